This is an optimization exercise on Yosys and OpenROAD, whose aim is small area, a short achievable clock period and few clock cycles, not a production implementation. In this exercise RTL edits were held to simulation tests only and were not proved equivalent to the original. Order is by start time. A run may have started before the one above it ended, and the first run may already hold edits. Some runs may be left out. An edit can pass the tests and still lose a function that they never use.

==> flow/config.mk <==
export PLATFORM = sky130hd
export DESIGN_NAME = LASER
export DESIGN_NICKNAME = LASER
export VERILOG_FILES = /design/flow/design.v
export SDC_FILE = /design/flow/constraint.sdc
export NUM_CORES = 4
export LEC_CHECK = 0
export CAP_MARGIN = 20
export CORE_MARGIN = 2
export CORE_UTILIZATION = 40
export SLEW_MARGIN = 20
==> flow/design.v <==
`timescale 1ps/1ps
module LASER (
	input CLK,
	input RST,
	input [3:0] X,
	input [3:0] Y,
	output reg [3:0] C1X,
	output reg [3:0] C1Y,
	output reg [3:0] C2X,
	output reg [3:0] C2Y,
	output DONE
);
parameter State_Data_Read									= 0,
					State_Calculate_Cover 					= 1,
					State_Next_Circle 							= 2,
					State_Refresh_Max_Cover_Circle	= 3,
					State_Data_Out 									= 4;
reg [2:0] State;
reg [3:0] DATA [39:0][1:0];  
reg [3:0] CNT_X,CNT_Y;
reg [5:0] CNT;
reg [2:0] STEP_CNT;
reg [6:0] ITER;  
reg [8:0] Calculate_REG;
reg [3:0] Distance1,Distance2,Distance3,Distance4;
reg S;
wire [3:0] Set_Circle [1:0];
reg [5:0] Max_Cover,Cover;
reg [3:0] Max_Cover_X,Max_Cover_Y;
reg inC1,inC2;
reg [7:0] sqrd1,sqrd2,sqrd3,sqrd4;
assign Set_Circle[0] = S ? C1X:C2X;
assign Set_Circle[1] = S ? C1Y:C2Y;
assign DONE = State== State_Data_Out ? 1'b1:1'b0;
always@(posedge CLK or posedge RST)begin
	if(RST)begin
		State <= State_Data_Read;	
		S<=0;
		{CNT_Y,CNT_X} <= 0;
		CNT <= 0;
		STEP_CNT <= 0;
		ITER <= 0;
		{Cover,Max_Cover} <= 0;
		{C1X,C1Y,C2X,C2Y} <= 0;
		{Max_Cover_Y,Max_Cover_X} <= 0; 
	end
	else begin
		case(State)
			State_Data_Read								:begin
				if(CNT>=39) begin
					State <= State_Calculate_Cover;
					CNT <= 0;
				end
				else CNT <= CNT+1;
				DATA[CNT][0] <= X;
				DATA[CNT][1] <= Y;
			end
			State_Calculate_Cover 				:begin  
				if(CNT>=39)begin
					State <= State_Next_Circle;
					CNT <= 0;
				end
				else begin
					CNT <= CNT+1;
				end
				if(inC1||inC2)begin
					Cover <= Cover+1;
				end
			end
			State_Next_Circle 						:begin  
				if(Cover>=Max_Cover)begin
					Max_Cover <= Cover;
					Max_Cover_Y <= CNT_Y;
					Max_Cover_X <= CNT_X;
				end
				if(Cover<=3)begin
					if(CNT_Y==15 && (CNT_X+10)>15)begin
						State <= State_Refresh_Max_Cover_Circle;
						CNT_Y <= 0;
						CNT_X <= 0;
					end
					else if((CNT_X+10)>15)begin
						CNT_Y <= CNT_Y+1;
						CNT_X <= 0;
						State <= State_Calculate_Cover;
					end
					else begin
						CNT_X <= CNT_X+10;
						State <= State_Calculate_Cover;
					end
				end
				else if(Cover<=10)begin
					if(CNT_Y==15 && (CNT_X+7)>15)begin
						State <= State_Refresh_Max_Cover_Circle;
						CNT_Y <= 0;
						CNT_X <= 0;
					end
					else if((CNT_X+7)>15)begin
						CNT_Y <= CNT_Y+1;
						CNT_X <= 0;
						State <= State_Calculate_Cover;
					end
					else begin
						CNT_X <= CNT_X+7;
						State <= State_Calculate_Cover;
					end
				end
				else if(Cover<=20)begin
					if(CNT_Y==15 && (CNT_X+3)>15)begin
						State <= State_Refresh_Max_Cover_Circle;
						CNT_Y <= 0;
						CNT_X <= 0;
					end
					else if((CNT_X+3)>15)begin
						CNT_Y <= CNT_Y+1;
						CNT_X <= 0;
						State <= State_Calculate_Cover;
					end
					else begin
						CNT_X <= CNT_X+3;
						State <= State_Calculate_Cover;
					end
				end
				else begin
					{CNT_Y,CNT_X}<= &{CNT_Y,CNT_X} ? 0:{CNT_Y,CNT_X}+1 ;
					State <= &{CNT_Y,CNT_X} ? State_Refresh_Max_Cover_Circle : State_Calculate_Cover;
				end
				Cover<=0;
			end
			State_Refresh_Max_Cover_Circle 	:begin 
				if(  (S&&{Max_Cover_Y,Max_Cover_X}=={C2Y,C2X}) ||
				 			(~S&&{Max_Cover_Y,Max_Cover_X}=={C1Y,C1X}) || (&ITER) ) State <= State_Data_Out;
				else begin 
					if(S) {C2Y,C2X} <= {Max_Cover_Y,Max_Cover_X};
					else {C1Y,C1X} <= {Max_Cover_Y,Max_Cover_X};
					State <= State_Calculate_Cover ; 
				end
				{CNT_Y,CNT_X} <= 0;
				CNT <= 0;
				STEP_CNT <= 0;
				ITER <= ITER+1;
				Cover<=0;
				S <= ~S;
			end
			State_Data_Out 								:begin 
				State <= State_Data_Read;	
				{CNT_Y,CNT_X} <= 0;
				S <= 0;
				CNT <= 0;
				STEP_CNT <= 0;
				ITER <= 0;
				{Cover,Max_Cover} <= 0;
				{C1X,C1Y,C2X,C2Y} <= 0;
				{Max_Cover_Y,Max_Cover_X} <= 0; 
			end
		endcase
	end
end
always@(*)begin
	if(State==State_Calculate_Cover)begin
		Distance1 = (CNT_X>DATA[CNT][0]) ? (CNT_X-DATA[CNT][0]):(DATA[CNT][0]-CNT_X);
		Distance2 = (CNT_Y>DATA[CNT][1]) ? (CNT_Y-DATA[CNT][1]):(DATA[CNT][1]-CNT_Y);	
		sqrd1 = Distance1*Distance1;
		sqrd2 = Distance2*Distance2;
		if( (sqrd1+sqrd2)<=16) inC1 = 1;
		else inC1 = 0;
		Distance3 = (Set_Circle[0]>DATA[CNT][0]) ? (Set_Circle[0]-DATA[CNT][0]):(DATA[CNT][0]-Set_Circle[0]);
		Distance4 = (Set_Circle[1]>DATA[CNT][1]) ? (Set_Circle[1]-DATA[CNT][1]):(DATA[CNT][1]-Set_Circle[1]);
		sqrd4 = Distance3*Distance3;
    sqrd3 = Distance4*Distance4;
		if( (sqrd3+sqrd4)<=16) inC2 = 1;
		else inC2 = 0;
	end
	else {Distance1,Distance2,inC1,inC2} = 0;
end
endmodule
==> flow/constraint.sdc <==
create_clock -name core_clock -period 9.0 [get_ports {CLK}]
set_input_delay 1.8000 -clock core_clock [delete_from_list [all_inputs] [get_ports {CLK}]]
set_output_delay 1.8000 -clock core_clock [all_outputs]
set_load 0.01 [all_outputs]
==> flow/run.sh <==
#!/bin/bash
# synth_recipe.tcl (not shown) runs the flow's synth.tcl, then flattens the netlist and writes it again
# the make line also repeats each setting of config.mk as NAME=value (left out here)
make -C /OpenROAD-flow-scripts/flow DESIGN_CONFIG=/design/flow/config.mk WORK_HOME=/design/flow/orfs CLKGATE_MAP_FILE= SYNTH_SCRIPT=/design/flow/synth_recipe.tcl finish
==> results of run 1 <==
## worst reg2reg max path: cells and delay by family (launching register included)
| family | cells | cell delay, ns |
|---|---|---|
| AO/OA/AOI/OAI | 10 | 2.02 |
| XOR/XNOR | 1 | 0.18 |
| adder cells (fa/ha/maj) | 7 | 2.77 |
| buffers and inverters | 10 | 1.56 |
| flip-flops | 1 | 0.38 |
| multiplexers | 2 | 0.33 |
| AND/OR/NAND/NOR | 5 | 1.31 |
## per-stage QoR
stage / std cells / hold slack, ns / TNS (ns)
5_1_grt: 2538 / 0.518 / -0.108
3_5_place_dp: 2446 / 0.482 / -0.316
2_1_floorplan: 1670 / 0.451 / 0
3_3_place_gp: 2445 / 0.473 / -0.0258
4_1_cts: 2521 / 0.494 / 0
6_report: 2538 / 0.494 / 0
## state kept, by name (all words and copies together), names as in the netlist, 6 cells and up
register	count
Cover	6
ITER	7
DATA	320
CNT	6
Max_Cover	6
## cell families after synthesis
| group | synth area share [%] |
|---|---|
| AOI/OAI and AO/OA | 10.7 |
| buffers and inverters | 4.16 |
| and+or+nand+nor | 9.90 |
| muxes | 10.7 |
| DFF | 54.8 |
| adders and majority gates | 8.19 |
| xor gates and xnor gates | 1.55 |
## routing by layer
metal	up-vias	global-route usage, %	share of wire, %
met3	148	3.76	7.8
met2	679	40.3	48
li1	6632	-	-
met4	0	10.2	4.4
met5	-	0	0
met1	7516	32.7	40
## repair_timing
| item | CTS | global route |
|---|---|---|
| hold buffers | 0 | 0 |
| buffers inserted | 3 | 16 |
| cloned | 0 | 1 |
| pin swaps | 0 | 27 |
| setup endpoints to repair | 6 | 6 |
| gates resized for setup | 5 | 83 |
## layout make-up
class,count,share of cell area (%)
Sequential cell,381,45.1
Multi-Input combinational cell,1074,36.4
Timing Repair Buffer,243,8.28
Clock buffer,54,4.65
Tap cell,672,3.41
Inverter,96,1.46
Clock inverter,18,0.669
## worst max-delay path by stage
stage | startpoint | endpoint | slack, ns | cells past startpoint
detailed placement | CNT[3] | Cover[3] | -0.17 | 34
global placement | CNT[3] | Cover[3] | -0.02 | 34
global route | CNT[3] | Cover[3] | -0.07 | 38
floorplan | CNT[3] | Cover[3] | 0.05 | 35
finish | CNT[3] | Cover[3] | 0.33 | 35
CTS | CNT[3] | Cover[3] | 0.005 | 34
## layout by cell type (no fill, tap or decap), types with 17 or more instances in the layout
cell                                n
sky130_fd_sc_hd__nand4_1           36
sky130_fd_sc_hd__clkbuf_16         45
sky130_fd_sc_hd__nor2_1            71
sky130_fd_sc_hd__nor4_2            27
sky130_fd_sc_hd__edfxtp_1         320
sky130_fd_sc_hd__nor3_2            22
sky130_fd_sc_hd__inv_1             92
sky130_fd_sc_hd__nor4_1            17
sky130_fd_sc_hd__xnor2_1           23
sky130_fd_sc_hd__a21o_1            22
sky130_fd_sc_hd__ha_1              78
sky130_fd_sc_hd__mux2_2           163
sky130_fd_sc_hd__o21ai_0           57
sky130_fd_sc_hd__nand2_1          130
sky130_fd_sc_hd__a21oi_1           31
sky130_fd_sc_hd__dfrtp_1           60
sky130_fd_sc_hd__mux2i_1           28
sky130_fd_sc_hd__a22oi_1          124
sky130_fd_sc_hd__nand3_1           21
sky130_fd_sc_hd__nor3_1            23
sky130_fd_sc_hd__buf_4            197
sky130_fd_sc_hd__fa_1              26
sky130_fd_sc_hd__clkdlybuf4s50_1   21
==> flow_summary.html, run 1 <==
<table>
<tr><th>Metric</th><th>Value</th></tr>
<tr><th colspan="2">Route</th></tr>
<tr><td>1st-iter DRT viols</td><td>1449</td></tr>
<tr><td>Remaining DRCs</td><td>0</td></tr>
<tr><td>Pre-Repair DR Iteration Count</td><td>6</td></tr>
<tr><td>DR vias/cell</td><td>5.90</td></tr>
<tr><td>WL/cell</td><td>25.7 µm</td></tr>
<tr><td>Vias post-DR</td><td>15000</td></tr>
<tr><td>Wire length after detailed routing</td><td>65.1 mm</td></tr>
<tr><td>Post-DRT Antenna Nets</td><td>0</td></tr>
<tr><th colspan="2">Setup path</th></tr>
<tr><td>Number of buffer and inverter instances along the worst setup path</td><td>10</td></tr>
<tr><td>Worst EP arrival</td><td>9.13 ns</td></tr>
<tr><td>CP most frequent cell</td><td>sky130_fd_sc_hd__buf_4</td></tr>
<tr><td>Endpoint of the most critical register-to-register path</td><td>Cover[3]</td></tr>
<tr><td>Family with the most delay on the worst path</td><td>adder cells</td></tr>
<tr><td>Startpoint types</td><td>flop</td></tr>
<tr><td>Slowest cell on the critical path</td><td>sky130_fd_sc_hd__nor3_1</td></tr>
<tr><td>Slack of the worst reg-to-reg path</td><td>0.33 ns</td></tr>
<tr><td>Max FO, Critical Path</td><td>15</td></tr>
<tr><td>R2r worst-path depth</td><td>35</td></tr>
<tr><td>Startpoint-to-endpoint class of the critical path</td><td>reg -&gt; reg</td></tr>
<tr><td>Startpoint of the most critical register-to-register path</td><td>CNT[3]</td></tr>
<tr><td>CP endpoint kind</td><td>flop</td></tr>
<tr><td>Crit path largest cell delay</td><td>0.55 ns</td></tr>
<tr><td>Required time worst endpoint</td><td>9.46 ns</td></tr>
<tr><th colspan="2">STA</th></tr>
<tr><td>Pins over their slew limit</td><td>0</td></tr>
<tr><td>Share of the clock period used by the worst path after layout</td><td>96.4%</td></tr>
<tr><td>Worst-case setup margin in the final layout</td><td>0.328 ns</td></tr>
<tr><td>Final hold violation count</td><td>0</td></tr>
<tr><td>Clock period minus final worst setup slack</td><td>8.67 ns</td></tr>
<tr><td>Relative slew slack</td><td>24.5%</td></tr>
<tr><td>Max Clock Skew</td><td>0.0199 ns</td></tr>
<tr><td>Maximum operating frequency</td><td>115 MHz</td></tr>
<tr><td>Setup violators final</td><td>0</td></tr>
<tr><td>Tightest Pin Transition</td><td>1.12 ns</td></tr>
<tr><th colspan="2">Status</th></tr>
<tr><td>Outcome</td><td>timing/DRC/antenna clean</td></tr>
<tr><th colspan="2">GRT</th></tr>
<tr><td>First-pass GRT wire length</td><td>97.0 mm</td></tr>
<tr><td>Global-route total usage across every layer</td><td>24.6%</td></tr>
<tr><td>Number of global-route vias before repair</td><td>14700</td></tr>
<tr><td>Maximum number of pins on one net before global-route repair</td><td>81</td></tr>
<tr><td>Total congestion overflow</td><td>0</td></tr>
<tr><td>Number of antenna violations at the first check in global routing</td><td>0</td></tr>
<tr><th colspan="2">Synth</th></tr>
<tr><td>Ranking of synthesized cells by area</td><td>sky130_fd_sc_hd__edfxtp_1 47%, sky130_fd_sc_hd__mux2_2 9.0%, sky130_fd_sc_hd__dfrtp_1 7.5%</td></tr>
<tr><td>Post-synth top area cell</td><td>sky130_fd_sc_hd__edfxtp_1</td></tr>
<tr><td>FF+latch count, synth</td><td>381</td></tr>
<tr><td>Top flip-flop cell by instance count after synthesis</td><td>sky130_fd_sc_hd__edfxtp_1</td></tr>
<tr><td>Part of the Yosys area used for sequential elements</td><td>54.8%</td></tr>
<tr><td>Number of nets in the synthesized netlist</td><td>1795</td></tr>
<tr><td>Fraction of synthesized cell area taken by the top area cell type</td><td>47.3%</td></tr>
<tr><td>Number of enable flip-flop cells after synthesis</td><td>320</td></tr>
<tr><td>Most instantiated cells after synthesis</td><td>320 x sky130_fd_sc_hd__edfxtp_1, 163 x sky130_fd_sc_hd__mux2_2, 135 x sky130_fd_sc_hd__a22oi_1, 134 x sky130_fd_sc_hd__nand2_1, 96 x sky130_fd_sc_hd__clkbuf_1</td></tr>
<tr><td>Top-count cell post-synth</td><td>sky130_fd_sc_hd__edfxtp_1</td></tr>
<tr><td>Synthesized instance count</td><td>1670</td></tr>
<tr><td>Synth Cell Area</td><td>20300 µm²</td></tr>
<tr><td>Distinct cell type count after synthesis</td><td>61</td></tr>
<tr><td>Fraction of registers with async set/reset</td><td>16.0%</td></tr>
<tr><td>Syn_area_per_cell</td><td>12.2 µm²</td></tr>
<tr><td>Count of synthesis-stage warnings from yosys</td><td>2</td></tr>
<tr><th colspan="2">Floorplanning</th></tr>
<tr><td>Initial Util</td><td>40.5%</td></tr>
<tr><td>Row count</td><td>82</td></tr>
<tr><td>I/O pin count</td><td>27</td></tr>
<tr><td>Total die area</td><td>52600 µm²</td></tr>
<tr><td>Die span in x</td><td>229 µm</td></tr>
<tr><td>Core Region</td><td>50200 µm²</td></tr>
<tr><td>Vertical die dimension</td><td>229 µm</td></tr>
<tr><th colspan="2">Layout</th></tr>
<tr><td>Area used by multi-input combinational logic</td><td>8990 µm²</td></tr>
<tr><td>Net count of the finished layout</td><td>1963</td></tr>
<tr><td>Number of antenna repair diodes</td><td>0</td></tr>
<tr><td>Final core area utilization</td><td>49.2%</td></tr>
<tr><td>Sequential cell area</td><td>11100 µm²</td></tr>
<tr><td>Final Instance Area</td><td>24700 µm²</td></tr>
<tr><td>P&amp;R area growth vs syn</td><td>21.5%</td></tr>
<tr><td>Fraction of layout cells with a size suffix above 1</td><td>30.1%</td></tr>
<tr><td>Number of fillers in the final layout</td><td>4406</td></tr>
<tr><th colspan="2">Clocking</th></tr>
<tr><td>H-tree levels</td><td>2</td></tr>
<tr><td>Clock-pin transition on the worst setup and hold timing paths</td><td>0.06 ns</td></tr>
<tr><td>CTS Buffer Depth</td><td>3</td></tr>
<tr><td>Clock tree sinks</td><td>381</td></tr>
<tr><td>Clk latency of the worst-skew pair</td><td>0.59 ns</td></tr>
<tr><td>TritonCTS clock tree</td><td>built</td></tr>
<tr><td>Clk root buf</td><td>sky130_fd_sc_hd__clkbuf_16</td></tr>
<tr><td>Clock buffer count from CTS</td><td>42</td></tr>
<tr><th colspan="2">Job</th></tr>
<tr><td>Number of maximum-capacitance constraint violations</td><td>0</td></tr>
<tr><th colspan="2">Placed design</th></tr>
<tr><td>HPWL after detailed placement</td><td>44.6 mm</td></tr>
<tr><td>Final weighted congestion in routability-driven placement</td><td>0.961</td></tr>
<tr><td>Quantity of I/O buffers inserted on ports</td><td>26</td></tr>
<tr><td>Post-placement cell area</td><td>22800 µm²</td></tr>
<tr><td>Post-Place Worst Slack</td><td>-0.171 ns</td></tr>
<tr><th colspan="2">Hold path</th></tr>
<tr><td>WHS Path Cells</td><td>1</td></tr>
<tr><td>Launch instance of the worst min-delay path</td><td>ITER[6]</td></tr>
<tr><td>Hold EP</td><td>ITER[6]</td></tr>
<tr><td>Path category of the worst min-delay check</td><td>reg -&gt; reg</td></tr>
</table>
Testbench counts, summed over its fixed seeds: cycles 3,865,014.
Power of run 1 is not shown: the default activity estimate is doubtful for this run.
==> inputs of run 2 (changes only) <==
==> flow/design.v (replaced) <==
`timescale 1ps/1ps
module LASER (
	input CLK,
	input RST,
	input [3:0] X,
	input [3:0] Y,
	output reg [3:0] C1X,
	output reg [3:0] C1Y,
	output reg [3:0] C2X,
	output reg [3:0] C2Y,
	output DONE
);
localparam ST_LOAD = 3'd0, ST_ROWS = 3'd1, ST_WAIT1 = 3'd2, ST_WAIT2 = 3'd3, ST_REFR = 3'd4;
reg [2:0] State;
reg [5:0] CNT;
reg [3:0] ROW;
reg [6:0] ITER;
reg S;                        
reg [5:0] Max_Cover;
reg [3:0] Max_X, Max_Y;
reg [159:0] PX, PY;
reg [39:0]  PF;               
reg [95:0] COV2;
reg [3:0]  Y2, Y3;
reg        V2, V3;
reg [5:0]  RMAX3;
reg [3:0]  RPOS3;
wire refresh = (State == ST_REFR);
wire [3:0] FX = S ? C1X : C2X;
wire [3:0] FY = S ? C1Y : C2Y;
wire term = (S ? ({Max_Y, Max_X} == {C2Y, C2X}) : ({Max_Y, Max_X} == {C1Y, C1X})) || (&ITER);
assign DONE = refresh & term;
wire [3:0] yS1 = refresh ? Max_Y : ROW;
wire [39:0] M [0:15];
wire [39:0] FT;               
genvar gi, gx;
generate
for (gi = 0; gi < 40; gi = gi + 1) begin : g_pt
	wire [3:0] px = PX[4*gi +: 4];
	wire [3:0] py = PY[4*gi +: 4];
	wire [3:0] dy = (py > yS1) ? (py - yS1) : (yS1 - py);
	wire r4 = (dy == 4'd0);
	wire r3 = (dy == 4'd1) || (dy == 4'd2);
	wire r2 = (dy == 4'd3);
	wire r0 = (dy == 4'd4);
	for (gx = 0; gx < 16; gx = gx + 1) begin : g_x
		wire [3:0] dx = (px > gx) ? (px - gx) : (gx - px);
		assign M[gx][gi] = PF[gi] | (r4 & (dx <= 4'd4)) | (r3 & (dx <= 4'd3)) |
		                   (r2 & (dx <= 4'd2)) | (r0 & (dx == 4'd0));
	end
	wire [3:0] dxf = (px > Max_X) ? (px - Max_X) : (Max_X - px);
	assign FT[gi] = (r4 & (dxf <= 4'd4)) | (r3 & (dxf <= 4'd3)) |
	                (r2 & (dxf <= 4'd2)) | (r0 & (dxf == 4'd0));
end
for (gx = 0; gx < 16; gx = gx + 1) begin : g_pc
	wire [5:0] c;
	LASER_pc40 u_pc (.b(M[gx]), .s(c));
	always @(posedge CLK) COV2[6*gx +: 6] <= c;
end
endgenerate
wire [5:0] cv [0:15];
wire [15:0] s1, s3, s7, s10, vis;
generate
for (gx = 0; gx < 16; gx = gx + 1) begin : g_st
	assign cv[gx] = COV2[6*gx +: 6];
	assign s10[gx] = (cv[gx] <= 6'd3);
	assign s7[gx]  = (cv[gx] > 6'd3)  && (cv[gx] <= 6'd10);
	assign s3[gx]  = (cv[gx] > 6'd10) && (cv[gx] <= 6'd20);
	assign s1[gx]  = (cv[gx] > 6'd20);
	if (gx == 0) begin : g_v0
		assign vis[gx] = 1'b1;
	end else begin : g_vn
		assign vis[gx] = (vis[gx-1] & s1[gx-1]) |
		                 ((gx >= 3)  ? (vis[(gx>=3)?gx-3:0]   & s3[(gx>=3)?gx-3:0])   : 1'b0) |
		                 ((gx >= 7)  ? (vis[(gx>=7)?gx-7:0]   & s7[(gx>=7)?gx-7:0])   : 1'b0) |
		                 ((gx >= 10) ? (vis[(gx>=10)?gx-10:0] & s10[(gx>=10)?gx-10:0]) : 1'b0);
	end
end
endgenerate
wire [6:0] tv [0:30];
wire [3:0] tp [0:30];
generate
for (gx = 0; gx < 16; gx = gx + 1) begin : g_leaf
	assign tv[15+gx] = {vis[gx], cv[gx]};
	assign tp[15+gx] = gx;
end
for (gx = 0; gx < 15; gx = gx + 1) begin : g_node
	wire right = (tv[2*gx+2] >= tv[2*gx+1]);
	assign tv[gx] = right ? tv[2*gx+2] : tv[2*gx+1];
	assign tp[gx] = right ? tp[2*gx+2] : tp[2*gx+1];
end
endgenerate
always @(posedge CLK) begin
	RMAX3 <= tv[0][5:0];
	RPOS3 <= tp[0];
	Y3 <= Y2;
	Y2 <= ROW;
end
wire f00 = ({1'b0, X} * {1'b0, X} + {1'b0, Y} * {1'b0, Y}) <= 10'd16;
always @(posedge CLK) begin
	PX <= {PX[155:0], (State == ST_LOAD) ? X : PX[159:156]};
	PY <= {PY[155:0], (State == ST_LOAD) ? Y : PY[159:156]};
	if (State == ST_LOAD)
		PF <= {PF[38:0], f00};
	else if (refresh)
		PF <= {FT[38:0], FT[39]};
	else
		PF <= {PF[38:0], PF[39]};
end
always @(posedge CLK or posedge RST) begin
	if (RST) begin
		State <= ST_LOAD;
		CNT <= 0;
		ROW <= 0;
		ITER <= 0;
		S <= 0;
		Max_Cover <= 0;
		{Max_Y, Max_X} <= 0;
		{C1X, C1Y, C2X, C2Y} <= 0;
		V2 <= 0;
		V3 <= 0;
	end else begin
		V2 <= (State == ST_ROWS);
		V3 <= V2;
		if (V3 && (RMAX3 >= Max_Cover)) begin
			Max_Cover <= RMAX3;
			{Max_Y, Max_X} <= {Y3, RPOS3};
		end
		case (State)
		ST_LOAD: begin
			CNT <= CNT + 1;
			if (CNT == 6'd39) begin
				CNT <= 0;
				State <= ST_ROWS;
				ROW <= 0;
			end
		end
		ST_ROWS: begin
			ROW <= ROW + 1;
			if (ROW == 4'd15) State <= ST_WAIT1;
		end
		ST_WAIT1: State <= ST_WAIT2;
		ST_WAIT2: State <= ST_REFR;
		ST_REFR: begin
			if (term) begin
				State <= ST_LOAD;
				CNT <= 0;
				ITER <= 0;
				S <= 0;
				Max_Cover <= 0;
				{Max_Y, Max_X} <= 0;
				{C1X, C1Y, C2X, C2Y} <= 0;
			end else begin
				if (S) {C2Y, C2X} <= {Max_Y, Max_X};
				else   {C1Y, C1X} <= {Max_Y, Max_X};
				S <= ~S;
				ITER <= ITER + 1;
				State <= ST_ROWS;
				ROW <= 0;
			end
		end
		default: State <= ST_LOAD;
		endcase
	end
end
endmodule
module LASER_pc40 (input [39:0] b, output [5:0] s);
  wire t1, t2, t3, t4, t5, t6, t7, t8, t9, t10, t11, t12, t13, t14, t15, t16, t17, t18, t19, t20, t21, t22, t23, t24, t25, t26, t27, t28, t29, t30, t31, t32, t33, t34, t35, t36, t37, t38, t39, t40, t41, t42, t43, t44, t45, t46, t47, t48, t49, t50, t51, t52, t53, t54, t55, t56, t57, t58, t59, t60, t61, t62, t63, t64, t65, t66, t67, t68;
  assign t1 = b[0] ^ b[1] ^ b[2];
  assign t2 = (b[0] & b[1]) | (b[0] & b[2]) | (b[1] & b[2]);
  assign t3 = b[3] ^ b[4] ^ b[5];
  assign t4 = (b[3] & b[4]) | (b[3] & b[5]) | (b[4] & b[5]);
  assign t5 = b[6] ^ b[7] ^ b[8];
  assign t6 = (b[6] & b[7]) | (b[6] & b[8]) | (b[7] & b[8]);
  assign t7 = b[9] ^ b[10] ^ b[11];
  assign t8 = (b[9] & b[10]) | (b[9] & b[11]) | (b[10] & b[11]);
  assign t9 = b[12] ^ b[13] ^ b[14];
  assign t10 = (b[12] & b[13]) | (b[12] & b[14]) | (b[13] & b[14]);
  assign t11 = b[15] ^ b[16] ^ b[17];
  assign t12 = (b[15] & b[16]) | (b[15] & b[17]) | (b[16] & b[17]);
  assign t13 = b[18] ^ b[19] ^ b[20];
  assign t14 = (b[18] & b[19]) | (b[18] & b[20]) | (b[19] & b[20]);
  assign t15 = b[21] ^ b[22] ^ b[23];
  assign t16 = (b[21] & b[22]) | (b[21] & b[23]) | (b[22] & b[23]);
  assign t17 = b[24] ^ b[25] ^ b[26];
  assign t18 = (b[24] & b[25]) | (b[24] & b[26]) | (b[25] & b[26]);
  assign t19 = b[27] ^ b[28] ^ b[29];
  assign t20 = (b[27] & b[28]) | (b[27] & b[29]) | (b[28] & b[29]);
  assign t21 = b[30] ^ b[31] ^ b[32];
  assign t22 = (b[30] & b[31]) | (b[30] & b[32]) | (b[31] & b[32]);
  assign t23 = b[33] ^ b[34] ^ b[35];
  assign t24 = (b[33] & b[34]) | (b[33] & b[35]) | (b[34] & b[35]);
  assign t25 = b[36] ^ b[37] ^ b[38];
  assign t26 = (b[36] & b[37]) | (b[36] & b[38]) | (b[37] & b[38]);
  assign t27 = t1 ^ t3 ^ t5;
  assign t28 = (t1 & t3) | (t1 & t5) | (t3 & t5);
  assign t29 = t7 ^ t9 ^ t11;
  assign t30 = (t7 & t9) | (t7 & t11) | (t9 & t11);
  assign t31 = t13 ^ t15 ^ t17;
  assign t32 = (t13 & t15) | (t13 & t17) | (t15 & t17);
  assign t33 = t19 ^ t21 ^ t23;
  assign t34 = (t19 & t21) | (t19 & t23) | (t21 & t23);
  assign t35 = t25 ^ b[39];
  assign t36 = t25 & b[39];
  assign t37 = t2 ^ t4 ^ t6;
  assign t38 = (t2 & t4) | (t2 & t6) | (t4 & t6);
  assign t39 = t8 ^ t10 ^ t12;
  assign t40 = (t8 & t10) | (t8 & t12) | (t10 & t12);
  assign t41 = t14 ^ t16 ^ t18;
  assign t42 = (t14 & t16) | (t14 & t18) | (t16 & t18);
  assign t43 = t20 ^ t22 ^ t24;
  assign t44 = (t20 & t22) | (t20 & t24) | (t22 & t24);
  assign t45 = t27 ^ t29 ^ t31;
  assign t46 = (t27 & t29) | (t27 & t31) | (t29 & t31);
  assign t47 = t33 ^ t35;
  assign t48 = t33 & t35;
  assign t49 = t28 ^ t30 ^ t32;
  assign t50 = (t28 & t30) | (t28 & t32) | (t30 & t32);
  assign t51 = t34 ^ t36 ^ t37;
  assign t52 = (t34 & t36) | (t34 & t37) | (t36 & t37);
  assign t53 = t39 ^ t41 ^ t43;
  assign t54 = (t39 & t41) | (t39 & t43) | (t41 & t43);
  assign t55 = t38 ^ t40 ^ t42;
  assign t56 = (t38 & t40) | (t38 & t42) | (t40 & t42);
  assign t57 = t46 ^ t48 ^ t49;
  assign t58 = (t46 & t48) | (t46 & t49) | (t48 & t49);
  assign t59 = t51 ^ t53 ^ t26;
  assign t60 = (t51 & t53) | (t51 & t26) | (t53 & t26);
  assign t61 = t50 ^ t52 ^ t54;
  assign t62 = (t50 & t52) | (t50 & t54) | (t52 & t54);
  assign t63 = t55 ^ t44;
  assign t64 = t55 & t44;
  assign t65 = t58 ^ t60 ^ t61;
  assign t66 = (t58 & t60) | (t58 & t61) | (t60 & t61);
  assign t67 = t62 ^ t64 ^ t56;
  assign t68 = (t62 & t64) | (t62 & t56) | (t64 & t56);
  assign s = {1'b0, t68, t66, t65, t57, t45} + {1'b0, 1'b0, t67, t63, t59, t47};
endmodule
==> run 2 against run 1 <==
  * Final cell count rose to 7.6 times the previous value
  * Sequential share of layout area fell by 37 points
  * Register-to-register slack got worse by 0.07 ns
  * Clock-buffer cell count rose by 51
  * Critical path depth rose by 10
  * Still clean on timing, DRC and antenna
  * Clock skew rose by 0.036 ns
  * Worst setup slack got worse by 0.070 ns
  * Synthesized area rose to 5.8 times the previous value
==> flow_summary.html, run 2 <==
<table>
<tr><th>Metric</th><th>Value</th></tr>
<tr><th colspan="2">Floorplanning</th></tr>
<tr><td>Die span in x</td><td>547 µm (+140%)</td></tr>
<tr><td>I/O pin count</td><td>27 (unchanged)</td></tr>
<tr><td>Total die area</td><td>299000 µm² (+470%)</td></tr>
<tr><td>Vertical die dimension</td><td>547 µm (+140%)</td></tr>
<tr><td>Row count</td><td>199 (+140%)</td></tr>
<tr><td>Initial Util</td><td>40.2% (-0.34 points)</td></tr>
<tr><td>Core Region</td><td>294000 µm² (+490%)</td></tr>
<tr><th colspan="2">Placed design</th></tr>
<tr><td>Final weighted congestion in routability-driven placement</td><td>1.04 (+7.8%)</td></tr>
<tr><td>Post-placement cell area</td><td>125000 µm² (+450%)</td></tr>
<tr><td>Quantity of I/O buffers inserted on ports</td><td>26 (unchanged)</td></tr>
<tr><td>HPWL after detailed placement</td><td>356 mm (+700%)</td></tr>
<tr><th colspan="2">STA</th></tr>
<tr><td>Final hold violation count</td><td>0 (unchanged)</td></tr>
<tr><td>Relative slew slack</td><td>23.7% (-0.86 points)</td></tr>
<tr><td>Pins over their slew limit</td><td>0 (unchanged)</td></tr>
<tr><td>Maximum operating frequency</td><td>114 MHz (-0.80%)</td></tr>
<tr><td>Clock period minus final worst setup slack</td><td>8.74 ns (+0.0703 ns)</td></tr>
<tr><td>Max Clock Skew</td><td>0.0558 ns (+0.0360 ns)</td></tr>
<tr><td>Share of the clock period used by the worst path after layout</td><td>97.1% (+0.78 points)</td></tr>
<tr><td>Tightest Pin Transition</td><td>1.14 ns (+0.0207 ns)</td></tr>
<tr><td>Setup repair after global routing missed its margin</td><td>yes</td></tr>
<tr><td>Setup violators final</td><td>0 (unchanged)</td></tr>
<tr><th colspan="2">Setup path</th></tr>
<tr><td>Family with the most delay on the worst path</td><td>compound AO/OA/AOI/OAI gates</td></tr>
<tr><td>Max FO, Critical Path</td><td>5 (-10)</td></tr>
<tr><td>R2r worst-path depth</td><td>45 (+29%)</td></tr>
<tr><td>Startpoint types</td><td>flop</td></tr>
<tr><td>Startpoint-to-endpoint class of the critical path</td><td>reg -&gt; reg</td></tr>
<tr><td>Slowest cell on the critical path</td><td>sky130_fd_sc_hd__o311ai_4</td></tr>
<tr><td>Worst EP arrival</td><td>9.38 ns (+0.25 ns)</td></tr>
<tr><td>Slack of the worst reg-to-reg path</td><td>0.26 ns (-0.07 ns)</td></tr>
<tr><td>Endpoint of the most critical register-to-register path</td><td>RPOS3[0]</td></tr>
<tr><td>CP endpoint kind</td><td>flop</td></tr>
<tr><td>Startpoint of the most critical register-to-register path</td><td>COV2[12]</td></tr>
<tr><td>Crit path largest cell delay</td><td>0.38 ns (-0.17 ns)</td></tr>
<tr><td>Number of buffer and inverter instances along the worst setup path</td><td>3 (-7)</td></tr>
<tr><td>Required time worst endpoint</td><td>9.64 ns (+0.18 ns)</td></tr>
<tr><td>CP most frequent cell</td><td>sky130_fd_sc_hd__a21o_1</td></tr>
<tr><th colspan="2">Clocking</th></tr>
<tr><td>H-tree levels</td><td>3 (+1)</td></tr>
<tr><td>TritonCTS clock tree</td><td>built</td></tr>
<tr><td>Clock tree sinks</td><td>527 (+38%)</td></tr>
<tr><td>Clk latency of the worst-skew pair</td><td>0.76 ns (+0.17 ns)</td></tr>
<tr><td>CTS Buffer Depth</td><td>3 (unchanged)</td></tr>
<tr><td>Hold buffer count at CTS</td><td>0 (unchanged)</td></tr>
<tr><td>Clock-pin transition on the worst setup and hold timing paths</td><td>0.07 ns (about the same)</td></tr>
<tr><td>Clk root buf</td><td>sky130_fd_sc_hd__clkbuf_16</td></tr>
<tr><td>Clock buffer count from CTS</td><td>79 (+88%)</td></tr>
<tr><th colspan="2">Route</th></tr>
<tr><td>Routed wl met3</td><td>39.1 mm (+670%)</td></tr>
<tr><td>Vias post-DR</td><td>115000 (+670%)</td></tr>
<tr><td>Wire length after detailed routing</td><td>467 mm (+620%)</td></tr>
<tr><td>Remaining DRCs</td><td>0 (unchanged)</td></tr>
<tr><td>Wire length on met2</td><td>196 mm (+530%)</td></tr>
<tr><td>WL/cell</td><td>24.3 µm (-5.3%)</td></tr>
<tr><td>Wire length on met1</td><td>206 mm (+690%)</td></tr>
<tr><td>Uppermost signal routing layer after detailed routing</td><td>met5</td></tr>
<tr><td>Pre-Repair DR Iteration Count</td><td>7 (+1)</td></tr>
<tr><td>1st-iter DRT viols</td><td>15000 (+930%)</td></tr>
<tr><td>Post-DRT Antenna Nets</td><td>0 (unchanged)</td></tr>
<tr><td>DR vias/cell</td><td>6.01 (+1.8%)</td></tr>
<tr><th colspan="2">Job</th></tr>
<tr><td>Number of maximum-capacitance constraint violations</td><td>0 (unchanged)</td></tr>
<tr><th colspan="2">Synth</th></tr>
<tr><td>Distinct cell type count after synthesis</td><td>116 (+90%)</td></tr>
<tr><td>Fraction of registers with async set/reset</td><td>10.1% (-6.0 points)</td></tr>
<tr><td>Top-count cell post-synth</td><td>sky130_fd_sc_hd__a21oi_1</td></tr>
<tr><td>Post-synth top area cell</td><td>sky130_fd_sc_hd__ha_1</td></tr>
<tr><td>FF+latch count, synth</td><td>527 (+38%)</td></tr>
<tr><td>Top flip-flop cell by instance count after synthesis</td><td>sky130_fd_sc_hd__dfxtp_1</td></tr>
<tr><td>Count of synthesis-stage warnings from yosys</td><td>1 (-1)</td></tr>
<tr><td>Syn_area_per_cell</td><td>7.59 µm² (-38%)</td></tr>
<tr><td>Part of the Yosys area used for sequential elements</td><td>9.17% (-46 points)</td></tr>
<tr><td>Ranking of synthesized cells by area</td><td>sky130_fd_sc_hd__ha_1 17%, sky130_fd_sc_hd__fa_1 12%, sky130_fd_sc_hd__dfxtp_1 8.0%</td></tr>
<tr><td>Most instantiated cells after synthesis</td><td>1712 x sky130_fd_sc_hd__a21oi_1, 1594 x sky130_fd_sc_hd__ha_1, 1326 x sky130_fd_sc_hd__nand2_1, 1273 x sky130_fd_sc_hd__inv_1, 1174 x sky130_fd_sc_hd__o21ai_0</td></tr>
<tr><td>Fraction of synthesized cell area taken by the top area cell type</td><td>16.9% (-30 points)</td></tr>
<tr><td>Synthesized instance count</td><td>15500 (+830%)</td></tr>
<tr><td>Number of enable flip-flop cells after synthesis</td><td>0 (-100%)</td></tr>
<tr><td>Number of nets in the synthesized netlist</td><td>17800 (+890%)</td></tr>
<tr><td>Synth Cell Area</td><td>118000 µm² (+480%)</td></tr>
<tr><th colspan="2">GRT</th></tr>
<tr><td>First-pass GRT wire length</td><td>693 mm (+610%)</td></tr>
<tr><td>Global-route total usage across every layer</td><td>29.9% (+5.3 points)</td></tr>
<tr><td>Maximum number of pins on one net before global-route repair</td><td>54 (-33%)</td></tr>
<tr><td>Number of antenna violations at the first check in global routing</td><td>15 (+15)</td></tr>
<tr><td>Total congestion overflow</td><td>0 (unchanged)</td></tr>
<tr><td>Number of global-route vias before repair</td><td>105000 (+610%)</td></tr>
<tr><th colspan="2">Status</th></tr>
<tr><td>Outcome</td><td>timing/DRC/antenna clean</td></tr>
<tr><th colspan="2">Layout</th></tr>
<tr><td>Largest regs</td><td>PX x160, PY x160, COV2 x96</td></tr>
<tr><td>Net count of the finished layout</td><td>17500 (+790%)</td></tr>
<tr><td>Fraction of layout cells with a size suffix above 1</td><td>8.80% (-21 points)</td></tr>
<tr><td>P&amp;R area growth vs syn</td><td>8.47%</td></tr>
<tr><td>Final core area utilization</td><td>43.6% (-5.6 points)</td></tr>
<tr><td>Most common cell after layout, fill and taps aside</td><td>sky130_fd_sc_hd__a21oi_1</td></tr>
<tr><td>Final Instance Area</td><td>128000 µm² (+420%)</td></tr>
<tr><td>Area used by multi-input combinational logic</td><td>101000 µm² (+1000%)</td></tr>
<tr><td>Most frequent cells in the layout</td><td>1645 x sky130_fd_sc_hd__a21oi_1, 1577 x sky130_fd_sc_hd__ha_1, 1307 x sky130_fd_sc_hd__nand2_1</td></tr>
<tr><td>Number of fillers in the final layout</td><td>29800 (+580%)</td></tr>
<tr><td>Sequential cell area</td><td>10800 µm² (-2.8%)</td></tr>
<tr><th colspan="2">Hold path</th></tr>
<tr><td>Path category of the worst min-delay check</td><td>reg -&gt; reg</td></tr>
<tr><td>Launch instance of the worst min-delay path</td><td>Y2[0]</td></tr>
<tr><td>WHS Path Cells</td><td>0 (-1)</td></tr>
<tr><td>Hold EP</td><td>Y3[0]</td></tr>
</table>
run 2: changes by cell type in the layout (fill, tap and decap cells not counted), sizes merged, moves of 490 or more:
cell   before   now
nor2       72  1164
a21o       22   512
o21ai      60  1182
mux2i      30   686
inv        99  1303
xnor2      25   740
a21oi      32  1713
nand2     134  1327
ha         85  1594
fa         30   683
run 2: cells by family after synthesis:
family                     count (synthesis)  share of synthesized area (%)
DFF                                      527                           9.17
buffers and inverters                   2172                           6.94
other                                      1                        0.00318
adders and majority gates               2278                           28.5
xor gates and xnor gates                 889                           6.62
muxes                                    824                           7.15
AOI/OAI and AO/OA                       5036                           26.9
and+or+nand+nor                         3801                           14.7
run 2: final cells by class:
class / count / area share, %
clock buffer: 105 / 1.75
tap: 3919 / 3.83
timing repair buffer: 435 / 2.73
clock inverter: 36 / 0.373
sequential: 527 / 8.47
multi-input combinational: 12800 / 78.9
inverter: 1341 / 3.96
antenna: 9 / 0.0176
run 2: worst max-delay path by stage:
| stage | startpoint | depth (start not counted) | endpoint |
|---|---|---|---|
| after floorplan | State[1] | 31 | COV2[52] |
| after CTS | COV2[6] | 46 | RMAX3[0] |
| after global placement | COV2[19] | 45 | RMAX3[3] |
| final | COV2[12] | 45 | RPOS3[0] |
| after global routing | COV2[12] | 46 | RMAX3[0] |
| after detailed placement | COV2[10] | 45 | RMAX3[0] |
run 2: repair_timing:
action / in CTS / in global routing
endpoints found under the setup margin: 7 / 10
buffers inserted: 1 / 5
pin swaps: 2 / 40
cloned: 0 / 1
resized for setup: 3 / 29
run 2: metrics by stage:
stage / hold WS (ns) / instances / setup TNS [ns] / setup WS (ns)
floorplan: 0.310 / 15500 / -136.20 / -1.83
global placement: 0.310 / 19000 / 0 / 0.144
detailed placement: 0.314 / 19000 / -0.0108 / -0.0108
CTS: 0.329 / 19200 / 0 / 0.00169
global route: 0.330 / 19200 / -1.06 / -0.163
finish: 0.326 / 19200 / 0 / 0.258
run 2: metal layers:
layer	vias up	global-route usage [%]
met3	777	4.68
met5	-	0
met4	2	13.8
met2	5246	44.1
li1	53900	-
met1	55400	42.4
run 2: worst register-to-register path, delay by kind of cell (launching register included):
kind	cells	cell delay [ns]
fa+ha+maj	4	1.13
mux	2	0.55
compound gates	31	5.69
buf+inv	3	0.40
flops	1	0.32
simple gates	5	0.53
Testbench counts for the RTL of run 2, summed over its fixed seeds: cycles 21,633.
Power of run 2 is not shown: the default activity estimate is doubtful for this run.
==> inputs of run 3 (changes only) <==
==> flow/design.v (replaced) <==
`timescale 1ps/1ps
module LASER (
	input CLK,
	input RST,
	input [3:0] X,
	input [3:0] Y,
	output reg [3:0] C1X,
	output reg [3:0] C1Y,
	output reg [3:0] C2X,
	output reg [3:0] C2Y,
	output reg DONE
);
localparam ST_LOAD = 2'd0, ST_ROWS = 2'd1, ST_DRAIN = 2'd2, ST_REFR = 2'd3;
reg [1:0] State;
reg [5:0] CNT;                
reg [3:0] ROW;
reg [6:0] ITER;
reg S;                        
reg [5:0] Max_Cover;
reg [3:0] Max_X, Max_Y;
reg TERM;
reg [159:0] PX, PY;
reg [39:0]  PF;               
wire refresh = (State == ST_REFR);
wire [39:0] M [0:15];
wire [39:0] FT;               
reg  [159:0] CLS;             
wire [3:0] yN;                
wire [159:0] PYN = {PY[155:0], (State == ST_LOAD) ? Y : PY[159:156]};
function TT(input [15:0] t, input integer k);
	TT = (k < 0) ? 1'b0 : (k > 15) ? 1'b1 : t[k];
endfunction
function GE7(input [6:0] a, input [6:0] b);
	reg g, e; integer i;
	begin
		g = 1'b0; e = 1'b1;
		for (i = 6; i >= 0; i = i - 1) begin
			g = g | (e & a[i] & ~b[i]);
			e = e & ~(a[i] ^ b[i]);
		end
		GE7 = g | e;
	end
endfunction
genvar gi, gx;
generate
for (gi = 0; gi < 40; gi = gi + 1) begin : g_pt
	wire [3:0] px = PX[4*gi +: 4];
	wire [3:0] pyn = PYN[4*gi +: 4];
	wire [4:0] d = {1'b0, pyn} - {1'b0, yN};
	always @(posedge CLK)
		CLS[4*gi +: 4] <= {(d == 5'd4) || (d == 5'h1c), (d == 5'd3) || (d == 5'h1d),
		                   (d == 5'd1) || (d == 5'd2) || (d == 5'h1f) || (d == 5'h1e),
		                   (d == 5'd0)};
	wire r4 = CLS[4*gi];
	wire r3 = CLS[4*gi+1];
	wire r2 = CLS[4*gi+2];
	wire r0 = CLS[4*gi+3];
	wire [15:0] t;
	for (gx = 0; gx < 16; gx = gx + 1) begin : g_t
		assign t[gx] = (px <= gx);
	end
	wire [15:0] raw;
	for (gx = 0; gx < 16; gx = gx + 1) begin : g_x
		assign raw[gx] =
			(r4 & TT(t, gx+4) & ~TT(t, gx-5)) | (r3 & TT(t, gx+3) & ~TT(t, gx-4)) |
			(r2 & TT(t, gx+2) & ~TT(t, gx-3)) | (r0 & TT(t, gx) & ~TT(t, gx-1));
		assign M[gx][gi] = PF[gi] | raw[gx];
	end
	assign FT[gi] = raw[Max_X];
end
endgenerate
reg [5:0] COVC [0:15];
reg [1:0] STC [0:15];         
generate
for (gx = 0; gx < 16; gx = gx + 1) begin : g_pc
	wire [5:0] c;
	LASER_pc40 u_pc (.clk(CLK), .b(M[gx]), .s(c));
	always @(posedge CLK) begin
		COVC[gx] <= c;
		STC[gx] <= (c <= 6'd3) ? 2'd0 : (c <= 6'd10) ? 2'd1 : (c <= 6'd20) ? 2'd2 : 2'd3;
	end
end
endgenerate
wire [15:0] k1, k3, k7, k10;
generate
for (gx = 0; gx < 16; gx = gx + 1) begin : g_k
	assign k1[gx]  = (STC[gx] == 2'd3);
	assign k3[gx]  = (STC[gx] == 2'd2);
	assign k7[gx]  = (STC[gx] == 2'd1);
	assign k10[gx] = (STC[gx] == 2'd0);
end
endgenerate
function STEP(input [15:0] k1, input [15:0] k3, input [15:0] k7, input [15:0] k10,
              input integer a, input integer b);
	STEP = (b - a == 1)  ? k1[a]  :
	       (b - a == 3)  ? k3[a]  :
	       (b - a == 7)  ? k7[a]  :
	       (b - a == 10) ? k10[a] : 1'b0;
endfunction
wire [15:0] vis;
wire [7:0] ent;               
wire [15:0] rv [8:15];        
assign vis[0] = 1'b1;
genvar ge, gj;
generate
for (gx = 1; gx < 8; gx = gx + 1) begin : g_lo
	wire [7:0] t;
	for (gj = 0; gj < 8; gj = gj + 1) begin : g_t
		assign t[gj] = (gj < gx) ? (vis[gj] & STEP(k1, k3, k7, k10, gj, gx)) : 1'b0;
	end
	assign vis[gx] = |t;
end
for (ge = 8; ge < 16; ge = ge + 1) begin : g_ent
	wire [7:0] t;
	for (gj = 0; gj < 8; gj = gj + 1) begin : g_t
		assign t[gj] = vis[gj] & STEP(k1, k3, k7, k10, gj, ge);
	end
	assign ent[ge-8] = |t;
	for (gx = 0; gx < 16; gx = gx + 1) begin : g_rv
		if (gx < ge) begin : g_z
			assign rv[ge][gx] = 1'b0;
		end else if (gx == ge) begin : g_o
			assign rv[ge][gx] = 1'b1;
		end else begin : g_r
			wire [15:0] u;
			for (gj = 0; gj < 16; gj = gj + 1) begin : g_u
				assign u[gj] = (gj >= ge && gj < gx) ? (rv[ge][gj] & STEP(k1, k3, k7, k10, gj, gx)) : 1'b0;
			end
			assign rv[ge][gx] = |u;
		end
	end
end
for (gx = 8; gx < 16; gx = gx + 1) begin : g_hi
	wire [7:0] t;
	for (ge = 8; ge < 16; ge = ge + 1) begin : g_t
		assign t[ge-8] = (ge <= gx) ? (ent[ge-8] & rv[ge][gx]) : 1'b0;
	end
	assign vis[gx] = |t;
end
endgenerate
reg [5:0]  COVD [0:15];
reg [15:0] VISD;
reg [23:0] GED;               
generate
for (gx = 0; gx < 16; gx = gx + 1) begin : g_cd
	always @(posedge CLK) COVD[gx] <= COVC[gx];
end
for (gx = 0; gx < 4; gx = gx + 1) begin : g_ge
	always @(posedge CLK) begin
		GED[6*gx+0] <= GE7({1'b0, COVC[4*gx+1]}, {1'b0, COVC[4*gx+0]});
		GED[6*gx+1] <= GE7({1'b0, COVC[4*gx+2]}, {1'b0, COVC[4*gx+0]});
		GED[6*gx+2] <= GE7({1'b0, COVC[4*gx+3]}, {1'b0, COVC[4*gx+0]});
		GED[6*gx+3] <= GE7({1'b0, COVC[4*gx+2]}, {1'b0, COVC[4*gx+1]});
		GED[6*gx+4] <= GE7({1'b0, COVC[4*gx+3]}, {1'b0, COVC[4*gx+1]});
		GED[6*gx+5] <= GE7({1'b0, COVC[4*gx+3]}, {1'b0, COVC[4*gx+2]});
	end
end
endgenerate
always @(posedge CLK) VISD <= vis;
wire [6:0] gv [0:3];          
wire [3:0] gp [0:3];
generate
for (gx = 0; gx < 4; gx = gx + 1) begin : g_grp
	localparam [1:0] G = gx;
	wire [3:0] v = VISD[4*gx +: 4];
	wire [5:0] g = GED[6*gx +: 6];
	wire [3:0] w;
	assign w[0] = v[0] & ~(v[1] & g[0]) & ~(v[2] & g[1]) & ~(v[3] & g[2]);
	assign w[1] = v[1] & (~v[0] | g[0]) & ~(v[2] & g[3]) & ~(v[3] & g[4]);
	assign w[2] = v[2] & (~v[0] | g[1]) & (~v[1] | g[3]) & ~(v[3] & g[5]);
	assign w[3] = v[3] & (~v[0] | g[2]) & (~v[1] | g[4]) & (~v[2] | g[5]);
	assign gv[gx] = {|v, ({6{w[0]}} & COVD[4*gx]) | ({6{w[1]}} & COVD[4*gx+1]) |
	                     ({6{w[2]}} & COVD[4*gx+2]) | ({6{w[3]}} & COVD[4*gx+3])};
	assign gp[gx] = {G, w[3] | w[2], w[3] | w[1]};
end
endgenerate
wire r01 = GE7(gv[1], gv[0]);
wire r23 = GE7(gv[3], gv[2]);
wire [6:0] v01 = r01 ? gv[1] : gv[0];
wire [3:0] p01 = r01 ? gp[1] : gp[0];
wire [6:0] v23 = r23 ? gv[3] : gv[2];
wire [3:0] p23 = r23 ? gp[3] : gp[2];
wire rr = GE7(v23, v01);
wire [6:0] tv0 = rr ? v23 : v01;
wire [3:0] tp0 = rr ? p23 : p01;
reg [5:0] RMAXE;
reg [3:0] RPOSE;
always @(posedge CLK) begin
	RMAXE <= tv0[5:0];
	RPOSE <= tp0;
end
reg [3:0] YB, YC, YD, YE;
reg VB, VC, VD, VE;
always @(posedge CLK) begin
	YB <= ROW; YC <= YB; YD <= YC; YE <= YD;
end
wire upd = VE && GE7({1'b0, RMAXE}, {1'b0, Max_Cover});
wire [3:0] nX = upd ? RPOSE : Max_X;
wire [3:0] nY = upd ? YE : Max_Y;
wire nterm = (S ? ({nY, nX} == {C2Y, C2X}) : ({nY, nX} == {C1Y, C1X})) || (&ITER);
wire last_drain = (State == ST_DRAIN) && (CNT == 6'd3);
assign yN = last_drain ? nY : (State == ST_ROWS) ? ROW + 4'd1 : 4'd0;
wire f00 = (X == 4'd0) ? (Y <= 4'd4) :
           (X <= 4'd2) ? (Y <= 4'd3) :
           (X == 4'd3) ? (Y <= 4'd2) :
           (X == 4'd4) ? (Y == 4'd0) : 1'b0;
always @(posedge CLK) begin
	PX <= {PX[155:0], (State == ST_LOAD) ? X : PX[159:156]};
	PY <= PYN;
	if (State == ST_LOAD)
		PF <= {PF[38:0], f00};
	else if (refresh)
		PF <= {FT[38:0], FT[39]};
	else
		PF <= {PF[38:0], PF[39]};
end
always @(posedge CLK or posedge RST) begin
	if (RST) begin
		State <= ST_LOAD;
		CNT <= 0;
		ROW <= 0;
		ITER <= 0;
		S <= 0;
		Max_Cover <= 0;
		{Max_Y, Max_X} <= 0;
		{C1X, C1Y, C2X, C2Y} <= 0;
		VB <= 0; VC <= 0; VD <= 0; VE <= 0;
		TERM <= 0;
		DONE <= 0;
	end else begin
		VB <= (State == ST_ROWS);
		VC <= VB; VD <= VC; VE <= VD;
		if (upd) begin
			Max_Cover <= RMAXE;
			{Max_Y, Max_X} <= {YE, RPOSE};
		end
		DONE <= last_drain & nterm;
		TERM <= nterm;
		case (State)
		ST_LOAD: begin
			CNT <= CNT + 1;
			if (CNT == 6'd39) begin
				CNT <= 0;
				State <= ST_ROWS;
				ROW <= 0;
			end
		end
		ST_ROWS: begin
			ROW <= ROW + 1;
			if (ROW == 4'd15) begin
				State <= ST_DRAIN;
				CNT <= 0;
			end
		end
		ST_DRAIN: begin
			CNT <= CNT + 1;
			if (CNT == 6'd3) State <= ST_REFR;
		end
		ST_REFR: begin
			CNT <= 0;
			ROW <= 0;
			if (TERM) begin
				State <= ST_LOAD;
				ITER <= 0;
				S <= 0;
				Max_Cover <= 0;
				{Max_Y, Max_X} <= 0;
				{C1X, C1Y, C2X, C2Y} <= 0;
			end else begin
				if (S) {C2Y, C2X} <= {Max_Y, Max_X};
				else   {C1Y, C1X} <= {Max_Y, Max_X};
				S <= ~S;
				ITER <= ITER + 1;
				State <= ST_ROWS;
			end
		end
		endcase
	end
end
endmodule
module LASER_pc40 (input clk, input [39:0] b, output [5:0] s);
  wire t1, t2, t3, t4, t5, t6, t7, t8, t9, t10, t11, t12, t13, t14, t15, t16, t17, t18, t19, t20, t21, t22, t23, t24, t25, t26, t27, t28, t29, t30, t31, t32, t33, t34, t35, t36, t37, t38, t39, t40, t41, t42, t43, t44, t45, t46, t47, t48, t49, t50, t51, t52, t53, t54, t55, t56, t57, t58, t59, t60, t61, t62, t63, t64, t65, t66;
  reg q0, q1, q2, q3, q4, q5, q6, q7, q8, q9, q10, q11, q12;
  assign t1 = b[0] ^ b[1] ^ b[2];
  assign t2 = (b[0] & b[1]) | (b[0] & b[2]) | (b[1] & b[2]);
  assign t3 = b[3] ^ b[4] ^ b[5];
  assign t4 = (b[3] & b[4]) | (b[3] & b[5]) | (b[4] & b[5]);
  assign t5 = b[6] ^ b[7] ^ b[8];
  assign t6 = (b[6] & b[7]) | (b[6] & b[8]) | (b[7] & b[8]);
  assign t7 = b[9] ^ b[10] ^ b[11];
  assign t8 = (b[9] & b[10]) | (b[9] & b[11]) | (b[10] & b[11]);
  assign t9 = b[12] ^ b[13] ^ b[14];
  assign t10 = (b[12] & b[13]) | (b[12] & b[14]) | (b[13] & b[14]);
  assign t11 = b[15] ^ b[16] ^ b[17];
  assign t12 = (b[15] & b[16]) | (b[15] & b[17]) | (b[16] & b[17]);
  assign t13 = b[18] ^ b[19] ^ b[20];
  assign t14 = (b[18] & b[19]) | (b[18] & b[20]) | (b[19] & b[20]);
  assign t15 = b[21] ^ b[22] ^ b[23];
  assign t16 = (b[21] & b[22]) | (b[21] & b[23]) | (b[22] & b[23]);
  assign t17 = b[24] ^ b[25] ^ b[26];
  assign t18 = (b[24] & b[25]) | (b[24] & b[26]) | (b[25] & b[26]);
  assign t19 = b[27] ^ b[28] ^ b[29];
  assign t20 = (b[27] & b[28]) | (b[27] & b[29]) | (b[28] & b[29]);
  assign t21 = b[30] ^ b[31] ^ b[32];
  assign t22 = (b[30] & b[31]) | (b[30] & b[32]) | (b[31] & b[32]);
  assign t23 = b[33] ^ b[34] ^ b[35];
  assign t24 = (b[33] & b[34]) | (b[33] & b[35]) | (b[34] & b[35]);
  assign t25 = b[36] ^ b[37] ^ b[38];
  assign t26 = (b[36] & b[37]) | (b[36] & b[38]) | (b[37] & b[38]);
  assign t27 = t1 ^ t3 ^ t5;
  assign t28 = (t1 & t3) | (t1 & t5) | (t3 & t5);
  assign t29 = t7 ^ t9 ^ t11;
  assign t30 = (t7 & t9) | (t7 & t11) | (t9 & t11);
  assign t31 = t13 ^ t15 ^ t17;
  assign t32 = (t13 & t15) | (t13 & t17) | (t15 & t17);
  assign t33 = t19 ^ t21 ^ t23;
  assign t34 = (t19 & t21) | (t19 & t23) | (t21 & t23);
  assign t35 = t2 ^ t4 ^ t6;
  assign t36 = (t2 & t4) | (t2 & t6) | (t4 & t6);
  assign t37 = t8 ^ t10 ^ t12;
  assign t38 = (t8 & t10) | (t8 & t12) | (t10 & t12);
  assign t39 = t14 ^ t16 ^ t18;
  assign t40 = (t14 & t16) | (t14 & t18) | (t16 & t18);
  assign t41 = t20 ^ t22 ^ t24;
  assign t42 = (t20 & t22) | (t20 & t24) | (t22 & t24);
  assign t43 = t27 ^ t29 ^ t31;
  assign t44 = (t27 & t29) | (t27 & t31) | (t29 & t31);
  assign t45 = t33 ^ t25 ^ b[39];
  assign t46 = (t33 & t25) | (t33 & b[39]) | (t25 & b[39]);
  assign t47 = t28 ^ t30 ^ t32;
  assign t48 = (t28 & t30) | (t28 & t32) | (t30 & t32);
  assign t49 = t34 ^ t35 ^ t37;
  assign t50 = (t34 & t35) | (t34 & t37) | (t35 & t37);
  assign t51 = t39 ^ t41 ^ t26;
  assign t52 = (t39 & t41) | (t39 & t26) | (t41 & t26);
  assign t53 = t36 ^ t38 ^ t40;
  assign t54 = (t36 & t38) | (t36 & t40) | (t38 & t40);
  assign t55 = q2 ^ q3 ^ q4;
  assign t56 = (q2 & q3) | (q2 & q4) | (q3 & q4);
  assign t57 = q7 ^ q8 ^ q9;
  assign t58 = (q7 & q8) | (q7 & q9) | (q8 & q9);
  assign t59 = t55 ^ q5 ^ q6;
  assign t60 = (t55 & q5) | (t55 & q6) | (q5 & q6);
  assign t61 = t56 ^ t57 ^ q10;
  assign t62 = (t56 & t57) | (t56 & q10) | (t57 & q10);
  assign t63 = t60 ^ t61 ^ q11;
  assign t64 = (t60 & t61) | (t60 & q11) | (t61 & q11);
  assign t65 = t62 ^ t58 ^ q12;
  assign t66 = (t62 & t58) | (t62 & q12) | (t58 & q12);
  always @(posedge clk) begin
    q0 <= t43;
    q1 <= t45;
    q2 <= t44;
    q3 <= t46;
    q4 <= t47;
    q5 <= t49;
    q6 <= t51;
    q7 <= t48;
    q8 <= t50;
    q9 <= t52;
    q10 <= t53;
    q11 <= t42;
    q12 <= t54;
  end
  assign s = {1'b0, t66, t64, t63, t59, q0} + {1'b0, 1'b0, t65, 1'b0, 1'b0, q1};
endmodule
--- a/flow/config.mk
+++ b/flow/config.mk
@@ -8,4 +8,5 @@
 export CAP_MARGIN = 20
 export CORE_MARGIN = 2
-export CORE_UTILIZATION = 40
+export CORE_UTILIZATION = 35
+export SETUP_SLACK_MARGIN = 5
 export SLEW_MARGIN = 20
==> run 3 against run 2 <==
  * Still clean
  * Die area decreased by 19%
  * Global-route usage fell by 6.1 points
  * Worst setup slack better by 4.4 ns
  * Fmax increased by 100%
  * Final cell count decreased by 30%
  * Register-to-register slack better by 4.4 ns
  * Synthesized area shrank 29%
  * Core utilization is 3.8 points lower
  * Via count down 33%
  * Sequential share of layout area is 15 points higher
  * Routed wire length shrank 35%
  * Critical endpoint is now CLS[105]
  * Largest cell class unchanged
==> flow_summary.html, run 3 <==
<table>
<tr><th>Metric</th><th>Value</th></tr>
<tr><th colspan="2">Status</th></tr>
<tr><td>Outcome</td><td>timing/DRC/antenna clean</td></tr>
<tr><th colspan="2">Synth</th></tr>
<tr><td>Top-count cell post-synth</td><td>sky130_fd_sc_hd__nor2_1</td></tr>
<tr><td>Fraction of registers with async set/reset</td><td>5.23% (-4.8 points)</td></tr>
<tr><td>Distinct cell type count after synthesis</td><td>105 (-9.5%)</td></tr>
<tr><td>Top flip-flop cell by instance count after synthesis</td><td>sky130_fd_sc_hd__dfxtp_1</td></tr>
<tr><td>Part of the Yosys area used for sequential elements</td><td>26.0% (+17 points)</td></tr>
<tr><td>Syn_area_per_cell</td><td>7.99 µm² (+5.3%)</td></tr>
<tr><td>Fraction of synthesized cell area taken by the top area cell type</td><td>24.4% (+7.4 points)</td></tr>
<tr><td>Most instantiated cells after synthesis</td><td>1140 x sky130_fd_sc_hd__nor2_1, 1015 x sky130_fd_sc_hd__dfxtp_1, 924 x sky130_fd_sc_hd__inv_1, 912 x sky130_fd_sc_hd__nand2_1, 884 x sky130_fd_sc_hd__a21oi_1</td></tr>
<tr><td>Post-synth top area cell</td><td>sky130_fd_sc_hd__dfxtp_1</td></tr>
<tr><td>Synth Cell Area</td><td>83400 µm² (-29%)</td></tr>
<tr><td>Count of synthesis-stage warnings from yosys</td><td>8 (+7)</td></tr>
<tr><td>Synthesized instance count</td><td>10400 (-33%)</td></tr>
<tr><td>Ranking of synthesized cells by area</td><td>sky130_fd_sc_hd__dfxtp_1 24%, sky130_fd_sc_hd__fa_1 14%, sky130_fd_sc_hd__a21oi_1 5.3%</td></tr>
<tr><td>Number of nets in the synthesized netlist</td><td>11300 (-37%)</td></tr>
<tr><td>FF+latch count, synth</td><td>1071 (+100%)</td></tr>
<tr><td>Number of enable flip-flop cells after synthesis</td><td>0 (unchanged)</td></tr>
<tr><th colspan="2">Setup path</th></tr>
<tr><td>CP endpoint kind</td><td>flop</td></tr>
<tr><td>Family with the most delay on the worst path</td><td>adder cells</td></tr>
<tr><td>Startpoint types</td><td>flop</td></tr>
<tr><td>Max FO, Critical Path</td><td>7 (+2)</td></tr>
<tr><td>Number of buffer and inverter instances along the worst setup path</td><td>4 (+1)</td></tr>
<tr><td>Crit path largest cell delay</td><td>0.40 ns (+0.02 ns)</td></tr>
<tr><td>Critical Path, Cell by Cell</td><td>nor2b_4 &gt; maj3_2 &gt; maj3_2 &gt; maj3_2 &gt; nor3b_4 &gt; o31ai_4 &gt; mux2i_4 &gt; o21ai_4 &gt; buf_12 &gt; buf_16 &gt; buf_6 &gt; ha_4 &gt; inv_2 &gt; fa_2 &gt; xnor2_4 &gt; o21ai_2 &gt; or2_4 &gt; o31ai_1</td></tr>
<tr><td>CP most frequent cell</td><td>sky130_fd_sc_hd__maj3_2</td></tr>
<tr><td>Slowest cell on the critical path</td><td>sky130_fd_sc_hd__fa_2</td></tr>
<tr><td>Worst setup path start</td><td>Max_Cover[0]</td></tr>
<tr><td>Worst EP arrival</td><td>5.08 ns (-4.30 ns)</td></tr>
<tr><td>Startpoint of the most critical register-to-register path</td><td>Max_Cover[0]</td></tr>
<tr><td>Startpoint-to-endpoint class of the critical path</td><td>reg -&gt; reg</td></tr>
<tr><td>Required time worst endpoint</td><td>9.75 ns (+0.11 ns)</td></tr>
<tr><th colspan="2">Layout</th></tr>
<tr><td>Area used by multi-input combinational logic</td><td>58100 µm² (-42%)</td></tr>
<tr><td>Final core area utilization</td><td>39.8% (-3.8 points)</td></tr>
<tr><td>Fraction of layout cells with a size suffix above 1</td><td>13.2% (+4.4 points)</td></tr>
<tr><td>Number of fillers in the final layout</td><td>23700 (-20%)</td></tr>
<tr><td>Net count of the finished layout</td><td>10900 (-38%)</td></tr>
<tr><td>P&amp;R area growth vs syn</td><td>13.3%</td></tr>
<tr><td>Sequential cell area</td><td>21900 µm² (+100%)</td></tr>
<tr><td>Most frequent cells in the layout</td><td>1104 x sky130_fd_sc_hd__nor2_1, 910 x sky130_fd_sc_hd__nand2_1, 902 x sky130_fd_sc_hd__dfxtp_1</td></tr>
<tr><td>Most common cell after layout, fill and taps aside</td><td>sky130_fd_sc_hd__nor2_1</td></tr>
<tr><td>Count of placed standard cells in the final layout, fillers left out</td><td>13300 (-30%)</td></tr>
<tr><td>Largest regs</td><td>CLS x160, PX x160, PY x160</td></tr>
<tr><th colspan="2">STA</th></tr>
<tr><td>Setup repair after global routing missed its margin</td><td>yes</td></tr>
<tr><td>Clock period minus final worst setup slack</td><td>4.33 ns (-4.41 ns)</td></tr>
<tr><td>Final hold violation count</td><td>0 (unchanged)</td></tr>
<tr><td>Maximum operating frequency</td><td>231 MHz (+100%)</td></tr>
<tr><td>Max Clock Skew</td><td>0.0892 ns (+0.0334 ns)</td></tr>
<tr><td>Hold slack final</td><td>0.324 ns (-0.00226 ns)</td></tr>
<tr><td>Share of the clock period used by the worst path after layout</td><td>48.1% (-49 points)</td></tr>
<tr><td>Setup violators final</td><td>0 (unchanged)</td></tr>
<tr><td>Relative slew slack</td><td>15.7% (-8.0 points)</td></tr>
<tr><td>Pins over their slew limit</td><td>0 (unchanged)</td></tr>
<tr><td>Tightest Pin Transition</td><td>1.26 ns (+0.114 ns)</td></tr>
<tr><td>Total Neg Setup Slack</td><td>0 ns (unchanged)</td></tr>
<tr><th colspan="2">GRT</th></tr>
<tr><td>Total congestion overflow</td><td>0 (unchanged)</td></tr>
<tr><td>First-pass GRT wire length</td><td>449 mm (-35%)</td></tr>
<tr><td>Global-route total usage across every layer</td><td>23.7% (-6.1 points)</td></tr>
<tr><td>Number of antenna violations at the first check in global routing</td><td>12 (-3)</td></tr>
<tr><td>Number of global-route vias before repair</td><td>71600 (-32%)</td></tr>
<tr><td>Maximum number of pins on one net before global-route repair</td><td>74 (+37%)</td></tr>
<tr><th colspan="2">Hold path</th></tr>
<tr><td>Launch instance of the worst min-delay path</td><td>YC[3]</td></tr>
<tr><td>Path category of the worst min-delay check</td><td>reg -&gt; reg</td></tr>
<tr><th colspan="2">Clocking</th></tr>
<tr><td>CTS Buffer Depth</td><td>3 (unchanged)</td></tr>
<tr><td>Clock buffer count from CTS</td><td>120 (+52%)</td></tr>
<tr><td>Clk latency of the worst-skew pair</td><td>0.85 ns (+0.09 ns)</td></tr>
<tr><td>TritonCTS clock tree</td><td>built</td></tr>
<tr><td>Clock-pin transition on the worst setup and hold timing paths</td><td>0.06 ns (about the same)</td></tr>
<tr><td>Clock tree sinks</td><td>1071 (+100%)</td></tr>
<tr><td>Clk root buf</td><td>sky130_fd_sc_hd__clkbuf_16</td></tr>
<tr><td>H-tree levels</td><td>3 (unchanged)</td></tr>
<tr><td>Hold buffer count at CTS</td><td>0 (unchanged)</td></tr>
<tr><th colspan="2">Route</th></tr>
<tr><td>1st-iter DRT viols</td><td>9549 (-36%)</td></tr>
<tr><td>Post-DRT Antenna Nets</td><td>0 (unchanged)</td></tr>
<tr><td>Vias post-DR</td><td>77000 (-33%)</td></tr>
<tr><td>Pre-Repair DR Iteration Count</td><td>7 (unchanged)</td></tr>
<tr><td>Wire length after detailed routing</td><td>304 mm (-35%)</td></tr>
<tr><td>Remaining DRCs</td><td>0 (unchanged)</td></tr>
<tr><td>WL/cell</td><td>22.8 µm (-6.4%)</td></tr>
<tr><td>DR vias/cell</td><td>5.77 (-3.9%)</td></tr>
<tr><th colspan="2">Placed design</th></tr>
<tr><td>HPWL after detailed placement</td><td>221 mm (-38%)</td></tr>
<tr><td>Final weighted congestion in routability-driven placement</td><td>1.00 (-3.3%)</td></tr>
<tr><td>Quantity of I/O buffers inserted on ports</td><td>26 (unchanged)</td></tr>
<tr><td>Post-Place Cells</td><td>13000 (-32%)</td></tr>
<tr><th colspan="2">Floorplanning</th></tr>
<tr><td>Die span in x</td><td>492 µm (-10%)</td></tr>
<tr><td>I/O pin count</td><td>27 (unchanged)</td></tr>
<tr><td>Row count</td><td>179 (-10%)</td></tr>
<tr><td>Total die area</td><td>242000 µm² (-19%)</td></tr>
<tr><td>Core Region</td><td>237000 µm² (-19%)</td></tr>
<tr><td>Initial Util</td><td>35.1% (-5.0 points)</td></tr>
<tr><td>Vertical die dimension</td><td>492 µm (-10%)</td></tr>
<tr><th colspan="2">Job</th></tr>
<tr><td>Number of maximum-capacitance constraint violations</td><td>0 (unchanged)</td></tr>
</table>
[run 3: cell count changes in the layout (fill, tap and decap cells not counted), sizes merged, moves of 153 or more]
cell / before / now
nand2b: 109 / 295
buf: 409 / 172
o21ai: 1182 / 880
ha: 1594 / 243
a21oi: 1713 / 885
o22ai: 63 / 216
a221oi: 207 / 25
dfxtp: 474 / 1015
mux2i: 686 / 93
inv: 1303 / 931
xnor2: 740 / 114
a21o: 512 / 132
nand2: 1327 / 913
[run 3: kinds of logic after synthesis]
kind of cell	share of synthesized area (%)
flops	26.0
other cells	0.00450
compound gates	23.0
xor+xnor	1.91
fa+ha+maj	17.9
simple gates	18.5
mux	5.19
buf+inv	7.47
[run 3: layer usage]
| metal | track usage (%) | routed length (µm) | vias up |
|---|---|---|---|
| met1 | 32.1 | 128000 | 37400 |
| met3 | 4.60 | 26300 | 592 |
| met2 | 36.4 | 133000 | 3708 |
| met4 | 11.3 | 16200 | 4 |
| li1 | - | - | 35400 |
| met5 | 0 | 24 | - |
[run 3: final cells by class]
type,count,share of cell area [%]
diodes,6,0.0159
clock buffers,154,3.57
clock inverters,74,1.15
inverters,955,3.84
multi-input cells,7714,61.5
flip-flops and latches,1071,23.2
well taps,3167,4.19
repair buffers,204,2.57
[run 3: repair_timing]
action / CTS / global route
endpoints found under the setup margin: 260 / 255
resized for setup: 319 / 327
gates cloned: 15 / 5
buffers inserted: 61 / 61
pin swaps: 87 / 181
[run 3: metrics by stage]
| stage | instance area [µm²] | setup slack (ns) |
|---|---|---|
| after global routing | 94500 | 4.53 |
| after detailed placement | 85900 | 3.71 |
| after CTS | 92600 | 4.74 |
| after global placement | 85900 | 3.86 |
| final | 94500 | 4.67 |
| after floorplan | 84000 | 3.53 |
[run 3: worst paths after layout]
kind / to / slack (ns) / cells after the start
max in group asynchronous: Max_X[1] / 6.97 / 3
setup / recovery: CLS[105] / 4.67 / 18
setup reg to reg: CLS[105] / 4.67 / 18
min in group asynchronous: CNT[4] / 1.48 / 3
hold / removal: YD[3] / 0.32 / 0
hold reg to reg: YD[3] / 0.32 / 0
Testbench counts for the RTL of run 3, summed over its fixed seeds: cycles 23,103.
Power of run 3 is not shown: the default activity estimate is doubtful for this run.
==> inputs of run 4 (changes only) <==
--- a/flow/design.v
+++ b/flow/design.v
@@ -201,4 +201,18 @@
 wire last_drain = (State == ST_DRAIN) && (CNT == 6'd3);
 assign yN = last_drain ? nY : (State == ST_ROWS) ? ROW + 4'd1 : 4'd0;
+wire [15:0] full;
+generate
+for (gx = 0; gx < 16; gx = gx + 1) begin : g_full
+	assign full[gx] = (COVC[gx] == 6'd40);
+end
+endgenerate
+wire early = VC & (|full);
+reg [3:0] xf;
+integer fi;
+always @* begin
+	xf = 4'd0;
+	for (fi = 15; fi >= 0; fi = fi - 1)
+		if (full[fi]) xf = fi;
+end
 wire f00 = (X == 4'd0) ? (Y <= 4'd4) :
            (X <= 4'd2) ? (Y <= 4'd3) :
@@ -276,4 +290,12 @@
 		end
 		endcase
+		if (early) begin
+			if (S) {C2Y, C2X} <= {YC, xf};
+			else   {C1Y, C1X} <= {YC, xf};
+			State <= ST_REFR;
+			TERM <= 1'b1;
+			DONE <= 1'b1;
+			VB <= 0; VC <= 0; VD <= 0; VE <= 0;
+		end
 	end
 end
--- a/flow/config.mk
+++ b/flow/config.mk
@@ -6,4 +6,5 @@
 export NUM_CORES = 4
 export LEC_CHECK = 0
+export ABC_AREA = 1
 export CAP_MARGIN = 20
 export CORE_MARGIN = 2
==> run 4 against run 3 <==
  * Die area fell by 2.0%
  * Clock-buffer cell count rose by 15
  * Register-to-register slack improved by 0.33 ns
  * Flip-flop and latch count did not move
  * Clock skew fell by 0.016 ns
  * Core utilization fell by 0.99 points
  * Sequential share of layout area rose by 0.96 points
  * Final cell count rose by 8.9%
  * Critical path type unchanged
==> flow_summary.html, run 4 <==
<table>
<tr><th>Metric</th><th>Value</th></tr>
<tr><th colspan="2">Status</th></tr>
<tr><td>Outcome</td><td>timing/DRC/antenna clean</td></tr>
<tr><th colspan="2">Layout</th></tr>
<tr><td>Area used by multi-input combinational logic</td><td>51200 µm² (-12%)</td></tr>
<tr><td>Final core area utilization</td><td>38.8% (-0.99 points)</td></tr>
<tr><td>Final Instance Area</td><td>90200 µm² (-4.6%)</td></tr>
<tr><td>Most frequent cells in the layout</td><td>2038 x sky130_fd_sc_hd__inv_1, 1725 x sky130_fd_sc_hd__nand2_1, 1304 x sky130_fd_sc_hd__nor2_1</td></tr>
<tr><td>Largest regs</td><td>CLS x160, PX x160, PY x160</td></tr>
<tr><td>P&amp;R area growth vs syn</td><td>10.3%</td></tr>
<tr><td>Sequential cell area</td><td>21800 µm² (-0.61%)</td></tr>
<tr><td>Most common cell after layout, fill and taps aside</td><td>sky130_fd_sc_hd__inv_1</td></tr>
<tr><td>Number of fillers in the final layout</td><td>24100 (+1.5%)</td></tr>
<tr><td>Net count of the finished layout</td><td>12200 (+12%)</td></tr>
<tr><td>Fraction of layout cells with a size suffix above 1</td><td>4.91% (-8.3 points)</td></tr>
<tr><th colspan="2">Clocking</th></tr>
<tr><td>Clk latency of the worst-skew pair</td><td>0.83 ns (-0.02 ns)</td></tr>
<tr><td>Clock buffer count from CTS</td><td>132 (+10%)</td></tr>
<tr><td>Clock-pin transition on the worst setup and hold timing paths</td><td>0.06 ns (about the same)</td></tr>
<tr><td>Clock tree sinks</td><td>1071 (unchanged)</td></tr>
<tr><td>CTS Buffer Depth</td><td>3 (unchanged)</td></tr>
<tr><td>Clk root buf</td><td>sky130_fd_sc_hd__clkbuf_16</td></tr>
<tr><td>H-tree levels</td><td>4 (+1)</td></tr>
<tr><td>TritonCTS clock tree</td><td>built</td></tr>
<tr><th colspan="2">Placed design</th></tr>
<tr><td>HPWL after detailed placement</td><td>249 mm (+13%)</td></tr>
<tr><td>Final weighted congestion in routability-driven placement</td><td>1.07 (+6.4%)</td></tr>
<tr><td>Quantity of I/O buffers inserted on ports</td><td>26 (unchanged)</td></tr>
<tr><td>Post-placement cell area</td><td>84800 µm² (-1.3%)</td></tr>
<tr><th colspan="2">Synth</th></tr>
<tr><td>Part of the Yosys area used for sequential elements</td><td>26.6% (+0.53 points)</td></tr>
<tr><td>Basic-gate share of the synthesized area counting and, or, nand and nor cells</td><td>26.2% (+7.7 points)</td></tr>
<tr><td>Largest family of logic cells by synthesized area</td><td>simple AND/OR/NAND/NOR gates</td></tr>
<tr><td>FF+latch count, synth</td><td>1071 (unchanged)</td></tr>
<tr><td>Top-count cell post-synth</td><td>sky130_fd_sc_hd__inv_1</td></tr>
<tr><td>Synth Cell Area</td><td>81700 µm² (-2.0%)</td></tr>
<tr><td>Synthesized instance count</td><td>11500 (+11%)</td></tr>
<tr><td>Multiplexer share of the synthesized area</td><td>0.0643% (-5.1 points)</td></tr>
<tr><td>Most instantiated cells after synthesis</td><td>2042 x sky130_fd_sc_hd__inv_1, 1732 x sky130_fd_sc_hd__nand2_1, 1330 x sky130_fd_sc_hd__nor2_1, 1015 x sky130_fd_sc_hd__dfxtp_1, 896 x sky130_fd_sc_hd__nand3_1</td></tr>
<tr><td>Distinct cell type count after synthesis</td><td>77 (-27%)</td></tr>
<tr><td>Number of nets in the synthesized netlist</td><td>12400 (+9.8%)</td></tr>
<tr><td>Count of synthesis-stage warnings from yosys</td><td>8 (unchanged)</td></tr>
<tr><td>Post-synth top area cell</td><td>sky130_fd_sc_hd__dfxtp_1</td></tr>
<tr><td>Ranking of synthesized cells by area</td><td>sky130_fd_sc_hd__dfxtp_1 25%, sky130_fd_sc_hd__fa_1 14%, sky130_fd_sc_hd__inv_1 9.4%</td></tr>
<tr><td>Fraction of registers with async set/reset</td><td>5.23% (unchanged)</td></tr>
<tr><td>Adder-cell area share of the yosys netlist</td><td>17.6% (-0.29 points)</td></tr>
<tr><td>Number of enable flip-flop cells after synthesis</td><td>0 (unchanged)</td></tr>
<tr><td>Post-synthesis share of cell area spent on xor and xnor gates</td><td>1.31% (-0.60 points)</td></tr>
<tr><td>Syn_area_per_cell</td><td>7.08 µm² (-11%)</td></tr>
<tr><td>Synth Area in Compound Gates</td><td>16.8% (-6.2 points)</td></tr>
<tr><td>Fraction of synthesized cell area taken by the top area cell type</td><td>24.9% (+0.50 points)</td></tr>
<tr><td>Top flip-flop cell by instance count after synthesis</td><td>sky130_fd_sc_hd__dfxtp_1</td></tr>
<tr><th colspan="2">STA</th></tr>
<tr><td>Share of the clock period used by the worst path after layout</td><td>44.5% (-3.6 points)</td></tr>
<tr><td>Max Clock Skew</td><td>0.0735 ns (-0.0157 ns)</td></tr>
<tr><td>Hold slack final</td><td>0.324 ns (+0.0000950 ns)</td></tr>
<tr><td>Tightest Pin Transition</td><td>1.07 ns (-0.184 ns)</td></tr>
<tr><td>Relative slew slack</td><td>26.6% (+11 points)</td></tr>
<tr><td>Setup repair after global routing missed its margin</td><td>yes</td></tr>
<tr><td>Pins over their slew limit</td><td>0 (unchanged)</td></tr>
<tr><td>Maximum operating frequency</td><td>250 MHz (+8.2%)</td></tr>
<tr><td>Final hold violation count</td><td>0 (unchanged)</td></tr>
<tr><td>Setup violators final</td><td>0 (unchanged)</td></tr>
<tr><td>Clock period minus final worst setup slack</td><td>4.01 ns (-0.327 ns)</td></tr>
<tr><td>Total Neg Setup Slack</td><td>0 ns (unchanged)</td></tr>
<tr><th colspan="2">Route</th></tr>
<tr><td>DR vias/cell</td><td>5.65 (-2.1%)</td></tr>
<tr><td>Remaining DRCs</td><td>0 (unchanged)</td></tr>
<tr><td>1st-iter DRT viols</td><td>12000 (+26%)</td></tr>
<tr><td>Post-DRT Antenna Nets</td><td>0 (unchanged)</td></tr>
<tr><td>WL/cell</td><td>21.9 µm (-3.5%)</td></tr>
<tr><td>Pre-Repair DR Iteration Count</td><td>9 (+2)</td></tr>
<tr><td>Vias post-DR</td><td>82100 (+6.6%)</td></tr>
<tr><td>Wire length after detailed routing</td><td>319 mm (+5.0%)</td></tr>
<tr><th colspan="2">Floorplanning</th></tr>
<tr><td>Vertical die dimension</td><td>487 µm (-0.99%)</td></tr>
<tr><td>I/O pin count</td><td>27 (unchanged)</td></tr>
<tr><td>Row count</td><td>177 (-1.1%)</td></tr>
<tr><td>Initial Util</td><td>35.2% (+0.053 points)</td></tr>
<tr><td>Core Region</td><td>232000 µm² (-2.1%)</td></tr>
<tr><td>Total die area</td><td>237000 µm² (-2.0%)</td></tr>
<tr><td>Die span in x</td><td>487 µm (-0.99%)</td></tr>
<tr><th colspan="2">GRT</th></tr>
<tr><td>Maximum number of pins on one net before global-route repair</td><td>86 (+16%)</td></tr>
<tr><td>First-pass GRT wire length</td><td>476 mm (+6.1%)</td></tr>
<tr><td>Met3 usage</td><td>6.39% (+1.8 points)</td></tr>
<tr><td>Number of antenna violations at the first check in global routing</td><td>3 (-9)</td></tr>
<tr><td>GR Layer Usage met2</td><td>39.6% (+3.2 points)</td></tr>
<tr><td>Global-route total usage across every layer</td><td>26.0% (+2.3 points)</td></tr>
<tr><td>Number of global-route vias before repair</td><td>75300 (+5.3%)</td></tr>
<tr><td>Total congestion overflow</td><td>0 (unchanged)</td></tr>
<tr><td>Gr busiest metal</td><td>met2</td></tr>
<tr><td>Global-route track usage on met1</td><td>34.5% (+2.4 points)</td></tr>
<tr><th colspan="2">Setup path</th></tr>
<tr><td>Slowest cell on the critical path</td><td>sky130_fd_sc_hd__fa_1</td></tr>
<tr><td>Critical Path, Cell by Cell</td><td>inv_1 &gt; nand2_1 &gt; nand2_1 &gt; inv_1 &gt; o22ai_1 &gt; a311oi_1 &gt; nand2_1 &gt; fa_1 &gt; fa_1 &gt; fa_1</td></tr>
<tr><td>Required time worst endpoint</td><td>9.65 ns (-0.10 ns)</td></tr>
<tr><td>Crit path largest cell delay</td><td>0.69 ns (+0.29 ns)</td></tr>
<tr><td>Worst setup path start</td><td>PX[143]</td></tr>
<tr><td>Max FO, Critical Path</td><td>10 (+3)</td></tr>
<tr><td>Startpoint of the most critical register-to-register path</td><td>PX[143]</td></tr>
<tr><td>Startpoint-to-endpoint class of the critical path</td><td>reg -&gt; reg</td></tr>
<tr><td>Worst EP arrival</td><td>4.66 ns (-0.42 ns)</td></tr>
<tr><td>CP endpoint kind</td><td>flop</td></tr>
<tr><td>Startpoint types</td><td>flop</td></tr>
<tr><th colspan="2">Hold path</th></tr>
<tr><td>Launch instance of the worst min-delay path</td><td>YD[3]</td></tr>
<tr><td>Path category of the worst min-delay check</td><td>reg -&gt; reg</td></tr>
<tr><th colspan="2">Job</th></tr>
<tr><td>Number of maximum-capacitance constraint violations</td><td>0 (unchanged)</td></tr>
</table>
==> run 4: cell types whose count changed after synthesis, sizes merged, moves of 90 or more <==
cell and delta:
nor4 +92, nor2 +210, inv +1127, nand3 +778, nand2b -295, clkbuf -266
nand2 +836, nor2b -149, o21ai -351, or2 -139, nor3 +464, mux2i -90
a21oi -469, mux4 -132
==> run 4: path summary, 6_finish.rpt <==
check	cells past startpoint	to	slack, ns
min in group asynchronous	3	Max_Cover[2]	1.51
max reg2reg	10	g_pc[3].u_pc.q3	4.99
max	10	g_pc[3].u_pc.q3	4.99
max in group asynchronous	3	Max_X[0]	6.90
min	0	YE[3]	0.32
min reg2reg	0	YE[3]	0.32
==> run 4: logic make-up (layout without fill, tap and decap cells) <==
kind of cell / count (synthesis) / count (layout)
AO/OA/AOI/OAI: 2112 / 2112
XOR/XNOR: 122 / 122
adder cells (fa/ha/maj): 810 / 810
buffers and inverters: 2479 / 2426
flip-flops: 1071 / 1071
multiplexers: 5 / 5
other: 1 / 5
AND/OR/NAND/NOR: 4939 / 4939
==> run 4: final cells by class <==
class | instances | area share, %
Multi-Input combinational cell | 7989 | 56.8
Sequential cell | 1071 | 24.1
Inverter | 2128 | 8.90
Tap cell | 3043 | 4.22
Clock buffer | 169 | 4.17
Clock inverter | 65 | 1.02
Timing Repair Buffer | 64 | 0.715
Antenna cell | 4 | 0.0111
==> run 4: through the flow <==
stage               cells  worst slack (ns)
finish              14500              4.99
detailed placement  14300              4.36
global route        14500              4.96
CTS                 14500              4.94
global placement    14300              4.31
floorplan           11500              4.40
==> run 4: critical path: cells and delay by family, from the launching register on <==
kind / cells / cell delay, ns
adders and majority gates: 3 / 1.80
and+or+nand+nor: 3 / 0.74
AOI/OAI and AO/OA: 2 / 0.52
DFF: 1 / 0.44
buffers and inverters: 2 / 0.34
==> run 4: per-layer routing <==
layer  part of all wire, %  routed length [µm]
met1                    41              130000
met2                    43              137000
met3                    11               34300
met4                   5.5               17600
met5                     0                   0
==> run 4: timing repair <==
action / 4_1_cts / 5_1_grt
gates cloned: 0 / 0
endpoints found under the setup margin: 223 / 280
hold buffers: 0 / 0
resized for setup: 49 / 131
buffers inserted: 2 / 1
Testbench counts for the RTL of run 4, summed over its fixed seeds: cycles 21,000.
Power of run 4 is not shown: the default activity estimate is doubtful for this run.
==> inputs of run 5 (changes only) <==
--- a/flow/design.v
+++ b/flow/design.v
@@ -11,6 +11,7 @@
 	output reg DONE
 );
-localparam ST_LOAD = 2'd0, ST_ROWS = 2'd1, ST_DRAIN = 2'd2, ST_REFR = 2'd3;
-reg [1:0] State;
+localparam ST_LOAD = 3'd0, ST_ROWS = 3'd1, ST_SREFR = 3'd2, ST_SROWS = 3'd3, ST_REFR = 3'd4;
+reg [2:0] State;
+reg [3:0] SPX, SPY;            
 reg [5:0] CNT;                
 reg [3:0] ROW;
@@ -22,5 +23,6 @@
 reg [159:0] PX, PY;
 reg [39:0]  PF;               
-wire refresh = (State == ST_REFR);
+wire refresh = (State == ST_REFR) || (State == ST_SREFR);
+wire [3:0] FXSEL = (State == ST_SREFR) ? SPX : Max_X;
 wire [39:0] M [0:15];
 wire [39:0] FT;               
@@ -67,5 +69,5 @@
 		assign M[gx][gi] = PF[gi] | raw[gx];
 	end
-	assign FT[gi] = raw[Max_X];
+	assign FT[gi] = raw[FXSEL];
 end
 endgenerate
@@ -192,4 +194,5 @@
 reg [3:0] YB, YC, YD, YE;
 reg VB, VC, VD, VE;
+reg SPB, SPC;                 
 always @(posedge CLK) begin
 	YB <= ROW; YC <= YB; YD <= YC; YE <= YD;
@@ -199,6 +202,10 @@
 wire [3:0] nY = upd ? YE : Max_Y;
 wire nterm = (S ? ({nY, nX} == {C2Y, C2X}) : ({nY, nX} == {C1Y, C1X})) || (&ITER);
-wire last_drain = (State == ST_DRAIN) && (CNT == 6'd3);
-assign yN = last_drain ? nY : (State == ST_ROWS) ? ROW + 4'd1 : 4'd0;
+wire guess_at = (State == ST_ROWS) && (ROW == 4'd15);
+wire last_merge = (State == ST_SROWS) && (CNT == 6'd2);
+wire check_at = (State == ST_SROWS) && (CNT == 6'd3);
+wire miss = check_at && ({Max_Y, Max_X} != {SPY, SPX});
+assign yN = guess_at ? nY : miss ? Max_Y :
+            ((State == ST_ROWS) || (State == ST_SROWS)) ? ROW + 4'd1 : 4'd0;
 wire [15:0] full;
 generate
@@ -207,5 +214,5 @@
 end
 endgenerate
-wire early = VC & (|full);
+wire early = VC & ~SPC & (|full);
 reg [3:0] xf;
 integer fi;
@@ -238,17 +245,21 @@
 		Max_Cover <= 0;
 		{Max_Y, Max_X} <= 0;
+		{SPY, SPX} <= 0;
 		{C1X, C1Y, C2X, C2Y} <= 0;
 		VB <= 0; VC <= 0; VD <= 0; VE <= 0;
+		SPB <= 0; SPC <= 0;
 		TERM <= 0;
 		DONE <= 0;
 	end else begin
-		VB <= (State == ST_ROWS);
+		VB <= (State == ST_ROWS) || (State == ST_SROWS);
+		SPB <= (State == ST_SROWS);
 		VC <= VB; VD <= VC; VE <= VD;
+		SPC <= SPB;
 		if (upd) begin
 			Max_Cover <= RMAXE;
 			{Max_Y, Max_X} <= {YE, RPOSE};
 		end
-		DONE <= last_drain & nterm;
-		TERM <= nterm;
+		DONE <= last_merge & nterm;
+		TERM <= last_merge & nterm;
 		case (State)
 		ST_LOAD: begin
@@ -263,11 +274,31 @@
 			ROW <= ROW + 1;
 			if (ROW == 4'd15) begin
-				State <= ST_DRAIN;
-				CNT <= 0;
+				State <= ST_SREFR;
+				{SPY, SPX} <= {nY, nX};
 			end
 		end
-		ST_DRAIN: begin
+		ST_SREFR: begin
+			CNT <= 0;
+			ROW <= 0;
+			State <= ST_SROWS;
+		end
+		ST_SROWS: begin
+			ROW <= ROW + 1;
 			CNT <= CNT + 1;
-			if (CNT == 6'd3) State <= ST_REFR;
+			if (last_merge && nterm) begin
+				State <= ST_REFR;
+				VB <= 0; VC <= 0; VD <= 0; VE <= 0;
+			end else if (check_at) begin
+				if (miss) begin
+					State <= ST_REFR;
+					VB <= 0; VC <= 0; VD <= 0; VE <= 0;
+				end else begin
+					if (S) {C2Y, C2X} <= {Max_Y, Max_X};
+					else   {C1Y, C1X} <= {Max_Y, Max_X};
+					S <= ~S;
+					ITER <= ITER + 1;
+					State <= ST_ROWS;
+				end
+			end
 		end
 		ST_REFR: begin
@@ -289,4 +320,5 @@
 			end
 		end
+		default: State <= ST_LOAD;
 		endcase
 		if (early) begin
==> run 5 against run 4 <==
  * Still clean
  * Clock-buffer cell count is 6 lower
  * Routed wire length is 2.2% higher
  * Global-route usage is 0.20 points lower
  * Final cell count is 3.1% higher
  * Die area is 2.1% higher
  * Synthesized area is 2.1% higher
  * Worst hold slack hardly changed
  * Worst setup slack worse by 0.078 ns
  * Critical endpoint is now g_pc[7].u_pc.q0
  * Highest routed layer is now met5
==> flow_summary.html, run 5 <==
<table>
<tr><th>Metric</th><th>Value</th></tr>
<tr><th colspan="2">Status</th></tr>
<tr><td>Outcome</td><td>timing/DRC/antenna clean</td></tr>
<tr><th colspan="2">Placed design</th></tr>
<tr><td>Quantity of I/O buffers inserted on ports</td><td>26 (unchanged)</td></tr>
<tr><td>HPWL after detailed placement</td><td>250 mm (+0.49%)</td></tr>
<tr><td>Final weighted congestion in routability-driven placement</td><td>1.00 (-5.7%)</td></tr>
<tr><th colspan="2">Route</th></tr>
<tr><td>1st-iter DRT viols</td><td>11800 (-1.3%)</td></tr>
<tr><td>Pre-Repair DR Iteration Count</td><td>9 (unchanged)</td></tr>
<tr><td>Wire length after detailed routing</td><td>326 mm (+2.2%)</td></tr>
<tr><td>DR vias/cell</td><td>5.67 (+0.33%)</td></tr>
<tr><td>Vias post-DR</td><td>85000 (+3.5%)</td></tr>
<tr><td>Remaining DRCs</td><td>0 (unchanged)</td></tr>
<tr><td>WL/cell</td><td>21.8 µm (-0.86%)</td></tr>
<tr><td>Post-DRT Antenna Nets</td><td>0 (unchanged)</td></tr>
<tr><th colspan="2">Setup path</th></tr>
<tr><td>Startpoint-to-endpoint class of the critical path</td><td>reg -&gt; reg</td></tr>
<tr><td>Critical Path, Cell by Cell</td><td>nor2_1 &gt; inv_1 &gt; nand2_1 &gt; inv_1 &gt; nor2_1 &gt; inv_1 &gt; a311oi_1 &gt; nand2_1 &gt; fa_1 &gt; fa_1 &gt; fa_1</td></tr>
<tr><td>Required time worst endpoint</td><td>9.72 ns (+0.07 ns)</td></tr>
<tr><td>Startpoint types</td><td>flop</td></tr>
<tr><td>Slowest cell on the critical path</td><td>sky130_fd_sc_hd__fa_1</td></tr>
<tr><td>CP endpoint kind</td><td>flop</td></tr>
<tr><td>Max FO, Critical Path</td><td>9 (-1)</td></tr>
<tr><td>Crit path largest cell delay</td><td>0.69 ns (about the same)</td></tr>
<tr><td>Worst EP arrival</td><td>4.81 ns (+0.15 ns)</td></tr>
<tr><th colspan="2">Floorplanning</th></tr>
<tr><td>Total die area</td><td>242000 µm² (+2.1%)</td></tr>
<tr><td>Initial Util</td><td>35.2% (-0.035 points)</td></tr>
<tr><td>I/O pin count</td><td>27 (unchanged)</td></tr>
<tr><td>Vertical die dimension</td><td>492 µm (+1.0%)</td></tr>
<tr><td>Die span in x</td><td>492 µm (+1.0%)</td></tr>
<tr><td>Core Region</td><td>237000 µm² (+2.2%)</td></tr>
<tr><td>Row count</td><td>179 (+1.1%)</td></tr>
<tr><th colspan="2">Hold path</th></tr>
<tr><td>Path category of the worst min-delay check</td><td>reg -&gt; reg</td></tr>
<tr><th colspan="2">Clocking</th></tr>
<tr><td>Clk root buf</td><td>sky130_fd_sc_hd__clkbuf_16</td></tr>
<tr><td>Clock-pin transition on the worst setup and hold timing paths</td><td>0.06 ns (about the same)</td></tr>
<tr><td>CTS Buffer Depth</td><td>3 (unchanged)</td></tr>
<tr><td>H-tree levels</td><td>4 (unchanged)</td></tr>
<tr><td>Clock buffer count from CTS</td><td>132 (unchanged)</td></tr>
<tr><td>TritonCTS clock tree</td><td>built</td></tr>
<tr><td>Clk latency of the worst-skew pair</td><td>0.82 ns (about the same)</td></tr>
<tr><td>Hold buffer count at CTS</td><td>0 (unchanged)</td></tr>
<tr><td>Clock tree sinks</td><td>1081 (+0.93%)</td></tr>
<tr><th colspan="2">STA</th></tr>
<tr><td>Setup repair after global routing missed its margin</td><td>yes</td></tr>
<tr><td>Setup violators final</td><td>0 (unchanged)</td></tr>
<tr><td>Share of the clock period used by the worst path after layout</td><td>45.4% (+0.87 points)</td></tr>
<tr><td>Max Clock Skew</td><td>0.0467 ns (-0.0268 ns)</td></tr>
<tr><td>Pins over their slew limit</td><td>0 (unchanged)</td></tr>
<tr><td>Total Neg Setup Slack</td><td>0 ns (unchanged)</td></tr>
<tr><td>Maximum operating frequency</td><td>245 MHz (-1.9%)</td></tr>
<tr><td>Clock period minus final worst setup slack</td><td>4.08 ns (+0.0779 ns)</td></tr>
<tr><td>Tightest Pin Transition</td><td>1.07 ns (-0.00318 ns)</td></tr>
<tr><td>Final hold violation count</td><td>0 (unchanged)</td></tr>
<tr><td>Relative slew slack</td><td>28.7% (+2.1 points)</td></tr>
<tr><th colspan="2">Synth</th></tr>
<tr><td>Part of the Yosys area used for sequential elements</td><td>26.3% (-0.24 points)</td></tr>
<tr><td>Fraction of registers with async set/reset</td><td>6.11% (+0.88 points)</td></tr>
<tr><td>Count of synthesis-stage warnings from yosys</td><td>8 (unchanged)</td></tr>
<tr><td>Synth Cell Area</td><td>83500 µm² (+2.1%)</td></tr>
<tr><td>Fraction of synthesized cell area taken by the top area cell type</td><td>24.3% (-0.51 points)</td></tr>
<tr><td>Number of nets in the synthesized netlist</td><td>12700 (+2.7%)</td></tr>
<tr><td>Ranking of synthesized cells by area</td><td>sky130_fd_sc_hd__dfxtp_1 24%, sky130_fd_sc_hd__fa_1 14%, sky130_fd_sc_hd__inv_1 9.6%</td></tr>
<tr><td>Synth Area in Compound Gates</td><td>15.9% (-0.95 points)</td></tr>
<tr><td>Basic-gate share of the synthesized area counting and, or, nand and nor cells</td><td>27.6% (+1.4 points)</td></tr>
<tr><td>Adder-cell area share of the yosys netlist</td><td>17.2% (-0.41 points)</td></tr>
<tr><td>Post-synth top area cell</td><td>sky130_fd_sc_hd__dfxtp_1</td></tr>
<tr><td>Multiplexer share of the synthesized area</td><td>0.0360% (-0.028 points)</td></tr>
<tr><td>FF+latch count, synth</td><td>1081 (+0.93%)</td></tr>
<tr><td>Syn_area_per_cell</td><td>7.03 µm² (-0.81%)</td></tr>
<tr><td>Most instantiated cells after synthesis</td><td>2126 x sky130_fd_sc_hd__inv_1, 1959 x sky130_fd_sc_hd__nand2_1, 1240 x sky130_fd_sc_hd__nor2_1, 1015 x sky130_fd_sc_hd__dfxtp_1, 902 x sky130_fd_sc_hd__nand3_1</td></tr>
<tr><td>Distinct cell type count after synthesis</td><td>70 (-9.1%)</td></tr>
<tr><td>Number of enable flip-flop cells after synthesis</td><td>0 (unchanged)</td></tr>
<tr><td>Top flip-flop cell by instance count after synthesis</td><td>sky130_fd_sc_hd__dfxtp_1</td></tr>
<tr><td>Top-count cell post-synth</td><td>sky130_fd_sc_hd__inv_1</td></tr>
<tr><td>Post-synthesis share of cell area spent on xor and xnor gates</td><td>1.33% (+0.026 points)</td></tr>
<tr><td>Synthesized instance count</td><td>11900 (+2.9%)</td></tr>
<tr><td>Largest family of logic cells by synthesized area</td><td>simple AND/OR/NAND/NOR gates</td></tr>
<tr><th colspan="2">GRT</th></tr>
<tr><td>Total congestion overflow</td><td>0 (unchanged)</td></tr>
<tr><td>Number of antenna violations at the first check in global routing</td><td>12 (+9)</td></tr>
<tr><td>First-pass GRT wire length</td><td>489 mm (+2.8%)</td></tr>
<tr><td>Number of global-route vias before repair</td><td>79500 (+5.5%)</td></tr>
<tr><td>Maximum number of pins on one net before global-route repair</td><td>155 (+80%)</td></tr>
<tr><td>Global-route total usage across every layer</td><td>25.8% (-0.20 points)</td></tr>
<tr><th colspan="2">Job</th></tr>
<tr><td>Number of maximum-capacitance constraint violations</td><td>0 (unchanged)</td></tr>
<tr><th colspan="2">Layout</th></tr>
<tr><td>Largest regs</td><td>CLS x160, PX x160, PY x160</td></tr>
<tr><td>Most frequent cells in the layout</td><td>2117 x sky130_fd_sc_hd__inv_1, 1954 x sky130_fd_sc_hd__nand2_1, 1210 x sky130_fd_sc_hd__nor2_1</td></tr>
<tr><td>Most common cell after layout, fill and taps aside</td><td>sky130_fd_sc_hd__inv_1</td></tr>
<tr><td>P&amp;R area growth vs syn</td><td>10.8%</td></tr>
<tr><td>Fraction of layout cells with a size suffix above 1</td><td>5.32% (+0.41 points)</td></tr>
<tr><td>Number of fillers in the final layout</td><td>24700 (+2.7%)</td></tr>
<tr><td>Net count of the finished layout</td><td>12500 (+2.6%)</td></tr>
</table>
-- run 5: per-stage QoR --
| stage | setup slack (ns) | instance area (µm²) | cells | hold slack (ns) | utilization [%] |
|---|---|---|---|---|---|
| floorplan | 4.81 | 83700 | 11900 | 0.310 | - |
| global placement | 4.15 | 86800 | 14700 | 0.311 | 36.5 |
| detailed placement | 4.12 | 86800 | 14700 | 0.312 | 36.5 |
| CTS | 4.98 | 91800 | 15000 | 0.323 | 38.7 |
| global route | 4.87 | 92400 | 15000 | 0.328 | 38.9 |
| finish | 4.92 | 92500 | 15000 | 0.324 | 38.9 |
-- run 5: per-layer routing --
| metal | part of all wire (%) | routed length (µm) | up-vias | track usage (%) |
|---|---|---|---|---|
| li1 | - | - | 39200 | - |
| met1 | 41 | 132000 | 39300 | 33.9 |
| met2 | 43 | 140000 | 5429 | 39.8 |
| met3 | 10 | 33200 | 1024 | 5.57 |
| met4 | 6.3 | 20500 | 6 | 13.3 |
| met5 | 0.0086 | 28 | - | 0 |
-- run 5: logic make-up (layout without fill, tap and decap cells) --
family | after synthesis | after routing
compound gates | 2006 | 2006
xor+xnor | 127 | 127
fa+ha+maj | 807 | 807
buf+inv | 2567 | 2505
flops | 1081 | 1081
mux | 3 | 3
other cells | 1 | 8
simple gates | 5284 | 5284
-- run 5: path summary, 6_finish.rpt --
| check | to | startpoint | slack (ns) | cells past startpoint |
|---|---|---|---|---|
| worst min register to register | YE[0] | YD[0] | 0.32 | 0 |
| max in group asynchronous | VE | RST | 6.81 | 3 |
| worst max register to register | g_pc[7].u_pc.q0 | PX[0] | 4.92 | 11 |
| worst min-delay path | YE[0] | YD[0] | 0.32 | 0 |
| worst max-delay path | g_pc[7].u_pc.q0 | PX[0] | 4.92 | 11 |
| min in group asynchronous | C1Y[1] | RST | 1.56 | 3 |
-- run 5: final cells by class --
| class | count | area, µm² | area share (%) |
|---|---|---|---|
| sequential | 1081 | 22000 | 23.8 |
| multi-input combinational | 8228 | 52700 | 57.0 |
| timing repair inverter | 1 | 7.51 | 0.00812 |
| inverter | 2199 | 8300 | 8.98 |
| tap | 3167 | 3960 | 4.29 |
| timing repair buffer | 65 | 731 | 0.790 |
| clock buffer | 163 | 3580 | 3.87 |
| antenna | 7 | 17.5 | 0.0189 |
| clock inverter | 77 | 1160 | 1.25 |
-- run 5: worst max-delay path: cells and delay by family (launching register included) --
kind	cells	cell delay, ns
compound gates	1	0.52
fa+ha+maj	3	1.91
buf+inv	3	0.30
flops	1	0.41
simple gates	4	0.86
-- run 5: what timing repair did --
| item | in CTS | in global routing |
|---|---|---|
| cloned | 1 | 2 |
| gates resized for setup | 73 | 156 |
| endpoints found under the setup margin | 224 | 280 |
| pin swaps | 2 | 1 |
| setup buffers | 5 | 3 |
Testbench counts for the RTL of run 5, summed over its fixed seeds: cycles 19,761.
Power of run 5 is not shown: the default activity estimate is doubtful for this run.
==> inputs of run 6 (changes only) <==
--- a/flow/design.v
+++ b/flow/design.v
@@ -206,5 +206,5 @@
 wire check_at = (State == ST_SROWS) && (CNT == 6'd3);
 wire miss = check_at && ({Max_Y, Max_X} != {SPY, SPX});
-assign yN = guess_at ? nY : miss ? Max_Y :
+assign yN = (guess_at | miss) ? Max_Y :
             ((State == ST_ROWS) || (State == ST_SROWS)) ? ROW + 4'd1 : 4'd0;
 wire [15:0] full;
@@ -275,5 +275,5 @@
 			if (ROW == 4'd15) begin
 				State <= ST_SREFR;
-				{SPY, SPX} <= {nY, nX};
+				{SPY, SPX} <= {Max_Y, Max_X};
 			end
 		end
==> run 6 against run 5 <==
  * Final cell count shrank 0.13%
  * Routed wire length grew 2.0%
  * Clock skew grew 0.0035 ns
  * Clock-buffer cell count grew 13
  * Worst hold slack gained 0.0013 ns
  * Sequential share of layout area is essentially flat
  * Via count is essentially flat
==> flow_summary.html, run 6 <==
<table>
<tr><th>Metric</th><th>Value</th></tr>
<tr><th colspan="2">Clocking</th></tr>
<tr><td>CTS Buffer Depth</td><td>3 (unchanged)</td></tr>
<tr><td>H-tree levels</td><td>4 (unchanged)</td></tr>
<tr><td>Hold buffer count at CTS</td><td>0 (unchanged)</td></tr>
<tr><td>Clock tree sinks</td><td>1081 (unchanged)</td></tr>
<tr><td>TritonCTS clock tree</td><td>built</td></tr>
<tr><td>Clock buffer count from CTS</td><td>130 (-1.5%)</td></tr>
<tr><td>Clock-pin transition on the worst setup and hold timing paths</td><td>0.07 ns (about the same)</td></tr>
<tr><td>Clk latency of the worst-skew pair</td><td>0.83 ns (about the same)</td></tr>
<tr><td>Clk root buf</td><td>sky130_fd_sc_hd__clkbuf_16</td></tr>
<tr><th colspan="2">Synth</th></tr>
<tr><td>Count of synthesis-stage warnings from yosys</td><td>8 (unchanged)</td></tr>
<tr><td>Post-synth top area cell</td><td>sky130_fd_sc_hd__dfxtp_1</td></tr>
<tr><td>Syn_area_per_cell</td><td>7.02 µm² (about the same)</td></tr>
<tr><td>Top flip-flop cell by instance count after synthesis</td><td>sky130_fd_sc_hd__dfxtp_1</td></tr>
<tr><td>Fraction of synthesized cell area taken by the top area cell type</td><td>24.4% (+0.062 points)</td></tr>
<tr><td>Most instantiated cells after synthesis</td><td>2102 x sky130_fd_sc_hd__inv_1, 1963 x sky130_fd_sc_hd__nand2_1, 1278 x sky130_fd_sc_hd__nor2_1, 1015 x sky130_fd_sc_hd__dfxtp_1, 836 x sky130_fd_sc_hd__nand3_1</td></tr>
<tr><td>FF+latch count, synth</td><td>1081 (unchanged)</td></tr>
<tr><td>Ranking of synthesized cells by area</td><td>sky130_fd_sc_hd__dfxtp_1 24%, sky130_fd_sc_hd__fa_1 14%, sky130_fd_sc_hd__inv_1 9.5%</td></tr>
<tr><td>Fraction of registers with async set/reset</td><td>6.11% (unchanged)</td></tr>
<tr><td>Part of the Yosys area used for sequential elements</td><td>26.4% (+0.067 points)</td></tr>
<tr><td>Synthesized instance count</td><td>11900 (-0.19%)</td></tr>
<tr><td>Number of nets in the synthesized netlist</td><td>12700 (-0.18%)</td></tr>
<tr><td>Number of enable flip-flop cells after synthesis</td><td>0 (unchanged)</td></tr>
<tr><td>Distinct cell type count after synthesis</td><td>70 (unchanged)</td></tr>
<tr><td>Synth Cell Area</td><td>83200 µm² (-0.25%)</td></tr>
<tr><td>Top-count cell post-synth</td><td>sky130_fd_sc_hd__inv_1</td></tr>
<tr><th colspan="2">Setup path</th></tr>
<tr><td>CP endpoint kind</td><td>flop</td></tr>
<tr><td>Worst setup path start</td><td>PX[133]</td></tr>
<tr><td>Max FO, Critical Path</td><td>9 (unchanged)</td></tr>
<tr><td>Startpoint of the most critical register-to-register path</td><td>PX[133]</td></tr>
<tr><td>Required time worst endpoint</td><td>9.69 ns (-0.03 ns)</td></tr>
<tr><td>Critical Path, Cell by Cell</td><td>nor2_2 &gt; inv_1 &gt; o21ai_0 &gt; inv_1 &gt; a221oi_1 &gt; nand2_1 &gt; fa_1 &gt; fa_1 &gt; fa_1</td></tr>
<tr><td>CP most frequent cell</td><td>sky130_fd_sc_hd__fa_1</td></tr>
<tr><td>Number of buffer and inverter instances along the worst setup path</td><td>2 (-1)</td></tr>
<tr><td>Crit path largest cell delay</td><td>0.66 ns (-0.03 ns)</td></tr>
<tr><td>Worst EP arrival</td><td>4.66 ns (-0.15 ns)</td></tr>
<tr><td>Family with the most delay on the worst path</td><td>adder cells</td></tr>
<tr><td>Slowest cell on the critical path</td><td>sky130_fd_sc_hd__fa_1</td></tr>
<tr><td>Startpoint-to-endpoint class of the critical path</td><td>reg -&gt; reg</td></tr>
<tr><td>Startpoint types</td><td>flop</td></tr>
<tr><th colspan="2">Route</th></tr>
<tr><td>DR vias/cell</td><td>5.68 (+0.11%)</td></tr>
<tr><td>WL/cell</td><td>22.2 µm (+2.1%)</td></tr>
<tr><td>Post-DRT Antenna Nets</td><td>0 (unchanged)</td></tr>
<tr><td>Pre-Repair DR Iteration Count</td><td>8 (-1)</td></tr>
<tr><td>Vias post-DR</td><td>85000 (-0.014%)</td></tr>
<tr><td>Remaining DRCs</td><td>0 (unchanged)</td></tr>
<tr><td>1st-iter DRT viols</td><td>12600 (+6.4%)</td></tr>
<tr><td>Wire length after detailed routing</td><td>333 mm (+2.0%)</td></tr>
<tr><th colspan="2">Floorplanning</th></tr>
<tr><td>I/O pin count</td><td>27 (unchanged)</td></tr>
<tr><td>Row count</td><td>179 (unchanged)</td></tr>
<tr><td>Total die area</td><td>242000 µm² (-0.25%)</td></tr>
<tr><td>Die span in x</td><td>492 µm (-0.13%)</td></tr>
<tr><td>Vertical die dimension</td><td>492 µm (-0.13%)</td></tr>
<tr><td>Initial Util</td><td>35.1% (-0.056 points)</td></tr>
<tr><td>Core Region</td><td>237000 µm² (about the same)</td></tr>
<tr><th colspan="2">GRT</th></tr>
<tr><td>Maximum number of pins on one net before global-route repair</td><td>176 (+14%)</td></tr>
<tr><td>Number of global-route vias before repair</td><td>77700 (-2.2%)</td></tr>
<tr><td>Global-route total usage across every layer</td><td>26.1% (+0.29 points)</td></tr>
<tr><td>Number of antenna violations at the first check in global routing</td><td>6 (-6)</td></tr>
<tr><td>Total congestion overflow</td><td>0 (unchanged)</td></tr>
<tr><td>First-pass GRT wire length</td><td>490 mm (+0.32%)</td></tr>
<tr><th colspan="2">Placed design</th></tr>
<tr><td>Quantity of I/O buffers inserted on ports</td><td>26 (unchanged)</td></tr>
<tr><td>Final weighted congestion in routability-driven placement</td><td>1.03 (+2.4%)</td></tr>
<tr><td>Post-Place Worst Slack</td><td>4.22 ns (+0.103 ns)</td></tr>
<tr><td>HPWL after detailed placement</td><td>254 mm (+1.5%)</td></tr>
<tr><th colspan="2">STA</th></tr>
<tr><td>Max Clock Skew</td><td>0.0502 ns (+0.00347 ns)</td></tr>
<tr><td>Relative slew slack</td><td>29.0% (+0.30 points)</td></tr>
<tr><td>Worst-case setup margin in the final layout</td><td>5.03 ns (+0.119 ns)</td></tr>
<tr><td>Hold slack final</td><td>0.326 ns (+0.00134 ns)</td></tr>
<tr><td>Total Neg Setup Slack</td><td>0 ns (unchanged)</td></tr>
<tr><td>Pins over their slew limit</td><td>0 (unchanged)</td></tr>
<tr><td>Final hold violation count</td><td>0 (unchanged)</td></tr>
<tr><td>Share of the clock period used by the worst path after layout</td><td>44.1% (-1.3 points)</td></tr>
<tr><td>Setup violators final</td><td>0 (unchanged)</td></tr>
<tr><td>Clock period minus final worst setup slack</td><td>3.97 ns (-0.119 ns)</td></tr>
<tr><td>Tightest Pin Transition</td><td>1.05 ns (-0.0182 ns)</td></tr>
<tr><td>Maximum operating frequency</td><td>252 MHz (+3.0%)</td></tr>
<tr><td>Setup repair after global routing missed its margin</td><td>yes</td></tr>
<tr><th colspan="2">Status</th></tr>
<tr><td>Outcome</td><td>timing/DRC/antenna clean</td></tr>
<tr><th colspan="2">Layout</th></tr>
<tr><td>P&amp;R area growth vs syn</td><td>10.9%</td></tr>
<tr><td>Most common cell after layout, fill and taps aside</td><td>sky130_fd_sc_hd__inv_1</td></tr>
<tr><td>Largest regs</td><td>CLS x160, PX x160, PY x160</td></tr>
<tr><td>Most frequent cells in the layout</td><td>2094 x sky130_fd_sc_hd__inv_1, 1958 x sky130_fd_sc_hd__nand2_1, 1230 x sky130_fd_sc_hd__nor2_1</td></tr>
<tr><td>Fraction of layout cells with a size suffix above 1</td><td>5.25% (-0.068 points)</td></tr>
<tr><td>Net count of the finished layout</td><td>12500 (-0.13%)</td></tr>
<tr><th colspan="2">Hold path</th></tr>
<tr><td>Path category of the worst min-delay check</td><td>reg -&gt; reg</td></tr>
<tr><td>Launch instance of the worst min-delay path</td><td>YD[1]</td></tr>
<tr><th colspan="2">Job</th></tr>
<tr><td>Number of maximum-capacitance constraint violations</td><td>0 (unchanged)</td></tr>
</table>
==> run 6: cell types whose count changed after synthesis, moves of 16 or more <==
cell                       before   now
sky130_fd_sc_hd__nand3_1      902   836
sky130_fd_sc_hd__nor2_1      1240  1278
sky130_fd_sc_hd__o21ai_0      461   490
sky130_fd_sc_hd__inv_1       2126  2102
sky130_fd_sc_hd__nor4_1       173   192
sky130_fd_sc_hd__a221oi_1      89    72
sky130_fd_sc_hd__o211ai_1      94    78
==> run 6: final timing paths <==
path / end / slack [ns] / depth (start not counted)
worst max-delay path: g_pc[12].u_pc.q1 / 5.03 / 9
worst min-delay path: YE[1] / 0.33 / 0
worst max register to register: g_pc[12].u_pc.q1 / 5.03 / 9
worst min register to register: YE[1] / 0.33 / 0
max in group asynchronous: State[2] / 6.82 / 3
min in group asynchronous: C1X[0] / 1.56 / 3
==> run 6: area by class of cell <==
| type | instances | area, µm² |
|---|---|---|
| Clock buffer | 176 | 3680 |
| Multi-Input combinational cell | 8245 | 52700 |
| Inverter | 2157 | 8120 |
| Antenna cell | 6 | 15.0 |
| Timing Repair Buffer | 77 | 967 |
| Clock inverter | 60 | 877 |
| Sequential cell | 1081 | 22000 |
| Fill cell | 24500 | 145000 |
| Tap cell | 3167 | 3960 |
==> run 6: routing by layer <==
layer	share of wire, %	track usage (%)	up-vias
met5	0.0039	0	-
met4	6.5	13.5	2
met3	9.8	4.57	955
met2	43	39.9	5497
met1	41	35.2	39300
li1	-	-	39200
==> run 6: worst reg2reg max path, delay by kind of cell (launching register included) <==
family,cells,cell delay [ns]
AO/OA/AOI/OAI,2,0.88
adder cells (fa/ha/maj),3,1.75
buffers and inverters,2,0.32
flip-flops,1,0.41
AND/OR/NAND/NOR,2,0.47
==> run 6: kinds of logic after synthesis <==
logic type / count (synthesis) / synth area share, %
flip-flops: 1081 / 26.4
buffers and inverters: 2528 / 11.4
other: 1 / 0.00450
multiplexers: 1 / 0.0120
XOR/XNOR: 128 / 1.35
adder cells (fa/ha/maj): 807 / 17.3
AND/OR/NAND/NOR: 5276 / 27.6
AO/OA/AOI/OAI: 2031 / 16.0
==> run 6: timing repair <==
action | in CTS | in global routing
gates resized for setup | 104 | 186
endpoints found under the setup margin | 277 | 302
buffers inserted | 4 | 7
pin swaps | 3 | 10
cloned | 2 | 6
==> run 6: per-stage QoR <==
| step | cells | util, % | instance area [µm²] |
|---|---|---|---|
| after floorplan | 11900 | - | 83300 |
| after global placement | 14700 | 36.4 | 86400 |
| after detailed placement | 14700 | 36.4 | 86400 |
| after CTS | 15000 | 38.6 | 91400 |
| after global routing | 15000 | 38.9 | 92300 |
| final | 15000 | 38.9 | 92300 |
Testbench counts for the RTL of run 6, summed over its fixed seeds: cycles 19,951.
Power of run 6 is not shown: the default activity estimate is doubtful for this run.
==> inputs of run 7 (changes only) <==
--- a/flow/design.v
+++ b/flow/design.v
@@ -73,5 +73,4 @@
 endgenerate
 reg [5:0] COVC [0:15];
-reg [1:0] STC [0:15];         
 generate
 for (gx = 0; gx < 16; gx = gx + 1) begin : g_pc
@@ -80,5 +79,4 @@
 	always @(posedge CLK) begin
 		COVC[gx] <= c;
-		STC[gx] <= (c <= 6'd3) ? 2'd0 : (c <= 6'd10) ? 2'd1 : (c <= 6'd20) ? 2'd2 : 2'd3;
 	end
 end
@@ -87,8 +85,8 @@
 generate
 for (gx = 0; gx < 16; gx = gx + 1) begin : g_k
-	assign k1[gx]  = (STC[gx] == 2'd3);
-	assign k3[gx]  = (STC[gx] == 2'd2);
-	assign k7[gx]  = (STC[gx] == 2'd1);
-	assign k10[gx] = (STC[gx] == 2'd0);
+	assign k10[gx] = (COVC[gx] <= 6'd3);
+	assign k7[gx]  = (COVC[gx] > 6'd3) && (COVC[gx] <= 6'd10);
+	assign k3[gx]  = (COVC[gx] > 6'd10) && (COVC[gx] <= 6'd20);
+	assign k1[gx]  = (COVC[gx] > 6'd20);
 end
 endgenerate
@@ -335,5 +333,5 @@
 module LASER_pc40 (input clk, input [39:0] b, output [5:0] s);
   wire t1, t2, t3, t4, t5, t6, t7, t8, t9, t10, t11, t12, t13, t14, t15, t16, t17, t18, t19, t20, t21, t22, t23, t24, t25, t26, t27, t28, t29, t30, t31, t32, t33, t34, t35, t36, t37, t38, t39, t40, t41, t42, t43, t44, t45, t46, t47, t48, t49, t50, t51, t52, t53, t54, t55, t56, t57, t58, t59, t60, t61, t62, t63, t64, t65, t66;
-  reg q0, q1, q2, q3, q4, q5, q6, q7, q8, q9, q10, q11, q12;
+  reg q0, q1, q2, q3, q4, q5, q6, q7, q8, q9, q10, q11, q12, q13, q14, q15, q16, q17, q18;
   assign t1 = b[0] ^ b[1] ^ b[2];
   assign t2 = (b[0] & b[1]) | (b[0] & b[2]) | (b[1] & b[2]);
@@ -378,43 +376,49 @@
   assign t41 = t20 ^ t22 ^ t24;
   assign t42 = (t20 & t22) | (t20 & t24) | (t22 & t24);
-  assign t43 = t27 ^ t29 ^ t31;
-  assign t44 = (t27 & t29) | (t27 & t31) | (t29 & t31);
-  assign t45 = t33 ^ t25 ^ b[39];
-  assign t46 = (t33 & t25) | (t33 & b[39]) | (t25 & b[39]);
-  assign t47 = t28 ^ t30 ^ t32;
-  assign t48 = (t28 & t30) | (t28 & t32) | (t30 & t32);
-  assign t49 = t34 ^ t35 ^ t37;
-  assign t50 = (t34 & t35) | (t34 & t37) | (t35 & t37);
-  assign t51 = t39 ^ t41 ^ t26;
-  assign t52 = (t39 & t41) | (t39 & t26) | (t41 & t26);
-  assign t53 = t36 ^ t38 ^ t40;
-  assign t54 = (t36 & t38) | (t36 & t40) | (t38 & t40);
-  assign t55 = q2 ^ q3 ^ q4;
-  assign t56 = (q2 & q3) | (q2 & q4) | (q3 & q4);
-  assign t57 = q7 ^ q8 ^ q9;
-  assign t58 = (q7 & q8) | (q7 & q9) | (q8 & q9);
-  assign t59 = t55 ^ q5 ^ q6;
-  assign t60 = (t55 & q5) | (t55 & q6) | (q5 & q6);
-  assign t61 = t56 ^ t57 ^ q10;
-  assign t62 = (t56 & t57) | (t56 & q10) | (t57 & q10);
-  assign t63 = t60 ^ t61 ^ q11;
-  assign t64 = (t60 & t61) | (t60 & q11) | (t61 & q11);
-  assign t65 = t62 ^ t58 ^ q12;
-  assign t66 = (t62 & t58) | (t62 & q12) | (t58 & q12);
+  assign t43 = q0 ^ q1 ^ q2;
+  assign t44 = (q0 & q1) | (q0 & q2) | (q1 & q2);
+  assign t45 = q3 ^ q4 ^ q5;
+  assign t46 = (q3 & q4) | (q3 & q5) | (q4 & q5);
+  assign t47 = q6 ^ q7 ^ q8;
+  assign t48 = (q6 & q7) | (q6 & q8) | (q7 & q8);
+  assign t49 = q9 ^ q10 ^ q11;
+  assign t50 = (q9 & q10) | (q9 & q11) | (q10 & q11);
+  assign t51 = q12 ^ q13 ^ q14;
+  assign t52 = (q12 & q13) | (q12 & q14) | (q13 & q14);
+  assign t53 = q15 ^ q16 ^ q17;
+  assign t54 = (q15 & q16) | (q15 & q17) | (q16 & q17);
+  assign t55 = t44 ^ t46 ^ t47;
+  assign t56 = (t44 & t46) | (t44 & t47) | (t46 & t47);
+  assign t57 = t48 ^ t50 ^ t52;
+  assign t58 = (t48 & t50) | (t48 & t52) | (t50 & t52);
+  assign t59 = t55 ^ t49 ^ t51;
+  assign t60 = (t55 & t49) | (t55 & t51) | (t49 & t51);
+  assign t61 = t56 ^ t57 ^ t53;
+  assign t62 = (t56 & t57) | (t56 & t53) | (t57 & t53);
+  assign t63 = t60 ^ t61 ^ q18;
+  assign t64 = (t60 & t61) | (t60 & q18) | (t61 & q18);
+  assign t65 = t62 ^ t58 ^ t54;
+  assign t66 = (t62 & t58) | (t62 & t54) | (t58 & t54);
   always @(posedge clk) begin
-    q0 <= t43;
-    q1 <= t45;
-    q2 <= t44;
-    q3 <= t46;
-    q4 <= t47;
-    q5 <= t49;
-    q6 <= t51;
-    q7 <= t48;
-    q8 <= t50;
-    q9 <= t52;
-    q10 <= t53;
-    q11 <= t42;
-    q12 <= t54;
+    q0 <= t27;
+    q1 <= t29;
+    q2 <= t31;
+    q3 <= t33;
+    q4 <= t25;
+    q5 <= b[39];
+    q6 <= t28;
+    q7 <= t30;
+    q8 <= t32;
+    q9 <= t34;
+    q10 <= t35;
+    q11 <= t37;
+    q12 <= t39;
+    q13 <= t41;
+    q14 <= t26;
+    q15 <= t36;
+    q16 <= t38;
+    q17 <= t40;
+    q18 <= t42;
   end
-  assign s = {1'b0, t66, t64, t63, t59, q0} + {1'b0, 1'b0, t65, 1'b0, 1'b0, q1};
+  assign s = {1'b0, t66, t64, t63, t59, t43} + {1'b0, 1'b0, t65, 1'b0, 1'b0, t45};
 endmodule
==> run 7 against run 6 <==
  * Synthesized area increased by 0.66%
  * Die area is 0.65% higher
  * Non-clock buffer count is 6 higher
  * Cell area grew 0.21%
  * Worst setup slack improved by 0.052 ns
  * Flip-flop and latch count up 66
  * Final cell count shrank 1.1%
  * Sequential share of layout area grew 1.3 points
  * Critical path depth increased by 2
  * Clock-buffer cell count is 1 lower
  * Synthesized cell count decreased by 1.5%
  * Highest routed layer unchanged
==> flow_summary.html, run 7 <==
<table>
<tr><th>Metric</th><th>Value</th></tr>
<tr><th colspan="2">Clocking</th></tr>
<tr><td>Clk latency of the worst-skew pair</td><td>0.84 ns (about the same)</td></tr>
<tr><td>Clock tree sinks</td><td>1147 (+6.1%)</td></tr>
<tr><td>CTS Buffer Depth</td><td>3 (unchanged)</td></tr>
<tr><td>Hold buffer count at CTS</td><td>0 (unchanged)</td></tr>
<tr><td>Clock buffer count from CTS</td><td>137 (+5.4%)</td></tr>
<tr><td>H-tree levels</td><td>4 (unchanged)</td></tr>
<tr><td>TritonCTS clock tree</td><td>built</td></tr>
<tr><td>Clk root buf</td><td>sky130_fd_sc_hd__clkbuf_16</td></tr>
<tr><td>Clock-pin transition on the worst setup and hold timing paths</td><td>0.07 ns (about the same)</td></tr>
<tr><th colspan="2">STA</th></tr>
<tr><td>Max Clock Skew</td><td>0.0493 ns (-0.000877 ns)</td></tr>
<tr><td>Total Neg Setup Slack</td><td>0 ns (unchanged)</td></tr>
<tr><td>Clock period minus final worst setup slack</td><td>3.91 ns (-0.0521 ns)</td></tr>
<tr><td>Setup violators final</td><td>0 (unchanged)</td></tr>
<tr><td>Tightest Pin Transition</td><td>1.19 ns (+0.142 ns)</td></tr>
<tr><td>Pins over their slew limit</td><td>0 (unchanged)</td></tr>
<tr><td>Relative slew slack</td><td>18.4% (-11 points)</td></tr>
<tr><td>Final hold violation count</td><td>0 (unchanged)</td></tr>
<tr><td>Setup repair after global routing missed its margin</td><td>no</td></tr>
<tr><td>Share of the clock period used by the worst path after layout</td><td>43.5% (-0.58 points)</td></tr>
<tr><td>Maximum operating frequency</td><td>256 MHz (+1.3%)</td></tr>
<tr><th colspan="2">Synth</th></tr>
<tr><td>Part of the Yosys area used for sequential elements</td><td>27.8% (+1.4 points)</td></tr>
<tr><td>Top flip-flop cell by instance count after synthesis</td><td>sky130_fd_sc_hd__dfxtp_1</td></tr>
<tr><td>Post-synth top area cell</td><td>sky130_fd_sc_hd__dfxtp_1</td></tr>
<tr><td>Top-count cell post-synth</td><td>sky130_fd_sc_hd__nand2_1</td></tr>
<tr><td>Most instantiated cells after synthesis</td><td>2019 x sky130_fd_sc_hd__nand2_1, 1882 x sky130_fd_sc_hd__inv_1, 1128 x sky130_fd_sc_hd__nor2_1, 1081 x sky130_fd_sc_hd__dfxtp_1, 877 x sky130_fd_sc_hd__nand3_1</td></tr>
<tr><td>Fraction of registers with async set/reset</td><td>5.75% (-0.35 points)</td></tr>
<tr><td>Synth Cell Area</td><td>83800 µm² (+0.66%)</td></tr>
<tr><td>Number of enable flip-flop cells after synthesis</td><td>0 (unchanged)</td></tr>
<tr><td>Synthesized instance count</td><td>11700 (-1.5%)</td></tr>
<tr><td>Ranking of synthesized cells by area</td><td>sky130_fd_sc_hd__dfxtp_1 26%, sky130_fd_sc_hd__fa_1 14%, sky130_fd_sc_hd__nand2_1 9.0%</td></tr>
<tr><td>Syn_area_per_cell</td><td>7.18 µm² (+2.2%)</td></tr>
<tr><td>FF+latch count, synth</td><td>1147 (+6.1%)</td></tr>
<tr><td>Distinct cell type count after synthesis</td><td>72 (+2.9%)</td></tr>
<tr><td>Number of nets in the synthesized netlist</td><td>12500 (-1.4%)</td></tr>
<tr><td>Count of synthesis-stage warnings from yosys</td><td>6 (-2)</td></tr>
<tr><td>Fraction of synthesized cell area taken by the top area cell type</td><td>25.8% (+1.4 points)</td></tr>
<tr><th colspan="2">Route</th></tr>
<tr><td>Wire length after detailed routing</td><td>335 mm (+0.66%)</td></tr>
<tr><td>Uppermost signal routing layer after detailed routing</td><td>met5</td></tr>
<tr><td>Vias post-DR</td><td>84400 (-0.66%)</td></tr>
<tr><td>Pre-Repair DR Iteration Count</td><td>12 (+4)</td></tr>
<tr><td>Post-DRT Antenna Nets</td><td>0 (unchanged)</td></tr>
<tr><td>Routed wl met3</td><td>34.8 mm (+6.6%)</td></tr>
<tr><td>Wire length on met1</td><td>134 mm (-1.7%)</td></tr>
<tr><td>DR vias/cell</td><td>5.70 (+0.41%)</td></tr>
<tr><td>Remaining DRCs</td><td>0 (unchanged)</td></tr>
<tr><td>1st-iter DRT viols</td><td>12200 (-3.1%)</td></tr>
<tr><td>Wire length on met2</td><td>146 mm (+2.9%)</td></tr>
<tr><td>WL/cell</td><td>22.6 µm (+1.7%)</td></tr>
<tr><th colspan="2">GRT</th></tr>
<tr><td>Number of global-route vias before repair</td><td>78100 (+0.59%)</td></tr>
<tr><td>Global-route total usage across every layer</td><td>26.5% (+0.35 points)</td></tr>
<tr><td>Total congestion overflow</td><td>0 (unchanged)</td></tr>
<tr><td>Number of antenna violations at the first check in global routing</td><td>9 (+3)</td></tr>
<tr><td>First-pass GRT wire length</td><td>496 mm (+1.2%)</td></tr>
<tr><td>Maximum number of pins on one net before global-route repair</td><td>130 (-26%)</td></tr>
<tr><th colspan="2">Setup path</th></tr>
<tr><td>Crit path largest cell delay</td><td>0.72 ns (+0.06 ns)</td></tr>
<tr><td>Worst EP arrival</td><td>4.56 ns (-0.10 ns)</td></tr>
<tr><td>CP most frequent cell</td><td>sky130_fd_sc_hd__o211ai_1</td></tr>
<tr><td>Critical Path, Cell by Cell</td><td>inv_1 &gt; nor3_2 &gt; inv_2 &gt; nand2_1 &gt; o21ai_4 &gt; inv_4 &gt; buf_4 &gt; o21ai_0 &gt; o211ai_1 &gt; o211ai_1 &gt; a31oi_1</td></tr>
<tr><td>Slowest cell on the critical path</td><td>sky130_fd_sc_hd__a31oi_1</td></tr>
<tr><td>Startpoint types</td><td>flop</td></tr>
<tr><td>Required time worst endpoint</td><td>9.65 ns (-0.04 ns)</td></tr>
<tr><td>Startpoint-to-endpoint class of the critical path</td><td>reg -&gt; reg</td></tr>
<tr><td>Max FO, Critical Path</td><td>52 (+43)</td></tr>
<tr><td>CP endpoint kind</td><td>flop</td></tr>
<tr><th colspan="2">Floorplanning</th></tr>
<tr><td>I/O pin count</td><td>27 (unchanged)</td></tr>
<tr><td>Total die area</td><td>243000 µm² (+0.65%)</td></tr>
<tr><td>Row count</td><td>179 (unchanged)</td></tr>
<tr><td>Die span in x</td><td>493 µm (+0.33%)</td></tr>
<tr><td>Core Region</td><td>238000 µm² (+0.38%)</td></tr>
<tr><td>Vertical die dimension</td><td>493 µm (+0.33%)</td></tr>
<tr><td>Initial Util</td><td>35.2% (+0.098 points)</td></tr>
<tr><th colspan="2">Layout</th></tr>
<tr><td>Number of fillers in the final layout</td><td>24500 (+0.033%)</td></tr>
<tr><td>Largest regs</td><td>CLS x160, PX x160, PY x160</td></tr>
<tr><td>Net count of the finished layout</td><td>12300 (-1.3%)</td></tr>
<tr><td>Fraction of layout cells with a size suffix above 1</td><td>4.00% (-1.2 points)</td></tr>
<tr><td>Most common cell after layout, fill and taps aside</td><td>sky130_fd_sc_hd__nand2_1</td></tr>
<tr><td>Final Instance Area</td><td>92500 µm² (+0.21%)</td></tr>
<tr><td>P&amp;R area growth vs syn</td><td>10.4%</td></tr>
<tr><td>Most frequent cells in the layout</td><td>2015 x sky130_fd_sc_hd__nand2_1, 1875 x sky130_fd_sc_hd__inv_1, 1123 x sky130_fd_sc_hd__nor2_1</td></tr>
<tr><th colspan="2">Hold path</th></tr>
<tr><td>Path category of the worst min-delay check</td><td>reg -&gt; reg</td></tr>
<tr><th colspan="2">Placed design</th></tr>
<tr><td>Post-placement cell area</td><td>87000 µm² (+0.69%)</td></tr>
<tr><td>HPWL after detailed placement</td><td>259 mm (+1.9%)</td></tr>
<tr><td>Final weighted congestion in routability-driven placement</td><td>1.00 (-2.3%)</td></tr>
<tr><td>Quantity of I/O buffers inserted on ports</td><td>26 (unchanged)</td></tr>
<tr><th colspan="2">Status</th></tr>
<tr><td>Outcome</td><td>timing/DRC/antenna clean</td></tr>
<tr><th colspan="2">Job</th></tr>
<tr><td>Number of maximum-capacitance constraint violations</td><td>0 (unchanged)</td></tr>
</table>
==> run 7: stage by stage <==
step                setup WS, ns  hold WS, ns  instances  util, %
floorplan                   4.47        0.310      11700        -
global placement            3.37        0.310      14500     36.6
detailed placement          3.63        0.315      14500     36.6
CTS                         5.02        0.328      14800     38.7
global route                5.01        0.336      14800     38.9
finish                      5.09        0.322      14800     38.9
==> run 7: layout make-up <==
cell class	count	area, µm²	area share [%]
Timing Repair Buffer	83	991	1.07
Sequential cell	1147	23300	25.2
Inverter	1965	7400	7.99
Clock buffer	175	3760	4.06
Antenna cell	5	12.5	0.0135
Clock inverter	73	1210	1.31
Multi-Input combinational cell	8195	51900	56.1
Tap cell	3167	3960	4.28
==> run 7: path summary, 6_finish.rpt <==
check                           startpoint       end  slack, ns  depth (start not counted)
worst max register to register    State[1]    PF[27]       5.09                         11
max in group asynchronous              RST  Max_Y[0]       6.84                          3
min in group asynchronous              RST    CNT[5]       1.56                          3
worst max-delay path              State[1]    PF[27]       5.09                         11
worst min-delay path                 YB[0]     YC[0]       0.32                          0
worst min register to register       YB[0]     YC[0]       0.32                          0
==> run 7: timing repair <==
action | 4_1_cts | 5_1_grt
resized for setup | 26 | 32
pin swaps | 4 | 2
cloned | 2 | 5
endpoints found under the setup margin | 175 | 175
setup buffers | 7 | 6
==> run 7: per-layer routing <==
metal / GRT usage (%) / vias up
li1: - / 38900
met1: 34.6 / 39200
met2: 41.2 / 5377
met3: 5.73 / 975
met4: 13.2 / 2
met5: 0 / -
==> run 7: critical path: cells and delay by family, from the launching register on <==
family,cells,cell delay (ns)
buf+inv,4,1.41
compound gates,5,1.40
simple gates,2,0.43
flops,1,0.37
==> run 7: cell families (layout without fill, tap and decap cells) <==
logic type / count (synthesis) / count (layout) / synth area share (%)
buffers and inverters: 2332 / 2296 / 10.5
other: 1 / 6 / 0.00448
AND/OR/NAND/NOR: 5234 / 5237 / 27.3
adder cells (fa/ha/maj): 811 / 811 / 17.2
AO/OA/AOI/OAI: 2001 / 2001 / 15.7
multiplexers: 7 / 7 / 0.0851
flip-flops: 1147 / 1147 / 27.8
XOR/XNOR: 138 / 138 / 1.44
Testbench counts for the RTL of run 7, summed over its fixed seeds: cycles 19,951.
Power of run 7 is not shown: the default activity estimate is doubtful for this run.
==> inputs of run 8 (changes only) <==
--- a/flow/design.v
+++ b/flow/design.v
@@ -200,10 +200,43 @@
 wire [3:0] nY = upd ? YE : Max_Y;
 wire nterm = (S ? ({nY, nX} == {C2Y, C2X}) : ({nY, nX} == {C1Y, C1X})) || (&ITER);
-wire guess_at = (State == ST_ROWS) && (ROW == 4'd15);
+reg  [5:0] BAND [0:15];
+reg  [5:0] CNTF;
+reg  [15:0] SK;               
+reg  FV;                      
+wire [5:0] cntf;
+LASER_cnt40 u_cntf (.clk(CLK), .b(PF), .s(cntf));
+wire pf_chg = (State == ST_LOAD) || refresh;
+wire [6:0] lim = {1'b0, Max_Cover} - {1'b0, CNTF};    
+wire [15:0] sk;
+generate
+for (gx = 0; gx < 16; gx = gx + 1) begin : g_band
+	wire inwin = ((Y >= gx) ? (Y - gx) : (gx - Y)) <= 4'd4;
+	always @(posedge CLK) begin
+		if (State == ST_LOAD)
+			BAND[gx] <= ((CNT == 6'd0) ? 6'd0 : BAND[gx]) + {5'd0, inwin};
+	end
+	assign sk[gx] = ~lim[6] && ({1'b0, BAND[gx]} < lim);
+end
+endgenerate
+always @(posedge CLK) begin
+	CNTF <= cntf;
+	FV <= ~pf_chg;
+	SK <= (FV & ~pf_chg) ? sk : 16'd0;
+end
+wire [15:0] after = ~SK & ~((16'd2 << ROW) - 16'd1);
+reg [3:0] nxt;
+integer ni;
+always @* begin
+	nxt = 4'd0;
+	for (ni = 15; ni >= 0; ni = ni - 1)
+		if (after[ni]) nxt = ni;
+end
+wire nxt_none = ~|after;
+wire guess_at = (State == ST_ROWS) && nxt_none;
 wire last_merge = (State == ST_SROWS) && (CNT == 6'd2);
 wire check_at = (State == ST_SROWS) && (CNT == 6'd3);
 wire miss = check_at && ({Max_Y, Max_X} != {SPY, SPX});
 assign yN = (guess_at | miss) ? Max_Y :
-            ((State == ST_ROWS) || (State == ST_SROWS)) ? ROW + 4'd1 : 4'd0;
+            (State == ST_ROWS) ? nxt : (State == ST_SROWS) ? ROW + 4'd1 : 4'd0;
 wire [15:0] full;
 generate
@@ -270,6 +303,6 @@
 		end
 		ST_ROWS: begin
-			ROW <= ROW + 1;
-			if (ROW == 4'd15) begin
+			ROW <= nxt;
+			if (nxt_none) begin
 				State <= ST_SREFR;
 				{SPY, SPX} <= {Max_Y, Max_X};
@@ -423,2 +456,72 @@
   assign s = {1'b0, t66, t64, t63, t59, t43} + {1'b0, 1'b0, t65, 1'b0, 1'b0, t45};
 endmodule
+module LASER_cnt40 (input clk, input [39:0] b, output [5:0] s);
+  wire t1, t2, t3, t4, t5, t6, t7, t8, t9, t10, t11, t12, t13, t14, t15, t16, t17, t18, t19, t20, t21, t22, t23, t24, t25, t26, t27, t28, t29, t30, t31, t32, t33, t34, t35, t36, t37, t38, t39, t40, t41, t42, t43, t44, t45, t46, t47, t48, t49, t50, t51, t52, t53, t54, t55, t56, t57, t58, t59, t60, t61, t62, t63, t64, t65, t66;
+  assign t1 = b[0] ^ b[1] ^ b[2];
+  assign t2 = (b[0] & b[1]) | (b[0] & b[2]) | (b[1] & b[2]);
+  assign t3 = b[3] ^ b[4] ^ b[5];
+  assign t4 = (b[3] & b[4]) | (b[3] & b[5]) | (b[4] & b[5]);
+  assign t5 = b[6] ^ b[7] ^ b[8];
+  assign t6 = (b[6] & b[7]) | (b[6] & b[8]) | (b[7] & b[8]);
+  assign t7 = b[9] ^ b[10] ^ b[11];
+  assign t8 = (b[9] & b[10]) | (b[9] & b[11]) | (b[10] & b[11]);
+  assign t9 = b[12] ^ b[13] ^ b[14];
+  assign t10 = (b[12] & b[13]) | (b[12] & b[14]) | (b[13] & b[14]);
+  assign t11 = b[15] ^ b[16] ^ b[17];
+  assign t12 = (b[15] & b[16]) | (b[15] & b[17]) | (b[16] & b[17]);
+  assign t13 = b[18] ^ b[19] ^ b[20];
+  assign t14 = (b[18] & b[19]) | (b[18] & b[20]) | (b[19] & b[20]);
+  assign t15 = b[21] ^ b[22] ^ b[23];
+  assign t16 = (b[21] & b[22]) | (b[21] & b[23]) | (b[22] & b[23]);
+  assign t17 = b[24] ^ b[25] ^ b[26];
+  assign t18 = (b[24] & b[25]) | (b[24] & b[26]) | (b[25] & b[26]);
+  assign t19 = b[27] ^ b[28] ^ b[29];
+  assign t20 = (b[27] & b[28]) | (b[27] & b[29]) | (b[28] & b[29]);
+  assign t21 = b[30] ^ b[31] ^ b[32];
+  assign t22 = (b[30] & b[31]) | (b[30] & b[32]) | (b[31] & b[32]);
+  assign t23 = b[33] ^ b[34] ^ b[35];
+  assign t24 = (b[33] & b[34]) | (b[33] & b[35]) | (b[34] & b[35]);
+  assign t25 = b[36] ^ b[37] ^ b[38];
+  assign t26 = (b[36] & b[37]) | (b[36] & b[38]) | (b[37] & b[38]);
+  assign t27 = t1 ^ t3 ^ t5;
+  assign t28 = (t1 & t3) | (t1 & t5) | (t3 & t5);
+  assign t29 = t7 ^ t9 ^ t11;
+  assign t30 = (t7 & t9) | (t7 & t11) | (t9 & t11);
+  assign t31 = t13 ^ t15 ^ t17;
+  assign t32 = (t13 & t15) | (t13 & t17) | (t15 & t17);
+  assign t33 = t19 ^ t21 ^ t23;
+  assign t34 = (t19 & t21) | (t19 & t23) | (t21 & t23);
+  assign t35 = t2 ^ t4 ^ t6;
+  assign t36 = (t2 & t4) | (t2 & t6) | (t4 & t6);
+  assign t37 = t8 ^ t10 ^ t12;
+  assign t38 = (t8 & t10) | (t8 & t12) | (t10 & t12);
+  assign t39 = t14 ^ t16 ^ t18;
+  assign t40 = (t14 & t16) | (t14 & t18) | (t16 & t18);
+  assign t41 = t20 ^ t22 ^ t24;
+  assign t42 = (t20 & t22) | (t20 & t24) | (t22 & t24);
+  assign t43 = t27 ^ t29 ^ t31;
+  assign t44 = (t27 & t29) | (t27 & t31) | (t29 & t31);
+  assign t45 = t33 ^ t25 ^ b[39];
+  assign t46 = (t33 & t25) | (t33 & b[39]) | (t25 & b[39]);
+  assign t47 = t28 ^ t30 ^ t32;
+  assign t48 = (t28 & t30) | (t28 & t32) | (t30 & t32);
+  assign t49 = t34 ^ t35 ^ t37;
+  assign t50 = (t34 & t35) | (t34 & t37) | (t35 & t37);
+  assign t51 = t39 ^ t41 ^ t26;
+  assign t52 = (t39 & t41) | (t39 & t26) | (t41 & t26);
+  assign t53 = t36 ^ t38 ^ t40;
+  assign t54 = (t36 & t38) | (t36 & t40) | (t38 & t40);
+  assign t55 = t44 ^ t46 ^ t47;
+  assign t56 = (t44 & t46) | (t44 & t47) | (t46 & t47);
+  assign t57 = t48 ^ t50 ^ t52;
+  assign t58 = (t48 & t50) | (t48 & t52) | (t50 & t52);
+  assign t59 = t55 ^ t49 ^ t51;
+  assign t60 = (t55 & t49) | (t55 & t51) | (t49 & t51);
+  assign t61 = t56 ^ t57 ^ t53;
+  assign t62 = (t56 & t57) | (t56 & t53) | (t57 & t53);
+  assign t63 = t60 ^ t61 ^ t42;
+  assign t64 = (t60 & t61) | (t60 & t42) | (t61 & t42);
+  assign t65 = t62 ^ t58 ^ t54;
+  assign t66 = (t62 & t58) | (t62 & t54) | (t58 & t54);
+  assign s = {1'b0, t66, t64, t63, t59, t43} + {1'b0, 1'b0, t65, 1'b0, 1'b0, t45};
+endmodule
==> run 8 against run 7 <==
  * Still clean
  * Core utilization is 2.3 points higher
  * Global-route usage is 0.41 points lower
  * Synthesized area is 11% higher
==> flow_summary.html, run 8 <==
<table>
<tr><th>Metric</th><th>Value</th></tr>
<tr><th colspan="2">Synth</th></tr>
<tr><td>Synthesized instance count</td><td>12700 (+8.5%)</td></tr>
<tr><td>Fraction of synthesized cell area taken by the top area cell type</td><td>23.8% (-2.1 points)</td></tr>
<tr><td>Synth Area in Compound Gates</td><td>16.2% (+0.50 points)</td></tr>
<tr><td>Top-count cell post-synth</td><td>sky130_fd_sc_hd__nand2_1</td></tr>
<tr><td>Basic-gate share of the synthesized area counting and, or, nand and nor cells</td><td>25.3% (-1.9 points)</td></tr>
<tr><td>Fraction of registers with async set/reset</td><td>5.24% (-0.51 points)</td></tr>
<tr><td>Largest family of logic cells by synthesized area</td><td>simple AND/OR/NAND/NOR gates</td></tr>
<tr><td>Top flip-flop cell by instance count after synthesis</td><td>sky130_fd_sc_hd__dfxtp_1</td></tr>
<tr><td>FF+latch count, synth</td><td>1259 (+9.8%)</td></tr>
<tr><td>Number of nets in the synthesized netlist</td><td>13700 (+9.3%)</td></tr>
<tr><td>Synth Cell Area</td><td>92900 µm² (+11%)</td></tr>
<tr><td>Distinct cell type count after synthesis</td><td>78 (+8.3%)</td></tr>
<tr><td>Adder-cell area share of the yosys netlist</td><td>18.0% (+0.86 points)</td></tr>
<tr><td>Syn_area_per_cell</td><td>7.34 µm² (+2.2%)</td></tr>
<tr><td>Multiplexer share of the synthesized area</td><td>0.0108% (-0.074 points)</td></tr>
<tr><td>Ranking of synthesized cells by area</td><td>sky130_fd_sc_hd__dfxtp_1 24%, sky130_fd_sc_hd__fa_1 13%, sky130_fd_sc_hd__nand2_1 8.4%</td></tr>
<tr><td>Most instantiated cells after synthesis</td><td>2076 x sky130_fd_sc_hd__nand2_1, 2036 x sky130_fd_sc_hd__inv_1, 1361 x sky130_fd_sc_hd__nor2_1, 1103 x sky130_fd_sc_hd__dfxtp_1, 871 x sky130_fd_sc_hd__nor3_1</td></tr>
<tr><td>Part of the Yosys area used for sequential elements</td><td>28.5% (+0.65 points)</td></tr>
<tr><td>Number of enable flip-flop cells after synthesis</td><td>90 (+90)</td></tr>
<tr><td>Count of synthesis-stage warnings from yosys</td><td>8 (+2)</td></tr>
<tr><td>Post-synthesis share of cell area spent on xor and xnor gates</td><td>1.74% (+0.30 points)</td></tr>
<tr><td>Post-synth top area cell</td><td>sky130_fd_sc_hd__dfxtp_1</td></tr>
<tr><th colspan="2">GRT</th></tr>
<tr><td>Total congestion overflow</td><td>0 (unchanged)</td></tr>
<tr><td>Global-route total usage across every layer</td><td>26.1% (-0.41 points)</td></tr>
<tr><td>Number of antenna violations at the first check in global routing</td><td>27 (+18)</td></tr>
<tr><td>First-pass GRT wire length</td><td>543 mm (+9.5%)</td></tr>
<tr><td>Number of global-route vias before repair</td><td>85600 (+9.6%)</td></tr>
<tr><td>Maximum number of pins on one net before global-route repair</td><td>132 (+1.5%)</td></tr>
<tr><th colspan="2">Setup path</th></tr>
<tr><td>Slowest cell on the critical path</td><td>sky130_fd_sc_hd__dfrtp_2</td></tr>
<tr><td>Startpoint of the most critical register-to-register path</td><td>ROW[0]</td></tr>
<tr><td>Startpoint types</td><td>flop</td></tr>
<tr><td>Endpoint of the most critical register-to-register path</td><td>CLS[102]</td></tr>
<tr><td>Startpoint-to-endpoint class of the critical path</td><td>reg -&gt; reg</td></tr>
<tr><td>R2r worst-path depth</td><td>29 (+18)</td></tr>
<tr><td>Max FO, Critical Path</td><td>7 (-87%)</td></tr>
<tr><td>Crit path largest cell delay</td><td>0.47 ns (-0.25 ns)</td></tr>
<tr><td>Slack of the worst reg-to-reg path</td><td>4.47 ns (-0.62 ns)</td></tr>
<tr><td>Required time worst endpoint</td><td>9.72 ns (+0.07 ns)</td></tr>
<tr><td>Worst EP arrival</td><td>5.25 ns (+0.69 ns)</td></tr>
<tr><td>CP endpoint kind</td><td>flop</td></tr>
<tr><th colspan="2">Route</th></tr>
<tr><td>1st-iter DRT viols</td><td>14100 (+15%)</td></tr>
<tr><td>WL/cell</td><td>22.5 µm (-0.56%)</td></tr>
<tr><td>Wire length after detailed routing</td><td>369 mm (+10%)</td></tr>
<tr><td>Pre-Repair DR Iteration Count</td><td>8 (-4)</td></tr>
<tr><td>DR vias/cell</td><td>5.66 (-0.65%)</td></tr>
<tr><td>Remaining DRCs</td><td>0 (unchanged)</td></tr>
<tr><td>Post-DRT Antenna Nets</td><td>0 (unchanged)</td></tr>
<tr><td>Vias post-DR</td><td>93000 (+10%)</td></tr>
<tr><th colspan="2">Clocking</th></tr>
<tr><td>Clock tree sinks</td><td>1259 (+9.8%)</td></tr>
<tr><td>H-tree levels</td><td>4 (unchanged)</td></tr>
<tr><td>Clock-pin transition on the worst setup and hold timing paths</td><td>0.07 ns (about the same)</td></tr>
<tr><td>CTS Buffer Depth</td><td>3 (unchanged)</td></tr>
<tr><td>Clock buffer count from CTS</td><td>154 (+12%)</td></tr>
<tr><td>Clk root buf</td><td>sky130_fd_sc_hd__clkbuf_16</td></tr>
<tr><td>TritonCTS clock tree</td><td>built</td></tr>
<tr><td>Clk latency of the worst-skew pair</td><td>0.88 ns (+0.04 ns)</td></tr>
<tr><th colspan="2">Hold path</th></tr>
<tr><td>Path category of the worst min-delay check</td><td>reg -&gt; reg</td></tr>
<tr><td>WHS Path Cells</td><td>0 (unchanged)</td></tr>
<tr><td>Hold EP</td><td>PY[127]</td></tr>
<tr><td>Launch instance of the worst min-delay path</td><td>PY[123]</td></tr>
<tr><th colspan="2">Layout</th></tr>
<tr><td>Largest regs</td><td>CLS x160, PX x160, PY x160</td></tr>
<tr><td>Number of fillers in the final layout</td><td>26600 (+8.6%)</td></tr>
<tr><td>Net count of the finished layout</td><td>13700 (+11%)</td></tr>
<tr><td>Most frequent cells in the layout</td><td>2020 x sky130_fd_sc_hd__nand2_1, 2003 x sky130_fd_sc_hd__inv_1, 1257 x sky130_fd_sc_hd__nor2_1</td></tr>
<tr><td>P&amp;R area growth vs syn</td><td>17.1%</td></tr>
<tr><td>Most common cell after layout, fill and taps aside</td><td>sky130_fd_sc_hd__nand2_1</td></tr>
<tr><td>Fraction of layout cells with a size suffix above 1</td><td>10.5% (+6.5 points)</td></tr>
<tr><th colspan="2">Status</th></tr>
<tr><td>Outcome</td><td>timing/DRC/antenna clean</td></tr>
<tr><th colspan="2">STA</th></tr>
<tr><td>Share of the clock period used by the worst path after layout</td><td>50.4% (+6.9 points)</td></tr>
<tr><td>Clock period minus final worst setup slack</td><td>4.53 ns (+0.620 ns)</td></tr>
<tr><td>Relative slew slack</td><td>22.2% (+3.8 points)</td></tr>
<tr><td>Setup repair after global routing missed its margin</td><td>yes</td></tr>
<tr><td>Pins over their slew limit</td><td>0 (unchanged)</td></tr>
<tr><td>Final hold violation count</td><td>0 (unchanged)</td></tr>
<tr><td>Max Clock Skew</td><td>0.0960 ns (+0.0468 ns)</td></tr>
<tr><td>Tightest Pin Transition</td><td>1.16 ns (-0.0367 ns)</td></tr>
<tr><td>Maximum operating frequency</td><td>221 MHz (-14%)</td></tr>
<tr><td>Total Neg Setup Slack</td><td>0 ns (unchanged)</td></tr>
<tr><td>Setup violators final</td><td>0 (unchanged)</td></tr>
<tr><th colspan="2">Floorplanning</th></tr>
<tr><td>I/O pin count</td><td>27 (unchanged)</td></tr>
<tr><td>Core Region</td><td>265000 µm² (+11%)</td></tr>
<tr><td>Total die area</td><td>270000 µm² (+11%)</td></tr>
<tr><td>Row count</td><td>189 (+5.6%)</td></tr>
<tr><td>Initial Util</td><td>35.1% (-0.082 points)</td></tr>
<tr><td>Vertical die dimension</td><td>519 µm (+5.3%)</td></tr>
<tr><td>Die span in x</td><td>519 µm (+5.3%)</td></tr>
<tr><th colspan="2">Job</th></tr>
<tr><td>Number of maximum-capacitance constraint violations</td><td>0 (unchanged)</td></tr>
<tr><th colspan="2">Placed design</th></tr>
<tr><td>Quantity of I/O buffers inserted on ports</td><td>26 (unchanged)</td></tr>
<tr><td>HPWL after detailed placement</td><td>269 mm (+4.0%)</td></tr>
<tr><td>Final weighted congestion in routability-driven placement</td><td>1.03 (+2.9%)</td></tr>
</table>
## run 8: worst max path at each step
stage | from | cells after the start | slack [ns] | to
6_report | ROW[0] | 29 | 4.47 | CLS[102]
5_1_grt | ROW[0] | 37 | 4.27 | CLS[65]
4_1_cts | ROW[0] | 36 | 4.55 | CLS[98]
3_5_place_dp | ROW[2] | 30 | 2.57 | CLS[90]
3_3_place_gp | ROW[2] | 30 | 2.65 | CLS[86]
2_1_floorplan | ROW[1] | 30 | 4.50 | CLS[109]
## run 8: repair_timing
item / 4_1_cts / 5_1_grt
pin swaps: 183 / 206
cloned: 17 / 3
endpoints found under the setup margin: 243 / 233
setup buffers: 146 / 84
gates resized for setup: 559 / 329
hold buffers: 0 / 0
## run 8: critical path: cells and delay by family (launching register included)
family | cells | cell delay (ns)
compound gates | 4 | 0.64
fa+ha+maj | 3 | 0.55
xor+xnor | 1 | 0.17
buf+inv | 9 | 1.03
simple gates | 12 | 1.50
flops | 1 | 0.47
## run 8: cells by family after synthesis
kind of cell / count (synthesis)
flops: 1259
compound gates: 2303
simple gates: 5433
buf+inv: 2505
mux: 1
xor+xnor: 185
other cells: 1
fa+ha+maj: 979
## run 8: layout make-up
cell class	count	area (µm²)	share of cell area [%]
diodes	7	17.5	0.0161
clock buffers	200	4410	4.05
clock inverters	80	1150	1.05
inverters	2117	8030	7.38
multi-input cells	8905	60800	55.8
flip-flops and latches	1259	26500	24.4
well taps	3533	4420	4.06
repair buffers	321	3510	3.23
repair inverters	1	5.00	0.00460
## run 8: metal layers
metal	track usage, %	routed length [µm]	vias to the layer above
met1	35.0	151000	43400
met3	5.77	39300	992
li1	-	-	42900
met2	39.3	157000	5763
met4	12.8	22000	10
met5	0	71	-
## run 8: stage by stage
stage | worst slack [ns] | hold WS, ns | util [%] | std cells | area [µm²]
6_report | 4.47 | 0.314 | 41.1 | 16400 | 109000
5_1_grt | 4.27 | 0.328 | 41.1 | 16400 | 109000
4_1_cts | 4.55 | 0.317 | 40.2 | 16300 | 106000
3_5_place_dp | 2.57 | 0.312 | 36.6 | 15900 | 96800
3_3_place_gp | 2.65 | 0.312 | 36.6 | 15900 | 96800
2_1_floorplan | 4.50 | 0.310 | - | 12700 | 93200
Testbench counts for the RTL of run 8, summed over its fixed seeds: cycles 18,944.
Power of run 8 is not shown: the default activity estimate is doubtful for this run.
==> inputs of run 9 (changes only) <==
--- a/flow/design.v
+++ b/flow/design.v
@@ -139,30 +139,16 @@
 end
 endgenerate
-reg [5:0]  COVD [0:15];
-reg [15:0] VISD;
-reg [23:0] GED;               
-generate
-for (gx = 0; gx < 16; gx = gx + 1) begin : g_cd
-	always @(posedge CLK) COVD[gx] <= COVC[gx];
-end
-for (gx = 0; gx < 4; gx = gx + 1) begin : g_ge
-	always @(posedge CLK) begin
-		GED[6*gx+0] <= GE7({1'b0, COVC[4*gx+1]}, {1'b0, COVC[4*gx+0]});
-		GED[6*gx+1] <= GE7({1'b0, COVC[4*gx+2]}, {1'b0, COVC[4*gx+0]});
-		GED[6*gx+2] <= GE7({1'b0, COVC[4*gx+3]}, {1'b0, COVC[4*gx+0]});
-		GED[6*gx+3] <= GE7({1'b0, COVC[4*gx+2]}, {1'b0, COVC[4*gx+1]});
-		GED[6*gx+4] <= GE7({1'b0, COVC[4*gx+3]}, {1'b0, COVC[4*gx+1]});
-		GED[6*gx+5] <= GE7({1'b0, COVC[4*gx+3]}, {1'b0, COVC[4*gx+2]});
-	end
-end
-endgenerate
-always @(posedge CLK) VISD <= vis;
 wire [6:0] gv [0:3];          
-wire [3:0] gp [0:3];
+wire [1:0] gp [0:3];
 generate
 for (gx = 0; gx < 4; gx = gx + 1) begin : g_grp
-	localparam [1:0] G = gx;
-	wire [3:0] v = VISD[4*gx +: 4];
-	wire [5:0] g = GED[6*gx +: 6];
+	wire [3:0] v = vis[4*gx +: 4];
+	wire [5:0] g;             
+	assign g[0] = GE7({1'b0, COVC[4*gx+1]}, {1'b0, COVC[4*gx+0]});
+	assign g[1] = GE7({1'b0, COVC[4*gx+2]}, {1'b0, COVC[4*gx+0]});
+	assign g[2] = GE7({1'b0, COVC[4*gx+3]}, {1'b0, COVC[4*gx+0]});
+	assign g[3] = GE7({1'b0, COVC[4*gx+2]}, {1'b0, COVC[4*gx+1]});
+	assign g[4] = GE7({1'b0, COVC[4*gx+3]}, {1'b0, COVC[4*gx+1]});
+	assign g[5] = GE7({1'b0, COVC[4*gx+3]}, {1'b0, COVC[4*gx+2]});
 	wire [3:0] w;
 	assign w[0] = v[0] & ~(v[1] & g[0]) & ~(v[2] & g[1]) & ~(v[3] & g[2]);
@@ -170,23 +156,31 @@
 	assign w[2] = v[2] & (~v[0] | g[1]) & (~v[1] | g[3]) & ~(v[3] & g[5]);
 	assign w[3] = v[3] & (~v[0] | g[2]) & (~v[1] | g[4]) & (~v[2] | g[5]);
-	assign gv[gx] = {|v, ({6{w[0]}} & COVD[4*gx]) | ({6{w[1]}} & COVD[4*gx+1]) |
-	                     ({6{w[2]}} & COVD[4*gx+2]) | ({6{w[3]}} & COVD[4*gx+3])};
-	assign gp[gx] = {G, w[3] | w[2], w[3] | w[1]};
+	assign gv[gx] = {|v, ({6{w[0]}} & COVC[4*gx]) | ({6{w[1]}} & COVC[4*gx+1]) |
+	                     ({6{w[2]}} & COVC[4*gx+2]) | ({6{w[3]}} & COVC[4*gx+3])};
+	assign gp[gx] = {w[3] | w[2], w[3] | w[1]};
 end
 endgenerate
-wire r01 = GE7(gv[1], gv[0]);
-wire r23 = GE7(gv[3], gv[2]);
-wire [6:0] v01 = r01 ? gv[1] : gv[0];
-wire [3:0] p01 = r01 ? gp[1] : gp[0];
-wire [6:0] v23 = r23 ? gv[3] : gv[2];
-wire [3:0] p23 = r23 ? gp[3] : gp[2];
+reg [6:0] GVD [0:3];
+reg [1:0] GPD [0:3];
+generate
+for (gx = 0; gx < 4; gx = gx + 1) begin : g_gd
+	always @(posedge CLK) begin
+		GVD[gx] <= gv[gx];
+		GPD[gx] <= gp[gx];
+	end
+end
+endgenerate
+wire r01 = GE7(GVD[1], GVD[0]);
+wire r23 = GE7(GVD[3], GVD[2]);
+wire [6:0] v01 = r01 ? GVD[1] : GVD[0];
+wire [3:0] p01 = r01 ? {2'd1, GPD[1]} : {2'd0, GPD[0]};
+wire [6:0] v23 = r23 ? GVD[3] : GVD[2];
+wire [3:0] p23 = r23 ? {2'd3, GPD[3]} : {2'd2, GPD[2]};
 wire rr = GE7(v23, v01);
-wire [6:0] tv0 = rr ? v23 : v01;
-wire [3:0] tp0 = rr ? p23 : p01;
 reg [5:0] RMAXE;
 reg [3:0] RPOSE;
 always @(posedge CLK) begin
-	RMAXE <= tv0[5:0];
-	RPOSE <= tp0;
+	RMAXE <= rr ? v23[5:0] : v01[5:0];
+	RPOSE <= rr ? p23 : p01;
 end
 reg [3:0] YB, YC, YD, YE;
@@ -200,43 +194,10 @@
 wire [3:0] nY = upd ? YE : Max_Y;
 wire nterm = (S ? ({nY, nX} == {C2Y, C2X}) : ({nY, nX} == {C1Y, C1X})) || (&ITER);
-reg  [5:0] BAND [0:15];
-reg  [5:0] CNTF;
-reg  [15:0] SK;               
-reg  FV;                      
-wire [5:0] cntf;
-LASER_cnt40 u_cntf (.clk(CLK), .b(PF), .s(cntf));
-wire pf_chg = (State == ST_LOAD) || refresh;
-wire [6:0] lim = {1'b0, Max_Cover} - {1'b0, CNTF};    
-wire [15:0] sk;
-generate
-for (gx = 0; gx < 16; gx = gx + 1) begin : g_band
-	wire inwin = ((Y >= gx) ? (Y - gx) : (gx - Y)) <= 4'd4;
-	always @(posedge CLK) begin
-		if (State == ST_LOAD)
-			BAND[gx] <= ((CNT == 6'd0) ? 6'd0 : BAND[gx]) + {5'd0, inwin};
-	end
-	assign sk[gx] = ~lim[6] && ({1'b0, BAND[gx]} < lim);
-end
-endgenerate
-always @(posedge CLK) begin
-	CNTF <= cntf;
-	FV <= ~pf_chg;
-	SK <= (FV & ~pf_chg) ? sk : 16'd0;
-end
-wire [15:0] after = ~SK & ~((16'd2 << ROW) - 16'd1);
-reg [3:0] nxt;
-integer ni;
-always @* begin
-	nxt = 4'd0;
-	for (ni = 15; ni >= 0; ni = ni - 1)
-		if (after[ni]) nxt = ni;
-end
-wire nxt_none = ~|after;
-wire guess_at = (State == ST_ROWS) && nxt_none;
+wire guess_at = (State == ST_ROWS) && (ROW == 4'd15);
 wire last_merge = (State == ST_SROWS) && (CNT == 6'd2);
 wire check_at = (State == ST_SROWS) && (CNT == 6'd3);
 wire miss = check_at && ({Max_Y, Max_X} != {SPY, SPX});
 assign yN = (guess_at | miss) ? Max_Y :
-            (State == ST_ROWS) ? nxt : (State == ST_SROWS) ? ROW + 4'd1 : 4'd0;
+            ((State == ST_ROWS) || (State == ST_SROWS)) ? ROW + 4'd1 : 4'd0;
 wire [15:0] full;
 generate
@@ -303,6 +264,6 @@
 		end
 		ST_ROWS: begin
-			ROW <= nxt;
-			if (nxt_none) begin
+			ROW <= ROW + 1;
+			if (ROW == 4'd15) begin
 				State <= ST_SREFR;
 				{SPY, SPX} <= {Max_Y, Max_X};
@@ -456,72 +417,2 @@
   assign s = {1'b0, t66, t64, t63, t59, t43} + {1'b0, 1'b0, t65, 1'b0, 1'b0, t45};
 endmodule
-module LASER_cnt40 (input clk, input [39:0] b, output [5:0] s);
-  wire t1, t2, t3, t4, t5, t6, t7, t8, t9, t10, t11, t12, t13, t14, t15, t16, t17, t18, t19, t20, t21, t22, t23, t24, t25, t26, t27, t28, t29, t30, t31, t32, t33, t34, t35, t36, t37, t38, t39, t40, t41, t42, t43, t44, t45, t46, t47, t48, t49, t50, t51, t52, t53, t54, t55, t56, t57, t58, t59, t60, t61, t62, t63, t64, t65, t66;
-  assign t1 = b[0] ^ b[1] ^ b[2];
-  assign t2 = (b[0] & b[1]) | (b[0] & b[2]) | (b[1] & b[2]);
-  assign t3 = b[3] ^ b[4] ^ b[5];
-  assign t4 = (b[3] & b[4]) | (b[3] & b[5]) | (b[4] & b[5]);
-  assign t5 = b[6] ^ b[7] ^ b[8];
-  assign t6 = (b[6] & b[7]) | (b[6] & b[8]) | (b[7] & b[8]);
-  assign t7 = b[9] ^ b[10] ^ b[11];
-  assign t8 = (b[9] & b[10]) | (b[9] & b[11]) | (b[10] & b[11]);
-  assign t9 = b[12] ^ b[13] ^ b[14];
-  assign t10 = (b[12] & b[13]) | (b[12] & b[14]) | (b[13] & b[14]);
-  assign t11 = b[15] ^ b[16] ^ b[17];
-  assign t12 = (b[15] & b[16]) | (b[15] & b[17]) | (b[16] & b[17]);
-  assign t13 = b[18] ^ b[19] ^ b[20];
-  assign t14 = (b[18] & b[19]) | (b[18] & b[20]) | (b[19] & b[20]);
-  assign t15 = b[21] ^ b[22] ^ b[23];
-  assign t16 = (b[21] & b[22]) | (b[21] & b[23]) | (b[22] & b[23]);
-  assign t17 = b[24] ^ b[25] ^ b[26];
-  assign t18 = (b[24] & b[25]) | (b[24] & b[26]) | (b[25] & b[26]);
-  assign t19 = b[27] ^ b[28] ^ b[29];
-  assign t20 = (b[27] & b[28]) | (b[27] & b[29]) | (b[28] & b[29]);
-  assign t21 = b[30] ^ b[31] ^ b[32];
-  assign t22 = (b[30] & b[31]) | (b[30] & b[32]) | (b[31] & b[32]);
-  assign t23 = b[33] ^ b[34] ^ b[35];
-  assign t24 = (b[33] & b[34]) | (b[33] & b[35]) | (b[34] & b[35]);
-  assign t25 = b[36] ^ b[37] ^ b[38];
-  assign t26 = (b[36] & b[37]) | (b[36] & b[38]) | (b[37] & b[38]);
-  assign t27 = t1 ^ t3 ^ t5;
-  assign t28 = (t1 & t3) | (t1 & t5) | (t3 & t5);
-  assign t29 = t7 ^ t9 ^ t11;
-  assign t30 = (t7 & t9) | (t7 & t11) | (t9 & t11);
-  assign t31 = t13 ^ t15 ^ t17;
-  assign t32 = (t13 & t15) | (t13 & t17) | (t15 & t17);
-  assign t33 = t19 ^ t21 ^ t23;
-  assign t34 = (t19 & t21) | (t19 & t23) | (t21 & t23);
-  assign t35 = t2 ^ t4 ^ t6;
-  assign t36 = (t2 & t4) | (t2 & t6) | (t4 & t6);
-  assign t37 = t8 ^ t10 ^ t12;
-  assign t38 = (t8 & t10) | (t8 & t12) | (t10 & t12);
-  assign t39 = t14 ^ t16 ^ t18;
-  assign t40 = (t14 & t16) | (t14 & t18) | (t16 & t18);
-  assign t41 = t20 ^ t22 ^ t24;
-  assign t42 = (t20 & t22) | (t20 & t24) | (t22 & t24);
-  assign t43 = t27 ^ t29 ^ t31;
-  assign t44 = (t27 & t29) | (t27 & t31) | (t29 & t31);
-  assign t45 = t33 ^ t25 ^ b[39];
-  assign t46 = (t33 & t25) | (t33 & b[39]) | (t25 & b[39]);
-  assign t47 = t28 ^ t30 ^ t32;
-  assign t48 = (t28 & t30) | (t28 & t32) | (t30 & t32);
-  assign t49 = t34 ^ t35 ^ t37;
-  assign t50 = (t34 & t35) | (t34 & t37) | (t35 & t37);
-  assign t51 = t39 ^ t41 ^ t26;
-  assign t52 = (t39 & t41) | (t39 & t26) | (t41 & t26);
-  assign t53 = t36 ^ t38 ^ t40;
-  assign t54 = (t36 & t38) | (t36 & t40) | (t38 & t40);
-  assign t55 = t44 ^ t46 ^ t47;
-  assign t56 = (t44 & t46) | (t44 & t47) | (t46 & t47);
-  assign t57 = t48 ^ t50 ^ t52;
-  assign t58 = (t48 & t50) | (t48 & t52) | (t50 & t52);
-  assign t59 = t55 ^ t49 ^ t51;
-  assign t60 = (t55 & t49) | (t55 & t51) | (t49 & t51);
-  assign t61 = t56 ^ t57 ^ t53;
-  assign t62 = (t56 & t57) | (t56 & t53) | (t57 & t53);
-  assign t63 = t60 ^ t61 ^ t42;
-  assign t64 = (t60 & t61) | (t60 & t42) | (t61 & t42);
-  assign t65 = t62 ^ t58 ^ t54;
-  assign t66 = (t62 & t58) | (t62 & t54) | (t58 & t54);
-  assign s = {1'b0, t66, t64, t63, t59, t43} + {1'b0, 1'b0, t65, 1'b0, 1'b0, t45};
-endmodule
==> run 9 against run 8 <==
  * Still clean on timing, DRC and antenna
  * Final cell count down 13%
  * Cell area down 19%
  * Worst setup slack better by 0.61 ns
  * Clock-buffer cell count down 46
  * First-iteration DRC count down 7.5%
  * Non-clock buffer count down 258
  * Sequential share of layout area down 0.26 points
  * Routed wire length down 16%
  * Register-to-register slack better by 0.61 ns
  * Core utilization down 2.7 points
==> flow_summary.html, run 9 <==
<table>
<tr><th>Metric</th><th>Value</th></tr>
<tr><th colspan="2">Placed design</th></tr>
<tr><td>Post-placement cell area</td><td>84100 µm² (-13%)</td></tr>
<tr><td>HPWL after detailed placement</td><td>240 mm (-11%)</td></tr>
<tr><td>Post-Place Worst Slack</td><td>4.73 ns (+2.16 ns)</td></tr>
<tr><td>Final weighted congestion in routability-driven placement</td><td>1.04 (+1.0%)</td></tr>
<tr><td>Quantity of I/O buffers inserted on ports</td><td>26 (unchanged)</td></tr>
<tr><th colspan="2">Synth</th></tr>
<tr><td>Top-count cell post-synth</td><td>sky130_fd_sc_hd__inv_1</td></tr>
<tr><td>Synth Cell Area</td><td>81000 µm² (-13%)</td></tr>
<tr><td>Syn_area_per_cell</td><td>7.12 µm² (-3.0%)</td></tr>
<tr><td>Ranking of synthesized cells by area</td><td>sky130_fd_sc_hd__dfxtp_1 24%, sky130_fd_sc_hd__fa_1 14%, sky130_fd_sc_hd__inv_1 8.7%</td></tr>
<tr><td>Number of nets in the synthesized netlist</td><td>12200 (-11%)</td></tr>
<tr><td>Fraction of registers with async set/reset</td><td>6.30% (+1.1 points)</td></tr>
<tr><td>FF+latch count, synth</td><td>1047 (-17%)</td></tr>
<tr><td>Synthesized instance count</td><td>11400 (-10%)</td></tr>
<tr><td>Post-synth top area cell</td><td>sky130_fd_sc_hd__dfxtp_1</td></tr>
<tr><td>Part of the Yosys area used for sequential elements</td><td>26.3% (-2.2 points)</td></tr>
<tr><td>Fraction of synthesized cell area taken by the top area cell type</td><td>24.2% (+0.48 points)</td></tr>
<tr><td>Number of enable flip-flop cells after synthesis</td><td>0 (-100%)</td></tr>
<tr><td>Count of synthesis-stage warnings from yosys</td><td>8 (unchanged)</td></tr>
<tr><td>Most instantiated cells after synthesis</td><td>1880 x sky130_fd_sc_hd__inv_1, 1856 x sky130_fd_sc_hd__nand2_1, 1215 x sky130_fd_sc_hd__nor2_1, 981 x sky130_fd_sc_hd__dfxtp_1, 845 x sky130_fd_sc_hd__nor3_1</td></tr>
<tr><td>Distinct cell type count after synthesis</td><td>76 (-2.6%)</td></tr>
<tr><td>Top flip-flop cell by instance count after synthesis</td><td>sky130_fd_sc_hd__dfxtp_1</td></tr>
<tr><th colspan="2">Layout</th></tr>
<tr><td>P&amp;R area growth vs syn</td><td>9.09%</td></tr>
<tr><td>Fraction of layout cells with a size suffix above 1</td><td>3.24% (-7.3 points)</td></tr>
<tr><td>Net count of the finished layout</td><td>12000 (-13%)</td></tr>
<tr><td>Most common cell after layout, fill and taps aside</td><td>sky130_fd_sc_hd__inv_1</td></tr>
<tr><td>Largest regs</td><td>CLS x160, PX x160, PY x160</td></tr>
<tr><td>Final Instance Area</td><td>88400 µm² (-19%)</td></tr>
<tr><td>Most frequent cells in the layout</td><td>1874 x sky130_fd_sc_hd__inv_1, 1851 x sky130_fd_sc_hd__nand2_1, 1210 x sky130_fd_sc_hd__nor2_1</td></tr>
<tr><th colspan="2">Setup path</th></tr>
<tr><td>Critical Path, Cell by Cell</td><td>clkinv_1 &gt; nor2_1 &gt; nor3_1 &gt; a2111oi_0 &gt; nand2_1 &gt; fa_1 &gt; fa_1</td></tr>
<tr><td>Max FO, Critical Path</td><td>10 (+3)</td></tr>
<tr><td>Worst EP arrival</td><td>4.58 ns (-0.67 ns)</td></tr>
<tr><td>Startpoint types</td><td>flop</td></tr>
<tr><td>Startpoint of the most critical register-to-register path</td><td>PX[15]</td></tr>
<tr><td>Startpoint-to-endpoint class of the critical path</td><td>reg -&gt; reg</td></tr>
<tr><td>Family with the most delay on the worst path</td><td>adder cells</td></tr>
<tr><td>CP most frequent cell</td><td>sky130_fd_sc_hd__fa_1</td></tr>
<tr><td>Number of buffer and inverter instances along the worst setup path</td><td>1 (-8)</td></tr>
<tr><td>Worst setup path start</td><td>PX[15]</td></tr>
<tr><td>CP endpoint kind</td><td>flop</td></tr>
<tr><td>Required time worst endpoint</td><td>9.66 ns (-0.06 ns)</td></tr>
<tr><td>Slowest cell on the critical path</td><td>sky130_fd_sc_hd__a2111oi_0</td></tr>
<tr><td>Crit path largest cell delay</td><td>0.94 ns (+0.47 ns)</td></tr>
<tr><th colspan="2">STA</th></tr>
<tr><td>Total Neg Setup Slack</td><td>0 ns (unchanged)</td></tr>
<tr><td>Tightest Pin Transition</td><td>1.15 ns (-0.00508 ns)</td></tr>
<tr><td>Maximum operating frequency</td><td>255 MHz (+16%)</td></tr>
<tr><td>Setup violators final</td><td>0 (unchanged)</td></tr>
<tr><td>Share of the clock period used by the worst path after layout</td><td>43.5% (-6.8 points)</td></tr>
<tr><td>Worst-case setup margin in the final layout</td><td>5.08 ns (+0.615 ns)</td></tr>
<tr><td>Final hold violation count</td><td>0 (unchanged)</td></tr>
<tr><td>Relative slew slack</td><td>21.3% (-0.93 points)</td></tr>
<tr><td>Pins over their slew limit</td><td>0 (unchanged)</td></tr>
<tr><td>Max Clock Skew</td><td>0.0553 ns (-0.0408 ns)</td></tr>
<tr><td>Setup repair after global routing missed its margin</td><td>yes</td></tr>
<tr><td>Clock period minus final worst setup slack</td><td>3.92 ns (-0.615 ns)</td></tr>
<tr><th colspan="2">Route</th></tr>
<tr><td>Remaining DRCs</td><td>0 (unchanged)</td></tr>
<tr><td>1st-iter DRT viols</td><td>13000 (-7.5%)</td></tr>
<tr><td>Pre-Repair DR Iteration Count</td><td>10 (+2)</td></tr>
<tr><td>WL/cell</td><td>21.6 µm (-3.8%)</td></tr>
<tr><td>Post-DRT Antenna Nets</td><td>0 (unchanged)</td></tr>
<tr><td>DR vias/cell</td><td>5.75 (+1.6%)</td></tr>
<tr><td>Wire length after detailed routing</td><td>310 mm (-16%)</td></tr>
<tr><td>Vias post-DR</td><td>82500 (-11%)</td></tr>
<tr><th colspan="2">Floorplanning</th></tr>
<tr><td>Row count</td><td>176 (-6.9%)</td></tr>
<tr><td>Core Region</td><td>230000 µm² (-13%)</td></tr>
<tr><td>Initial Util</td><td>35.2% (+0.087 points)</td></tr>
<tr><td>Vertical die dimension</td><td>485 µm (-6.6%)</td></tr>
<tr><td>Total die area</td><td>235000 µm² (-13%)</td></tr>
<tr><td>I/O pin count</td><td>27 (unchanged)</td></tr>
<tr><td>Die span in x</td><td>485 µm (-6.6%)</td></tr>
<tr><th colspan="2">Clocking</th></tr>
<tr><td>Clock tree sinks</td><td>1047 (-17%)</td></tr>
<tr><td>H-tree levels</td><td>3 (-1)</td></tr>
<tr><td>Clock buffer count from CTS</td><td>118 (-23%)</td></tr>
<tr><td>Clk latency of the worst-skew pair</td><td>0.81 ns (-0.07 ns)</td></tr>
<tr><td>CTS Buffer Depth</td><td>3 (unchanged)</td></tr>
<tr><td>Clock-pin transition on the worst setup and hold timing paths</td><td>0.07 ns (about the same)</td></tr>
<tr><td>TritonCTS clock tree</td><td>built</td></tr>
<tr><td>Clk root buf</td><td>sky130_fd_sc_hd__clkbuf_16</td></tr>
<tr><th colspan="2">GRT</th></tr>
<tr><td>Maximum number of pins on one net before global-route repair</td><td>149 (+13%)</td></tr>
<tr><td>Total congestion overflow</td><td>0 (unchanged)</td></tr>
<tr><td>Global-route total usage across every layer</td><td>25.4% (-0.61 points)</td></tr>
<tr><td>Number of antenna violations at the first check in global routing</td><td>7 (-74%)</td></tr>
<tr><td>Number of global-route vias before repair</td><td>75400 (-12%)</td></tr>
<tr><td>First-pass GRT wire length</td><td>470 mm (-14%)</td></tr>
<tr><th colspan="2">Hold path</th></tr>
<tr><td>Path category of the worst min-delay check</td><td>reg -&gt; reg</td></tr>
<tr><td>Launch instance of the worst min-delay path</td><td>YD[0]</td></tr>
<tr><th colspan="2">Job</th></tr>
<tr><td>Number of maximum-capacitance constraint violations</td><td>0 (unchanged)</td></tr>
<tr><th colspan="2">Status</th></tr>
<tr><td>Outcome</td><td>timing/DRC/antenna clean</td></tr>
</table>
[run 9: cell count changes after synthesis, moves of 81 or more]
cell,previous run,this run
sky130_fd_sc_hd__edfxtp_1,90,0
sky130_fd_sc_hd__ha_1,377,239
sky130_fd_sc_hd__o21ai_0,583,502
sky130_fd_sc_hd__nand2_1,2076,1856
sky130_fd_sc_hd__dfxtp_1,1103,981
sky130_fd_sc_hd__nor2_1,1361,1215
sky130_fd_sc_hd__inv_1,2036,1880
[run 9: what timing repair did]
action	in CTS	in global routing
gates cloned	1	0
gates resized for setup	5	25
pin swaps	1	2
endpoints found under the setup margin	141	206
buffers inserted	0	4
hold buffers	0	0
[run 9: path summary, 6_finish.rpt]
check | endpoint | slack (ns) | cells past startpoint
worst max-delay path | g_pc[6].u_pc.q0 | 5.08 | 7
worst min-delay path | YE[0] | 0.32 | 0
worst max register to register | g_pc[6].u_pc.q0 | 5.08 | 7
max in group asynchronous | VC | 6.63 | 3
min in group asynchronous | Max_Cover[0] | 1.42 | 2
worst min register to register | YE[0] | 0.32 | 0
[run 9: layout make-up]
type / instances / area, µm²
antenna: 4 / 10.0
clock inverter: 65 / 798
sequential: 1047 / 21300
fill: 23600 / 142000
inverter: 1972 / 7430
multi-input combinational: 8007 / 51100
timing repair buffer: 63 / 601
tap: 3026 / 3790
clock buffer: 154 / 3350
[run 9: cell families (layout without fill, tap and decap cells)]
group / Yosys count / in the layout / synth area share [%]
adders and majority gates: 807 / 807 / 17.7
DFF: 1047 / 1047 / 26.3
xor gates and xnor gates: 143 / 143 / 1.55
other: 1 / 5 / 0.00463
and+or+nand+nor: 4921 / 4922 / 26.3
muxes: 2 / 2 / 0.0278
buffers and inverters: 2330 / 2254 / 10.9
AOI/OAI and AO/OA: 2132 / 2132 / 17.2
[run 9: per-layer routing]
metal  vias up  track usage (%)  share of wire, %
met4         8             11.8               5.7
met3       918             5.36                11
met1     37800             34.8                41
met5         -                0             0.015
met2      5657             38.3                42
li1      38000                -                 -
[run 9: through the flow]
stage               utilization (%)  instances  hold slack [ns]
finish                         38.4      14300            0.324
global route                   38.4      14300            0.337
CTS                            38.3      14300            0.321
detailed placement             36.5      14100            0.314
global placement               36.5      14100            0.311
floorplan                         -      11400            0.310
[run 9: worst reg2reg max path, delay by kind of cell, from the launching register on]
family | cells | cell delay (ns)
buf+inv | 1 | 0.37
simple gates | 3 | 0.81
compound gates | 1 | 0.94
flops | 1 | 0.55
fa+ha+maj | 2 | 1.12
Testbench counts for the RTL of run 9, summed over its fixed seeds: cycles 19,951.
Power of run 9 is not shown: the default activity estimate is doubtful for this run.
==> inputs of run 10 (changes only) <==
--- a/flow/design.v
+++ b/flow/design.v
@@ -178,23 +178,25 @@
 wire [3:0] p23 = r23 ? {2'd3, GPD[3]} : {2'd2, GPD[2]};
 wire rr = GE7(v23, v01);
-reg [5:0] RMAXE;
-reg [3:0] RPOSE;
-always @(posedge CLK) begin
-	RMAXE <= rr ? v23[5:0] : v01[5:0];
-	RPOSE <= rr ? p23 : p01;
-end
-reg [3:0] YB, YC, YD, YE;
-reg VB, VC, VD, VE;
+wire [5:0] RMAXE = rr ? v23[5:0] : v01[5:0];
+wire [3:0] RPOSE = rr ? p23 : p01;
+reg [3:0] YB, YC, YD;
+reg VB, VC, VD;
 reg SPB, SPC;                 
 always @(posedge CLK) begin
-	YB <= ROW; YC <= YB; YD <= YC; YE <= YD;
+	YB <= ROW; YC <= YB; YD <= YC;
 end
-wire upd = VE && GE7({1'b0, RMAXE}, {1'b0, Max_Cover});
+wire [3:0] ug;
+generate
+for (gx = 0; gx < 4; gx = gx + 1) begin : g_ug
+	assign ug[gx] = GVD[gx][6] & GE7({1'b0, GVD[gx][5:0]}, {1'b0, Max_Cover});
+end
+endgenerate
+wire upd = VD && (|ug);
 wire [3:0] nX = upd ? RPOSE : Max_X;
-wire [3:0] nY = upd ? YE : Max_Y;
+wire [3:0] nY = upd ? YD : Max_Y;
 wire nterm = (S ? ({nY, nX} == {C2Y, C2X}) : ({nY, nX} == {C1Y, C1X})) || (&ITER);
 wire guess_at = (State == ST_ROWS) && (ROW == 4'd15);
-wire last_merge = (State == ST_SROWS) && (CNT == 6'd2);
-wire check_at = (State == ST_SROWS) && (CNT == 6'd3);
+wire last_merge = (State == ST_SROWS) && (CNT == 6'd1);
+wire check_at = (State == ST_SROWS) && (CNT == 6'd2);
 wire miss = check_at && ({Max_Y, Max_X} != {SPY, SPX});
 assign yN = (guess_at | miss) ? Max_Y :
@@ -239,5 +241,5 @@
 		{SPY, SPX} <= 0;
 		{C1X, C1Y, C2X, C2Y} <= 0;
-		VB <= 0; VC <= 0; VD <= 0; VE <= 0;
+		VB <= 0; VC <= 0; VD <= 0;
 		SPB <= 0; SPC <= 0;
 		TERM <= 0;
@@ -246,9 +248,9 @@
 		VB <= (State == ST_ROWS) || (State == ST_SROWS);
 		SPB <= (State == ST_SROWS);
-		VC <= VB; VD <= VC; VE <= VD;
+		VC <= VB; VD <= VC;
 		SPC <= SPB;
 		if (upd) begin
 			Max_Cover <= RMAXE;
-			{Max_Y, Max_X} <= {YE, RPOSE};
+			{Max_Y, Max_X} <= {YD, RPOSE};
 		end
 		DONE <= last_merge & nterm;
@@ -280,9 +282,9 @@
 			if (last_merge && nterm) begin
 				State <= ST_REFR;
-				VB <= 0; VC <= 0; VD <= 0; VE <= 0;
+				VB <= 0; VC <= 0; VD <= 0;
 			end else if (check_at) begin
 				if (miss) begin
 					State <= ST_REFR;
-					VB <= 0; VC <= 0; VD <= 0; VE <= 0;
+					VB <= 0; VC <= 0; VD <= 0;
 				end else begin
 					if (S) {C2Y, C2X} <= {Max_Y, Max_X};
@@ -320,5 +322,5 @@
 			TERM <= 1'b1;
 			DONE <= 1'b1;
-			VB <= 0; VC <= 0; VD <= 0; VE <= 0;
+			VB <= 0; VC <= 0; VD <= 0;
 		end
 	end
==> run 10 against run 9 <==
  * Still clean on timing, DRC and antenna
  * Core utilization is 0.25 points higher
  * Global-route usage grew 0.84 points
  * Fmax increased by 1.1%
  * Synthesized area is 0.53% higher
  * Cell area grew 1.4%
  * Clock-buffer cell count increased by 3
  * First-iteration DRC count shrank 7.8%
==> flow_summary.html, run 10 <==
<table>
<tr><th>Metric</th><th>Value</th></tr>
<tr><th colspan="2">Synth</th></tr>
<tr><td>Top-count cell post-synth</td><td>sky130_fd_sc_hd__nand2_1</td></tr>
<tr><td>Number of nets in the synthesized netlist</td><td>12300 (+0.96%)</td></tr>
<tr><td>Ranking of synthesized cells by area</td><td>sky130_fd_sc_hd__dfxtp_1 24%, sky130_fd_sc_hd__fa_1 14%, sky130_fd_sc_hd__nand2_1 8.8%</td></tr>
<tr><td>Syn_area_per_cell</td><td>7.08 µm² (-0.46%)</td></tr>
<tr><td>Fraction of synthesized cell area taken by the top area cell type</td><td>23.8% (-0.47 points)</td></tr>
<tr><td>Top flip-flop cell by instance count after synthesis</td><td>sky130_fd_sc_hd__dfxtp_1</td></tr>
<tr><td>FF+latch count, synth</td><td>1032 (-1.4%)</td></tr>
<tr><td>Fraction of registers with async set/reset</td><td>6.30% (about the same)</td></tr>
<tr><td>Number of enable flip-flop cells after synthesis</td><td>0 (unchanged)</td></tr>
<tr><td>Part of the Yosys area used for sequential elements</td><td>25.8% (-0.51 points)</td></tr>
<tr><td>Synth Cell Area</td><td>81400 µm² (+0.53%)</td></tr>
<tr><td>Synthesized instance count</td><td>11500 (+0.99%)</td></tr>
<tr><td>Most instantiated cells after synthesis</td><td>1906 x sky130_fd_sc_hd__nand2_1, 1903 x sky130_fd_sc_hd__inv_1, 1277 x sky130_fd_sc_hd__nor2_1, 967 x sky130_fd_sc_hd__dfxtp_1, 855 x sky130_fd_sc_hd__nor3_1</td></tr>
<tr><td>Count of synthesis-stage warnings from yosys</td><td>8 (unchanged)</td></tr>
<tr><td>Post-synth top area cell</td><td>sky130_fd_sc_hd__dfxtp_1</td></tr>
<tr><td>Distinct cell type count after synthesis</td><td>74 (-2.6%)</td></tr>
<tr><th colspan="2">Setup path</th></tr>
<tr><td>CP most frequent cell</td><td>sky130_fd_sc_hd__nor2_1</td></tr>
<tr><td>R2r worst-path depth</td><td>10 (+3)</td></tr>
<tr><td>Worst EP arrival</td><td>4.53 ns (-0.05 ns)</td></tr>
<tr><td>Crit path largest cell delay</td><td>0.65 ns (-0.29 ns)</td></tr>
<tr><td>Required time worst endpoint</td><td>9.66 ns (about the same)</td></tr>
<tr><td>Family with the most delay on the worst path</td><td>simple AND/OR/NAND/NOR gates</td></tr>
<tr><td>Startpoint types</td><td>flop</td></tr>
<tr><td>Slowest cell on the critical path</td><td>sky130_fd_sc_hd__a2111oi_0</td></tr>
<tr><td>Number of buffer and inverter instances along the worst setup path</td><td>2 (+1)</td></tr>
<tr><td>Logic depth of the worst setup path including buffers</td><td>10 (+3)</td></tr>
<tr><td>Critical Path, Cell by Cell</td><td>nor2_1 &gt; inv_1 &gt; nor2_1 &gt; inv_1 &gt; nor2_1 &gt; nor3_1 &gt; a2111oi_0 &gt; nand2_1 &gt; fa_1 &gt; fa_1</td></tr>
<tr><td>CP endpoint kind</td><td>flop</td></tr>
<tr><td>Startpoint-to-endpoint class of the critical path</td><td>reg -&gt; reg</td></tr>
<tr><td>Max FO, Critical Path</td><td>13 (+3)</td></tr>
<tr><th colspan="2">Layout</th></tr>
<tr><td>Fraction of layout cells with a size suffix above 1</td><td>3.90% (+0.67 points)</td></tr>
<tr><td>P&amp;R area growth vs syn</td><td>10.1%</td></tr>
<tr><td>Number of fillers in the final layout</td><td>23900 (+1.4%)</td></tr>
<tr><td>Most common cell after layout, fill and taps aside</td><td>sky130_fd_sc_hd__nand2_1</td></tr>
<tr><td>Most frequent cells in the layout</td><td>1902 x sky130_fd_sc_hd__nand2_1, 1892 x sky130_fd_sc_hd__inv_1, 1270 x sky130_fd_sc_hd__nor2_1</td></tr>
<tr><td>Net count of the finished layout</td><td>12200 (+1.2%)</td></tr>
<tr><td>Largest regs</td><td>CLS x160, PX x160, PY x160</td></tr>
<tr><th colspan="2">Route</th></tr>
<tr><td>Post-DRT Antenna Nets</td><td>0 (unchanged)</td></tr>
<tr><td>1st-iter DRT viols</td><td>12000 (-7.8%)</td></tr>
<tr><td>DR vias/cell</td><td>5.78 (+0.57%)</td></tr>
<tr><td>Wire length after detailed routing</td><td>325 mm (+4.8%)</td></tr>
<tr><td>Vias post-DR</td><td>83900 (+1.7%)</td></tr>
<tr><td>WL/cell</td><td>22.4 µm (+3.6%)</td></tr>
<tr><td>Remaining DRCs</td><td>0 (unchanged)</td></tr>
<tr><td>Pre-Repair DR Iteration Count</td><td>9 (-1)</td></tr>
<tr><th colspan="2">STA</th></tr>
<tr><td>Setup repair after global routing missed its margin</td><td>yes</td></tr>
<tr><td>Relative slew slack</td><td>25.8% (+4.5 points)</td></tr>
<tr><td>Max Clock Skew</td><td>0.0610 ns (+0.00569 ns)</td></tr>
<tr><td>Clock period minus final worst setup slack</td><td>3.88 ns (-0.0430 ns)</td></tr>
<tr><td>Total Neg Setup Slack</td><td>0 ns (unchanged)</td></tr>
<tr><td>Pins over their slew limit</td><td>0 (unchanged)</td></tr>
<tr><td>Setup violators final</td><td>0 (unchanged)</td></tr>
<tr><td>Tightest Pin Transition</td><td>1.08 ns (-0.0661 ns)</td></tr>
<tr><td>Maximum operating frequency</td><td>258 MHz (+1.1%)</td></tr>
<tr><td>Share of the clock period used by the worst path after layout</td><td>43.1% (-0.48 points)</td></tr>
<tr><td>Final hold violation count</td><td>0 (unchanged)</td></tr>
<tr><th colspan="2">Clocking</th></tr>
<tr><td>Clk latency of the worst-skew pair</td><td>0.83 ns (+0.02 ns)</td></tr>
<tr><td>H-tree levels</td><td>3 (unchanged)</td></tr>
<tr><td>Clock buffer count from CTS</td><td>121 (+2.5%)</td></tr>
<tr><td>Clk root buf</td><td>sky130_fd_sc_hd__clkbuf_16</td></tr>
<tr><td>Hold buffer count at CTS</td><td>0 (unchanged)</td></tr>
<tr><td>TritonCTS clock tree</td><td>built</td></tr>
<tr><td>CTS Buffer Depth</td><td>3 (unchanged)</td></tr>
<tr><td>Clock tree sinks</td><td>1032 (-1.4%)</td></tr>
<tr><td>Clock-pin transition on the worst setup and hold timing paths</td><td>0.06 ns (about the same)</td></tr>
<tr><th colspan="2">Hold path</th></tr>
<tr><td>Path category of the worst min-delay check</td><td>reg -&gt; reg</td></tr>
<tr><td>WHS Path Cells</td><td>0 (unchanged)</td></tr>
<tr><th colspan="2">Placed design</th></tr>
<tr><td>HPWL after detailed placement</td><td>249 mm (+3.8%)</td></tr>
<tr><td>Quantity of I/O buffers inserted on ports</td><td>26 (unchanged)</td></tr>
<tr><td>Final weighted congestion in routability-driven placement</td><td>1.02 (-2.6%)</td></tr>
<tr><th colspan="2">GRT</th></tr>
<tr><td>Number of antenna violations at the first check in global routing</td><td>21 (+14)</td></tr>
<tr><td>Total congestion overflow</td><td>0 (unchanged)</td></tr>
<tr><td>Number of global-route vias before repair</td><td>76600 (+1.6%)</td></tr>
<tr><td>Met3 usage</td><td>4.63% (-0.73 points)</td></tr>
<tr><td>Global-route total usage across every layer</td><td>26.3% (+0.84 points)</td></tr>
<tr><td>Maximum number of pins on one net before global-route repair</td><td>170 (+14%)</td></tr>
<tr><td>Gr busiest metal</td><td>met2</td></tr>
<tr><td>GR Layer Usage met2</td><td>39.9% (+1.6 points)</td></tr>
<tr><td>First-pass GRT wire length</td><td>483 mm (+2.8%)</td></tr>
<tr><td>Global-route track usage on met1</td><td>35.7% (+0.96 points)</td></tr>
<tr><th colspan="2">Floorplanning</th></tr>
<tr><td>I/O pin count</td><td>27 (unchanged)</td></tr>
<tr><td>Vertical die dimension</td><td>486 µm (+0.26%)</td></tr>
<tr><td>Row count</td><td>177 (+0.57%)</td></tr>
<tr><td>Initial Util</td><td>35.1% (-0.081 points)</td></tr>
<tr><td>Core Region</td><td>232000 µm² (+0.76%)</td></tr>
<tr><td>Total die area</td><td>237000 µm² (+0.52%)</td></tr>
<tr><td>Die span in x</td><td>486 µm (+0.26%)</td></tr>
<tr><th colspan="2">Job</th></tr>
<tr><td>Number of maximum-capacitance constraint violations</td><td>0 (unchanged)</td></tr>
<tr><th colspan="2">Status</th></tr>
<tr><td>Outcome</td><td>timing/DRC/antenna clean</td></tr>
</table>
==> run 10: through the flow <==
step | setup WS, ns | util [%] | hold slack (ns) | std cells | area, µm²
after floorplan | 4.65 | - | 0.310 | 11500 | 81500
after global placement | 3.96 | 36.5 | 0.312 | 14200 | 84500
after detailed placement | 3.87 | 36.5 | 0.312 | 14200 | 84500
after CTS | 5.00 | 38.4 | 0.327 | 14500 | 89100
after global routing | 4.99 | 38.6 | 0.329 | 14500 | 89600
final | 5.12 | 38.7 | 0.326 | 14500 | 89600
==> run 10: layout make-up <==
type / instances / area (µm²) / area share (%)
well taps: 3043 / 3810 / 4.25
inverters: 1981 / 7470 / 8.34
diodes: 6 / 15.0 / 0.0168
multi-input cells: 8107 / 51800 / 57.8
flip-flops and latches: 1032 / 21000 / 23.4
clock buffers: 157 / 3380 / 3.78
repair buffers: 101 / 1180 / 1.32
clock inverters: 72 / 983 / 1.10
==> run 10: final timing paths <==
path | from | endpoint | slack (ns)
min in group asynchronous | RST | SPY[1] | 1.61
max in group asynchronous | RST | C2X[3] | 6.80
worst min-delay path | YB[2] | YC[2] | 0.33
worst max-delay path | PX[39] | g_pc[5].u_pc.q1 | 5.12
worst max register to register | PX[39] | g_pc[5].u_pc.q1 | 5.12
worst min register to register | YB[2] | YC[2] | 0.33
==> run 10: worst register-to-register path: cells and delay by family, from the launching register on <==
family / cells / cell delay (ns)
buffers and inverters: 2 / 0.27
AOI/OAI and AO/OA: 1 / 0.65
and+or+nand+nor: 5 / 1.28
DFF: 1 / 0.52
adders and majority gates: 2 / 1.03
==> run 10: repair_timing <==
item	CTS	global route
endpoints found under the setup margin	215	225
gates cloned	1	5
pin swaps	2	4
setup buffers	2	25
endpoints found under the hold margin	0	0
gates resized for setup	39	46
==> run 10: kinds of logic after synthesis <==
kind of cell / share of synthesized area, %
simple gates: 26.6
buf+inv: 10.9
compound gates: 17.5
flops: 25.8
fa+ha+maj: 17.7
xor+xnor: 1.46
mux: 0.0369
other cells: 0.00461
==> run 10: routing by layer <==
metal	up-vias	wire (µm)	share of wire, %
li1	38400	-	-
met1	39100	133000	41
met3	910	33500	10
met4	6	20400	6.3
met5	-	36	0.011
met2	5442	138000	42
Testbench counts for the RTL of run 10, summed over its fixed seeds: cycles 19,488.
Power of run 10 is not shown: the default activity estimate is doubtful for this run.
==> inputs of run 11 (changes only) <==
--- a/flow/design.v
+++ b/flow/design.v
@@ -25,4 +25,5 @@
 wire refresh = (State == ST_REFR) || (State == ST_SREFR);
 wire [3:0] FXSEL = (State == ST_SREFR) ? SPX : Max_X;
+wire [15:0] FXOH = 16'd1 << FXSEL;        
 wire [39:0] M [0:15];
 wire [39:0] FT;               
@@ -69,5 +70,5 @@
 		assign M[gx][gi] = PF[gi] | raw[gx];
 	end
-	assign FT[gi] = raw[FXSEL];
+	assign FT[gi] = |(raw & FXOH);
 end
 endgenerate
==> run 11 against run 10 <==
  * Fmax down 3.0%
  * Register-to-register slack worse by 0.12 ns
  * Clock skew down 0.014 ns
  * Cell area down 1.2%
  * Sequential share of layout area up 0.29 points
  * Still clean
  * Worst hold slack worse by 0.0038 ns
  * Synthesized cell count down 4.2%
  * Highest routed layer unchanged
  * Clock-buffer cell count up 10
  * Die area down 2.7%
==> flow_summary.html, run 11 <==
<table>
<tr><th>Metric</th><th>Value</th></tr>
<tr><th colspan="2">Status</th></tr>
<tr><td>Outcome</td><td>timing/DRC/antenna clean</td></tr>
<tr><th colspan="2">STA</th></tr>
<tr><td>Tightest Pin Transition</td><td>1.22 ns (+0.133 ns)</td></tr>
<tr><td>Max Clock Skew</td><td>0.0468 ns (-0.0142 ns)</td></tr>
<tr><td>Relative slew slack</td><td>18.6% (-7.2 points)</td></tr>
<tr><td>Total Neg Setup Slack</td><td>0 ns (unchanged)</td></tr>
<tr><td>Pins over their slew limit</td><td>0 (unchanged)</td></tr>
<tr><td>Setup repair after global routing missed its margin</td><td>yes</td></tr>
<tr><td>Clock period minus final worst setup slack</td><td>4.00 ns (+0.121 ns)</td></tr>
<tr><td>Maximum operating frequency</td><td>250 MHz (-3.0%)</td></tr>
<tr><td>Share of the clock period used by the worst path after layout</td><td>44.4% (+1.3 points)</td></tr>
<tr><td>Final hold violation count</td><td>0 (unchanged)</td></tr>
<tr><td>Setup violators final</td><td>0 (unchanged)</td></tr>
<tr><th colspan="2">Setup path</th></tr>
<tr><td>CP most frequent cell</td><td>sky130_fd_sc_hd__inv_1</td></tr>
<tr><td>Slowest cell on the critical path</td><td>sky130_fd_sc_hd__buf_4</td></tr>
<tr><td>Worst EP arrival</td><td>4.69 ns (+0.16 ns)</td></tr>
<tr><td>Startpoint-to-endpoint class of the critical path</td><td>reg -&gt; reg</td></tr>
<tr><td>Required time worst endpoint</td><td>9.70 ns (+0.04 ns)</td></tr>
<tr><td>Max FO, Critical Path</td><td>15 (+2)</td></tr>
<tr><td>R2r worst-path depth</td><td>17 (+7)</td></tr>
<tr><td>Startpoint types</td><td>flop</td></tr>
<tr><td>Number of buffer and inverter instances along the worst setup path</td><td>7 (+5)</td></tr>
<tr><td>CP endpoint kind</td><td>flop</td></tr>
<tr><td>Crit path largest cell delay</td><td>0.49 ns (-0.16 ns)</td></tr>
<tr><td>Critical Path, Cell by Cell</td><td>inv_1 &gt; nand2_1 &gt; nor2_2 &gt; inv_1 &gt; o21ai_2 &gt; inv_1 &gt; nand2_1 &gt; nor2_1 &gt; inv_1 &gt; nor2_2 &gt; buf_4 &gt; clkinv_4 &gt; buf_4 &gt; o22ai_1 &gt; or4_1 &gt; nor4_1 &gt; a21oi_1</td></tr>
<tr><td>Family with the most delay on the worst path</td><td>buffers and inverters</td></tr>
<tr><td>Logic depth of the worst setup path including buffers</td><td>17 (+7)</td></tr>
<tr><th colspan="2">Synth</th></tr>
<tr><td>Number of nets in the synthesized netlist</td><td>11800 (-3.9%)</td></tr>
<tr><td>Number of enable flip-flop cells after synthesis</td><td>0 (unchanged)</td></tr>
<tr><td>Most instantiated cells after synthesis</td><td>1946 x sky130_fd_sc_hd__inv_1, 1798 x sky130_fd_sc_hd__nand2_1, 1179 x sky130_fd_sc_hd__nor2_1, 967 x sky130_fd_sc_hd__dfxtp_1, 708 x sky130_fd_sc_hd__nor3_1</td></tr>
<tr><td>Post-synth top area cell</td><td>sky130_fd_sc_hd__dfxtp_1</td></tr>
<tr><td>Distinct cell type count after synthesis</td><td>69 (-6.8%)</td></tr>
<tr><td>Fraction of registers with async set/reset</td><td>6.30% (unchanged)</td></tr>
<tr><td>Synthesized instance count</td><td>11000 (-4.2%)</td></tr>
<tr><td>Syn_area_per_cell</td><td>7.20 µm² (+1.6%)</td></tr>
<tr><td>Part of the Yosys area used for sequential elements</td><td>26.5% (+0.71 points)</td></tr>
<tr><td>Synth Cell Area</td><td>79200 µm² (-2.7%)</td></tr>
<tr><td>Count of synthesis-stage warnings from yosys</td><td>8 (unchanged)</td></tr>
<tr><td>Top flip-flop cell by instance count after synthesis</td><td>sky130_fd_sc_hd__dfxtp_1</td></tr>
<tr><td>Fraction of synthesized cell area taken by the top area cell type</td><td>24.4% (+0.66 points)</td></tr>
<tr><td>Top-count cell post-synth</td><td>sky130_fd_sc_hd__inv_1</td></tr>
<tr><td>Ranking of synthesized cells by area</td><td>sky130_fd_sc_hd__dfxtp_1 24%, sky130_fd_sc_hd__fa_1 14%, sky130_fd_sc_hd__inv_1 9.2%</td></tr>
<tr><td>FF+latch count, synth</td><td>1032 (unchanged)</td></tr>
<tr><th colspan="2">Layout</th></tr>
<tr><td>Most frequent cells in the layout</td><td>1934 x sky130_fd_sc_hd__inv_1, 1788 x sky130_fd_sc_hd__nand2_1, 1167 x sky130_fd_sc_hd__nor2_1</td></tr>
<tr><td>Area used by multi-input combinational logic</td><td>49900 µm² (-3.6%)</td></tr>
<tr><td>Count of placed standard cells in the final layout, fillers left out</td><td>14100 (-2.8%)</td></tr>
<tr><td>Largest regs</td><td>CLS x160, PX x160, PY x160</td></tr>
<tr><td>P&amp;R area growth vs syn</td><td>11.8%</td></tr>
<tr><td>Number of fillers in the final layout</td><td>22900 (-4.5%)</td></tr>
<tr><td>Sequential cell area</td><td>21000 µm² (about the same)</td></tr>
<tr><td>Fraction of layout cells with a size suffix above 1</td><td>4.73% (+0.83 points)</td></tr>
<tr><td>Most common cell after layout, fill and taps aside</td><td>sky130_fd_sc_hd__inv_1</td></tr>
<tr><td>Net count of the finished layout</td><td>11800 (-3.0%)</td></tr>
<tr><th colspan="2">Hold path</th></tr>
<tr><td>Path category of the worst min-delay check</td><td>reg -&gt; reg</td></tr>
<tr><td>WHS Path Cells</td><td>0 (unchanged)</td></tr>
<tr><th colspan="2">Placed design</th></tr>
<tr><td>Post-Place Cells</td><td>13800 (-3.0%)</td></tr>
<tr><td>Quantity of I/O buffers inserted on ports</td><td>26 (unchanged)</td></tr>
<tr><td>HPWL after detailed placement</td><td>283 mm (+13%)</td></tr>
<tr><td>Final weighted congestion in routability-driven placement</td><td>1.03 (+1.7%)</td></tr>
<tr><th colspan="2">Route</th></tr>
<tr><td>WL/cell</td><td>26.1 µm (+17%)</td></tr>
<tr><td>Vias post-DR</td><td>84500 (+0.71%)</td></tr>
<tr><td>Remaining DRCs</td><td>0 (unchanged)</td></tr>
<tr><td>Wire length after detailed routing</td><td>368 mm (+13%)</td></tr>
<tr><td>DR vias/cell</td><td>5.99 (+3.6%)</td></tr>
<tr><td>1st-iter DRT viols</td><td>13700 (+14%)</td></tr>
<tr><td>Pre-Repair DR Iteration Count</td><td>10 (+1)</td></tr>
<tr><td>Post-DRT Antenna Nets</td><td>0 (unchanged)</td></tr>
<tr><th colspan="2">Clocking</th></tr>
<tr><td>Clock buffer count from CTS</td><td>135 (+12%)</td></tr>
<tr><td>Clock tree sinks</td><td>1032 (unchanged)</td></tr>
<tr><td>Clk root buf</td><td>sky130_fd_sc_hd__clkbuf_16</td></tr>
<tr><td>Clock-pin transition on the worst setup and hold timing paths</td><td>0.07 ns (about the same)</td></tr>
<tr><td>Clk latency of the worst-skew pair</td><td>0.83 ns (about the same)</td></tr>
<tr><td>H-tree levels</td><td>4 (+1)</td></tr>
<tr><td>Hold buffer count at CTS</td><td>0 (unchanged)</td></tr>
<tr><td>TritonCTS clock tree</td><td>built</td></tr>
<tr><td>CTS Buffer Depth</td><td>3 (unchanged)</td></tr>
<tr><th colspan="2">GRT</th></tr>
<tr><td>First-pass GRT wire length</td><td>533 mm (+10%)</td></tr>
<tr><td>Total congestion overflow</td><td>0 (unchanged)</td></tr>
<tr><td>Number of global-route vias before repair</td><td>79400 (+3.6%)</td></tr>
<tr><td>Global-route total usage across every layer</td><td>30.8% (+4.5 points)</td></tr>
<tr><td>Maximum number of pins on one net before global-route repair</td><td>66 (-61%)</td></tr>
<tr><td>Number of antenna violations at the first check in global routing</td><td>25 (+19%)</td></tr>
<tr><th colspan="2">Floorplanning</th></tr>
<tr><td>Core Region</td><td>225000 µm² (-3.0%)</td></tr>
<tr><td>Vertical die dimension</td><td>480 µm (-1.3%)</td></tr>
<tr><td>Die span in x</td><td>480 µm (-1.3%)</td></tr>
<tr><td>Total die area</td><td>230000 µm² (-2.7%)</td></tr>
<tr><td>Row count</td><td>174 (-1.7%)</td></tr>
<tr><td>Initial Util</td><td>35.2% (+0.11 points)</td></tr>
<tr><td>I/O pin count</td><td>27 (unchanged)</td></tr>
<tr><th colspan="2">Job</th></tr>
<tr><td>Number of maximum-capacitance constraint violations</td><td>0 (unchanged)</td></tr>
</table>
==> run 11: final timing paths <==
| path | from | endpoint | slack [ns] |
|---|---|---|---|
| min in group asynchronous | RST | Max_Cover[5] | 1.57 |
| setup / recovery | State[2] | PF[20] | 5.00 |
| setup reg to reg | State[2] | PF[20] | 5.00 |
| hold / removal | YB[0] | YC[0] | 0.32 |
| hold reg to reg | YB[0] | YC[0] | 0.32 |
| max in group asynchronous | RST | Max_Y[1] | 6.76 |
==> run 11: timing repair <==
action / in CTS / in global routing
endpoints found under the setup margin: 235 / 266
resized for setup: 32 / 91
setup buffers: 12 / 18
cloned: 4 / 5
pin swaps: 9 / 14
==> run 11: layout make-up <==
cell class              instances  share of cell area, %
multi-input cells            7668                   56.4
clock inverters                79                   1.50
inverters                    2024                   8.61
diodes                          9                 0.0254
clock buffers                 167                   4.14
well taps                    2992                   4.23
flip-flops and latches       1032                   23.7
repair buffers                121                   1.39
repair inverters                1                0.00989
==> run 11: through the flow <==
step	worst slack (ns)	area, µm²	hold WS (ns)	util, %
floorplan	4.57	79300	0.310	-
global placement	3.80	82700	0.315	36.8
detailed placement	3.80	82700	0.314	36.8
CTS	4.97	88000	0.325	39.1
global route	4.88	88600	0.327	39.4
finish	5.00	88600	0.322	39.4
==> run 11: logic make-up (layout without fill, tap and decap cells) <==
family,Yosys count,count (layout),share of synthesized area (%)
adders and majority gates,811,811,18.2
xor gates and xnor gates,137,137,1.51
DFF,1032,1032,26.5
AOI/OAI and AO/OA,2015,2015,17.1
other,1,10,0.00473
and+or+nand+nor,4702,4704,25.7
buffers and inverters,2314,2392,11.0
==> run 11: metal layers <==
| metal | GRT usage, % | up-vias | part of all wire (%) |
|---|---|---|---|
| li1 | - | 37100 | - |
| met1 | 40.5 | 40000 | 40 |
| met2 | 46.1 | 6137 | 42 |
| met3 | 7.73 | 1278 | 12 |
| met4 | 16.9 | 18 | 6.7 |
| met5 | 0 | - | 0.031 |
Testbench counts for the RTL of run 11, summed over its fixed seeds: cycles 19,488.
Power of run 11 is not shown: the default activity estimate is doubtful for this run.
==> inputs of run 12 (changes only) <==
--- a/flow/config.mk
+++ b/flow/config.mk
@@ -10,4 +10,5 @@
 export CORE_MARGIN = 2
 export CORE_UTILIZATION = 35
+export CTS_BUF_LIST = sky130_fd_sc_hd__clkbuf_8
 export SETUP_SLACK_MARGIN = 5
 export SLEW_MARGIN = 20
==> run 12 against run 11 <==
  * Still clean on timing, DRC and antenna
  * Via count grew 0.34%
  * Synthesized area is the same
  * Cell area shrank 0.62%
  * Critical path type unchanged
  * Largest cell class unchanged
  * Highest routed layer unchanged
==> flow_summary.html, run 12 <==
<table>
<tr><th>Metric</th><th>Value</th></tr>
<tr><th colspan="2">Floorplanning</th></tr>
<tr><td>Initial Util</td><td>35.2% (unchanged)</td></tr>
<tr><td>I/O pin count</td><td>27 (unchanged)</td></tr>
<tr><td>Core Region</td><td>225000 µm² (unchanged)</td></tr>
<tr><td>Vertical die dimension</td><td>480 µm (unchanged)</td></tr>
<tr><td>Die span in x</td><td>480 µm (unchanged)</td></tr>
<tr><td>Total die area</td><td>230000 µm² (unchanged)</td></tr>
<tr><td>Row count</td><td>174 (unchanged)</td></tr>
<tr><th colspan="2">Synth</th></tr>
<tr><td>Adder-cell area share of the yosys netlist</td><td>18.2% (unchanged)</td></tr>
<tr><td>FF+latch count, synth</td><td>1032 (unchanged)</td></tr>
<tr><td>Syn_area_per_cell</td><td>7.20 µm² (unchanged)</td></tr>
<tr><td>Post-synth top area cell</td><td>sky130_fd_sc_hd__dfxtp_1</td></tr>
<tr><td>Count of synthesis-stage warnings from yosys</td><td>8 (unchanged)</td></tr>
<tr><td>Fraction of synthesized cell area taken by the top area cell type</td><td>24.4% (unchanged)</td></tr>
<tr><td>Part of the Yosys area used for sequential elements</td><td>26.5% (unchanged)</td></tr>
<tr><td>Number of nets in the synthesized netlist</td><td>11800 (unchanged)</td></tr>
<tr><td>Top-count cell post-synth</td><td>sky130_fd_sc_hd__inv_1</td></tr>
<tr><td>Fraction of registers with async set/reset</td><td>6.30% (unchanged)</td></tr>
<tr><td>Most instantiated cells after synthesis</td><td>1946 x sky130_fd_sc_hd__inv_1, 1798 x sky130_fd_sc_hd__nand2_1, 1179 x sky130_fd_sc_hd__nor2_1, 967 x sky130_fd_sc_hd__dfxtp_1, 708 x sky130_fd_sc_hd__nor3_1</td></tr>
<tr><td>Synth Cell Area</td><td>79200 µm² (unchanged)</td></tr>
<tr><td>Top flip-flop cell by instance count after synthesis</td><td>sky130_fd_sc_hd__dfxtp_1</td></tr>
<tr><td>Ranking of synthesized cells by area</td><td>sky130_fd_sc_hd__dfxtp_1 24%, sky130_fd_sc_hd__fa_1 14%, sky130_fd_sc_hd__inv_1 9.2%</td></tr>
<tr><td>Largest family of logic cells by synthesized area</td><td>simple AND/OR/NAND/NOR gates</td></tr>
<tr><td>Synthesized instance count</td><td>11000 (unchanged)</td></tr>
<tr><td>Multiplexer share of the synthesized area</td><td>0% (unchanged)</td></tr>
<tr><td>Synth Area in Compound Gates</td><td>17.1% (unchanged)</td></tr>
<tr><td>Distinct cell type count after synthesis</td><td>69 (unchanged)</td></tr>
<tr><td>Number of enable flip-flop cells after synthesis</td><td>0 (unchanged)</td></tr>
<tr><td>Basic-gate share of the synthesized area counting and, or, nand and nor cells</td><td>25.7% (unchanged)</td></tr>
<tr><td>Post-synthesis share of cell area spent on xor and xnor gates</td><td>1.51% (unchanged)</td></tr>
<tr><th colspan="2">Layout</th></tr>
<tr><td>Sequential cell area</td><td>21000 µm² (about the same)</td></tr>
<tr><td>Final core area utilization</td><td>39.1% (-0.24 points)</td></tr>
<tr><td>Largest regs</td><td>CLS x160, PX x160, PY x160</td></tr>
<tr><td>Most frequent cells in the layout</td><td>1971 x sky130_fd_sc_hd__inv_1, 1788 x sky130_fd_sc_hd__nand2_1, 1166 x sky130_fd_sc_hd__nor2_1</td></tr>
<tr><td>Area used by multi-input combinational logic</td><td>50000 µm² (+0.18%)</td></tr>
<tr><td>Most common cell after layout, fill and taps aside</td><td>sky130_fd_sc_hd__inv_1</td></tr>
<tr><td>Net count of the finished layout</td><td>11900 (+0.50%)</td></tr>
<tr><td>Number of fillers in the final layout</td><td>23000 (+0.69%)</td></tr>
<tr><td>Fraction of layout cells with a size suffix above 1</td><td>5.55% (+0.81 points)</td></tr>
<tr><td>P&amp;R area growth vs syn</td><td>11.1%</td></tr>
<tr><th colspan="2">Route</th></tr>
<tr><td>Remaining DRCs</td><td>0 (unchanged)</td></tr>
<tr><td>Post-DRT Antenna Nets</td><td>0 (unchanged)</td></tr>
<tr><td>Vias post-DR</td><td>84700 (+0.34%)</td></tr>
<tr><td>Wire length after detailed routing</td><td>371 mm (+0.58%)</td></tr>
<tr><td>DR vias/cell</td><td>5.96 (-0.48%)</td></tr>
<tr><td>Pre-Repair DR Iteration Count</td><td>9 (-1)</td></tr>
<tr><td>1st-iter DRT viols</td><td>13700 (+0.26%)</td></tr>
<tr><td>WL/cell</td><td>26.1 µm (-0.24%)</td></tr>
<tr><th colspan="2">STA</th></tr>
<tr><td>Setup violators final</td><td>0 (unchanged)</td></tr>
<tr><td>Tightest Pin Transition</td><td>1.17 ns (-0.0504 ns)</td></tr>
<tr><td>Setup repair after global routing missed its margin</td><td>yes</td></tr>
<tr><td>Pins over their slew limit</td><td>0 (unchanged)</td></tr>
<tr><td>Maximum operating frequency</td><td>248 MHz (-0.95%)</td></tr>
<tr><td>Worst-case setup margin in the final layout</td><td>4.96 ns (-0.0384 ns)</td></tr>
<tr><td>Final hold violation count</td><td>0 (unchanged)</td></tr>
<tr><td>Max Clock Skew</td><td>0.0594 ns (+0.0126 ns)</td></tr>
<tr><td>Relative slew slack</td><td>22.0% (+3.4 points)</td></tr>
<tr><td>Share of the clock period used by the worst path after layout</td><td>44.8% (+0.43 points)</td></tr>
<tr><td>Clock period minus final worst setup slack</td><td>4.04 ns (+0.0384 ns)</td></tr>
<tr><td>Total Neg Setup Slack</td><td>0 ns (unchanged)</td></tr>
<tr><th colspan="2">Clocking</th></tr>
<tr><td>Clk latency of the worst-skew pair</td><td>1.04 ns (+0.21 ns)</td></tr>
<tr><td>TritonCTS clock tree</td><td>built</td></tr>
<tr><td>CTS Buffer Depth</td><td>3 (unchanged)</td></tr>
<tr><td>Clock-pin transition on the worst setup and hold timing paths</td><td>0.06 ns (about the same)</td></tr>
<tr><td>Clock tree sinks</td><td>1032 (unchanged)</td></tr>
<tr><td>Clock buffer count from CTS</td><td>192 (+42%)</td></tr>
<tr><td>H-tree levels</td><td>4 (unchanged)</td></tr>
<tr><td>Hold buffer count at CTS</td><td>0 (unchanged)</td></tr>
<tr><td>Clk root buf</td><td>sky130_fd_sc_hd__clkbuf_8</td></tr>
<tr><th colspan="2">Setup path</th></tr>
<tr><td>Max FO, Critical Path</td><td>13 (-2)</td></tr>
<tr><td>Startpoint types</td><td>flop</td></tr>
<tr><td>R2r worst-path depth</td><td>9 (-8)</td></tr>
<tr><td>Required time worst endpoint</td><td>9.86 ns (+0.16 ns)</td></tr>
<tr><td>Crit path largest cell delay</td><td>0.89 ns (+0.40 ns)</td></tr>
<tr><td>Slowest cell on the critical path</td><td>sky130_fd_sc_hd__a2111oi_1</td></tr>
<tr><td>Startpoint-to-endpoint class of the critical path</td><td>reg -&gt; reg</td></tr>
<tr><td>Endpoint of the most critical register-to-register path</td><td>g_pc[5].u_pc.q8</td></tr>
<tr><td>CP endpoint kind</td><td>flop</td></tr>
<tr><td>Critical Path, Cell by Cell</td><td>inv_1 &gt; a21oi_1 &gt; nor2_1 &gt; inv_1 &gt; nor3_1 &gt; a2111oi_1 &gt; nand2_1 &gt; fa_1 &gt; fa_1</td></tr>
<tr><td>Slack of the worst reg-to-reg path</td><td>4.96 ns (-0.04 ns)</td></tr>
<tr><td>Worst EP arrival</td><td>4.89 ns (+0.20 ns)</td></tr>
<tr><td>Worst setup path start</td><td>PX[75]</td></tr>
<tr><td>Worst Setup EP</td><td>g_pc[5].u_pc.q8</td></tr>
<tr><td>Startpoint of the most critical register-to-register path</td><td>PX[75]</td></tr>
<tr><th colspan="2">GRT</th></tr>
<tr><td>Number of antenna violations at the first check in global routing</td><td>31 (+24%)</td></tr>
<tr><td>Global-route total usage across every layer</td><td>30.8% (about the same)</td></tr>
<tr><td>First-pass GRT wire length</td><td>533 mm (about the same)</td></tr>
<tr><td>Maximum number of pins on one net before global-route repair</td><td>66 (unchanged)</td></tr>
<tr><td>Total congestion overflow</td><td>0 (unchanged)</td></tr>
<tr><td>Number of global-route vias before repair</td><td>79700 (+0.46%)</td></tr>
<tr><th colspan="2">Hold path</th></tr>
<tr><td>WHS Path Cells</td><td>0 (unchanged)</td></tr>
<tr><td>Path category of the worst min-delay check</td><td>reg -&gt; reg</td></tr>
<tr><th colspan="2">Placed design</th></tr>
<tr><td>HPWL after detailed placement</td><td>283 mm (unchanged)</td></tr>
<tr><td>Final weighted congestion in routability-driven placement</td><td>1.03 (unchanged)</td></tr>
<tr><td>Post-Place Worst Slack</td><td>3.80 ns (unchanged)</td></tr>
<tr><td>Quantity of I/O buffers inserted on ports</td><td>26 (unchanged)</td></tr>
<tr><th colspan="2">Status</th></tr>
<tr><td>Outcome</td><td>timing/DRC/antenna clean</td></tr>
<tr><th colspan="2">Job</th></tr>
<tr><td>Number of maximum-capacitance constraint violations</td><td>0 (unchanged)</td></tr>
</table>
## run 12: cell families (layout without fill, tap and decap cells)
logic type,after synthesis,count (layout)
buffers and inverters,2314,2498
and+or+nand+nor,4702,4705
AOI/OAI and AO/OA,2015,2015
xor gates and xnor gates,137,137
DFF,1032,1032
adders and majority gates,811,811
other,1,19
## run 12: final cells by class
type / count / share of cell area (%)
timing repair buffer: 122 / 1.50
multi-input combinational: 7669 / 56.8
tap: 2992 / 4.25
clock buffer: 232 / 3.63
timing repair inverter: 1 / 0.00995
sequential: 1032 / 23.9
antenna: 18 / 0.0512
clock inverter: 119 / 1.19
inverter: 2024 / 8.67
## run 12: critical path: cells and delay by family (launching register included)
family,cells,cell delay [ns]
AND/OR/NAND/NOR,3,0.51
adder cells (fa/ha/maj),2,1.18
buffers and inverters,2,0.31
AO/OA/AOI/OAI,2,1.29
flip-flops,1,0.60
## run 12: what timing repair did
action	4_1_cts	5_1_grt
setup endpoints to repair	236	245
setup buffers	8	23
gates cloned	4	7
pin swaps	8	12
gates resized for setup	38	102
## run 12: how the worst min path moves through the flow
stage,from,endpoint,slack (ns)
global placement,YB[3],YC[3],0.32
CTS,YB[0],YC[0],0.32
floorplan,YB[0],YC[0],0.31
finish,YB[0],YC[0],0.32
global route,YB[0],YC[0],0.33
detailed placement,YB[0],YC[0],0.31
## run 12: metrics by stage
step | cell area, µm² | hold WS, ns | cells
final | 88000 | 0.324 | 14200
after global routing | 88000 | 0.331 | 14200
after CTS | 87300 | 0.325 | 14200
after detailed placement | 82700 | 0.314 | 13800
after global placement | 82700 | 0.315 | 13800
after floorplan | 79300 | 0.310 | 11000
## run 12: routing by layer
layer | up-vias | GRT usage (%) | routed length [µm]
met5 | - | 0 | 68
met4 | 8 | 17.5 | 25900
met3 | 1324 | 8.24 | 42800
met2 | 6296 | 45.8 | 155000
met1 | 39900 | 40.2 | 147000
li1 | 37200 | - | -
Power of run 12 is not shown: the default activity estimate is doubtful for this run.
==> inputs of run 13 (changes only) <==
--- a/flow/design.v
+++ b/flow/design.v
@@ -25,5 +25,4 @@
 wire refresh = (State == ST_REFR) || (State == ST_SREFR);
 wire [3:0] FXSEL = (State == ST_SREFR) ? SPX : Max_X;
-wire [15:0] FXOH = 16'd1 << FXSEL;        
 wire [39:0] M [0:15];
 wire [39:0] FT;               
@@ -70,5 +69,5 @@
 		assign M[gx][gi] = PF[gi] | raw[gx];
 	end
-	assign FT[gi] = |(raw & FXOH);
+	assign FT[gi] = raw[FXSEL];
 end
 endgenerate
==> run 13 against run 12 <==
  * Flip-flop and latch count unchanged
  * Global-route usage decreased by 4.4 points
  * Die area rose by 2.7%
  * Worst hold slack improved by 0.0040 ns
  * Largest cell class unchanged
  * First-iteration DRC count shrank 13%
  * Core utilization is 0.44 points lower
  * Register-to-register slack better by 0.15 ns
  * Critical endpoint is now C1Y[1]
  * Routed wire length is 12% lower
  * Synthesized area increased by 2.8%
  * Cell area grew 1.9%
  * Worst setup slack improved by 0.14 ns
==> flow_summary.html, run 13 <==
<table>
<tr><th>Metric</th><th>Value</th></tr>
<tr><th colspan="2">Clocking</th></tr>
<tr><td>Clock-pin transition on the worst setup and hold timing paths</td><td>0.06 ns (about the same)</td></tr>
<tr><td>Clock buffer count from CTS</td><td>192 (unchanged)</td></tr>
<tr><td>TritonCTS clock tree</td><td>built</td></tr>
<tr><td>CTS Buffer Depth</td><td>3 (unchanged)</td></tr>
<tr><td>Clk latency of the worst-skew pair</td><td>1.02 ns (-0.02 ns)</td></tr>
<tr><td>Hold buffer count at CTS</td><td>0 (unchanged)</td></tr>
<tr><td>Clk root buf</td><td>sky130_fd_sc_hd__clkbuf_8</td></tr>
<tr><td>H-tree levels</td><td>4 (unchanged)</td></tr>
<tr><td>Clock tree sinks</td><td>1032 (unchanged)</td></tr>
<tr><th colspan="2">Setup path</th></tr>
<tr><td>Slowest cell on the critical path</td><td>sky130_fd_sc_hd__clkdlybuf4s50_1</td></tr>
<tr><td>Startpoint-to-endpoint class of the critical path</td><td>reg -&gt; out</td></tr>
<tr><td>Number of buffer and inverter instances along the worst setup path</td><td>1 (-1)</td></tr>
<tr><td>Worst EP arrival</td><td>2.10 ns (-2.79 ns)</td></tr>
<tr><td>Startpoint types</td><td>flop</td></tr>
<tr><td>Crit path largest cell delay</td><td>0.60 ns (-0.29 ns)</td></tr>
<tr><td>Critical Path, Cell by Cell</td><td>clkdlybuf4s50_1</td></tr>
<tr><td>Max FO, Critical Path</td><td>5 (-8)</td></tr>
<tr><td>Family with the most delay on the worst path</td><td>buffers and inverters</td></tr>
<tr><td>Required time worst endpoint</td><td>7.20 ns (-2.66 ns)</td></tr>
<tr><td>CP endpoint kind</td><td>output pin</td></tr>
<tr><th colspan="2">Layout</th></tr>
<tr><td>Final core area utilization</td><td>38.7% (-0.44 points)</td></tr>
<tr><td>Most common cell after layout, fill and taps aside</td><td>sky130_fd_sc_hd__inv_1</td></tr>
<tr><td>Fraction of layout cells with a size suffix above 1</td><td>4.86% (-0.68 points)</td></tr>
<tr><td>Most frequent cells in the layout</td><td>1928 x sky130_fd_sc_hd__inv_1, 1902 x sky130_fd_sc_hd__nand2_1, 1268 x sky130_fd_sc_hd__nor2_1</td></tr>
<tr><td>P&amp;R area growth vs syn</td><td>10.2%</td></tr>
<tr><td>Largest regs</td><td>CLS x160, PX x160, PY x160</td></tr>
<tr><td>Net count of the finished layout</td><td>12200 (+3.2%)</td></tr>
<tr><th colspan="2">GRT</th></tr>
<tr><td>Total congestion overflow</td><td>0 (unchanged)</td></tr>
<tr><td>Global-route total usage across every layer</td><td>26.4% (-4.4 points)</td></tr>
<tr><td>First-pass GRT wire length</td><td>484 mm (-9.1%)</td></tr>
<tr><td>Number of global-route vias before repair</td><td>77000 (-3.4%)</td></tr>
<tr><td>Maximum number of pins on one net before global-route repair</td><td>170 (+160%)</td></tr>
<tr><td>Number of antenna violations at the first check in global routing</td><td>20 (-35%)</td></tr>
<tr><th colspan="2">Synth</th></tr>
<tr><td>Top-count cell post-synth</td><td>sky130_fd_sc_hd__nand2_1</td></tr>
<tr><td>Syn_area_per_cell</td><td>7.08 µm² (-1.6%)</td></tr>
<tr><td>Part of the Yosys area used for sequential elements</td><td>25.8% (-0.71 points)</td></tr>
<tr><td>Top flip-flop cell by instance count after synthesis</td><td>sky130_fd_sc_hd__dfxtp_1</td></tr>
<tr><td>FF+latch count, synth</td><td>1032 (unchanged)</td></tr>
<tr><td>Fraction of synthesized cell area taken by the top area cell type</td><td>23.8% (-0.66 points)</td></tr>
<tr><td>Count of synthesis-stage warnings from yosys</td><td>8 (unchanged)</td></tr>
<tr><td>Fraction of registers with async set/reset</td><td>6.30% (unchanged)</td></tr>
<tr><td>Most instantiated cells after synthesis</td><td>1906 x sky130_fd_sc_hd__nand2_1, 1903 x sky130_fd_sc_hd__inv_1, 1277 x sky130_fd_sc_hd__nor2_1, 967 x sky130_fd_sc_hd__dfxtp_1, 855 x sky130_fd_sc_hd__nor3_1</td></tr>
<tr><td>Synth Cell Area</td><td>81400 µm² (+2.8%)</td></tr>
<tr><td>Synthesized instance count</td><td>11500 (+4.4%)</td></tr>
<tr><td>Distinct cell type count after synthesis</td><td>74 (+7.2%)</td></tr>
<tr><td>Ranking of synthesized cells by area</td><td>sky130_fd_sc_hd__dfxtp_1 24%, sky130_fd_sc_hd__fa_1 14%, sky130_fd_sc_hd__nand2_1 8.8%</td></tr>
<tr><td>Number of enable flip-flop cells after synthesis</td><td>0 (unchanged)</td></tr>
<tr><td>Post-synth top area cell</td><td>sky130_fd_sc_hd__dfxtp_1</td></tr>
<tr><td>Number of nets in the synthesized netlist</td><td>12300 (+4.1%)</td></tr>
<tr><th colspan="2">STA</th></tr>
<tr><td>Total Neg Setup Slack</td><td>0 ns (unchanged)</td></tr>
<tr><td>Hold slack final</td><td>0.328 ns (+0.00399 ns)</td></tr>
<tr><td>Share of the clock period used by the worst path after layout</td><td>43.3% (-1.5 points)</td></tr>
<tr><td>Relative slew slack</td><td>22.1% (+0.13 points)</td></tr>
<tr><td>Pins over their slew limit</td><td>0 (unchanged)</td></tr>
<tr><td>Final hold violation count</td><td>0 (unchanged)</td></tr>
<tr><td>Clock period minus final worst setup slack</td><td>3.90 ns (-0.137 ns)</td></tr>
<tr><td>Setup repair after global routing missed its margin</td><td>no</td></tr>
<tr><td>Max Clock Skew</td><td>0.0681 ns (+0.00872 ns)</td></tr>
<tr><td>Maximum operating frequency</td><td>257 MHz (+3.5%)</td></tr>
<tr><td>Tightest Pin Transition</td><td>1.16 ns (-0.0113 ns)</td></tr>
<tr><td>Setup violators final</td><td>0 (unchanged)</td></tr>
<tr><th colspan="2">Hold path</th></tr>
<tr><td>Path category of the worst min-delay check</td><td>reg -&gt; reg</td></tr>
<tr><th colspan="2">Floorplanning</th></tr>
<tr><td>I/O pin count</td><td>27 (unchanged)</td></tr>
<tr><td>Initial Util</td><td>35.1% (-0.11 points)</td></tr>
<tr><td>Vertical die dimension</td><td>486 µm (+1.4%)</td></tr>
<tr><td>Core Region</td><td>232000 µm² (+3.1%)</td></tr>
<tr><td>Total die area</td><td>237000 µm² (+2.7%)</td></tr>
<tr><td>Row count</td><td>177 (+1.7%)</td></tr>
<tr><td>Die span in x</td><td>486 µm (+1.4%)</td></tr>
<tr><th colspan="2">Route</th></tr>
<tr><td>1st-iter DRT viols</td><td>11900 (-13%)</td></tr>
<tr><td>Pre-Repair DR Iteration Count</td><td>9 (unchanged)</td></tr>
<tr><td>WL/cell</td><td>22.3 µm (-14%)</td></tr>
<tr><td>Remaining DRCs</td><td>0 (unchanged)</td></tr>
<tr><td>Post-DRT Antenna Nets</td><td>0 (unchanged)</td></tr>
<tr><td>Wire length after detailed routing</td><td>326 mm (-12%)</td></tr>
<tr><td>Vias post-DR</td><td>84000 (-0.85%)</td></tr>
<tr><td>DR vias/cell</td><td>5.74 (-3.7%)</td></tr>
<tr><th colspan="2">Placed design</th></tr>
<tr><td>Quantity of I/O buffers inserted on ports</td><td>26 (unchanged)</td></tr>
<tr><td>Final weighted congestion in routability-driven placement</td><td>1.02 (-1.7%)</td></tr>
<tr><td>HPWL after detailed placement</td><td>249 mm (-12%)</td></tr>
<tr><th colspan="2">Status</th></tr>
<tr><td>Outcome</td><td>timing/DRC/antenna clean</td></tr>
<tr><th colspan="2">Job</th></tr>
<tr><td>Number of maximum-capacitance constraint violations</td><td>0 (unchanged)</td></tr>
</table>
[run 13: cell types whose count changed after synthesis, moves of 82 or more]
cell,change
sky130_fd_sc_hd__o22ai_1,-150
sky130_fd_sc_hd__nand2_1,+108
sky130_fd_sc_hd__nor2_1,+98
sky130_fd_sc_hd__o21ai_0,+174
sky130_fd_sc_hd__clkbuf_1,+82
sky130_fd_sc_hd__nor3_1,+147
[run 13: kinds of logic after synthesis]
group	Yosys count	synth area share [%]
simple gates	5007	26.6
buf+inv	2358	10.9
compound gates	2148	17.5
flops	1032	25.8
fa+ha+maj	811	17.7
xor+xnor	136	1.46
mux	3	0.0369
other cells	1	0.00461
[run 13: area by class of cell]
class / instances / area [µm²]
clock inverter: 104 / 881
tap: 3043 / 3810
inverter: 1981 / 7470
clock buffer: 249 / 3430
antenna: 5 / 12.5
multi-input combinational: 8107 / 51800
sequential: 1032 / 21000
fill: 24000 / 142000
timing repair buffer: 110 / 1340
[run 13: timing repair]
action | in CTS | in global routing
cloned | 1 | 7
pin swaps | 2 | 4
endpoints found under the hold margin | 0 | 0
endpoints found under the setup margin | 216 | 219
buffers inserted | 2 | 32
resized for setup | 36 | 49
[run 13: path summary, 6_finish.rpt]
path / from / to / slack, ns / cells past startpoint
max: C1Y[1] / C1Y[1] / 5.10 / 1
min: YB[0] / YC[0] / 0.33 / 0
max reg2reg: PX[51] / g_pc[8].u_pc.q1 / 5.11 / 9
min reg2reg: YB[0] / YC[0] / 0.33 / 0
max in group asynchronous: RST / DONE / 6.94 / 3
min in group asynchronous: RST / Max_Cover[3] / 1.43 / 3
[run 13: through the flow]
stage	worst slack (ns)	cell area, µm²	instances
5_1_grt	5.01	89700	14600
3_3_place_gp	3.96	84500	14200
6_report	5.10	89700	14600
2_1_floorplan	4.65	81500	11500
3_5_place_dp	3.87	84500	14200
4_1_cts	5.01	89000	14600
[run 13: per-layer routing]
layer | routed length, µm | global-route usage, %
met5 | 48 | 0
met2 | 138000 | 40.0
met4 | 20400 | 13.4
met1 | 134000 | 35.8
met3 | 33900 | 4.94
Testbench counts for the RTL of run 13, summed over its fixed seeds: cycles 19,488.
Power of run 13 is not shown: the default activity estimate is doubtful for this run.

==> re-timing with driven ports <==
The flow's constraints put no driver on any port. The routed layouts listed below were extracted and timed again, unchanged, in two steps.
Step 1: set_driving_cell puts a clkbuf_16 on CLK and a buf_2 on each other input, an assumption about the parent block.
Step 2 adds t to the input delays and takes it off the output delays; t is the mean of the earliest and latest rising clock arrival at the registers after step 1. Input paths then give back, and output paths get back, about the clock's delay inside the block.
Three values: ideal ports, drivers, drivers and shift; two values: the first two.
| run | shift t [ns] | setup slack, ns | worst setup path after step 2 | clock arrival spread, ns | worst slew at a driven data input, ns |
|---|---|---|---|---|---|
| run 1 | 0.632 | 0.328 / 0.328 / 0.328 | register to register | 0.030 / 0.030 | 0.03 |
| run 2 | 0.857 | 0.258 / 0.258 / 0.258 | register to register | 0.076 / 0.077 | 0.04 |
| run 3 | 0.887 | 4.667 / 4.667 / 4.624 | input to register | 0.093 / 0.093 | 0.04 |
| run 4 | 0.887 | 4.994 / 4.994 / 4.860 | input to register | 0.074 / 0.074 | 0.11 |
| run 5 | 0.892 | 4.916 / 4.916 / 4.683 | input to register | 0.048 / 0.048 | 0.04 |
| run 6 | 0.905 | 5.035 / 5.035 / 4.677 | input to register | 0.056 / 0.055 | 0.04 |
| run 7 | 0.912 | 5.087 / 5.064 / 4.758 | input to register | 0.052 / 0.051 | 0.09 |
| run 8 | 0.933 | 4.467 / 4.467 / 4.445 | input to register | 0.098 / 0.098 | 0.09 |
| run 9 | 0.879 | 5.081 / 5.081 / 4.811 | input to register | 0.056 / 0.056 | 0.03 |
| run 10 | 0.893 | 5.124 / 5.108 / 4.336 | input to register | 0.063 / 0.063 | 0.05 |
| run 11 | 0.913 | 5.003 / 5.003 / 4.637 | input to register | 0.047 / 0.047 | 0.11 |
| run 12 | 1.085 | 4.965 / 4.965 / 4.672 | input to register | 0.075 / 0.076 | 0.11 |
| run 13 | 1.078 | 5.102 / 5.005 / 4.213 | input to register | 0.081 / 0.081 | 0.05 |
After both steps setup and hold are still met in every run listed. For run 13, which loses most, drivers alone change the setup slack by -0.097 ns; drivers and shift together by -0.889 ns.
